Source: an optimization exercise on an open RTL-to-GDS flow (aim: small area). Production flows keep margins and buffers that such runs may drop.
Where RTL was checked, it was by simulation tests only, not by an equivalence proof against the original.
Runs are listed by start time; runs that overlapped did not see each other's results, and the first one shown may already differ from the original design.
The series may have gaps, and a smaller design here may also do less where the tests do not look.
Function not checked in runs 1, 2 and 10: the RTL went through the layout flow alone.
The flow treats the clock pin as an ideal source, which a real chip does not have.

[design/flow/constraint.sdc]
create_clock -name core_clock -period 6.0 [get_ports {clk}]
set_input_delay 1.2000 -clock core_clock [delete_from_list [all_inputs] [get_ports {clk}]]
set_output_delay 1.2000 -clock core_clock [all_outputs]
set_load 0.01 [all_outputs]
[design/flow/config.mk]
export PLATFORM = sky130hd
export DESIGN_NAME = stego_top
export DESIGN_NICKNAME = stego_top
export VERILOG_FILES = /design/flow/design.v
export SDC_FILE = /design/flow/constraint.sdc
export NUM_CORES = 4
export LEC_CHECK = 0
export ABC_AREA = 1
export CAP_MARGIN = 20
export CORE_MARGIN = 2
export CORE_UTILIZATION = 55
export PLACE_DENSITY = 0.7
export SLEW_MARGIN = 20
[design/flow/run.sh]
#!/bin/bash
# synth_recipe.tcl (not shown) runs the flow's synth.tcl, then flattens the netlist and writes it again
# the make line also repeats each setting of config.mk as NAME=value (left out here)
make -C /OpenROAD-flow-scripts/flow DESIGN_CONFIG=/design/flow/config.mk WORK_HOME=/design/flow/orfs CLKGATE_MAP_FILE= SYNTH_SCRIPT=/design/flow/synth_recipe.tcl finish
[design/flow/design.v]
`timescale 1ns / 1ps
module Controller(
   input clk, rst, input [5:0] Switches,
   output reg [15:0] add_img,
   output reg [15:0] add_imgencoder,
   output reg [11:0] add_data,
   input flag_AV_edge_detected, flag_AV_starting_img_pixels
    );
wire m1  = Switches == 6'd1;
wire m2  = Switches == 6'd2;
wire m4  = Switches == 6'd4;
wire m8  = Switches == 6'd8;
wire m16 = Switches == 6'd16;
wire m32 = Switches == 6'd32;
wire valid = m1 | m2 | m4 | m8 | m16 | m32;
reg       started;
reg [4:0] c;
wire c_last = (m4  & c[4] & c[2] & c[1] & c[0]) |    
              (m8  & c[2] & c[0]) |                  
              (m16 & c[3] & c[1] & c[0]) |           
              (m32 & c[2]);                          
wire cmode  = m4 | m8 | m16 | m32;
wire run    = valid & flag_AV_starting_img_pixels & started;
wire hit    = run & flag_AV_edge_detected;
wire step   = hit & ((m1 & (&add_img[1:0])) | (m2 & (&add_img[2:0])) | c_last);
always @(posedge clk, posedge rst) begin
    if (rst) begin
        add_img <= 0;
        add_imgencoder <= 0;
        add_data <= 0;
        started <= 0;
        c <= 0;
    end else begin
        if (valid)
            add_img <= add_img + 1'b1;
        if (valid & flag_AV_starting_img_pixels)
            started <= 1'b1;
        if (run)
            add_imgencoder <= add_imgencoder + 1'b1;
        if (hit & cmode)
            c <= c_last ? 5'd0 : c + 1'b1;
        if (step)
            add_data <= add_data + 1'b1;
    end
end
endmodule
`timescale 1ns / 1ps
module encoder(
input clk, rst, input [5:0] Switches,
input [23:0]  message,
input [23:0] img,
output reg [23:0] stego_out,
input flagAV_edge_detected, flag_start_encoding,
output reg flag_starting_decoding
    );
wire m1  = Switches == 6'd1;
wire m2  = Switches == 6'd2;
wire m4  = Switches == 6'd4;
wire m8  = Switches == 6'd8;
wire m16 = Switches == 6'd16;
wire m32 = Switches == 6'd32;
wire valid = m1 | m2 | m4 | m8 | m16 | m32;
reg [4:0] p;
reg enable1, enable2;
wire p_last = (m1  & p[4]) |                          
              (m2  & p[4] & p[0]) |                   
              (m4  & p[4] & p[2] & p[1] & p[0]) |     
              (m8  & p[4] & p[2]) |                   
              (m16 & p[4] & p[2] & p[1]) |            
              (m32 & p[4]);                           
wire [2:0] w = m1 ? 3'd6 : m2 ? 3'd3 : m4 ? 3'd1 : m8 ? 3'd4 : m16 ? 3'd2 : 3'd5;
localparam [23:0] P1 = 24'b011101011101011101111101;   
localparam [23:0] P2 = 24'b001101011001011101111001;   
localparam [23:0] P3 = 24'b000101011001010101110001;   
localparam [23:0] P4 = 24'b000001001001010001100001;   
localparam [23:0] P5 = 24'b000001000001000001000001;   
wire [23:0] dec = 24'd1 << p;
wire M0 = |(dec & message);
wire M1 = |(dec & P1 & {1'b0, message[23:1]});
wire M2 = |(dec & P2 & {2'b0, message[23:2]});
wire M3 = |(dec & P3 & {3'b0, message[23:3]});
wire M4 = |(dec & P4 & {4'b0, message[23:4]});
wire M5 = |(dec & P5 & {5'b0, message[23:5]});
wire l32 = m32 & p[4];    
reg [23:0] emb;
always @* begin
    emb = img;
    emb[0]  = m4 ? img[0] : M0;
    emb[1]  = (m1 | m32 & ~l32) ? M1 : img[1];
    emb[8]  = m1 ? M2 : (m2 | m8 | l32) ? M1 : m32 ? M2 : img[8];
    emb[9]  = m1 ? M3 : img[9];
    emb[16] = m1 ? M4 : m4 ? M0 : m16 ? M1 : (m2 | m8 | l32) ? M2 : M3;
    emb[17] = m1 ? M5 : (m8 | l32) ? M3 : m32 ? M4 : img[17];
end
always @(posedge clk, posedge rst) begin
    if (rst) begin
        stego_out <= 0;
        p <= 0;
        flag_starting_decoding <= 0;
        enable1 <= 0;
        enable2 <= 0;
    end else if (flag_start_encoding) begin
        enable1 <= flagAV_edge_detected;
        enable2 <= enable1;
        if (enable2) begin
            flag_starting_decoding <= 1'b1;
            if (valid) begin
                stego_out <= emb;
                p <= p_last ? 5'd0 : p + w;
            end
        end else begin
            stego_out <= img;
            flag_starting_decoding <= 1'b0;
        end
    end
end
endmodule
`timescale 1ns / 1ps
module Decoderr(
    input clk, rst, input [5:0] Switches,
    input flag_enable_Decoder,
    input [23:0] stego_in,
    output reg [23:0] msg_out
    );
wire m1  = Switches == 6'd1;
wire m2  = Switches == 6'd2;
wire m4  = Switches == 6'd4;
wire m8  = Switches == 6'd8;
wire m16 = Switches == 6'd16;
wire m32 = Switches == 6'd32;
wire valid = m1 | m2 | m4 | m8 | m16 | m32;
reg [23:0] out;
reg [4:0] k;
wire k_last = (m1  & k[1] & k[0]) |                  
              (m2  & k[2] & k[1] & k[0]) |           
              (m4  & k[4] & k[2] & k[1] & k[0]) |    
              (m8  & k[2] & k[0]) |                  
              (m16 & k[3] & k[1] & k[0]) |           
              (m32 & k[2]);                          
wire l32 = m32 & k[2];
wire [5:0] s6 = {stego_in[17:16], stego_in[9:8], stego_in[1:0]};
wire [2:0] s3 = {stego_in[16], stego_in[8], stego_in[0]};
wire [3:0] s4 = {stego_in[17:16], stego_in[8], stego_in[0]};
wire [1:0] s2 = {stego_in[16], stego_in[0]};
wire [4:0] s5 = {stego_in[17:16], stego_in[8], stego_in[1:0]};
wire en = flag_enable_Decoder & valid;
wire sh1 = en & m4;
wire sh2 = en & m16;
wire sh3 = en & m2;
wire sh4 = en & (m8 | l32);
wire sh5 = en & m32 & ~l32;
wire sh6 = en & m1;
wire h   = ~en;
wire [29:0] ext = {stego_in[17], stego_in[16], stego_in[9], stego_in[8], stego_in[1], stego_in[0], out};
wire [23:0] nxt;
genvar i;
generate for (i = 0; i < 24; i = i + 1) begin : g
    wire x1 = (i + 1 < 24) ? out[(i+1) % 24] : stego_in[16];
    wire x2 = (i + 2 < 24) ? out[(i+2) % 24] : (i == 22 ? stego_in[0] : stego_in[16]);
    wire x3 = (i + 3 < 24) ? out[(i+3) % 24] : (i == 21 ? stego_in[0] : i == 22 ? stego_in[8] : stego_in[16]);
    wire x4 = (i + 4 < 24) ? out[(i+4) % 24] : (i == 20 ? stego_in[0] : i == 21 ? stego_in[8] : i == 22 ? stego_in[16] : stego_in[17]);
    wire x5 = (i + 5 < 24) ? out[(i+5) % 24] : (i == 19 ? stego_in[0] : i == 20 ? stego_in[1] : i == 21 ? stego_in[8] : i == 22 ? stego_in[16] : stego_in[17]);
    wire x6 = (i + 6 < 24) ? out[(i+6) % 24] : ext[i + 6 - 24 + 24];
    assign nxt[i] = (h & out[i]) | (sh1 & x1) | (sh2 & x2) | (sh3 & x3) | (sh4 & x4) | (sh5 & x5) | (sh6 & x6);
end endgenerate
always @(posedge clk, posedge rst) begin
    if (rst) begin
        out <= 0;
        k <= 0;
        msg_out <= 0;
    end else begin
        out <= nxt;
        if (en) begin
            if (k == 5'd0)
                msg_out <= out;
            k <= k_last ? 5'd0 : k + 1'b1;
        end
    end
end
endmodule
`timescale 1ns / 1ps
module stego_top(
    input         clk,
    input         rst,
    input  [5:0]  sw,
    input         edge_detected,
    input         start_pixels,
    input  [23:0] message,
    input  [23:0] img,
    output [15:0] add_img,
    output [15:0] add_imgencoder,
    output [11:0] add_data,
    output [23:0] stego_out,
    output        stego_valid,
    output [23:0] msg_out
    );
Controller u_ctrl(
    .clk(clk), .rst(rst), .Switches(sw),
    .add_img(add_img), .add_imgencoder(add_imgencoder), .add_data(add_data),
    .flag_AV_edge_detected(edge_detected),
    .flag_AV_starting_img_pixels(start_pixels)
    );
encoder u_enc(
    .clk(clk), .rst(rst), .Switches(sw),
    .message(message), .img(img),
    .stego_out(stego_out),
    .flagAV_edge_detected(edge_detected),
    .flag_start_encoding(start_pixels),
    .flag_starting_decoding(stego_valid)
    );
Decoderr u_dec(
    .clk(clk), .rst(rst), .Switches(sw),
    .flag_enable_Decoder(stego_valid),
    .stego_in(stego_out),
    .msg_out(msg_out)
    );
endmodule
==> flow_summary.ini, run 1 <==
[critical_path]
critPathLaunchType = primary input
critPathLaunch = sw[5]
r2r-start = u_enc.p[4]
end_kind = register
cp.arrival_ns = 4.38
r2r_slack_ns = 2.89
critPathKind = in -> reg
critPathMaxFanout = 37
cp.required_ns = 6.37

[timing]
finalClockSkew_ns = 0.007172
hold_viol = 0
setup_viol = 0
grt_setup_unrepaired = false
final.setup.tns_ns = 0
relSlewSlack_pct = 39.21
fmax_ghz = 0.2488
tightestPinTransition_ns = 0.9119
min_period_over_period_pct = 66.98
finalMaxSlewViolations = 0
fin_crit_ns = 4.019

[finish]
diodes = 0
nNetsFinal = 1255
stdcell_count = 1379
regArea_um2 = 3378
fill_cells = 1169
syn_to_final_growth_pct = 27.78
multi_input_area_um2 = 3735
drive_above_1_share_pct = 4.587

[clock_network]
cts_setup_buffers = 0
cts_buffers = 17
cts_root_buf = clkbuf_16
cts_tree = done
clkLatencyLatePin_ns = 0.43
htree_levels = 4
clockBufferDepth = 2
clk_pin_slew_ns = 0.06
hold_buffers = 0
cts.sinks = 135
cts_resized = 0

[global_route]
grt_pass1_vias = 6958
grt_max_degree = 99
gr-usage-all-layers_pct = 28.72
grt_first_pass_wirelength_mm = 34.02
antenna_found_initial = 0
grt_overflow_total = 0

[floorplanning]
io_pins = 151
start_util_pct = 56.09
die_w_um = 123.0
die-area_um2 = 15120
die_h_um = 123.0
coreArea_um2 = 13880
rows = 43

[placed_design]
place_congestion = 0.9532
dp.cells = 1347
hpwl_mm = 15.15
io_buffers = 150

[synth]
ys.flop_type = dfrtp_1
synth.area.top_cells = dfrtp_1 (43%), nand2_1 (13%), inv_1 (5.6%)
synth_seq_cells = 135
syn-num-nets = 1122
async_flop_share_pct = 100.0
ys_seq_area_share_pct = 43.39
syn_avg_cell_area_um2 = 7.394
yosys.area.top_type = dfrtp_1
netlist_instances = 1053
synth-edff-count = 0
synthesis.area_um2 = 7786
ys.warnings.count = 3
yosysTopAreaCellShare_pct = 43.39
ys_types = 40

[drt]
detailroute.via_count = 7641
final_antenna_net_count = 0
vias_per_cell = 5.541
drt_iter0_drc = 757
firstDrtPassIters = 7
routed_wl_mm = 21.58
wl_per_cell_um = 15.65
drc = 0

[worst_hold_path]
hold_path_class = reg -> reg
hold_start = u_ctrl.add_img[15]

[status]
status = complete, no violations

[job]
maxCapViolCount = 0
## logic make-up (layout without fill, tap and decap cells)
kind of cell / count (synthesis) / after routing / synth area share, %
AOI/OAI and AO/OA: 184 / 184 / 13.23
and+or+nand+nor: 520 / 520 / 28.57
adders and majority gates: 11 / 11 / 1.864
xor gates and xnor gates: 37 / 37 / 4.162
DFF: 135 / 135 / 43.39
muxes: 1 / 1 / 0.1446
buffers and inverters: 165 / 311 / 8.645
## critical path, cell delays in order
cell and delay [ns]:
clkdlybuf4s50_1 0.48, nor2_2 0.20, nand4_1 0.27, nand2_1 0.23, nor3_4 0.09, nor2_4 0.64, nand2_1 0.73, o22ai_1 0.39
nor2_1 0.07, nand2_1 0.06
## placed cells by master, fill, tap and decap left out, drive strengths merged, types with 3 or more instances in the layout
cell / Yosys / layout
a21oi: 59 / 59
xor2: 28 / 28
ha: 10 / 10
nor4: 7 / 7
clkdlybuf4s50: 0 / 150
dfrtp: 135 / 135
buf: 22 / 4
o211ai: 3 / 3
clkinvlp: 0 / 3
clkbuf: 18 / 19
clkinv: 4 / 10
nand3: 75 / 75
nand4: 29 / 29
nand2: 272 / 272
inv: 121 / 123
o22ai: 55 / 55
nor3: 24 / 24
nor2: 111 / 111
xnor2: 9 / 9
o21ai: 59 / 59
## registers in the layout, summed over array words and instances (netlist names)
| name | flops |
|---|---|
| u_ctrl.started | 1 |
| u_dec.out | 24 |
| u_dec.k | 5 |
| u_ctrl.add_img | 16 |
| u_ctrl.c | 5 |
| u_enc.flag_starting_decoding | 1 |
| u_enc.enable1 | 1 |
| u_ctrl.add_data | 12 |
| u_enc.stego_out | 24 |
| u_dec.msg_out | 24 |
| u_ctrl.add_imgencoder | 16 |
| u_enc.p | 5 |
| u_enc.enable2 | 1 |
## final cells by class
type | instances | share of cell area [%]
Multi-Input combinational cell | 753 | 37.54
Inverter | 125 | 4.816
Clock inverter | 13 | 1.484
Clock buffer | 19 | 4.552
Timing Repair Buffer | 154 | 15.39
Tap cell | 180 | 2.264
Sequential cell | 135 | 33.95
## stage by stage
| step | setup WS, ns | util [%] | hold slack [ns] | instance area, µm² |
|---|---|---|---|---|
| 2_1_floorplan | 1.189 | - | 0.4492 | 7786 |
| 3_3_place_gp | 1.729 | 67.35 | 0.4599 | 9349 |
| 3_5_place_dp | 1.651 | 67.35 | 0.4645 | 9349 |
| 4_1_cts | 2.091 | 71.68 | 0.4735 | 9950 |
| 5_1_grt | 1.677 | 71.68 | 0.4884 | 9950 |
| 6_report | 1.981 | 71.68 | 0.4671 | 9950 |
## path summary, 6_finish.rpt
check | to | depth (start not counted)
max | u_dec.out[16] | 10
min | u_ctrl.add_img[15] | 1
max reg2reg | u_enc.stego_out[9] | 9
min reg2reg | u_ctrl.add_img[15] | 1
max in group asynchronous | u_ctrl.add_data[9] | 3
min in group asynchronous | u_ctrl.add_img[13] | 2
## synth_stat cells (all sizes together) (2+ instances only)
master    n
inv     121
o22ai    55
nor4      7
nand4    29
nor2    111
o21ai    59
clkbuf   18
ha       10
a21oi    59
o211ai    3
dfrtp   135
clkinv    4
nand2   272
nand3    75
xnor2     9
a22oi     2
buf      22
o31ai     2
nor3     24
xor2     28
## metal layers
metal / global-route usage [%] / part of all wire (%)
met2: 47.38 / 50
met3: 6.135 / 5.3
met5: 0 / 0
met4: 10.37 / 2.9
met1: 37.43 / 42
Power of run 1 is not shown: the default activity estimate is doubtful for this run.
==> run 2: changes to the inputs <==
--- a/design/flow/design.v
+++ b/design/flow/design.v
@@ -23,24 +23,38 @@
 wire run    = valid & flag_AV_starting_img_pixels & started;
 wire hit    = run & flag_AV_edge_detected;
 wire step   = hit & ((m1 & (&add_img[1:0])) | (m2 & (&add_img[2:0])) | c_last);
+function [15:0] inc16(input [15:0] q, input en);
+    integer i;
+    reg t;
+    begin
+        t = en;
+        for (i = 0; i < 16; i = i + 1) begin
+            inc16[i] = q[i] ^ t;
+            t = t & q[i];
+        end
+    end
+endfunction
 always @(posedge clk, posedge rst) begin
     if (rst) begin
         add_img <= 0;
         add_imgencoder <= 0;
         add_data <= 0;
+    end else begin
+        add_img <= inc16(add_img, valid);
+        add_imgencoder <= inc16(add_imgencoder, run);
+        add_data <= inc16({4'd0, add_data}, step);
+    end
+end
+wire [15:0] c_inc = inc16({11'd0, c}, 1'b1);
+always @(posedge clk) begin
+    if (rst) begin
         started <= 0;
         c <= 0;
     end else begin
-        if (valid)
-            add_img <= add_img + 1'b1;
         if (valid & flag_AV_starting_img_pixels)
             started <= 1'b1;
-        if (run)
-            add_imgencoder <= add_imgencoder + 1'b1;
         if (hit & cmode)
-            c <= c_last ? 5'd0 : c + 1'b1;
-        if (step)
-            add_data <= add_data + 1'b1;
+            c <= c_last ? 5'd0 : c_inc[4:0];
     end
 end
 endmodule
@@ -69,18 +83,25 @@
               (m16 & p[4] & p[2] & p[1]) |            
               (m32 & p[4]);                           
 wire [2:0] w = m1 ? 3'd6 : m2 ? 3'd3 : m4 ? 3'd1 : m8 ? 3'd4 : m16 ? 3'd2 : 3'd5;
-localparam [23:0] P1 = 24'b011101011101011101111101;   
-localparam [23:0] P2 = 24'b001101011001011101111001;   
-localparam [23:0] P3 = 24'b000101011001010101110001;   
-localparam [23:0] P4 = 24'b000001001001010001100001;   
-localparam [23:0] P5 = 24'b000001000001000001000001;   
-wire [23:0] dec = 24'd1 << p;
-wire M0 = |(dec & message);
-wire M1 = |(dec & P1 & {1'b0, message[23:1]});
-wire M2 = |(dec & P2 & {2'b0, message[23:2]});
-wire M3 = |(dec & P3 & {3'b0, message[23:3]});
-wire M4 = |(dec & P4 & {4'b0, message[23:4]});
-wire M5 = |(dec & P5 & {5'b0, message[23:5]});
+function [4:0] add5(input [4:0] a, input [2:0] b);
+    integer i;
+    reg cy;
+    reg [4:0] bb;
+    begin
+        cy = 1'b0;
+        bb = {2'b00, b};
+        for (i = 0; i < 5; i = i + 1) begin
+            add5[i] = a[i] ^ bb[i] ^ cy;
+            cy = (a[i] & bb[i]) | (cy & (a[i] ^ bb[i]));
+        end
+    end
+endfunction
+wire M0 = (p[0] ? (p[1] ? (p[2] ? (p[3] ? message[15] : (p[4] ? message[23] : message[7])) : (p[3] ? message[11] : (p[4] ? message[19] : message[3]))) : (p[2] ? (p[3] ? message[13] : (p[4] ? message[21] : message[5])) : (p[3] ? message[9] : (p[4] ? message[17] : message[1])))) : (p[1] ? (p[2] ? (p[3] ? message[14] : (p[4] ? message[22] : message[6])) : (p[3] ? message[10] : (p[4] ? message[18] : message[2]))) : (p[2] ? (p[3] ? message[12] : (p[4] ? message[20] : message[4])) : (p[3] ? message[8] : (p[4] ? message[16] : message[0])))));   
+wire M1 = (p[0] ? (p[1] ? (p[2] ? message[16] : message[4]) : (p[2] ? (p[4] ? message[22] : message[6]) : message[10])) : (p[1] ? (p[2] ? (p[3] ? message[15] : (p[4] ? message[23] : message[7])) : (p[3] ? message[11] : (p[4] ? message[19] : message[3]))) : (p[2] ? (p[3] ? message[13] : (p[4] ? message[21] : message[5])) : (p[3] ? message[9] : (p[4] ? message[17] : message[1])))));   
+wire M2 = (p[0] ? (p[1] ? (p[2] ? message[17] : message[5]) : (p[2] ? (p[4] ? message[23] : message[7]) : message[11])) : (p[1] ? (p[2] ? message[8] : (p[3] ? message[12] : message[20])) : (p[2] ? (p[3] ? message[14] : (p[4] ? message[22] : message[6])) : (p[3] ? message[10] : (p[4] ? message[18] : message[2])))));   
+wire M3 = (p[0] ? (p[1] ? message[18] : message[8]) : (p[1] ? (p[2] ? message[9] : (p[3] ? message[13] : message[21])) : (p[2] ? (p[3] ? message[15] : (p[4] ? message[23] : message[7])) : (p[3] ? message[11] : (p[4] ? message[19] : message[3])))));   
+wire M4 = (p[0] ? (p[1] ? message[19] : message[9]) : (p[1] ? (p[2] ? message[10] : (p[3] ? message[14] : message[22])) : (p[2] ? message[16] : message[4])));   
+wire M5 = (p[1] ? (p[2] ? message[11] : message[23]) : (p[2] ? message[17] : message[5]));   
 wire l32 = m32 & p[4];    
 reg [23:0] emb;
 always @* begin
@@ -95,23 +116,28 @@
 always @(posedge clk, posedge rst) begin
     if (rst) begin
         stego_out <= 0;
+        flag_starting_decoding <= 0;
+    end else if (flag_start_encoding) begin
+        if (enable2) begin
+            flag_starting_decoding <= 1'b1;
+            if (valid)
+                stego_out <= emb;
+        end else begin
+            stego_out <= img;
+            flag_starting_decoding <= 1'b0;
+        end
+    end
+end
+always @(posedge clk) begin
+    if (rst) begin
         p <= 0;
-        flag_starting_decoding <= 0;
         enable1 <= 0;
         enable2 <= 0;
     end else if (flag_start_encoding) begin
         enable1 <= flagAV_edge_detected;
         enable2 <= enable1;
-        if (enable2) begin
-            flag_starting_decoding <= 1'b1;
-            if (valid) begin
-                stego_out <= emb;
-                p <= p_last ? 5'd0 : p + w;
-            end
-        end else begin
-            stego_out <= img;
-            flag_starting_decoding <= 1'b0;
-        end
+        if (enable2 & valid)
+            p <= p_last ? 5'd0 : add5(p, w);
     end
 end
 endmodule
@@ -137,13 +163,19 @@
               (m8  & k[2] & k[0]) |                  
               (m16 & k[3] & k[1] & k[0]) |           
               (m32 & k[2]);                          
-wire l32 = m32 & k[2];
-wire [5:0] s6 = {stego_in[17:16], stego_in[9:8], stego_in[1:0]};
-wire [2:0] s3 = {stego_in[16], stego_in[8], stego_in[0]};
-wire [3:0] s4 = {stego_in[17:16], stego_in[8], stego_in[0]};
-wire [1:0] s2 = {stego_in[16], stego_in[0]};
-wire [4:0] s5 = {stego_in[17:16], stego_in[8], stego_in[1:0]};
-wire en = flag_enable_Decoder & valid;
+wire l32 = m32 & k[2];    
+function [4:0] inc5(input [4:0] q);
+    integer i;
+    reg t;
+    begin
+        t = 1'b1;
+        for (i = 0; i < 5; i = i + 1) begin
+            inc5[i] = q[i] ^ t;
+            t = t & q[i];
+        end
+    end
+endfunction
+wire en  = flag_enable_Decoder & valid;
 wire sh1 = en & m4;
 wire sh2 = en & m16;
 wire sh3 = en & m2;
@@ -160,21 +192,23 @@
     wire x3 = (i + 3 < 24) ? out[(i+3) % 24] : (i == 21 ? stego_in[0] : i == 22 ? stego_in[8] : stego_in[16]);
     wire x4 = (i + 4 < 24) ? out[(i+4) % 24] : (i == 20 ? stego_in[0] : i == 21 ? stego_in[8] : i == 22 ? stego_in[16] : stego_in[17]);
     wire x5 = (i + 5 < 24) ? out[(i+5) % 24] : (i == 19 ? stego_in[0] : i == 20 ? stego_in[1] : i == 21 ? stego_in[8] : i == 22 ? stego_in[16] : stego_in[17]);
-    wire x6 = (i + 6 < 24) ? out[(i+6) % 24] : ext[i + 6 - 24 + 24];
+    wire x6 = ext[i + 6];
     assign nxt[i] = (h & out[i]) | (sh1 & x1) | (sh2 & x2) | (sh3 & x3) | (sh4 & x4) | (sh5 & x5) | (sh6 & x6);
 end endgenerate
 always @(posedge clk, posedge rst) begin
+    if (rst)
+        msg_out <= 0;
+    else if (en & (k == 5'd0))
+        msg_out <= out;
+end
+always @(posedge clk) begin
     if (rst) begin
         out <= 0;
         k <= 0;
-        msg_out <= 0;
     end else begin
         out <= nxt;
-        if (en) begin
-            if (k == 5'd0)
-                msg_out <= out;
-            k <= k_last ? 5'd0 : k + 1'b1;
-        end
+        if (en)
+            k <= k_last ? 5'd0 : inc5(k);
     end
 end
 endmodule
==> design/flow/flow/run.sh (new file) <==
#!/bin/bash
# Standard layout, with two changes in how it is made:
#  - ports are buffered with the smallest buffer (buf_1) instead of the
#    default pick;
#  - after floorplan, combinational cells are set to their smallest size;
#    placement and the timing repairs size them up where needed.
set -euo pipefail
export BUFFER_PORTS_ARGS="-buffer_cell sky130_fd_sc_hd__buf_1"
export POST_FLOORPLAN_TCL="$PWD/flow/downsize.tcl"
bash standard.sh > standard.log 2>&1
==> design/flow/flow/downsize.tcl (new file) <==
# Runs after floorplan (POST_FLOORPLAN_TCL): give every combinational cell
# the smallest cell of the same function. Registers keep their cells.
# Placement's repair_design and the later timing repairs size up again
# wherever slew, capacitance or timing need it.
sta::make_equiv_cells [lindex [get_libs *] 0]
set n 0
set saved 0.0
foreach inst [get_cells *] {
  set lc [get_lib_cells -of_objects $inst]
  set name [get_name $lc]
  if {[string match "*__df*" $name] || [string match "*__tap*" $name]} continue
  set eq [sta::find_equiv_cells $lc]
  if {$eq == ""} continue
  set best $lc
  if {[catch {set ba [get_property $lc area]}]} continue
  foreach c $eq {
    if {$c == "NULL" || $c == ""} continue
    set cn [get_name $c]
    if {[string match "*lpflow*" $cn] || [string match "*probe*" $cn]} continue
    if {[catch {set a [get_property $c area]}]} continue
    if {$a < $ba} { set best $c; set ba $a }
  }
  if {$best != $lc} {
    set saved [expr {$saved + [get_property $lc area] - $ba}]
    replace_cell $inst $best
    incr n
  }
}
puts "downsize: replaced $n cells, [format %.1f $saved] um2"
==> design/flow/standard.sh (new file) <==
#!/bin/bash
# synth_recipe.tcl (not shown) runs the flow's synth.tcl, then flattens the netlist and writes it again
# the make line also repeats each setting of config.mk as NAME=value (left out here)
make -C /OpenROAD-flow-scripts/flow DESIGN_CONFIG=/design/flow/config.mk WORK_HOME=/design/flow/orfs CLKGATE_MAP_FILE= SYNTH_SCRIPT=/design/flow/synth_recipe.tcl "${@:-finish}"
--- a/design/flow/config.mk
+++ b/design/flow/config.mk
@@ -5,9 +5,10 @@
 export SDC_FILE = /design/flow/constraint.sdc
 export NUM_CORES = 4
 export LEC_CHECK = 0
-export ABC_AREA = 1
+export ABC_AREA = 0
 export CAP_MARGIN = 20
 export CORE_MARGIN = 2
 export CORE_UTILIZATION = 55
+export CTS_BUF_LIST = sky130_fd_sc_hd__clkbuf_8
 export PLACE_DENSITY = 0.7
 export SLEW_MARGIN = 20
removed: design/flow/run.sh
==> run 2 against run 1 <==
Net effect:
- still clean
- final cell count decreased by 28%
- routed wire length is 23% lower
- via count decreased by 23%
- sequential share of layout area is 5.9 points higher
- first-iteration DRC count is 11% lower
- synthesized cell count fell by 35%
- die area fell by 8.9%
- global-route usage is 4.2 points lower
- critical path depth increased by 11
- critical endpoint is now u_ctrl.add_imgencoder[15]
==> flow_summary.ini, run 2 <==
[status]
status = complete, no violations

[worst_hold_path]
hold-path-endpoint = u_ctrl.add_imgencoder[15]
hold_path_class = reg -> reg
hold_depth = 1
hold_start = u_ctrl.add_imgencoder[15]

[synth]
synth_commonest_cells = nand2_1 (117), dfrtp_1 (93), ha_1 (50)
synth.area.top_cells = dfrtp_1 (33%), dfxtp_1 (12%), ha_1 (8.9%)
netlist_instances = 686
yosysTopAreaCellShare_pct = 32.93
ys_seq_area_share_pct = 44.82
yosys.area.top_type = dfrtp_1
async_flop_share_pct = 68.89
ys_types = 63
synth_top_family_by_area = compound AO/OA/AOI/OAI gates
ys.flop_type = dfrtp_1
synth_seq_cells = 135
yosysMostFrequentCell = nand2_1
synth-simple-area-share_pct = 14.20
synth-compound-area-share_pct = 15.74
synth_mux_area_share_pct = 10.14
synth-edff-count = 0
ys.warnings.count = 3
synth-xor-area-share_pct = 0.8674
synthAdderAreaFrac_pct = 9.418
synthesis.area_um2 = 7068
syn_avg_cell_area_um2 = 10.30
syn-num-nets = 796

[critical_path]
cp.arrival_ns = 5.46
end_kind = register
reg2reg_depth = 17
critPathMaxFanout = 11
critPathLaunchType = primary input
reg2reg_to = u_ctrl.add_imgencoder[15]
cp.required_ns = 6.35
r2r-start = u_ctrl.started
r2r_slack_ns = 2.55
critPathKind = in -> reg

[global_route]
grt_first_pass_wirelength_mm = 27.46
grt_overflow_total = 0
gr-usage-all-layers_pct = 24.50
antenna_found_initial = 0
grt_pass1_vias = 5636
grt_max_degree = 61

[floorplanning]
die_h_um = 117.4
die-area_um2 = 13770
rows = 41
io_pins = 151
start_util_pct = 56.24
coreArea_um2 = 12570
die_w_um = 117.4

[drt]
drt_iter0_drc = 673
drc = 0
final_antenna_net_count = 0
wl_per_cell_um = 16.74
firstDrtPassIters = 10
vias_per_cell = 5.968
detailroute.via_count = 5890
routed_wl_mm = 16.52

[clock_network]
cts_buffers = 17
clk_pin_slew_ns = 0.08
hold_buffers = 0
clkLatencyLatePin_ns = 0.46
cts_tree = done
cts_root_buf = clkbuf_8
htree_levels = 4
cts.sinks = 135
cts_resized = 0
cts_setup_buffers = 0
clockBufferDepth = 2

[timing]
grt_setup_unrepaired = false
finalMaxSlewViolations = 0
min_period_over_period_pct = 85.11
layout_setup_ws_ns = 0.8937
fin_crit_ns = 5.106
finalClockSkew_ns = 0.009101
relSlewSlack_pct = 28.15
tightestPinTransition_ns = 1.078
final.setup.tns_ns = 0
hold_viol = 0
setup_viol = 0
fmax_ghz = 0.1958

[finish]
reg_top3 = u_dec.msg_out: 24 flops, u_dec.out: 24 flops, u_enc.stego_out: 24 flops
mostFrequentLayoutCells = buf_1 (150), nand2_1 (117), dfrtp_1 (93), ha_1 (50), dfxtp_1 (42)
fill_cells = 1061
design_area_um2 = 7955
diodes = 0
syn_to_final_growth_pct = 12.55
nNetsFinal = 912
layout_commonest_cell = buf_1
drive_above_1_share_pct = 8.712

[placed_design]
place_congestion = 0.8412
placed_area_um2 = 7537
hpwl_mm = 11.57
io_buffers = 150
dp_slack_ns = 0.4056

[job]
maxCapViolCount = 0
run 2: kinds of logic after synthesis:
kind of cell	after synthesis
and+or+nand+nor	213
AOI/OAI and AO/OA	151
DFF	135
buffers and inverters	77
adders and majority gates	52
muxes	51
xor gates and xnor gates	7
run 2: how the worst max path moves through the flow:
| stage | from | end |
|---|---|---|
| after floorplan | sw[2] | u_ctrl.add_imgencoder[15] |
| after global placement | sw[3] | u_ctrl.add_imgencoder[15] |
| after detailed placement | sw[3] | u_ctrl.add_imgencoder[15] |
| after CTS | sw[3] | u_ctrl.add_imgencoder[15] |
| after global routing | sw[3] | u_ctrl.add_imgencoder[15] |
| final | sw[3] | u_ctrl.add_imgencoder[15] |
run 2: metal layers:
layer / vias to the layer above / part of all wire, % / global-route usage [%]
met5: - / 0 / 0
met4: 0 / 2.8 / 11.30
met3: 31 / 7.1 / 6.226
met2: 266 / 49 / 40.20
met1: 2840 / 41 / 30.47
li1: 2753 / - / -
run 2: worst max-delay path: stages:
cell	delay, ns
buf_1	0.32
nor2b_1	0.13
o311ai_1	0.44
nand4_1	0.24
and3_1	0.24
ha_1	0.19
ha_1	0.18
ha_1	0.18
ha_1	0.18
ha_1	0.18
ha_1	0.18
ha_1	0.18
ha_1	0.18
ha_1	0.18
ha_1	0.18
ha_1	0.19
ha_1	0.18
ha_1	0.18
ha_1	0.18
ha_1	0.18
xor2_1	0.15
run 2: cell type report:
type                       count  area (µm²)  area share, %
multi-input combinational    474        3446          43.32
inverter                      10       40.04         0.5033
clock inverter                13       156.4          1.966
timing repair buffer         164       668.1          8.399
tap                          172       215.2          2.705
clock buffer                  19       261.5          3.287
sequential                   135        3168          39.82
run 2: through the flow:
stage	utilization (%)	hold slack [ns]	std cells
global route	63.30	0.4875	987
CTS	63.30	0.4678	987
detailed placement	59.97	0.4558	955
global placement	59.97	0.4513	955
finish	63.30	0.4650	987
floorplan	-	0.4440	686
Power of run 2 is not shown: the default activity estimate is doubtful for this run.
==> run 3: changes to the inputs <==
--- a/design/flow/design.v
+++ b/design/flow/design.v
@@ -6,13 +6,14 @@
    output reg [11:0] add_data,
    input flag_AV_edge_detected, flag_AV_starting_img_pixels
     );
-wire m1  = Switches == 6'd1;
-wire m2  = Switches == 6'd2;
-wire m4  = Switches == 6'd4;
-wire m8  = Switches == 6'd8;
-wire m16 = Switches == 6'd16;
-wire m32 = Switches == 6'd32;
-wire valid = m1 | m2 | m4 | m8 | m16 | m32;
+wire valid = (Switches == 6'd1) | (Switches == 6'd2) | (Switches == 6'd4) |
+             (Switches == 6'd8) | (Switches == 6'd16) | (Switches == 6'd32);
+wire m1  = Switches[0];
+wire m2  = Switches[1];
+wire m4  = Switches[2];
+wire m8  = Switches[3];
+wire m16 = Switches[4];
+wire m32 = Switches[5];
 reg       started;
 reg [4:0] c;
 wire c_last = (m4  & c[4] & c[2] & c[1] & c[0]) |    
@@ -67,13 +68,14 @@
 input flagAV_edge_detected, flag_start_encoding,
 output reg flag_starting_decoding
     );
-wire m1  = Switches == 6'd1;
-wire m2  = Switches == 6'd2;
-wire m4  = Switches == 6'd4;
-wire m8  = Switches == 6'd8;
-wire m16 = Switches == 6'd16;
-wire m32 = Switches == 6'd32;
-wire valid = m1 | m2 | m4 | m8 | m16 | m32;
+wire valid = (Switches == 6'd1) | (Switches == 6'd2) | (Switches == 6'd4) |
+             (Switches == 6'd8) | (Switches == 6'd16) | (Switches == 6'd32);
+wire m1  = Switches[0];
+wire m2  = Switches[1];
+wire m4  = Switches[2];
+wire m8  = Switches[3];
+wire m16 = Switches[4];
+wire m32 = Switches[5];
 reg [4:0] p;
 reg enable1, enable2;
 wire p_last = (m1  & p[4]) |                          
@@ -82,7 +84,7 @@
               (m8  & p[4] & p[2]) |                   
               (m16 & p[4] & p[2] & p[1]) |            
               (m32 & p[4]);                           
-wire [2:0] w = m1 ? 3'd6 : m2 ? 3'd3 : m4 ? 3'd1 : m8 ? 3'd4 : m16 ? 3'd2 : 3'd5;
+wire [2:0] w = {m1 | m8 | m32, m1 | m2 | m16, m2 | m4 | m32};
 function [4:0] add5(input [4:0] a, input [2:0] b);
     integer i;
     reg cy;
@@ -148,13 +150,14 @@
     input [23:0] stego_in,
     output reg [23:0] msg_out
     );
-wire m1  = Switches == 6'd1;
-wire m2  = Switches == 6'd2;
-wire m4  = Switches == 6'd4;
-wire m8  = Switches == 6'd8;
-wire m16 = Switches == 6'd16;
-wire m32 = Switches == 6'd32;
-wire valid = m1 | m2 | m4 | m8 | m16 | m32;
+wire valid = (Switches == 6'd1) | (Switches == 6'd2) | (Switches == 6'd4) |
+             (Switches == 6'd8) | (Switches == 6'd16) | (Switches == 6'd32);
+wire m1  = Switches[0];
+wire m2  = Switches[1];
+wire m4  = Switches[2];
+wire m8  = Switches[3];
+wire m16 = Switches[4];
+wire m32 = Switches[5];
 reg [23:0] out;
 reg [4:0] k;
 wire k_last = (m1  & k[1] & k[0]) |                  
==> design/flow/flow/run.sh (replaced) <==
#!/bin/bash
# Standard layout, with these changes in how it is made:
#  - ports are buffered with the smallest buffer (buf_1) instead of the
#    default pick;
#  - after floorplan, combinational cells are set to their smallest size;
#    placement and the timing repairs size them up where needed;
#  - clock tree: clkbuf_8 buffers, no dummy loads.
set -euo pipefail
export BUFFER_PORTS_ARGS="-buffer_cell sky130_fd_sc_hd__buf_1"
export POST_FLOORPLAN_TCL="$PWD/flow/downsize.tcl"
export CTS_ARGS="-sink_clustering_enable -repair_clock_nets -buf_list sky130_fd_sc_hd__clkbuf_8 -dont_use_dummy_load"
bash standard.sh > standard.log 2>&1
--- a/design/flow/flow/downsize.tcl
+++ b/design/flow/flow/downsize.tcl
@@ -1,7 +1,9 @@
-# Runs after floorplan (POST_FLOORPLAN_TCL): give every combinational cell
-# the smallest cell of the same function. Registers keep their cells.
+# Runs after floorplan (POST_FLOORPLAN_TCL): removes synthesis buffers and
+# gives every combinational cell the smallest cell of the same function.
+# Registers keep their cells.
 # Placement's repair_design and the later timing repairs size up again
 # wherever slew, capacitance or timing need it.
+remove_buffers
 sta::make_equiv_cells [lindex [get_libs *] 0]
 set n 0
 set saved 0.0
--- a/design/flow/config.mk
+++ b/design/flow/config.mk
@@ -8,7 +8,7 @@
 export ABC_AREA = 0
 export CAP_MARGIN = 20
 export CORE_MARGIN = 2
-export CORE_UTILIZATION = 55
-export CTS_BUF_LIST = sky130_fd_sc_hd__clkbuf_8
-export PLACE_DENSITY = 0.7
+export CORE_UTILIZATION = 45
+export GPL_TIMING_DRIVEN = 0
+export PLACE_DENSITY = 0.6
 export SLEW_MARGIN = 20
==> run 3 against run 2 <==
Net effect:
- still clean
- synthesized area shrank 2.9%
- critical path depth is the same
- non-clock buffer count shrank 8
- first-iteration DRC count shrank 21%
- flip-flop and latch count is the same
- sequential share of layout area grew 1.0 points
- global-route usage shrank 3.7 points
- critical path type unchanged
==> flow_summary.ini, run 3 <==
[status]
status = complete, no violations

[worst_hold_path]
hold_depth = 1
hold_path_class = reg -> reg

[global_route]
grt_first_pass_wirelength_mm = 27.14
grt_overflow_total = 0
grt_pass1_vias = 5403
grt_max_degree = 73
gr-usage-all-layers_pct = 20.81
antenna_found_initial = 0

[critical_path]
critPathKind = in -> reg
reg2reg_depth = 16
cpMaxStageDelayCell = buf_1
crit_path_end = u_ctrl.add_imgencoder[15]
critPathLaunchType = primary input
crit_chain = buf_1, nor2b_1, o211ai_1, nand3_1, and3_1, ha_1, ha_1, ha_1, ha_1, ha_1, ha_1, ha_1, ha_1, ha_1, ha_1, ha_1, ha_1, ha_1, ha_1, ha_1, xor2_1
cp.arrival_ns = 5.97
r2r_slack_ns = 2.39
crit_path_frequent_cell = ha_1
r2r-start = u_ctrl.c[2]
critical-path-max-stage-delay_ns = 0.67
end_kind = register
critPathMaxFanout = 21
cp.required_ns = 6.33
reg2reg_to = u_ctrl.add_data[11]
critPathLaunch = sw[5]

[clock_network]
cts_resized = 0
clkLatencyLatePin_ns = 0.44
hold_buffers = 0
htree_levels = 4
cts_tree = done
clk_pin_slew_ns = 0.07
clockBufferDepth = 2
cts_buffers = 17
cts.sinks = 135
cts_setup_buffers = 0
cts_root_buf = clkbuf_8

[floorplanning]
rows = 45
coreArea_um2 = 15030
die-area_um2 = 16260
start_util_pct = 45.68
die_w_um = 127.5
io_pins = 151
die_h_um = 127.5

[synth]
async_flop_share_pct = 68.89
ys_seq_area_share_pct = 46.14
yosysMostFrequentCell = dfrtp_1
yosysTopAreaCellShare_pct = 33.89
syn-num-nets = 728
synth-edff-count = 0
ys.warnings.count = 3
syn_avg_cell_area_um2 = 11.11
netlist_instances = 618
synth_commonest_cells = dfrtp_1 (93), ha_1 (50), mux2_1 (50)
synthesis.area_um2 = 6867
ys_types = 55
yosys.area.top_type = dfrtp_1
synth_seq_cells = 135
ys.flop_type = dfrtp_1
synth.area.top_cells = dfrtp_1 (34%), dfxtp_1 (12%), ha_1 (9.1%)

[job]
maxCapViolCount = 0

[finish]
reg_top3 = u_dec.msg_out: 24 flops, u_dec.out: 24 flops, u_enc.stego_out: 24 flops
drive_above_1_share_pct = 5.420
nNetsFinal = 850
syn_to_final_growth_pct = 12.96
mostFrequentLayoutCells = buf_1 (147), dfrtp_1 (93), mux2_1 (51), ha_1 (50), nand2_1 (47)
regArea_um2 = 3168
diodes = 0
multi_input_area_um2 = 3358
layout_commonest_cell = buf_1
fill_cells = 1360

[drt]
wl_per_cell_um = 17.63
routed_wl_mm = 16.33
drt_iter0_drc = 532
firstDrtPassIters = 7
final_antenna_net_count = 0
wl_met3_mm = 1.033
wirelength_met1_mm = 6.900
routed.top_layer = met4
wl_met2_mm = 8.165
drc = 0
detailroute.via_count = 5411
vias_per_cell = 5.843

[timing]
fin_crit_ns = 5.640
hold_viol = 0
finalMaxSlewViolations = 0
relSlewSlack_pct = 36.15
final.setup.tns_ns = 0
fmax_ghz = 0.1773
setup_viol = 0
min_period_over_period_pct = 93.99
grt_setup_unrepaired = false
finalClockSkew_ns = 0.01927
tightestPinTransition_ns = 0.9535

[placed_design]
hpwl_mm = 11.54
io_buffers = 150
place_congestion = 0.8753
-- run 3: layer usage --
metal,vias up,track usage [%]
li1,2542,-
met1,2654,26.12
met2,196,34.73
met3,19,5.528
met4,0,7.434
met5,-,0
-- run 3: kinds of logic (layout without fill, tap and decap cells) --
family | Yosys count | after routing | share of synthesized area [%]
AO/OA/AOI/OAI | 166 | 166 | 16.82
XOR/XNOR | 6 | 6 | 0.7653
adder cells (fa/ha/maj) | 52 | 52 | 9.694
buffers and inverters | 67 | 187 | 5.266
flip-flops | 135 | 135 | 46.14
multiplexers | 75 | 75 | 13.19
AND/OR/NAND/NOR | 117 | 117 | 8.127
-- run 3: worst min-delay path by stage --
| stage | from | end | slack, ns |
|---|---|---|---|
| 6_report | u_ctrl.add_imgencoder[15] | u_ctrl.add_imgencoder[15] | 0.46 |
| 5_1_grt | u_ctrl.add_imgencoder[15] | u_ctrl.add_imgencoder[15] | 0.48 |
| 4_1_cts | u_ctrl.add_imgencoder[15] | u_ctrl.add_imgencoder[15] | 0.47 |
| 3_5_place_dp | u_ctrl.add_imgencoder[15] | u_ctrl.add_imgencoder[15] | 0.45 |
| 3_3_place_gp | u_dec.out[0] | u_dec.msg_out[0] | 0.45 |
| 2_1_floorplan | u_dec.out[0] | u_dec.msg_out[0] | 0.44 |
-- run 3: layout make-up --
type	count	share of cell area [%]
Multi-Input combinational cell	416	43.30
Timing Repair Buffer	156	9.066
Tap cell	188	3.033
Sequential cell	135	40.85
Inverter	14	0.7421
Clock buffer	17	3.017
-- run 3: stage by stage --
| stage | utilization (%) | setup WS (ns) | cells | cell area (µm²) | hold WS, ns |
|---|---|---|---|---|---|
| CTS | 51.49 | 0.3836 | 925 | 7741 | 0.4664 |
| finish | 51.59 | 0.3604 | 926 | 7756 | 0.4634 |
| global placement | 48.78 | -2.262 | 903 | 7333 | 0.4515 |
| floorplan | - | 0.9590 | 618 | 6867 | 0.4357 |
| detailed placement | 49.94 | -0.1001 | 908 | 7507 | 0.4528 |
| global route | 51.59 | 0.03460 | 926 | 7756 | 0.4803 |
-- run 3: critical path, delay by kind of cell --
kind                     cells  cell delay, ns
AO/OA/AOI/OAI                1            0.50
XOR/XNOR                     1            0.16
adder cells (fa/ha/maj)     15            2.70
buffers and inverters        1            0.67
AND/OR/NAND/NOR              3            0.76
Power of run 3 is not shown: the default activity estimate is doubtful for this run.
==> run 4: changes to the inputs <==
==> design/flow/flow/run.sh (replaced) <==
#!/bin/bash
# Standard layout (standard.sh, unchanged synthesis), with these changes in
# how it is made:
#  - ports are buffered with the smallest buffer (buf_1) instead of the
#    default pick;
#  - after floorplan, combinational cells are set to their smallest size;
#    placement's repair_design sizes them up where slew or load need it;
#  - clock tree: clkbuf_8 buffers, no dummy loads;
#  - after CTS, area recovery: each combinational cell takes the smallest
#    size that keeps slews, loads and slacks within margins.
set -euo pipefail
export BUFFER_PORTS_ARGS="-buffer_cell sky130_fd_sc_hd__buf_1"
export POST_FLOORPLAN_TCL="$PWD/flow/downsize.tcl"
export CTS_ARGS="-sink_clustering_enable -repair_clock_nets -buf_list sky130_fd_sc_hd__clkbuf_8 -dont_use_dummy_load"
export POST_CTS_TCL="$PWD/flow/area_recover.tcl"
bash standard.sh > standard.log 2>&1
==> design/flow/flow/area_recover.tcl (new file) <==
# Area recovery: gives each combinational cell the smallest cell of the
# same function that keeps every slew and capacitance at least
# AR_MARGIN below its limit and the setup and hold slacks above AR_SETUP
# and AR_HOLD (ns). Registers, clock-tree cells and port buffers keep
# their cells.
set ar_margin [expr {[info exists ::env(AR_MARGIN)] ? $::env(AR_MARGIN) : 0.2}]
set ar_setup  [expr {[info exists ::env(AR_SETUP)] ? $::env(AR_SETUP) : 0.3}]
set ar_hold   [expr {[info exists ::env(AR_HOLD)] ? $::env(AR_HOLD) : 0.05}]
estimate_parasitics -placement
sta::make_equiv_cells [lindex [get_libs *] 0]

proc ar_ok {} {
  global ar_margin ar_setup ar_hold
  if {[sta::max_slew_check_slack_limit] < $ar_margin} { return 0 }
  if {[sta::max_capacitance_check_slack_limit] < $ar_margin} { return 0 }
  if {[sta::worst_slack_cmd max] < $ar_setup * 1e-9} { return 0 }
  if {[sta::worst_slack_cmd min] < $ar_hold * 1e-9} { return 0 }
  return 1
}

if {![ar_ok]} {
  puts "area_recover: the design does not meet the margins before recovery; skipped"
} else {
  set cands {}
  foreach inst [get_cells *] {
    set lc [get_lib_cells -quiet -of_objects $inst]
    if {$lc == "" || [catch {set name [get_name $lc]}]} continue
    if {[regexp {__(df|tap|fill|decap|clkbuf|clkinv|conb)} $name]} continue
    set iname [get_full_name $inst]
    if {[regexp {^(input|output)[0-9]+$} $iname]} continue
    set skip 0
    foreach p [get_pins -of_objects $inst -filter "direction==output"] {
      set n [get_nets -quiet -of_objects $p]
      if {$n != "" && [[sta::sta_to_db_net $n] getSigType] == "CLOCK"} { set skip 1 }
    }
    if {$skip} continue
    if {[catch {set a0 [get_property $lc area]}]} continue
    lappend cands [list $inst $a0]
  }
  set saved 0.0
  set changed 0
  foreach c [lsort -real -decreasing -index 1 $cands] {
    lassign $c inst a0
    set lc0 [get_lib_cells -of_objects $inst]
    set smaller {}
    set eqs [sta::find_equiv_cells $lc0]
    if {$eqs == "" || $eqs == "NULL"} continue
    foreach e $eqs {
      if {$e == "NULL"} continue
      set en [get_name $e]
      if {[regexp {lpflow|probe} $en]} continue
      if {[catch {set a [get_property $e area]}]} continue
      if {$a < $a0} { lappend smaller [list $e $a] }
    }
    foreach s [lsort -real -index 1 $smaller] {
      lassign $s e a
      replace_cell $inst $e
      if {[ar_ok]} {
        set saved [expr {$saved + $a0 - $a}]
        incr changed
        break
      }
      replace_cell $inst $lc0
    }
  }
  puts "area_recover: resized $changed cells, [format %.1f $saved] um2 less"
}
--- a/design/flow/flow/downsize.tcl
+++ b/design/flow/flow/downsize.tcl
@@ -1,9 +1,7 @@
-# Runs after floorplan (POST_FLOORPLAN_TCL): removes synthesis buffers and
-# gives every combinational cell the smallest cell of the same function.
-# Registers keep their cells.
+# Runs after floorplan (POST_FLOORPLAN_TCL): give every combinational cell
+# the smallest cell of the same function. Registers keep their cells.
 # Placement's repair_design and the later timing repairs size up again
 # wherever slew, capacitance or timing need it.
-remove_buffers
 sta::make_equiv_cells [lindex [get_libs *] 0]
 set n 0
 set saved 0.0
--- a/design/flow/config.mk
+++ b/design/flow/config.mk
@@ -9,6 +9,5 @@
 export CAP_MARGIN = 20
 export CORE_MARGIN = 2
 export CORE_UTILIZATION = 45
-export GPL_TIMING_DRIVEN = 0
 export PLACE_DENSITY = 0.6
 export SLEW_MARGIN = 20
==> run 4 against run 3 <==
Net effect:
- synthesized area unchanged
- synthesized cell count unchanged
- the run now fails in 4_1_cts
==> flow_summary.ini, run 4 <==
[floorplanning]
die_w_um = 127.5
die_h_um = 127.5
rows = 45
io_pins = 151
start_util_pct = 45.68

[synth]
syn_avg_cell_area_um2 = 11.11
ys_seq_area_share_pct = 46.14
yosysTopAreaCellShare_pct = 33.89
ys.warnings.count = 3
synthesis.area_um2 = 6867
syn-num-nets = 728
ys_types = 55
synth_seq_cells = 135
netlist_instances = 618
synth-edff-count = 0
async_flop_share_pct = 68.89
yosysMostFrequentCell = dfrtp_1
synth_commonest_cells = dfrtp_1 (93), ha_1 (50), mux2_1 (50)
yosys.area.top_type = dfrtp_1
synth.area.top_cells = dfrtp_1 (34%), dfxtp_1 (12%), ha_1 (9.1%)
ys.flop_type = dfrtp_1

[placed_design]
dp_slack_ns = 0.3491
io_buffers = 150
place_congestion = 0.8619
hpwl_mm = 11.70

[status]
lastStage = 4_1_cts
stop_error = Error: cts.tcl, 90 can't read "ar_margin": no such variable
status = stopped before the end

[clock_network]
cts.sinks = 135
## run 4: cell counts after synthesis
Identical to the previous run, type by type.
## run 4: worst max-delay path by stage
stage	endpoint	slack, ns
2_1_floorplan	u_ctrl.add_imgencoder[15]	0.96
3_3_place_gp	u_ctrl.add_imgencoder[15]	0.57
3_5_place_dp	u_ctrl.add_imgencoder[15]	0.35
## run 4: kinds of logic after synthesis
family          Yosys count  synth area share, %
compound gates          166                16.82
flops                   135                46.14
simple gates            117                8.127
mux                      75                13.19
buf+inv                  67                5.266
fa+ha+maj                52                9.694
xor+xnor                  6               0.7653
## run 4: per-stage QoR
| step | util [%] | cells | area [µm²] |
|---|---|---|---|
| 3_5_place_dp | 49.68 | 917 | 7468 |
| 3_3_place_gp | 49.68 | 917 | 7468 |
| 2_1_floorplan | - | 618 | 6867 |
==> run 5: changes to the inputs <==
==> design/flow/flow/run.sh (replaced) <==
#!/bin/bash
# Standard layout, with these changes in how it is made:
#  - ports are buffered with the smallest buffer (buf_1) instead of the
#    default pick;
#  - after floorplan, combinational cells are set to their smallest size;
#    placement and the timing repairs size them up where needed;
#  - clock tree: clkbuf_8 buffers, no dummy loads.
set -euo pipefail
export BUFFER_PORTS_ARGS="-buffer_cell sky130_fd_sc_hd__buf_1"
export POST_FLOORPLAN_TCL="$PWD/flow/downsize.tcl"
export CTS_ARGS="-sink_clustering_enable -repair_clock_nets -buf_list sky130_fd_sc_hd__clkbuf_8 -dont_use_dummy_load"
bash standard.sh > standard.log 2>&1
--- a/design/flow/config.mk
+++ b/design/flow/config.mk
@@ -8,6 +8,7 @@
 export ABC_AREA = 0
 export CAP_MARGIN = 20
 export CORE_MARGIN = 2
-export CORE_UTILIZATION = 45
-export PLACE_DENSITY = 0.6
+export CORE_UTILIZATION = 55
+export CTS_BUF_LIST = sky130_fd_sc_hd__clkbuf_8
+export PLACE_DENSITY = 0.7
 export SLEW_MARGIN = 20
removed: design/flow/flow/area_recover.tcl
==> run 5 against run 4 <==
Net effect:
- the run now finishes clean
- synthesized area unchanged
- synthesized cell count unchanged
==> flow_summary.ini, run 5 <==
[global_route]
antenna_found_initial = 0
grt_max_degree = 94
gr-usage-all-layers_pct = 24.76
grt_pass1_vias = 5398
grt_overflow_total = 0
grt_first_pass_wirelength_mm = 26.05

[clock_network]
clkLatencyLatePin_ns = 0.44
htree_levels = 4
hold_buffers = 0
cts_setup_buffers = 0
cts_tree = done
cts_buffers = 17
cts.sinks = 135
cts_root_buf = clkbuf_8
clockBufferDepth = 2
clk_pin_slew_ns = 0.08
cts_resized = 0

[synth]
synth_seq_cells = 135
synthesis.area_um2 = 6867
syn_avg_cell_area_um2 = 11.11
ys.flop_type = dfrtp_1
synth-edff-count = 0
yosysTopAreaCellShare_pct = 33.89
synth.area.top_cells = dfrtp_1 (34%), dfxtp_1 (12%), ha_1 (9.1%)
yosys.area.top_type = dfrtp_1
netlist_instances = 618
ys.warnings.count = 3
synth_commonest_cells = dfrtp_1 (93), ha_1 (50), mux2_1 (50)
syn-num-nets = 728
yosysMostFrequentCell = dfrtp_1
ys_types = 55
ys_seq_area_share_pct = 46.14
async_flop_share_pct = 68.89

[finish]
layout_commonest_cell = buf_1
syn_to_final_growth_pct = 11.86
mostFrequentLayoutCells = buf_1 (150), dfrtp_1 (93), mux2_1 (51), ha_1 (50), nand2_1 (46)
diodes = 0
fill_cells = 1062
drive_above_1_share_pct = 5.772
nNetsFinal = 857
reg_top3 = u_dec.msg_out: 24 flops, u_dec.out: 24 flops, u_enc.stego_out: 24 flops

[drt]
firstDrtPassIters = 9
routed_wl_mm = 15.88
drt_iter0_drc = 629
vias_per_cell = 6.026
wl_per_cell_um = 17.39
final_antenna_net_count = 0
drc = 0
detailroute.via_count = 5502

[timing]
fmax_ghz = 0.1961
hold_viol = 0
min_period_over_period_pct = 84.99
relSlewSlack_pct = 44.32
fin_crit_ns = 5.099
grt_setup_unrepaired = false
tightestPinTransition_ns = 0.8351
final.setup.tns_ns = 0
finalMaxSlewViolations = 0
finalClockSkew_ns = 0.02565
setup_viol = 0

[placed_design]
place_congestion = 0.9012
io_buffers = 150
hpwl_mm = 11.19

[critical_path]
critPathMaxFanout = 8
end_kind = register
r2r_slack_ns = 2.37
cp.required_ns = 6.34
cp.arrival_ns = 5.44
critPathKind = in -> reg
critPathLaunchType = primary input
reg2reg_depth = 16

[worst_hold_path]
hold_path_class = reg -> reg
hold_depth = 1

[job]
maxCapViolCount = 0

[floorplanning]
rows = 40
io_pins = 151
die_w_um = 115.7
coreArea_um2 = 12110
die-area_um2 = 13390
die_h_um = 115.7
start_util_pct = 56.69

[status]
status = complete, no violations
## run 5: cell counts after synthesis
Identical to the previous run, type by type.
## run 5: logic make-up (layout without fill, tap and decap cells)
logic type | after synthesis | in the layout | synth area share [%]
buf+inv | 67 | 194 | 5.266
mux | 75 | 75 | 13.19
xor+xnor | 6 | 6 | 0.7653
fa+ha+maj | 52 | 52 | 9.694
simple gates | 117 | 117 | 8.127
compound gates | 166 | 166 | 16.82
flops | 135 | 135 | 46.14
## run 5: worst max-delay path: stages
cell and delay (ns):
buf_1 0.29, nor2_1 0.16, o211ai_1 0.27, nand3_1 0.36, and3_1 0.30, ha_1 0.18
ha_1 0.19, ha_1 0.18, ha_1 0.18, ha_1 0.18, ha_1 0.18, ha_1 0.18
ha_1 0.18, ha_1 0.18, ha_1 0.18, ha_1 0.18, ha_1 0.18, ha_1 0.17
ha_1 0.18, ha_1 0.18, xor2_1 0.15
## run 5: worst paths after layout
kind | start | end
setup / recovery | sw[1] | u_ctrl.add_imgencoder[15]
hold / removal | u_ctrl.add_imgencoder[15] | u_ctrl.add_imgencoder[15]
setup reg to reg | u_ctrl.c[2] | u_ctrl.add_data[11]
hold reg to reg | u_ctrl.add_imgencoder[15] | u_ctrl.add_imgencoder[15]
max in group asynchronous | rst | u_enc.stego_out[0]
min in group asynchronous | rst | u_dec.msg_out[0]
## run 5: area by class of cell
| cell class | count | area, µm² | area share (%) |
|---|---|---|---|
| inverters | 14 | 57.56 | 0.7493 |
| clock buffers | 17 | 234.0 | 3.046 |
| repair buffers | 163 | 660.6 | 8.601 |
| well taps | 168 | 210.2 | 2.737 |
| multi-input cells | 416 | 3351 | 43.62 |
| flip-flops and latches | 135 | 3168 | 41.24 |
## run 5: through the flow
stage | cells | instance area, µm² | util, % | worst slack (ns) | hold WS, ns
floorplan | 618 | 6867 | - | 0.9590 | 0.4357
global placement | 896 | 7436 | 61.39 | 0.5933 | 0.4518
detailed placement | 896 | 7436 | 61.39 | 0.4202 | 0.4567
CTS | 913 | 7670 | 63.33 | 0.8989 | 0.4686
global route | 913 | 7681 | 63.42 | 0.7129 | 0.4786
finish | 913 | 7681 | 63.42 | 0.9006 | 0.4642
## run 5: metal layers
layer  vias to the layer above  share of wire (%)  GRT usage, %
met5                         -                  0             0
met4                         0                2.5         10.63
met3                        34                5.7         5.230
met2                       214                 51         42.26
met1                      2697                 41         30.53
li1                       2557                  -             -
Power of run 5 is not shown: the default activity estimate is doubtful for this run.
==> run 6: changes to the inputs <==
==> design/flow/flow/run.sh (replaced) <==
#!/bin/bash
# Standard layout (standard.sh, unchanged synthesis), with these changes in
# how it is made:
#  - ports are buffered with the smallest buffer (buf_1) instead of the
#    default pick;
#  - after floorplan, combinational cells are set to their smallest size;
#    placement's repair_design sizes them up where slew or load need it;
#  - clock tree: clkbuf_8 buffers, no dummy loads;
#  - after CTS, area recovery: each combinational cell takes the smallest
#    size that keeps slews, loads and slacks within margins.
set -euo pipefail
export BUFFER_PORTS_ARGS="-buffer_cell sky130_fd_sc_hd__buf_1"
export POST_FLOORPLAN_TCL="$PWD/flow/downsize.tcl"
export CTS_ARGS="-sink_clustering_enable -repair_clock_nets -buf_list sky130_fd_sc_hd__clkbuf_8 -dont_use_dummy_load"
export POST_CTS_TCL="$PWD/flow/area_recover.tcl"
bash standard.sh > standard.log 2>&1
==> design/flow/flow/area_recover.tcl (new file) <==
# Area recovery: gives each combinational cell the smallest cell of the
# same function that keeps every slew and capacitance at least
# AR_MARGIN below its limit and the setup and hold slacks above AR_SETUP
# and AR_HOLD (ns). Registers, clock-tree cells and port buffers keep
# their cells.
set ::ar_margin [expr {[info exists ::env(AR_MARGIN)] ? $::env(AR_MARGIN) : 0.2}]
set ::ar_setup  [expr {[info exists ::env(AR_SETUP)] ? $::env(AR_SETUP) : 0.3}]
set ::ar_hold   [expr {[info exists ::env(AR_HOLD)] ? $::env(AR_HOLD) : 0.05}]
estimate_parasitics -placement
sta::make_equiv_cells [lindex [get_libs *] 0]

proc ar_ok {} {
  global ar_margin ar_setup ar_hold ;# set at global scope above
  if {[sta::max_slew_check_slack_limit] < $ar_margin} { return 0 }
  if {[sta::max_capacitance_check_slack_limit] < $ar_margin} { return 0 }
  if {[sta::worst_slack_cmd max] < $ar_setup * 1e-9} { return 0 }
  if {[sta::worst_slack_cmd min] < $ar_hold * 1e-9} { return 0 }
  return 1
}

if {![ar_ok]} {
  puts "area_recover: the design does not meet the margins before recovery; skipped"
} else {
  set cands {}
  foreach inst [get_cells *] {
    set lc [get_lib_cells -quiet -of_objects $inst]
    if {$lc == "" || [catch {set name [get_name $lc]}]} continue
    if {[regexp {__(df|tap|fill|decap|clkbuf|clkinv|conb)} $name]} continue
    set iname [get_full_name $inst]
    if {[regexp {^(input|output)[0-9]+$} $iname]} continue
    set skip 0
    foreach p [get_pins -of_objects $inst -filter "direction==output"] {
      set n [get_nets -quiet -of_objects $p]
      if {$n != "" && [[sta::sta_to_db_net $n] getSigType] == "CLOCK"} { set skip 1 }
    }
    if {$skip} continue
    if {[catch {set a0 [get_property $lc area]}]} continue
    lappend cands [list $inst $a0]
  }
  set saved 0.0
  set changed 0
  foreach c [lsort -real -decreasing -index 1 $cands] {
    lassign $c inst a0
    set lc0 [get_lib_cells -of_objects $inst]
    set smaller {}
    set eqs [sta::find_equiv_cells $lc0]
    if {$eqs == "" || $eqs == "NULL"} continue
    foreach e $eqs {
      if {$e == "NULL"} continue
      set en [get_name $e]
      if {[regexp {lpflow|probe} $en]} continue
      if {[catch {set a [get_property $e area]}]} continue
      if {$a < $a0} { lappend smaller [list $e $a] }
    }
    foreach s [lsort -real -index 1 $smaller] {
      lassign $s e a
      replace_cell $inst $e
      if {[ar_ok]} {
        set saved [expr {$saved + $a0 - $a}]
        incr changed
        break
      }
      replace_cell $inst $lc0
    }
  }
  puts "area_recover: resized $changed cells, [format %.1f $saved] um2 less"
}
--- a/design/flow/config.mk
+++ b/design/flow/config.mk
@@ -8,7 +8,6 @@
 export ABC_AREA = 0
 export CAP_MARGIN = 20
 export CORE_MARGIN = 2
-export CORE_UTILIZATION = 55
-export CTS_BUF_LIST = sky130_fd_sc_hd__clkbuf_8
-export PLACE_DENSITY = 0.7
+export CORE_UTILIZATION = 45
+export PLACE_DENSITY = 0.6
 export SLEW_MARGIN = 20
==> run 6 against run 5 <==
Net effect:
- non-clock buffer count rose by 2
- maximum frequency down 3.7%
- register-to-register slack gained 0.04 ns
==> flow_summary.ini, run 6 <==
[timing]
finalClockSkew_ns = 0.02185
layout_setup_ws_ns = 0.7047
fmax_ghz = 0.1888
tightestPinTransition_ns = 1.130
relSlewSlack_pct = 24.29
grt_setup_unrepaired = false
finalMaxSlewViolations = 0
setup_viol = 0
final.setup.tns_ns = 0
min_period_over_period_pct = 88.26
fin_crit_ns = 5.295
hold_viol = 0

[finish]
stdcell_count = 935
drive_above_1_share_pct = 4.552
nNetsFinal = 859
layout_commonest_cell = buf_1
syn_to_final_growth_pct = 11.57
reg_top3 = u_dec.msg_out: 24 flops, u_dec.out: 24 flops, u_enc.stego_out: 24 flops
mostFrequentLayoutCells = buf_1 (150), dfrtp_1 (93), mux2_1 (51), ha_1 (50), nand2_1 (47)
final_util_pct = 50.96
diodes = 0

[synth]
yosysMostFrequentCell = dfrtp_1
netlist_instances = 618
synth_commonest_cells = dfrtp_1 (93), ha_1 (50), mux2_1 (50)
ys_types = 55
synthesis.area_um2 = 6867
synth.area.top_cells = dfrtp_1 (34%), dfxtp_1 (12%), ha_1 (9.1%)
synth_seq_cells = 135
yosysTopAreaCellShare_pct = 33.89
syn_avg_cell_area_um2 = 11.11
syn-num-nets = 728
ys.warnings.count = 3
async_flop_share_pct = 68.89
synth-edff-count = 0
ys_seq_area_share_pct = 46.14
ys.flop_type = dfrtp_1
yosys.area.top_type = dfrtp_1

[global_route]
grt_first_pass_wirelength_mm = 26.93
grt_max_degree = 59
antenna_found_initial = 0
grt_overflow_total = 0
grt_pass1_vias = 5316
gr-usage-all-layers_pct = 20.65

[critical_path]
cp.arrival_ns = 5.62
critPathMaxFanout = 13
reg2reg_depth = 16
end_kind = register
crit_chain = buf_1, clkbuf_1, nor4b_1, o21ai_1, nand3_1, and3_1, ha_1, ha_1, ha_1, ha_1, ha_1, ha_1, ha_1, ha_1, ha_1, ha_1, ha_1, ha_1, ha_1, ha_1, ha_1, xor2_1
critical-path-max-stage-delay_ns = 0.49
crit_path_frequent_cell = ha_1
critPathKind = in -> reg
cp.required_ns = 6.33
cpMaxStageDelayCell = clkbuf_1
critPathLaunchType = primary input

[floorplanning]
coreArea_um2 = 15030
io_pins = 151
die_w_um = 127.5
rows = 45
start_util_pct = 45.68
die_h_um = 127.5
die-area_um2 = 16260

[clock_network]
clkLatencyLatePin_ns = 0.44
clk_pin_slew_ns = 0.07
cts_tree = done
cts.sinks = 135

[drt]
detailroute.via_count = 5473
firstDrtPassIters = 7
routed_wl_mm = 16.24
wl_per_cell_um = 17.37
drc = 0
final_antenna_net_count = 0
drt_iter0_drc = 673
vias_per_cell = 5.853

[placed_design]
io_buffers = 150
hpwl_mm = 11.70
place_congestion = 0.8619
dp_slack_ns = 0.3491
dp.cells = 917

[worst_hold_path]
hold_depth = 1
hold_path_class = reg -> reg

[status]
status = complete, no violations

[job]
maxCapViolCount = 0
[run 6: changes by cell type in the layout (fill, tap and decap cells not counted), sizes merged]
cell    delta
buf       -11
clkbuf    +13
[run 6: logic make-up (layout without fill, tap and decap cells)]
family          count (synthesis)  count (layout)  synth area share [%]
compound gates                166             166                 16.82
flops                         135             135                 46.14
simple gates                  117             117                 8.127
mux                            75              75                 13.19
buf+inv                        67             196                 5.266
fa+ha+maj                      52              52                 9.694
xor+xnor                        6               6                0.7653
[run 6: worst max-delay path: cells and delay by family]
family          cells  cell delay, ns
xor+xnor            1            0.16
fa+ha+maj          15            2.75
compound gates      1            0.19
buf+inv             2            0.72
simple gates        3            0.63
[run 6: final cells by class]
| cell class | instances | area (µm²) |
|---|---|---|
| clock buffers | 17 | 234.0 |
| fillers | 1418 | 7372 |
| inverters | 14 | 52.55 |
| multi-input cells | 416 | 3327 |
| flip-flops and latches | 135 | 3168 |
| well taps | 188 | 235.2 |
| repair buffers | 165 | 644.4 |
[run 6: worst paths after layout]
path / startpoint / endpoint / slack (ns)
max: sw[2] / u_ctrl.add_imgencoder[15] / 0.70
min in group asynchronous: rst / u_ctrl.add_data[7] / 1.42
max in group asynchronous: rst / u_dec.msg_out[16] / 3.40
min reg2reg: u_ctrl.add_data[11] / u_ctrl.add_data[11] / 0.46
min: u_ctrl.add_data[11] / u_ctrl.add_data[11] / 0.46
max reg2reg: u_ctrl.c[2] / u_ctrl.add_data[11] / 2.41
[run 6: per-layer routing]
| metal | GRT usage (%) | share of wire [%] | vias up |
|---|---|---|---|
| met3 | 5.025 | 6.7 | 24 |
| met5 | 0 | 0 | - |
| met4 | 5.882 | 1.3 | 0 |
| met2 | 33.69 | 48 | 247 |
| met1 | 27.50 | 44 | 2642 |
| li1 | - | - | 2560 |
[run 6: per-stage QoR]
step | area [µm²] | hold slack, ns
detailed placement | 7468 | 0.4566
global placement | 7468 | 0.4516
global route | 7661 | 0.4800
floorplan | 6867 | 0.4357
finish | 7661 | 0.4599
Power of run 6 is not shown: the default activity estimate is doubtful for this run.
==> run 7: changes to the inputs <==
--- a/design/flow/flow/area_recover.tcl
+++ b/design/flow/flow/area_recover.tcl
@@ -1,11 +1,7 @@
-# Area recovery: gives each combinational cell the smallest cell of the
-# same function that keeps every slew and capacitance at least
-# AR_MARGIN below its limit and the setup and hold slacks above AR_SETUP
-# and AR_HOLD (ns). Registers, clock-tree cells and port buffers keep
-# their cells.
 set ::ar_margin [expr {[info exists ::env(AR_MARGIN)] ? $::env(AR_MARGIN) : 0.2}]
 set ::ar_setup  [expr {[info exists ::env(AR_SETUP)] ? $::env(AR_SETUP) : 0.3}]
 set ::ar_hold   [expr {[info exists ::env(AR_HOLD)] ? $::env(AR_HOLD) : 0.05}]
+set ::ar_clk_slew [expr {[info exists ::env(AR_CLK_SLEW)] ? $::env(AR_CLK_SLEW) : 0.10}]
 estimate_parasitics -placement
 sta::make_equiv_cells [lindex [get_libs *] 0]
 
@@ -16,6 +12,15 @@
   if {[sta::worst_slack_cmd max] < $ar_setup * 1e-9} { return 0 }
   if {[sta::worst_slack_cmd min] < $ar_hold * 1e-9} { return 0 }
   return 1
+}
+
+proc ar_clk_slew {} {
+  set mx 0
+  foreach p [get_pins -quiet */CLK] {
+    set s [get_property $p slew_max]
+    if {$s > $mx} { set mx $s }
+  }
+  return $mx
 }
 
 if {![ar_ok]} {
@@ -64,4 +69,28 @@
     }
   }
   puts "area_recover: resized $changed cells, [format %.1f $saved] um2 less"
+
+  # clock buffers: smallest clkbuf that keeps the clock pins' slews low
+  set csaved 0.0
+  set cchanged 0
+  set clkbufs {}
+  foreach b {1 2 4 8 16} { lappend clkbufs [get_lib_cells sky130_fd_sc_hd__clkbuf_$b] }
+  foreach inst [get_cells *] {
+    set lc0 [get_lib_cells -quiet -of_objects $inst]
+    if {$lc0 == "" || [catch {set n0 [get_name $lc0]}]} continue
+    if {![regexp {__clkbuf_[0-9]+$} $n0]} continue
+    set a0 [get_property $lc0 area]
+    foreach c $clkbufs {
+      set a [get_property $c area]
+      if {$a >= $a0} break
+      replace_cell $inst $c
+      if {[ar_clk_slew] <= $::ar_clk_slew && [ar_ok]} {
+        set csaved [expr {$csaved + $a0 - $a}]
+        incr cchanged
+        break
+      }
+      replace_cell $inst $lc0
+    }
+  }
+  puts "area_recover: resized $cchanged clock buffers, [format %.1f $csaved] um2 less, clock pin slew [format %.1f [expr {[ar_clk_slew] * 1e3}]] ps"
 }
--- a/design/flow/config.mk
+++ b/design/flow/config.mk
@@ -5,7 +5,7 @@
 export SDC_FILE = /design/flow/constraint.sdc
 export NUM_CORES = 4
 export LEC_CHECK = 0
-export ABC_AREA = 0
+export ABC_AREA = 1
 export CAP_MARGIN = 20
 export CORE_MARGIN = 2
 export CORE_UTILIZATION = 45
==> run 7 against run 6 <==
Net effect:
- still clean on timing, DRC and antenna
- critical path depth up 3
- flip-flop and latch count unchanged
- sequential share of layout area up 0.47 points
- count of clock-buffer cells in the layout unchanged
- clock skew up 0.012 ns
- register-to-register slack better by 0.22 ns
- die area up 0.64%
- utilization down 0.76 points
- synthesized area up 0.66%
- routed wire length up 5.0%
- global-route usage up 0.92 points
- maximum frequency up 16%
- largest cell class is now registers
==> flow_summary.ini, run 7 <==
[status]
status = complete, no violations

[synth]
ys.flop_type = dfrtp_1
synth-edff-count = 0
synthesis.area_um2 = 6912
yosysMostFrequentCell = nand2_1
syn-num-nets = 936
ys_seq_area_share_pct = 45.84
yosys.area.top_type = dfrtp_1
syn_avg_cell_area_um2 = 8.368
ys_types = 46
synth_commonest_cells = nand2_1 (188), dfrtp_1 (93), nor2_1 (90)
synth.area.top_cells = dfrtp_1 (34%), dfxtp_1 (12%), nand2_1 (10%)
async_flop_share_pct = 68.89
synth_seq_cells = 135
netlist_instances = 826
yosysTopAreaCellShare_pct = 33.67
ys.warnings.count = 3

[floorplanning]
io_pins = 151
die_w_um = 127.9
die-area_um2 = 16370
die_h_um = 127.9
rows = 45
start_util_pct = 45.80
coreArea_um2 = 15090

[timing]
finalMaxSlewViolations = 0
fin_crit_ns = 4.559
min_period_over_period_pct = 75.98
fmax_ghz = 0.2194
hold_viol = 0
finalClockSkew_ns = 0.03344
grt_setup_unrepaired = false
tightestPinTransition_ns = 1.020
relSlewSlack_pct = 32.02
setup_viol = 0
final.setup.tns_ns = 0

[global_route]
grt_overflow_total = 0
grt_max_degree = 58
grt_pass1_vias = 5614
gr-usage-all-layers_pct = 21.57
antenna_found_initial = 1
grt_first_pass_wirelength_mm = 28.03

[critical_path]
end_kind = register
critPathMaxFanout = 11
cp.required_ns = 6.59
critPathLaunchType = primary input
critPathKind = in -> reg
cp.arrival_ns = 5.15

[clock_network]
clk_pin_slew_ns = 0.10
clkLatencyLatePin_ns = 0.70
cts.sinks = 135
cts_tree = done

[job]
maxCapViolCount = 0

[drt]
firstDrtPassIters = 5
wl_per_cell_um = 14.81
drt_iter0_drc = 598
detailroute.via_count = 6079
drc = 0
vias_per_cell = 5.277
final_antenna_net_count = 0
routed_wl_mm = 17.06

[finish]
multi_input_area_um2 = 3117
drive_above_1_share_pct = 3.430
syn_to_final_growth_pct = 9.594
mostFrequentLayoutCells = nand2_1 (196), buf_1 (150), nor2_1 (96), dfrtp_1 (93), inv_1 (61)
regArea_um2 = 3168
reg_top3 = u_dec.msg_out: 24 flops, u_dec.out: 24 flops, u_enc.stego_out: 24 flops
layout_commonest_cell = nand2_1
fill_cells = 1541
nNetsFinal = 1074

[placed_design]
io_buffers = 150
hpwl_mm = 12.02
place_congestion = 0.8973

[worst_hold_path]
hold_path_class = reg -> reg
==> run 7: stage by stage <==
stage,instance area (µm²),cells,setup WS [ns],utilization (%),hold slack [ns]
final,7575,1152,1.441,50.20,0.4610
after global routing,7575,1152,1.253,50.20,0.5003
after detailed placement,7415,1132,0.6724,49.14,0.4580
after global placement,7415,1132,0.7772,49.14,0.4520
after floorplan,6912,826,1.195,-,0.4474
==> run 7: layer usage <==
layer,global-route usage (%),part of all wire [%],vias to the layer above
met5,0,0,-
met4,5.882,1.0,0
li1,-,-,3036
met3,4.508,5.8,14
met2,35.17,47,200
met1,29.31,46,2829
==> run 7: cells by family (layout without fill, tap and decap cells) <==
| logic type | after synthesis | after routing | share of synthesized area [%] |
|---|---|---|---|
| adder cells (fa/ha/maj) | 52 | 52 | 9.631 |
| other | 0 | 2 | 0 |
| AND/OR/NAND/NOR | 342 | 342 | 21.51 |
| AO/OA/AOI/OAI | 183 | 183 | 15.22 |
| buffers and inverters | 110 | 246 | 7.295 |
| XOR/XNOR | 4 | 4 | 0.5068 |
| flip-flops | 135 | 135 | 45.84 |
==> run 7: worst paths after layout <==
| check | from | to | slack, ns | depth (start not counted) |
|---|---|---|---|---|
| min | u_ctrl.add_img[15] | u_ctrl.add_img[15] | 0.46 | 1 |
| max | sw[5] | u_ctrl.add_imgencoder[15] | 1.44 | 25 |
| max reg2reg | u_enc.flag_starting_decoding | u_dec.out[20] | 2.63 | 11 |
| max in group asynchronous | rst | u_ctrl.add_data[11] | 3.72 | 4 |
| min in group asynchronous | rst | u_enc.stego_out[8] | 1.16 | 3 |
| min reg2reg | u_ctrl.add_img[15] | u_ctrl.add_img[15] | 0.46 | 1 |
==> run 7: worst max-delay path, stage by stage <==
cell and delay (ns):
buf_1 0.21, inv_1 0.22, nand2_1 0.08, nor2_1 0.22, inv_2 0.04, nand4_1 0.07
nand2_1 0.10, nand2_1 0.12, nor2_1 0.07, ha_1 0.18, ha_1 0.18, ha_1 0.18
ha_1 0.18, ha_1 0.18, ha_1 0.18, ha_1 0.18, ha_1 0.18, ha_1 0.18
ha_1 0.18, ha_1 0.18, ha_1 0.18, ha_1 0.18, ha_1 0.17, ha_1 0.18
xor2_1 0.15
==> run 7: layout make-up <==
type,count,area share [%]
diodes,2,0.06607
clock buffers,17,2.065
inverters,69,3.419
multi-input cells,581,41.15
flip-flops and latches,135,41.82
well taps,188,3.105
repair buffers,160,8.375
Power of run 7 is not shown: the default activity estimate is doubtful for this run.
==> run 8: changes to the inputs <==
--- a/design/flow/config.mk
+++ b/design/flow/config.mk
@@ -5,7 +5,7 @@
 export SDC_FILE = /design/flow/constraint.sdc
 export NUM_CORES = 4
 export LEC_CHECK = 0
-export ABC_AREA = 1
+export ABC_AREA = 0
 export CAP_MARGIN = 20
 export CORE_MARGIN = 2
 export CORE_UTILIZATION = 45
==> run 8 against run 7 <==
Net effect:
- highest routed layer unchanged
- final cell count down 19%
- count of clock-buffer cells in the layout unchanged
- routed wire length down 4.5%
- maximum frequency down 9.5%
- flip-flop and latch count unchanged
- still clean on timing, DRC and antenna
==> flow_summary.ini, run 8 <==
[job]
maxCapViolCount = 0

[timing]
fin_crit_ns = 5.037
final.setup.tns_ns = 0
fmax_ghz = 0.1985
hold_viol = 0
setup_viol = 0
finalClockSkew_ns = 0.03271
tightestPinTransition_ns = 1.126
grt_setup_unrepaired = false
min_period_over_period_pct = 83.96
finalMaxSlewViolations = 0
relSlewSlack_pct = 24.52

[critical_path]
critPathKind = in -> reg
cp.arrival_ns = 5.63
end_kind = register
reg2reg_to = u_ctrl.add_data[11]
critPathMaxFanout = 13
cp.required_ns = 6.59
reg2reg_depth = 16
critPathLaunchType = primary input
r2r-start = u_ctrl.c[2]
r2r_slack_ns = 2.40

[floorplanning]
coreArea_um2 = 15030
rows = 45
die_h_um = 127.5
die-area_um2 = 16260
die_w_um = 127.5
io_pins = 151
start_util_pct = 45.68

[finish]
mostFrequentLayoutCells = buf_1 (150), dfrtp_1 (93), mux2_1 (51), ha_1 (50), nand2_1 (47)
nNetsFinal = 859
layout_commonest_cell = buf_1
drive_above_1_share_pct = 4.552
reg_top3 = u_dec.msg_out: 24 flops, u_dec.out: 24 flops, u_enc.stego_out: 24 flops
syn_to_final_growth_pct = 10.68
final_util_pct = 50.55

[worst_hold_path]
hold-path-endpoint = u_ctrl.add_data[11]
hold_path_class = reg -> reg
hold_depth = 1
hold_start = u_ctrl.add_data[11]

[drt]
routed_wl_mm = 16.30
detailroute.via_count = 5487
drc = 0
final_antenna_net_count = 0
drt_iter0_drc = 729
vias_per_cell = 5.862
wl_per_cell_um = 17.42
firstDrtPassIters = 8

[clock_network]
clk_pin_slew_ns = 0.08
clkLatencyLatePin_ns = 0.72
cts.sinks = 135
cts_tree = done

[synth]
ys_types = 55
synth_commonest_cells = dfrtp_1 (93), ha_1 (50), mux2_1 (50)
netlist_instances = 618
ys_seq_area_share_pct = 46.14
ys.flop_type = dfrtp_1
ys.warnings.count = 3
synth_seq_cells = 135
synth-edff-count = 0
yosysTopAreaCellShare_pct = 33.89
yosysMostFrequentCell = dfrtp_1
synthesis.area_um2 = 6867
syn_avg_cell_area_um2 = 11.11
yosys.area.top_type = dfrtp_1
async_flop_share_pct = 68.89
syn-num-nets = 728
synth.area.top_cells = dfrtp_1 (34%), dfxtp_1 (12%), ha_1 (9.1%)

[global_route]
gr-usage-all-layers_pct = 20.67
grt_first_pass_wirelength_mm = 26.93
grt_pass1_vias = 5312
grt_overflow_total = 0
antenna_found_initial = 1
grt_max_degree = 59

[placed_design]
hpwl_mm = 11.70
place_congestion = 0.8619
io_buffers = 150

[status]
status = complete, no violations
==> run 8: cell types whose count changed after synthesis, moves of 16 or more <==
cell      before  now
mux2_1         0   50
nand3_1       31    3
a222oi_1       0   35
inv_1         60   13
mux2i_1        0   17
o21ai_0       46   30
o22ai_1       50    3
nor2_1        90   28
nand2_1      188   47
==> run 8: logic make-up after synthesis <==
| kind of cell | Yosys count | share of synthesized area (%) |
|---|---|---|
| buffers and inverters | 67 | 5.266 |
| flip-flops | 135 | 46.14 |
| adder cells (fa/ha/maj) | 52 | 9.694 |
| XOR/XNOR | 6 | 0.7653 |
| multiplexers | 75 | 13.19 |
| AO/OA/AOI/OAI | 166 | 16.82 |
| AND/OR/NAND/NOR | 117 | 8.127 |
==> run 8: area by class of cell <==
type                       instances  area [µm²]
inverter                          14       53.80
sequential                       135        3168
clock buffer                      17       168.9
tap                              188       235.2
antenna                            1       2.502
timing repair buffer             165       644.4
fill                            1424        7433
multi-input combinational        416        3327
==> run 8: critical path: stages <==
cell,delay (ns)
buf_1,0.24
clkbuf_1,0.48
nor4b_1,0.12
o21ai_1,0.19
nand3_1,0.22
and3_1,0.29
ha_1,0.18
ha_1,0.18
ha_1,0.18
ha_1,0.19
ha_1,0.19
ha_1,0.18
ha_1,0.17
ha_1,0.18
ha_1,0.18
ha_1,0.18
ha_1,0.20
ha_1,0.19
ha_1,0.18
ha_1,0.18
ha_1,0.19
xor2_1,0.16
==> run 8: layer usage <==
layer / vias to the layer above / routed length (µm) / GRT usage, %
li1: 2563 / - / -
met1: 2654 / 7083 / 27.55
met2: 247 / 7819 / 33.66
met3: 23 / 1191 / 5.067
met4: 0 / 208 / 5.882
met5: - / 0 / 0
==> run 8: how the worst max path moves through the flow <==
stage / startpoint / endpoint / slack, ns / depth (start not counted)
after floorplan: sw[2] / u_ctrl.add_imgencoder[15] / 0.96 / 21
after global placement: sw[2] / u_ctrl.add_imgencoder[15] / 0.57 / 21
after detailed placement: sw[4] / u_ctrl.add_imgencoder[15] / 0.35 / 21
after global routing: sw[2] / u_ctrl.add_imgencoder[15] / 0.68 / 22
final: sw[2] / u_ctrl.add_imgencoder[15] / 0.96 / 22
==> run 8: per-stage QoR <==
stage / worst slack (ns) / hold slack, ns / cells / instance area (µm²)
detailed placement: 0.3491 / 0.4566 / 917 / 7468
floorplan: 0.9590 / 0.4357 / 618 / 6867
finish: 0.9625 / 0.4610 / 936 / 7600
global route: 0.6767 / 0.4812 / 936 / 7600
global placement: 0.5658 / 0.4516 / 917 / 7468
Power of run 8 is not shown: the default activity estimate is doubtful for this run.
==> run 9: changes to the inputs <==
--- a/design/flow/flow/run.sh
+++ b/design/flow/flow/run.sh
@@ -13,4 +13,6 @@
 export POST_FLOORPLAN_TCL="$PWD/flow/downsize.tcl"
 export CTS_ARGS="-sink_clustering_enable -repair_clock_nets -buf_list sky130_fd_sc_hd__clkbuf_8 -dont_use_dummy_load"
 export POST_CTS_TCL="$PWD/flow/area_recover.tcl"
+export AR_MARGIN=0.1
+export AR_CLK_SLEW=0.11
 bash standard.sh > standard.log 2>&1
==> design/flow/config.mk (replaced) <==
export PLATFORM = sky130hd
export DESIGN_NAME = stego_top
export DESIGN_NICKNAME = stego_top
export VERILOG_FILES = /design/flow/design.v
export SDC_FILE = /design/flow/constraint.sdc
export NUM_CORES = 4
export LEC_CHECK = 0
export ABC_AREA = 1
export CAP_MARGIN = 10
export CORE_MARGIN = 2
export CORE_UTILIZATION = 45
export PLACE_DENSITY = 0.6
export SLEW_MARGIN = 10
==> run 9 against run 8 <==
Net effect:
- setup slack improved by 0.47 ns
- final cell count rose by 23%
- critical endpoint unchanged
- routed wire length increased by 4.9%
- count of clock-buffer cells in the layout did not move
- synthesized cell count grew 34%
- synthesized area grew 0.66%
- maximum frequency rose by 10%
- sequential share of layout area is 0.18 points higher
- via count grew 11%
- highest routed layer unchanged
- critical path depth increased by 3
- hold slack is essentially flat
==> flow_summary.ini, run 9 <==
[global_route]
gr-usage-all-layers_pct = 21.57
grtUsageMet1_pct = 29.31
grt_first_pass_wirelength_mm = 28.03
grt_max_degree = 58
met2_usage_pct = 35.17
gr-usage-met3_pct = 4.508
grt_pass1_vias = 5614
grt_overflow_total = 0
antenna_found_initial = 1
gr-max-usage-layer = met2

[finish]
layout_commonest_cell = nand2_1
reg_top3 = u_dec.msg_out: 24 flops, u_dec.out: 24 flops, u_enc.stego_out: 24 flops
nNetsFinal = 1074
final_util_pct = 50.15
fill_cells = 1543
design_area_um2 = 7567
syn_to_final_growth_pct = 9.486
mostFrequentLayoutCells = nand2_1 (196), buf_1 (150), nor2_1 (96), dfrtp_1 (93), inv_1 (61)
drive_above_1_share_pct = 3.326

[timing]
fmax_ghz = 0.2191
hold_viol = 0
fin_crit_ns = 4.564
layout_setup_ws_ns = 1.436
grt_setup_unrepaired = false
relSlewSlack_pct = 25.01
min_period_over_period_pct = 76.07
finalMaxSlewViolations = 0
tightestPinTransition_ns = 1.125
final.setup.tns_ns = 0
finalClockSkew_ns = 0.03969
setup_viol = 0

[synth]
ys_types = 46
synth_commonest_cells = nand2_1 (188), dfrtp_1 (93), nor2_1 (90)
ys.warnings.count = 3
synth-xor-area-share_pct = 0.5069
syn-num-nets = 936
synth_top_family_by_area = simple AND/OR/NAND/NOR gates
yosys.area.top_type = dfrtp_1
synthAdderAreaFrac_pct = 9.631
ys_seq_area_share_pct = 45.84
yosysTopAreaCellShare_pct = 33.67
synth-compound-area-share_pct = 15.22
yosysMostFrequentCell = nand2_1
netlist_instances = 826
ys.flop_type = dfrtp_1
synth.area.top_cells = dfrtp_1 (34%), dfxtp_1 (12%), nand2_1 (10%)
syn_avg_cell_area_um2 = 8.368
synth_seq_cells = 135
synth-edff-count = 0
synth_mux_area_share_pct = 0
async_flop_share_pct = 68.89
synthesis.area_um2 = 6912
synth-simple-area-share_pct = 21.51

[critical_path]
cp.required_ns = 6.59
end_kind = register
cp.arrival_ns = 5.16
critPathMaxFanout = 11
critPathKind = in -> reg
critPathLaunchType = primary input

[worst_hold_path]
hold_path_class = reg -> reg

[drt]
drt_iter0_drc = 599
firstDrtPassIters = 5
routed_wl_mm = 17.11
wl_per_cell_um = 14.85
drc = 0
detailroute.via_count = 6076
vias_per_cell = 5.274
final_antenna_net_count = 0

[clock_network]
cts_tree = done
clk_pin_slew_ns = 0.10
clkLatencyLatePin_ns = 0.71
cts.sinks = 135

[placed_design]
io_buffers = 150
place_congestion = 0.8973
dp_slack_ns = 0.6724
hpwl_mm = 12.02
placed_area_um2 = 7415

[job]
maxCapViolCount = 0

[floorplanning]
die_w_um = 127.9
coreArea_um2 = 15090
start_util_pct = 45.80
die-area_um2 = 16370
rows = 45
io_pins = 151
die_h_um = 127.9

[status]
status = complete, no violations
-- run 9: area by class of cell --
class	count	area, µm²	share of cell area, %
multi-input combinational	581	3117	41.19
sequential	135	3168	41.87
antenna	2	5.005	0.06614
timing repair buffer	160	633.1	8.366
tap	188	235.2	3.108
inverter	69	259.0	3.423
clock buffer	17	150.1	1.984
-- run 9: path summary, 6_finish.rpt --
check / from / to / slack (ns) / cells past startpoint
max: sw[5] / u_ctrl.add_imgencoder[15] / 1.44 / 25
min in group asynchronous: rst / u_enc.stego_out[8] / 1.17 / 3
min reg2reg: u_ctrl.add_img[15] / u_ctrl.add_img[15] / 0.46 / 1
min: u_ctrl.add_img[15] / u_ctrl.add_img[15] / 0.46 / 1
max reg2reg: u_enc.flag_starting_decoding / u_dec.out[20] / 2.61 / 11
max in group asynchronous: rst / u_ctrl.add_data[11] / 3.71 / 4
-- run 9: logic make-up after synthesis --
logic type	count (synthesis)
adders and majority gates	52
and+or+nand+nor	342
xor gates and xnor gates	4
DFF	135
AOI/OAI and AO/OA	183
buffers and inverters	110
-- run 9: per-layer routing --
| layer | wire length [µm] | part of all wire [%] |
|---|---|---|
| met1 | 7710 | 45 |
| met2 | 8066 | 47 |
| met3 | 1149 | 6.7 |
| met4 | 180 | 1.1 |
| met5 | 0 | 0 |
-- run 9: metrics by stage --
stage / std cells / hold slack, ns
2_1_floorplan: 826 / 0.4474
3_3_place_gp: 1132 / 0.4520
3_5_place_dp: 1132 / 0.4580
5_1_grt: 1152 / 0.5003
6_report: 1152 / 0.4610
-- run 9: critical path, stage by stage --
cell,delay (ns)
buf_1,0.21
inv_1,0.22
nand2_1,0.08
nor2_1,0.22
inv_2,0.04
nand4_1,0.07
nand2_1,0.10
nand2_1,0.12
nor2_1,0.07
ha_1,0.18
ha_1,0.18
ha_1,0.18
ha_1,0.18
ha_1,0.18
ha_1,0.18
ha_1,0.18
ha_1,0.18
ha_1,0.18
ha_1,0.18
ha_1,0.18
ha_1,0.18
ha_1,0.18
ha_1,0.17
ha_1,0.18
xor2_1,0.15
Power of run 9 is not shown: the default activity estimate is doubtful for this run.
==> run 10: changes to the inputs <==
--- a/design/flow/design.v
+++ b/design/flow/design.v
@@ -48,15 +48,9 @@
 end
 wire [15:0] c_inc = inc16({11'd0, c}, 1'b1);
 always @(posedge clk) begin
-    if (rst) begin
-        started <= 0;
-        c <= 0;
-    end else begin
-        if (valid & flag_AV_starting_img_pixels)
-            started <= 1'b1;
-        if (hit & cmode)
-            c <= c_last ? 5'd0 : c_inc[4:0];
-    end
+    started <= ~rst & (started | (valid & flag_AV_starting_img_pixels));
+    if ((hit & cmode) | rst)
+        c <= (c_last | rst) ? 5'd0 : c_inc[4:0];
 end
 endmodule
 `timescale 1ns / 1ps
@@ -131,16 +125,12 @@
     end
 end
 always @(posedge clk) begin
-    if (rst) begin
-        p <= 0;
-        enable1 <= 0;
-        enable2 <= 0;
-    end else if (flag_start_encoding) begin
-        enable1 <= flagAV_edge_detected;
-        enable2 <= enable1;
-        if (enable2 & valid)
-            p <= p_last ? 5'd0 : add5(p, w);
-    end
+    if (flag_start_encoding | rst) begin
+        enable1 <= flagAV_edge_detected & ~rst;
+        enable2 <= enable1 & ~rst;
+    end
+    if ((flag_start_encoding & enable2 & valid) | rst)
+        p <= (p_last | rst) ? 5'd0 : add5(p, w);
 end
 endmodule
 `timescale 1ns / 1ps
@@ -178,14 +168,14 @@
         end
     end
 endfunction
-wire en  = flag_enable_Decoder & valid;
+wire en  = flag_enable_Decoder & valid & ~rst;
 wire sh1 = en & m4;
 wire sh2 = en & m16;
 wire sh3 = en & m2;
 wire sh4 = en & (m8 | l32);
 wire sh5 = en & m32 & ~l32;
 wire sh6 = en & m1;
-wire h   = ~en;
+wire h   = ~(flag_enable_Decoder & valid) & ~rst;
 wire [29:0] ext = {stego_in[17], stego_in[16], stego_in[9], stego_in[8], stego_in[1], stego_in[0], out};
 wire [23:0] nxt;
 genvar i;
@@ -205,14 +195,9 @@
         msg_out <= out;
 end
 always @(posedge clk) begin
-    if (rst) begin
-        out <= 0;
-        k <= 0;
-    end else begin
-        out <= nxt;
-        if (en)
-            k <= k_last ? 5'd0 : inc5(k);
-    end
+    out <= nxt;
+    if (en | rst)
+        k <= (k_last | rst) ? 5'd0 : inc5(k);
 end
 endmodule
 `timescale 1ns / 1ps
==> design/flow/flow/run.sh (replaced) <==
#!/bin/bash
# Standard layout (standard.sh, unchanged synthesis), with these changes in
# how it is made:
#  - ports are buffered with the smallest buffer (buf_1) instead of the
#    default pick;
#  - clock tree: clkbuf_8 buffers, no dummy loads;
#  - after CTS, area recovery: each combinational cell takes the smallest
#    size that keeps slews, loads and slacks within margins.

set -euo pipefail
export BUFFER_PORTS_ARGS="-buffer_cell sky130_fd_sc_hd__buf_1"
export CTS_ARGS="-sink_clustering_enable -repair_clock_nets -buf_list sky130_fd_sc_hd__clkbuf_8 -dont_use_dummy_load"
export POST_CTS_TCL="$PWD/flow/area_recover.tcl"
bash standard.sh > standard.log 2>&1
--- a/design/flow/config.mk
+++ b/design/flow/config.mk
@@ -6,8 +6,8 @@
 export NUM_CORES = 4
 export LEC_CHECK = 0
 export ABC_AREA = 1
-export CAP_MARGIN = 10
+export CAP_MARGIN = 20
 export CORE_MARGIN = 2
 export CORE_UTILIZATION = 45
 export PLACE_DENSITY = 0.6
-export SLEW_MARGIN = 10
+export SLEW_MARGIN = 20
removed: design/flow/flow/downsize.tcl
==> run 10 against run 9 <==
Net effect:
- routed wire length increased by 0.71%
- sequential share of layout area increased by 2.2 points
- first-iteration DRC count decreased by 37%
- hold slack got worse by 0.0024 ns
- synthesized cell count decreased by 5.9%
- register-to-register slack got worse by 0.03 ns
- clock skew increased by 0.014 ns
- largest cell class unchanged
- final cell count decreased by 5.0%
- count of clock-buffer cells in the layout unchanged
- global-route usage increased by 0.29 points
- maximum frequency decreased by 2.5%
==> flow_summary.ini, run 10 <==
[global_route]
gr-usage-met3_pct = 4.816
gr-max-usage-layer = met2
grtUsageMet1_pct = 29.14
met2_usage_pct = 35.26
grt_overflow_total = 0
grt_max_degree = 59
grt_first_pass_wirelength_mm = 28.01
grt_pass1_vias = 5617
gr-usage-all-layers_pct = 21.86
antenna_found_initial = 1

[critical_path]
crit_chain = buf_1, clkinv_1, nand2_1, nor2_1, nand3b_1, nand2_1, nand2_1, nor2_1, ha_1, ha_1, ha_1, ha_1, ha_1, ha_1, ha_1, ha_1, ha_1, ha_1, ha_1, ha_1, ha_1, ha_1, ha_1, xor2_1
crit_path_end = u_ctrl.add_imgencoder[15]
critical-path-max-stage-delay_ns = 0.36
critPathLaunchType = primary input
crit_path_frequent_cell = ha_1
r2r-start = u_ctrl.add_img[0]
cp.required_ns = 6.58
cp.arrival_ns = 5.27
reg2reg_to = u_ctrl.add_img[15]
critPathKind = in -> reg
critPathLaunch = sw[5]
cpMaxStageDelayCell = buf_1
cp_num_buf_inv = 2
reg2reg_depth = 16
cpLargestDelayFamily = adder cells
r2r_slack_ns = 2.58
path_depth = 24
end_kind = register
critPathMaxFanout = 10

[synth]
ys_seq_area_share_pct = 48.95
synth_top_family_by_area = simple AND/OR/NAND/NOR gates
ys.warnings.count = 3
synth_commonest_cells = nand2_1 (188), dfrtp_1 (93), inv_1 (73)
yosysMostFrequentCell = nand2_1
synth_seq_cells = 135
syn_avg_cell_area_um2 = 8.778
async_flop_share_pct = 68.89
synthesis.area_um2 = 6820
synthAdderAreaFrac_pct = 9.760
ys.flop_type = dfrtp_1
synth-simple-area-share_pct = 18.35
synth_mux_area_share_pct = 0.1468
ys_types = 39
synth-xor-area-share_pct = 0.7705
yosysTopAreaCellShare_pct = 34.12
synth-compound-area-share_pct = 14.18
yosys.area.top_type = dfrtp_1
synth.area.top_cells = dfrtp_1 (34%), nand2_1 (10%), ha_1 (9.2%)
netlist_instances = 777
syn-num-nets = 887
synth-edff-count = 17

[timing]
grt_setup_unrepaired = false
tightestPinTransition_ns = 0.8979
fmax_ghz = 0.2136
relSlewSlack_pct = 39.51
final.setup.tns_ns = 0
finalClockSkew_ns = 0.05321
fin_crit_ns = 4.682
finalMaxSlewViolations = 0
min_period_over_period_pct = 78.04
hold_viol = 0
setup_viol = 0

[job]
maxCapViolCount = 0

[finish]
mostFrequentLayoutCells = nand2_1 (193), buf_1 (150), dfrtp_1 (93), inv_1 (72), a21oi_1 (57)
fill_cells = 1438
syn_to_final_growth_pct = 10.95
nNetsFinal = 1021
reg_top3 = u_dec.msg_out: 24 flops, u_dec.out: 24 flops, u_enc.stego_out: 24 flops
drive_above_1_share_pct = 3.630
final_util_pct = 51.67
layout_commonest_cell = nand2_1

[drt]
firstDrtPassIters = 5
wl_per_cell_um = 15.75
routed_wl_mm = 17.23
vias_per_cell = 5.434
detailroute.via_count = 5945
final_antenna_net_count = 0
drt_iter0_drc = 380
drc = 0

[floorplanning]
die-area_um2 = 16160
rows = 44
start_util_pct = 46.57
die_h_um = 127.1
die_w_um = 127.1
io_pins = 151
coreArea_um2 = 14640

[clock_network]
cts.sinks = 135
cts_tree = done
clk_pin_slew_ns = 0.07
clkLatencyLatePin_ns = 0.72

[worst_hold_path]
hold_path_class = reg -> reg

[status]
status = complete, no violations

[placed_design]
place_congestion = 0.8961
hpwl_mm = 12.90
io_buffers = 150
-- run 10: area by class of cell --
cell class                 count  area, µm²  share of cell area [%]
clock buffer                  17      160.2                   2.116
multi-input combinational    521       2904                   38.38
tap                          184      230.2                   3.042
inverter                      82      307.8                   4.067
sequential                   135       3338                   44.11
timing repair buffer         154      624.3                   8.251
antenna                        1      2.502                 0.03307
-- run 10: logic make-up after synthesis --
group           after synthesis
compound gates              165
xor+xnor                      6
fa+ha+maj                    52
buf+inv                     121
flops                       135
mux                           1
simple gates                297
-- run 10: layer usage --
layer  vias to the layer above  part of all wire [%]
met3                        26                   5.5
met4                         0                   1.6
met5                         -                     0
met1                      2851                    45
li1                       2872                     -
met2                       196                    48
-- run 10: worst min path at each step --
stage | start | endpoint | slack [ns] | depth (start not counted)
3_5_place_dp | u_ctrl.add_imgencoder[15] | u_ctrl.add_imgencoder[15] | 0.45 | 1
3_3_place_gp | u_ctrl.started | u_ctrl.started | 0.45 | 2
5_1_grt | u_ctrl.add_imgencoder[15] | u_ctrl.add_imgencoder[15] | 0.48 | 1
6_report | u_ctrl.add_imgencoder[15] | u_ctrl.add_imgencoder[15] | 0.46 | 1
2_1_floorplan | u_dec.out[0] | u_dec.msg_out[0] | 0.43 | 2
-- run 10: stage by stage --
stage	setup slack (ns)	instances	area (µm²)	hold WS, ns
6_report	1.318	1094	7567	0.4586
3_3_place_gp	0.7800	1073	7396	0.4494
2_1_floorplan	1.246	777	6820	0.4349
5_1_grt	1.082	1094	7567	0.4759
3_5_place_dp	0.6432	1073	7396	0.4533
Power of run 10 is not shown: the default activity estimate is doubtful for this run.
==> run 11: changes to the inputs <==
--- a/design/flow/design.v
+++ b/design/flow/design.v
@@ -48,9 +48,15 @@
 end
 wire [15:0] c_inc = inc16({11'd0, c}, 1'b1);
 always @(posedge clk) begin
-    started <= ~rst & (started | (valid & flag_AV_starting_img_pixels));
-    if ((hit & cmode) | rst)
-        c <= (c_last | rst) ? 5'd0 : c_inc[4:0];
+    if (rst) begin
+        started <= 0;
+        c <= 0;
+    end else begin
+        if (valid & flag_AV_starting_img_pixels)
+            started <= 1'b1;
+        if (hit & cmode)
+            c <= c_last ? 5'd0 : c_inc[4:0];
+    end
 end
 endmodule
 `timescale 1ns / 1ps
@@ -125,12 +131,16 @@
     end
 end
 always @(posedge clk) begin
-    if (flag_start_encoding | rst) begin
-        enable1 <= flagAV_edge_detected & ~rst;
-        enable2 <= enable1 & ~rst;
-    end
-    if ((flag_start_encoding & enable2 & valid) | rst)
-        p <= (p_last | rst) ? 5'd0 : add5(p, w);
+    if (rst) begin
+        p <= 0;
+        enable1 <= 0;
+        enable2 <= 0;
+    end else if (flag_start_encoding) begin
+        enable1 <= flagAV_edge_detected;
+        enable2 <= enable1;
+        if (enable2 & valid)
+            p <= p_last ? 5'd0 : add5(p, w);
+    end
 end
 endmodule
 `timescale 1ns / 1ps
@@ -168,14 +178,14 @@
         end
     end
 endfunction
-wire en  = flag_enable_Decoder & valid & ~rst;
+wire en  = flag_enable_Decoder & valid;
 wire sh1 = en & m4;
 wire sh2 = en & m16;
 wire sh3 = en & m2;
 wire sh4 = en & (m8 | l32);
 wire sh5 = en & m32 & ~l32;
 wire sh6 = en & m1;
-wire h   = ~(flag_enable_Decoder & valid) & ~rst;
+wire h   = ~en;
 wire [29:0] ext = {stego_in[17], stego_in[16], stego_in[9], stego_in[8], stego_in[1], stego_in[0], out};
 wire [23:0] nxt;
 genvar i;
@@ -195,9 +205,14 @@
         msg_out <= out;
 end
 always @(posedge clk) begin
-    out <= nxt;
-    if (en | rst)
-        k <= (k_last | rst) ? 5'd0 : inc5(k);
+    if (rst) begin
+        out <= 0;
+        k <= 0;
+    end else begin
+        out <= nxt;
+        if (en)
+            k <= k_last ? 5'd0 : inc5(k);
+    end
 end
 endmodule
 `timescale 1ns / 1ps
--- a/design/flow/config.mk
+++ b/design/flow/config.mk
@@ -8,6 +8,6 @@
 export ABC_AREA = 1
 export CAP_MARGIN = 20
 export CORE_MARGIN = 2
-export CORE_UTILIZATION = 45
-export PLACE_DENSITY = 0.6
+export CORE_UTILIZATION = 55
+export PLACE_DENSITY = 0.7
 export SLEW_MARGIN = 20
==> run 11 against run 10 <==
Net effect:
- still clean on timing, DRC and antenna
- utilization rose by 10 points
- critical path depth is the same
- maximum frequency increased by 2.2%
- largest cell class unchanged
==> flow_summary.ini, run 11 <==
[floorplanning]
io_pins = 151
rows = 40
die_h_um = 116.1
die-area_um2 = 13480
die_w_um = 116.1
coreArea_um2 = 12160
start_util_pct = 56.83

[placed_design]
hpwl_mm = 12.26
io_buffers = 150
place_congestion = 0.9175
dp.cells = 1106
placed_area_um2 = 7475

[critical_path]
cpMaxStageDelayCell = buf_1
crit_chain = buf_1, inv_1, nand3_1, nand2_1, nand4_1, nand2_1, nand2_1, nor2_1, ha_1, ha_1, ha_1, ha_1, ha_1, ha_1, ha_1, ha_1, ha_1, ha_1, ha_1, ha_1, ha_1, ha_1, ha_1, xor2_1
end_kind = register
critPathLaunchType = primary input
cp.arrival_ns = 5.22
critical-path-max-stage-delay_ns = 0.36
critPathKind = in -> reg
crit_path_frequent_cell = ha_1
critPathMaxFanout = 11
cp.required_ns = 6.64

[clock_network]
cts.sinks = 135
cts_tree = done
clkLatencyLatePin_ns = 0.77
clk_pin_slew_ns = 0.09

[synth]
synth_mux_area_share_pct = 0
synthAdderAreaFrac_pct = 9.631
synth.area.top_cells = dfrtp_1 (34%), dfxtp_1 (12%), nand2_1 (10%)
ys.warnings.count = 3
synth-simple-area-share_pct = 21.51
synth-compound-area-share_pct = 15.22
ys.flop_type = dfrtp_1
synth-edff-count = 0
synth_top_family_by_area = simple AND/OR/NAND/NOR gates
syn_avg_cell_area_um2 = 8.368
async_flop_share_pct = 68.89
ys_types = 46
yosys.area.top_type = dfrtp_1
netlist_instances = 826
synth_seq_cells = 135
synth_commonest_cells = nand2_1 (188), dfrtp_1 (93), nor2_1 (90)
synthesis.area_um2 = 6912
syn-num-nets = 936
yosysMostFrequentCell = nand2_1
synth-xor-area-share_pct = 0.5069
ys_seq_area_share_pct = 45.84
yosysTopAreaCellShare_pct = 33.67

[global_route]
grt_pass1_vias = 6013
gr-usage-all-layers_pct = 26.70
antenna_found_initial = 1
grt_max_degree = 70
grt_overflow_total = 0
grt_first_pass_wirelength_mm = 28.11

[drt]
routed_wl_mm = 17.20
vias_per_cell = 5.573
firstDrtPassIters = 5
drc = 0
detailroute.via_count = 6270
drt_iter0_drc = 498
wl_per_cell_um = 15.29
final_antenna_net_count = 0

[finish]
syn_to_final_growth_pct = 8.997
reg_top3 = u_dec.msg_out: 24 flops, u_dec.out: 24 flops, u_enc.stego_out: 24 flops
design_area_um2 = 7533
drive_above_1_share_pct = 3.243
layout_commonest_cell = nand2_1
mostFrequentLayoutCells = nand2_1 (196), buf_1 (150), nor2_1 (95), dfrtp_1 (93), inv_1 (61)
nNetsFinal = 1068
stdcell_count = 1125
fill_cells = 1175
final_util_pct = 61.94

[timing]
finalClockSkew_ns = 0.03971
grt_setup_unrepaired = false
finalMaxSlewViolations = 0
fmax_ghz = 0.2182
final.setup.tns_ns = 0
relSlewSlack_pct = 42.60
min_period_over_period_pct = 76.37
setup_viol = 0
fin_crit_ns = 4.582
tightestPinTransition_ns = 0.8586
hold_viol = 0

[status]
status = complete, no violations

[job]
maxCapViolCount = 0

[worst_hold_path]
hold_path_class = reg -> reg
[run 11: through the flow]
step / hold WS, ns / worst slack [ns]
5_1_grt: 0.5012 / 1.210
3_3_place_gp: 0.4519 / 0.7433
3_5_place_dp: 0.4516 / 0.6310
6_report: 0.4669 / 1.418
2_1_floorplan: 0.4474 / 1.195
[run 11: cell type report]
cell class	instances	area, µm²	share of cell area [%]
multi-input cells	581	3124	41.47
diodes	1	2.502	0.03322
flip-flops and latches	135	3168	42.05
inverters	69	261.5	3.471
clock buffers	17	168.9	2.242
repair buffers	154	598.1	7.939
well taps	168	210.2	2.790
[run 11: worst paths after layout]
check / start / endpoint / slack (ns) / cells past startpoint
max: sw[5] / u_ctrl.add_imgencoder[15] / 1.42 / 24
min: u_ctrl.started / u_ctrl.started / 0.47 / 2
max reg2reg: u_ctrl.started / u_ctrl.add_imgencoder[15] / 2.59 / 18
min reg2reg: u_ctrl.started / u_ctrl.started / 0.47 / 2
max in group asynchronous: rst / u_ctrl.add_imgencoder[1] / 3.65 / 5
min in group asynchronous: rst / u_dec.msg_out[15] / 0.98 / 3
[run 11: cells by family after synthesis]
kind of cell,count (synthesis)
and+or+nand+nor,342
adders and majority gates,52
buffers and inverters,110
AOI/OAI and AO/OA,183
xor gates and xnor gates,4
DFF,135
[run 11: routing by layer]
layer  GRT usage [%]  part of all wire (%)  vias up
met3           7.628                   8.0       35
met2           44.37                    47      260
li1                -                     -     3016
met4           10.40                   2.0        0
met5               0                     0        -
met1           33.16                    42     2959
[run 11: worst max-delay path: cells and delay by family]
family	cells	cell delay [ns]
adders and majority gates	15	2.70
xor gates and xnor gates	1	0.16
and+or+nand+nor	6	0.58
buffers and inverters	2	0.57
Power of run 11 is not shown: the default activity estimate is doubtful for this run.
==> run 12: changes to the inputs <==
--- a/design/flow/config.mk
+++ b/design/flow/config.mk
@@ -8,6 +8,6 @@
 export ABC_AREA = 1
 export CAP_MARGIN = 20
 export CORE_MARGIN = 2
-export CORE_UTILIZATION = 55
-export PLACE_DENSITY = 0.7
+export CORE_UTILIZATION = 45
+export PLACE_DENSITY = 0.6
 export SLEW_MARGIN = 20
==> run 12 against run 11 <==
Net effect:
- still clean on timing, DRC and antenna
- first-iteration DRC count down 8.8%
- count of clock-buffer cells in the layout unchanged
- routed wire length rose by 0.15%
- flip-flop and latch count unchanged
- non-clock buffer count did not move
- design area hardly changed
- via count decreased by 5.0%
- clock skew is 0.0051 ns lower
- register-to-register slack improved by 0.03 ns
- highest routed layer unchanged
==> flow_summary.ini, run 12 <==
[drt]
routed_wl_mm = 17.23
drt_iter0_drc = 454
detailroute.via_count = 5957
wl_per_cell_um = 15.05
firstDrtPassIters = 6
vias_per_cell = 5.203
drc = 0
final_antenna_net_count = 0

[synth]
ys_seq_area_share_pct = 45.84
ys.flop_type = dfrtp_1
yosys.area.top_type = dfrtp_1
synth_commonest_cells = nand2_1 (188), dfrtp_1 (93), nor2_1 (90)
yosysTopAreaCellShare_pct = 33.67
ys_types = 46
synth-edff-count = 0
synthesis.area_um2 = 6912
syn_avg_cell_area_um2 = 8.368
async_flop_share_pct = 68.89
synth.area.top_cells = dfrtp_1 (34%), dfxtp_1 (12%), nand2_1 (10%)
netlist_instances = 826
syn-num-nets = 936
yosysMostFrequentCell = nand2_1
ys.warnings.count = 3
synth_seq_cells = 135

[timing]
final.setup.tns_ns = 0
tightestPinTransition_ns = 0.9304
grt_setup_unrepaired = false
fin_crit_ns = 4.508
fmax_ghz = 0.2219
setup_viol = 0
hold_viol = 0
min_period_over_period_pct = 75.13
finalClockSkew_ns = 0.03456
finalMaxSlewViolations = 0
layout_setup_ws_ns = 1.492
relSlewSlack_pct = 37.80

[critical_path]
critPathKind = in -> reg
cp.arrival_ns = 5.08
critPathMaxFanout = 6
r2r-start = u_ctrl.add_img[0]
end_kind = register
reg2reg_to = u_ctrl.add_img[15]
r2r_slack_ns = 2.62
reg2reg_depth = 16
cp.required_ns = 6.57
critPathLaunchType = primary input

[clock_network]
clk_pin_slew_ns = 0.08
cts_tree = done
clkLatencyLatePin_ns = 0.71
cts.sinks = 135

[finish]
nNetsFinal = 1068
final_util_pct = 49.90
drive_above_1_share_pct = 3.138
syn_to_final_growth_pct = 8.943
fill_cells = 1594
stdcell_count = 1145
reg_top3 = u_dec.msg_out: 24 flops, u_dec.out: 24 flops, u_enc.stego_out: 24 flops
layout_commonest_cell = nand2_1
mostFrequentLayoutCells = nand2_1 (196), buf_1 (150), nor2_1 (95), dfrtp_1 (93), inv_1 (61)

[placed_design]
dp.cells = 1127
place_congestion = 0.8862
hpwl_mm = 12.10
dp_slack_ns = 0.8170
io_buffers = 150

[floorplanning]
start_util_pct = 45.80
die-area_um2 = 16370
rows = 45
die_h_um = 127.9
coreArea_um2 = 15090
io_pins = 151
die_w_um = 127.9

[job]
maxCapViolCount = 0

[status]
status = complete, no violations

[global_route]
gr-usage-all-layers_pct = 21.88
grt_pass1_vias = 5636
antenna_found_initial = 1
grt_overflow_total = 0
grt_max_degree = 74
grt_first_pass_wirelength_mm = 28.45

[worst_hold_path]
hold_start = u_ctrl.started
hold_depth = 2
hold_path_class = reg -> reg
hold-path-endpoint = u_ctrl.started
[run 12: cell count changes in the layout (fill, tap and decap cells not counted)]
cell | before | now
clkbuf_2 | 4 | 3
inv_2 | 6 | 7
clkbuf_1 | 0 | 1
clkbuf_8 | 7 | 5
buf_4 | 0 | 1
inv_4 | 1 | 0
buf_12 | 1 | 0
clkbuf_4 | 9 | 11
[run 12: how the worst max path moves through the flow]
stage          slack, ns                         to  start
6_report            1.49  u_ctrl.add_imgencoder[15]  sw[4]
5_1_grt             1.32  u_ctrl.add_imgencoder[15]  sw[4]
3_5_place_dp        0.82  u_ctrl.add_imgencoder[15]  sw[0]
3_3_place_gp        0.91  u_ctrl.add_imgencoder[15]  sw[0]
2_1_floorplan       1.19  u_ctrl.add_imgencoder[15]  sw[0]
[run 12: metal layers]
layer  global-route usage [%]  wire length [µm]
met5                        0                 0
met3                    5.467               981
met4                    5.559               194
met1                    29.24              7984
met2                    35.77              8068
[run 12: stage by stage]
stage                     cell area, µm²  hold slack [ns]
after floorplan                     6912           0.4474
after global placement              7507           0.4553
after detailed placement            7507           0.4528
after global routing                7530           0.4971
final                               7530           0.4690
[run 12: area by class of cell]
| type | instances | area, µm² | area share [%] |
|---|---|---|---|
| Multi-Input combinational cell | 581 | 3124 | 41.49 |
| Tap cell | 188 | 235.2 | 3.124 |
| Timing Repair Buffer | 154 | 584.3 | 7.760 |
| Clock buffer | 17 | 156.4 | 2.077 |
| Sequential cell | 135 | 3168 | 42.07 |
| Antenna cell | 1 | 2.502 | 0.03323 |
| Inverter | 69 | 259.0 | 3.440 |
[run 12: cell families (layout without fill, tap and decap cells)]
| kind of cell | count (synthesis) | in the layout | share of synthesized area (%) |
|---|---|---|---|
| buf+inv | 110 | 240 | 7.295 |
| fa+ha+maj | 52 | 52 | 9.631 |
| simple gates | 342 | 342 | 21.51 |
| flops | 135 | 135 | 45.84 |
| xor+xnor | 4 | 4 | 0.5068 |
| compound gates | 183 | 183 | 15.22 |
| other cells | 0 | 1 | 0 |
[run 12: critical path: stages]
cell and delay (ns):
buf_1 0.16, inv_1 0.17, nand2_1 0.08, nor2_1 0.23
inv_2 0.04, nand4_1 0.07, nand2_1 0.11, nand2_1 0.13
nor2_1 0.08, ha_1 0.18, ha_1 0.18, ha_1 0.18
ha_1 0.17, ha_1 0.18, ha_1 0.18, ha_1 0.17
ha_1 0.17, ha_1 0.18, ha_1 0.18, ha_1 0.18
ha_1 0.18, ha_1 0.18, ha_1 0.18, ha_1 0.18
xor2_1 0.15
Power of run 12 is not shown: the default activity estimate is doubtful for this run.
==> run 13: changes to the inputs <==
==> design/flow/flow/run.sh (replaced) <==
#!/bin/bash
# Layout made with ORFS as in standard.sh, with these changes in how it is
# made:
#  - synthesis: the standard script (synth_recipe.tcl, so the same registers
#    and names), except that ABC maps the logic with flow/abc_area_own.script
#    (area-only mapping) instead of ORFS's area script;
#  - ports are buffered with the smallest buffer (buf_1) instead of the
#    default pick;
#  - clock tree: clkbuf_8 buffers, no dummy loads;
#  - after CTS, area recovery: each combinational cell takes the smallest
#    size that keeps slews, loads and slacks within margins; clock buffers
#    too, keeping flip-flop clock-pin slews low.
set -euo pipefail
W=$PWD
{ echo "source $W/flow/synth_abc.tcl"; cat synth_recipe.tcl; } > own_synth.tcl
sed -E "s#SYNTH_SCRIPT=[^ ]+#SYNTH_SCRIPT=$W/own_synth.tcl#" standard.sh > standard_own.sh
grep -q "SYNTH_SCRIPT=$W/own_synth.tcl" standard_own.sh
export OWN_ABC_SCRIPT="$W/flow/abc_area_own.script"
export BUFFER_PORTS_ARGS="-buffer_cell sky130_fd_sc_hd__buf_1"
export CTS_ARGS="-sink_clustering_enable -repair_clock_nets -buf_list sky130_fd_sc_hd__clkbuf_8 -dont_use_dummy_load"
export POST_CTS_TCL="$W/flow/area_recover.tcl"
bash standard_own.sh > standard.log 2>&1
==> design/flow/flow/abc_area_own.script (new file) <==
strash
dc2
balance
rewrite
refactor
balance
rewrite
rewrite -z
balance
refactor -z
rewrite -z
balance
dch -f
map -a
strash
dch -f
map -a
topo
dnsize -c
==> design/flow/flow/synth_abc.tcl (new file) <==
# Sourced by own_synth.tcl: ABC maps the logic with flow/abc_area_own.script
# (area-only mapping, no buffering or upsizing for speed) instead of the
# script ORFS picks. Everything else in the synthesis is the standard one.
proc abc {args} {
  set i [lsearch -exact $args -script]
  if {$i >= 0} {
    lset args [expr {$i + 1}] $::env(OWN_ABC_SCRIPT)
  }
  yosys abc {*}$args
}
==> run 13 against run 12 <==
Net effect:
- still clean
- design area fell by 2.5%
- maximum frequency down 3.7%
- non-clock buffer count up 9
- utilization increased by 3.2 points
- global-route usage is 2.1 points higher
- synthesized area shrank 8.1%
- flip-flop and latch count stayed put
- register-to-register slack about the same
==> flow_summary.ini, run 13 <==
[status]
status = complete, no violations

[drt]
drt_iter0_drc = 518
detailroute.via_count = 5897
drc = 0
vias_per_cell = 5.736
final_antenna_net_count = 0
routed_wl_mm = 17.10
firstDrtPassIters = 5
wl_per_cell_um = 16.63

[finish]
drive_above_1_share_pct = 3.420
diodes = 0
syn_to_final_growth_pct = 15.53
reg_top3 = u_dec.msg_out: 24 flops, u_dec.out: 24 flops, u_enc.stego_out: 24 flops
layout_commonest_cell = buf_1
mostFrequentLayoutCells = buf_1 (150), nand2_1 (114), dfrtp_1 (93), a21oi_1 (63), clkinv_1 (56)
nNetsFinal = 960
design_area_um2 = 7342

[floorplanning]
die-area_um2 = 15090
die_h_um = 122.8
rows = 43
start_util_pct = 45.96
io_pins = 151
die_w_um = 122.8
coreArea_um2 = 13830

[timing]
tightestPinTransition_ns = 0.9963
fmax_ghz = 0.2136
fin_crit_ns = 4.681
finalClockSkew_ns = 0.05329
final.setup.tns_ns = 0
grt_setup_unrepaired = false
hold_viol = 0
min_period_over_period_pct = 78.02
finalMaxSlewViolations = 0
relSlewSlack_pct = 33.58
setup_viol = 0

[clock_network]
cts_tree = done
cts.sinks = 135
clk_pin_slew_ns = 0.10
clkLatencyLatePin_ns = 0.76

[synth]
ys_types = 32
yosysMostFrequentCell = nand2_1
yosysTopAreaCellShare_pct = 36.62
synth-edff-count = 0
ys_seq_area_share_pct = 49.85
ys.warnings.count = 3
synth_seq_cells = 135
async_flop_share_pct = 68.89
synthesis.area_um2 = 6355
syn_avg_cell_area_um2 = 9.429
synth.area.top_cells = dfrtp_1 (37%), dfxtp_1 (13%), ha_1 (9.8%)
netlist_instances = 674
yosys.area.top_type = dfrtp_1
syn-num-nets = 784
ys.flop_type = dfrtp_1
synth_commonest_cells = nand2_1 (114), dfrtp_1 (93), a21oi_1 (63)

[placed_design]
io_buffers = 150
hpwl_mm = 12.22
placed_area_um2 = 7191
place_congestion = 0.9685

[worst_hold_path]
hold-path-endpoint = u_enc.enable2
hold_path_class = reg -> reg
hold_start = u_enc.enable1
hold_depth = 2

[critical_path]
critPathKind = in -> reg
reg2reg_depth = 6
cp.arrival_ns = 5.35
end_kind = register
reg2reg_to = u_enc.stego_out[0]
cp.required_ns = 6.67
critPathLaunchType = primary input
r2r-start = u_enc.enable2
critPathMaxFanout = 7
r2r_slack_ns = 2.62

[global_route]
gr-usage-all-layers_pct = 23.96
grt_pass1_vias = 5648
grt_first_pass_wirelength_mm = 28.10
antenna_found_initial = 0
grt_max_degree = 75
grt_overflow_total = 0

[job]
maxCapViolCount = 0
[run 13: layout make-up]
cell class	count	area, µm²
multi-input cells	476	2928
flip-flops and latches	135	3168
fillers	1288	6485
clock buffers	17	172.7
repair buffers	163	634.4
well taps	180	225.2
inverters	57	214.0
[run 13: kinds of logic (layout without fill, tap and decap cells)]
| group | after synthesis | after routing | share of synthesized area [%] |
|---|---|---|---|
| flip-flops | 135 | 135 | 49.85 |
| multiplexers | 8 | 8 | 1.398 |
| AO/OA/AOI/OAI | 232 | 232 | 22.52 |
| buffers and inverters | 63 | 237 | 4.076 |
| AND/OR/NAND/NOR | 180 | 180 | 11.12 |
| adder cells (fa/ha/maj) | 52 | 52 | 10.47 |
| XOR/XNOR | 4 | 4 | 0.5514 |
[run 13: layer usage]
layer	wire (µm)	global-route usage (%)	up-vias
li1	-	-	2794
met1	7224	31.55	2758
met2	8090	37.40	306
met3	1413	6.041	39
met4	370	10.34	0
met5	0	0	-
[run 13: critical path: stages]
cell and delay [ns]:
buf_1 0.30, clkinv_1 0.26, nand3_1 0.18, clkinv_1 0.09, o21ai_0 0.09, o32ai_1 0.17, nand2_1 0.15, nor2_1 0.08
ha_1 0.18, ha_1 0.18, ha_1 0.18, ha_1 0.18, ha_1 0.18, ha_1 0.18, ha_1 0.18, ha_1 0.18
ha_1 0.17, ha_1 0.18, ha_1 0.18, ha_1 0.18, ha_1 0.18, ha_1 0.18, ha_1 0.19, xor2_1 0.16
[run 13: worst max path at each step]
stage | cells after the start | startpoint | end
final | 24 | sw[5] | u_ctrl.add_imgencoder[15]
after global routing | 22 | sw[0] | u_ctrl.add_imgencoder[15]
after detailed placement | 24 | sw[5] | u_ctrl.add_imgencoder[15]
after global placement | 24 | sw[5] | u_ctrl.add_imgencoder[15]
after floorplan | 23 | sw[5] | u_ctrl.add_imgencoder[15]
[run 13: stage by stage]
stage	instances	hold slack (ns)	util (%)	setup slack, ns
2_1_floorplan	674	0.4191	-	1.291
3_5_place_dp	1010	0.4386	52.00	0.5524
5_1_grt	1028	0.4736	53.10	1.170
6_report	1028	0.4600	53.10	1.319
3_3_place_gp	1010	0.4307	52.00	0.7551
Power of run 13 is not shown: the default activity estimate is doubtful for this run.
==> run 14: changes to the inputs <==
--- a/design/flow/flow/run.sh
+++ b/design/flow/flow/run.sh
@@ -3,7 +3,7 @@
 # made:
 #  - synthesis: the standard script (synth_recipe.tcl, so the same registers
 #    and names), except that ABC maps the logic with flow/abc_area_own.script
-#    (area-only mapping) instead of ORFS's area script;
+#    (area-oriented mapping with the delay target relaxed) instead of ORFS's area script;
 #  - ports are buffered with the smallest buffer (buf_1) instead of the
 #    default pick;
 #  - clock tree: clkbuf_8 buffers, no dummy loads;
==> design/flow/flow/abc_area_own.script (replaced) <==
strash
dc2
&get -n
&st
&dch -f
&nf -R 1000 -p -F 8 -A 4
&put
strash
dch -f
&get -n
&st
&dch -f
&nf -R 1000 -p -F 8 -A 4
&put
topo
dnsize -c
==> run 14 against run 13 <==
Net effect:
- non-clock buffer count unchanged
- sequential share of layout area increased by 0.39 points
- via count decreased by 11%
- maximum frequency decreased by 1.7%
- critical endpoint unchanged
==> flow_summary.ini, run 14 <==
[finish]
reg_top3 = u_dec.msg_out: 24 flops, u_dec.out: 24 flops, u_enc.stego_out: 24 flops
drive_above_1_share_pct = 3.506
layout_commonest_cell = buf_1
nNetsFinal = 825
syn_to_final_growth_pct = 15.65
mostFrequentLayoutCells = buf_1 (150), dfrtp_1 (93), ha_1 (50), mux2_1 (46), dfxtp_1 (42)

[critical_path]
crit_path_frequent_cell = ha_1
critPathMaxFanout = 12
critical-path-max-stage-delay_ns = 0.43
path_depth = 22
crit_chain = buf_1, clkbuf_1, a22oi_1, a311oi_1, nor2_1, and3_1, ha_1, ha_1, ha_1, ha_1, ha_1, ha_1, ha_1, ha_1, ha_1, ha_1, ha_1, ha_1, ha_1, ha_1, ha_1, xor2_1
critPathLaunchType = primary input
cp.required_ns = 6.60
critPathKind = in -> reg
cp_num_buf_inv = 2
cpMaxStageDelayCell = clkbuf_1
cpLargestDelayFamily = adder cells
reg2reg_depth = 17
end_kind = register
cp.arrival_ns = 5.36

[floorplanning]
coreArea_um2 = 13770
die_w_um = 122.2
start_util_pct = 45.68
io_pins = 151
die-area_um2 = 14940
rows = 43
die_h_um = 122.2

[timing]
final.setup.tns_ns = 0
fin_crit_ns = 4.760
relSlewSlack_pct = 30.32
grt_setup_unrepaired = false
hold_viol = 0
fmax_ghz = 0.2101
tightestPinTransition_ns = 1.045
setup_viol = 0
finalClockSkew_ns = 0.05588
finalMaxSlewViolations = 0
min_period_over_period_pct = 79.33

[synth]
yosys.area.top_type = dfrtp_1
netlist_instances = 539
syn_avg_cell_area_um2 = 11.67
yosysTopAreaCellShare_pct = 36.99
ys_seq_area_share_pct = 50.36
ys.flop_type = dfrtp_1
yosysMostFrequentCell = dfrtp_1
async_flop_share_pct = 68.89
synth_seq_cells = 135
synthesis.area_um2 = 6291
syn-num-nets = 649
synth_commonest_cells = dfrtp_1 (93), ha_1 (50), mux2_1 (46)
ys_types = 45
synth-edff-count = 0
ys.warnings.count = 3
synth.area.top_cells = dfrtp_1 (37%), dfxtp_1 (13%), ha_1 (9.9%)

[drt]
drc = 0
drt_iter0_drc = 933
firstDrtPassIters = 9
final_antenna_net_count = 0
routed_wl_mm = 15.54
wl_per_cell_um = 17.38
vias_per_cell = 5.888
detailroute.via_count = 5264

[clock_network]
clk_pin_slew_ns = 0.08
cts_tree = done
cts.sinks = 135
clkLatencyLatePin_ns = 0.75

[worst_hold_path]
hold_depth = 1
hold_path_class = reg -> reg

[global_route]
gr-usage-all-layers_pct = 21.45
grt_max_degree = 72
antenna_found_initial = 1
grt_pass1_vias = 5011
grt_first_pass_wirelength_mm = 25.21
grt_overflow_total = 0

[placed_design]
hpwl_mm = 10.96
io_buffers = 150
place_congestion = 0.9293

[job]
maxCapViolCount = 0

[status]
status = complete, no violations
-- run 14: changes by cell type in the layout (fill, tap and decap cells not counted), moves of 6 or more --
cell / previous run / this run
a222oi_1: 0 / 40
o21ai_0: 51 / 20
nor2_1: 46 / 38
clkinv_1: 56 / 13
and3_1: 2 / 8
o22ai_1: 27 / 1
mux2i_1: 1 / 14
nand2_1: 114 / 37
a22oi_1: 34 / 8
mux2_1: 0 / 46
a221oi_1: 18 / 4
mux2_2: 7 / 0
a21oi_1: 63 / 31
-- run 14: cells by family (layout without fill, tap and decap cells) --
| group | Yosys count | after routing | synth area share [%] |
|---|---|---|---|
| XOR/XNOR | 5 | 5 | 0.6961 |
| adder cells (fa/ha/maj) | 53 | 53 | 10.74 |
| other | 0 | 1 | 0 |
| multiplexers | 61 | 61 | 10.82 |
| buffers and inverters | 20 | 194 | 1.551 |
| AO/OA/AOI/OAI | 156 | 156 | 18.14 |
| AND/OR/NAND/NOR | 109 | 109 | 7.697 |
| flip-flops | 135 | 135 | 50.36 |
-- run 14: final timing paths --
| kind | from | endpoint | slack (ns) |
|---|---|---|---|
| hold reg to reg | u_ctrl.add_data[11] | u_ctrl.add_data[11] | 0.47 |
| hold / removal | u_ctrl.add_data[11] | u_ctrl.add_data[11] | 0.47 |
| max in group asynchronous | rst | u_ctrl.add_imgencoder[5] | 3.92 |
| setup / recovery | sw[5] | u_ctrl.add_imgencoder[15] | 1.24 |
| setup reg to reg | u_ctrl.started | u_ctrl.add_imgencoder[15] | 2.58 |
| min in group asynchronous | rst | u_dec.msg_out[4] | 0.77 |
-- run 14: area by class of cell --
cell class | count | area (µm²)
fillers | 1349 | 6497
flip-flops and latches | 135 | 3168
repair buffers | 163 | 635.6
inverters | 14 | 52.55
well taps | 180 | 225.2
diodes | 1 | 2.502
clock buffers | 17 | 166.4
multi-input cells | 384 | 3025
-- run 14: per-layer routing --
| layer | vias up | GRT usage, % | wire, µm |
|---|---|---|---|
| met5 | - | 0 | 0 |
| met4 | 0 | 8.764 | 278 |
| met3 | 24 | 5.065 | 1041 |
| met2 | 214 | 34.79 | 7703 |
| met1 | 2563 | 27.68 | 6515 |
| li1 | 2463 | - | - |
-- run 14: worst reg2reg max path, stage by stage, from the launching register on --
cell,delay (ns)
dfxtp_1,0.33
and3_1,0.18
ha_1,0.19
ha_1,0.18
ha_1,0.18
ha_1,0.18
ha_1,0.17
ha_1,0.18
ha_1,0.17
ha_1,0.18
ha_1,0.18
ha_1,0.17
ha_1,0.17
ha_1,0.18
ha_1,0.17
ha_1,0.18
ha_1,0.18
xor2_1,0.16
-- run 14: through the flow --
step           instances  utilization [%]  cell area [µm²]  worst slack [ns]  hold slack (ns)
6_report             894            52.83             7276             1.240           0.4713
2_1_floorplan        539                -             6291            0.7071           0.4318
3_3_place_gp         875            51.82             7137            0.6222           0.4504
5_1_grt              894            52.83             7276            0.9745           0.4888
3_5_place_dp         875            51.82             7137            0.5225           0.4626
Power of run 14 is not shown: the default activity estimate is doubtful for this run.
==> run 15: changes to the inputs <==
--- a/design/flow/design.v
+++ b/design/flow/design.v
@@ -178,14 +178,14 @@
         end
     end
 endfunction
-wire en  = flag_enable_Decoder & valid;
+wire en  = flag_enable_Decoder & valid & ~rst;
 wire sh1 = en & m4;
 wire sh2 = en & m16;
 wire sh3 = en & m2;
 wire sh4 = en & (m8 | l32);
 wire sh5 = en & m32 & ~l32;
 wire sh6 = en & m1;
-wire h   = ~en;
+wire h   = ~(flag_enable_Decoder & valid) & ~rst;
 wire [29:0] ext = {stego_in[17], stego_in[16], stego_in[9], stego_in[8], stego_in[1], stego_in[0], out};
 wire [23:0] nxt;
 genvar i;
@@ -204,15 +204,13 @@
     else if (en & (k == 5'd0))
         msg_out <= out;
 end
+always @(posedge clk)
+    out <= nxt;    
 always @(posedge clk) begin
-    if (rst) begin
-        out <= 0;
+    if (rst)
         k <= 0;
-    end else begin
-        out <= nxt;
-        if (en)
-            k <= k_last ? 5'd0 : inc5(k);
-    end
+    else if (en)
+        k <= k_last ? 5'd0 : inc5(k);
 end
 endmodule
 `timescale 1ns / 1ps
==> run 15 against run 14 <==
Net effect:
- still clean
- register-to-register slack got worse by 0.09 ns
- sequential share of layout area rose by 0.22 points
- maximum frequency fell by 1.2%
- count of clock-buffer cells in the layout did not move
- first-iteration DRC count rose by 2.3%
- utilization fell by 0.057 points
- flip-flop and latch count did not move
- global-route usage fell by 0.63 points
- clock skew fell by 0.0026 ns
- critical path depth did not move
- critical path type unchanged
==> flow_summary.ini, run 15 <==
[critical_path]
cpMaxStageDelayCell = nor4_1
critPathKind = in -> reg
cp.arrival_ns = 5.43
critPathLaunchType = primary input
cp_num_buf_inv = 2
cp.required_ns = 6.61
end_kind = register
crit_chain = buf_1, nor4_1, a21oi_1, nand3_1, a21oi_1, clkbuf_1, ha_1, ha_1, ha_1, ha_1, ha_1, ha_1, ha_1, ha_1, ha_1, ha_1, ha_1, ha_1, ha_1, ha_1, ha_1, xor2_1
r2r_slack_ns = 2.49
critical-path-max-stage-delay_ns = 0.62
crit_path_frequent_cell = ha_1
cpLargestDelayFamily = adder cells
critPathMaxFanout = 11

[drt]
wl_per_cell_um = 16.88
vias_per_cell = 5.776
drt_iter0_drc = 954
detailroute.via_count = 5204
final_antenna_net_count = 0
routed_wl_mm = 15.21
drc = 0
firstDrtPassIters = 10

[worst_hold_path]
hold_path_class = reg -> reg

[finish]
drive_above_1_share_pct = 2.913
design_area_um2 = 7239
mostFrequentLayoutCells = buf_1 (150), dfrtp_1 (93), ha_1 (50), mux2_1 (46), dfxtp_1 (42)
syn_to_final_growth_pct = 15.65
layout_commonest_cell = buf_1
reg_top3 = u_dec.msg_out: 24 flops, u_dec.out: 24 flops, u_enc.stego_out: 24 flops
fill_cells = 1312
nNetsFinal = 833
diodes = 0

[timing]
setup_viol = 0
min_period_over_period_pct = 80.29
grt_setup_unrepaired = false
fmax_ghz = 0.2076
relSlewSlack_pct = 27.66
finalClockSkew_ns = 0.05332
hold_viol = 0
fin_crit_ns = 4.817
final.setup.tns_ns = 0
finalMaxSlewViolations = 0
tightestPinTransition_ns = 1.084

[synth]
ys.warnings.count = 3
ys_seq_area_share_pct = 50.61
async_flop_share_pct = 68.89
syn-num-nets = 657
yosys.area.top_type = dfrtp_1
synth.area.top_cells = dfrtp_1 (37%), dfxtp_1 (13%), ha_1 (10%)
netlist_instances = 547
syn_avg_cell_area_um2 = 11.44
yosysTopAreaCellShare_pct = 37.18
synth_commonest_cells = dfrtp_1 (93), ha_1 (50), mux2_1 (46)
synthesis.area_um2 = 6260
synth-edff-count = 0
yosysMostFrequentCell = dfrtp_1
ys_types = 37
synth_seq_cells = 135
ys.flop_type = dfrtp_1

[floorplanning]
rows = 43
io_pins = 151
die_w_um = 121.9
die-area_um2 = 14870
die_h_um = 121.9
start_util_pct = 45.63
coreArea_um2 = 13720

[placed_design]
placed_area_um2 = 7111
hpwl_mm = 11.00
io_buffers = 150
place_congestion = 0.8784

[status]
status = complete, no violations

[global_route]
met2_usage_pct = 33.80
gr-max-usage-layer = met2
grt_first_pass_wirelength_mm = 24.14
gr-usage-all-layers_pct = 20.82
antenna_found_initial = 0
gr-usage-met3_pct = 5.150
grt_max_degree = 63
grt_pass1_vias = 4893
grt_overflow_total = 0
grtUsageMet1_pct = 27.00

[job]
maxCapViolCount = 0

[clock_network]
cts.sinks = 135
clkLatencyLatePin_ns = 0.76
cts_tree = done
clk_pin_slew_ns = 0.07
-- run 15: kinds of logic after synthesis --
logic type	after synthesis	synth area share, %
AOI/OAI and AO/OA	145	16.71
DFF	135	50.61
and+or+nand+nor	133	9.434
muxes	61	10.67
adders and majority gates	52	10.63
buffers and inverters	17	1.379
xor gates and xnor gates	4	0.5598
-- run 15: cell type report --
type                            instances  area (µm²)  area share [%]
Sequential cell                       135        3168           43.76
Multi-Input combinational cell        395        3005           41.51
Timing Repair Buffer                  163       633.1           8.745
Tap cell                              180       225.2           3.111
Clock buffer                           17       166.4           2.299
Inverter                               11       41.29          0.5703
-- run 15: per-stage QoR --
stage | util, % | cells | hold WS, ns | worst slack (ns)
5_1_grt | 52.77 | 901 | 0.5037 | 1.015
2_1_floorplan | - | 547 | 0.4323 | 0.8552
3_5_place_dp | 51.83 | 883 | 0.4622 | 0.4930
3_3_place_gp | 51.83 | 883 | 0.4462 | 0.7072
6_report | 52.77 | 901 | 0.4731 | 1.183
-- run 15: layer usage --
metal / vias to the layer above / wire length [µm]
met5: - / 0
li1: 2470 / -
met2: 214 / 7595
met4: 0 / 231
met3: 16 / 1033
met1: 2504 / 6347
-- run 15: path summary, 6_finish.rpt --
| check | to | depth (start not counted) | start |
|---|---|---|---|
| worst max-delay path | u_ctrl.add_img[15] | 22 | sw[2] |
| worst min-delay path | u_ctrl.add_data[11] | 1 | u_ctrl.add_data[11] |
| worst max register to register | u_ctrl.add_imgencoder[15] | 17 | u_ctrl.started |
| worst min register to register | u_ctrl.add_data[11] | 1 | u_ctrl.add_data[11] |
| max in group asynchronous | u_ctrl.add_imgencoder[7] | 3 | rst |
| min in group asynchronous | u_enc.stego_out[1] | 2 | rst |
Power of run 15 is not shown: the default activity estimate is doubtful for this run.
==> run 16: changes to the inputs <==
--- a/design/flow/flow/run.sh
+++ b/design/flow/flow/run.sh
@@ -18,5 +18,6 @@
 export OWN_ABC_SCRIPT="$W/flow/abc_area_own.script"
 export BUFFER_PORTS_ARGS="-buffer_cell sky130_fd_sc_hd__buf_1"
 export CTS_ARGS="-sink_clustering_enable -repair_clock_nets -buf_list sky130_fd_sc_hd__clkbuf_8 -dont_use_dummy_load"
+export AR_CLK_SLEW=0.09
 export POST_CTS_TCL="$W/flow/area_recover.tcl"
 bash standard_own.sh > standard.log 2>&1
==> run 16 against run 15 <==
Net effect:
- maximum frequency is 1.4% higher
- count of clock-buffer cells in the layout stayed put
- synthesized cell count stayed put
- global-route usage hardly changed
- synthesized area stayed put
==> flow_summary.ini, run 16 <==
[status]
status = complete, no violations

[timing]
hold_viol = 0
final.setup.tns_ns = 0
whs_ns = 0.4745
finalMaxSlewViolations = 0
fmax_ghz = 0.2106
min_period_over_period_pct = 79.16
finalClockSkew_ns = 0.03531
tightestPinTransition_ns = 1.064
grt_setup_unrepaired = false
fin_crit_ns = 4.749
relSlewSlack_pct = 29.05
setup_viol = 0

[synth]
synthesis.area_um2 = 6260
synth_seq_cells = 135
yosysMostFrequentCell = dfrtp_1
synth_commonest_cells = dfrtp_1 (93), ha_1 (50), mux2_1 (46)
async_flop_share_pct = 68.89
ys.warnings.count = 3
yosys.area.top_type = dfrtp_1
ys.flop_type = dfrtp_1
yosysTopAreaCellShare_pct = 37.18
syn_avg_cell_area_um2 = 11.44
ys_seq_area_share_pct = 50.61
synth.area.top_cells = dfrtp_1 (37%), dfxtp_1 (13%), ha_1 (10%)
syn-num-nets = 657
netlist_instances = 547
ys_types = 37
synth-edff-count = 0

[clock_network]
clk_pin_slew_ns = 0.07
cts.sinks = 135
clkLatencyLatePin_ns = 0.78
cts_tree = done

[finish]
layout_commonest_cell = buf_1
mostFrequentLayoutCells = buf_1 (150), dfrtp_1 (93), ha_1 (50), mux2_1 (46), dfxtp_1 (42)
reg_top3 = u_dec.msg_out: 24 flops, u_dec.out: 24 flops, u_enc.stego_out: 24 flops
nNetsFinal = 833
drive_above_1_share_pct = 2.913
stdcell_count = 901
fill_cells = 1307
syn_to_final_growth_pct = 16.09
final_util_pct = 52.97
diodes = 0

[floorplanning]
die_w_um = 121.9
die-area_um2 = 14870
rows = 43
die_h_um = 121.9
coreArea_um2 = 13720
start_util_pct = 45.63
io_pins = 151

[global_route]
antenna_found_initial = 0
grt_overflow_total = 0
gr-usage-all-layers_pct = 20.85
grt_max_degree = 63
grtUsageMet1_pct = 27.00
grt_first_pass_wirelength_mm = 24.14
grt_pass1_vias = 4891
gr-usage-met3_pct = 5.290
met2_usage_pct = 33.80
gr-max-usage-layer = met2

[drt]
firstDrtPassIters = 9
detailroute.via_count = 5192
final_antenna_net_count = 0
drt_iter0_drc = 767
drc = 0
vias_per_cell = 5.762
wl_per_cell_um = 16.90
routed_wl_mm = 15.23

[critical_path]
cpLargestDelayFamily = adder cells
cp.arrival_ns = 5.39
end_kind = register
crit_chain = buf_1, nor4_1, a21oi_1, nand3_1, a21oi_1, clkbuf_1, ha_1, ha_1, ha_1, ha_1, ha_1, ha_1, ha_1, ha_1, ha_1, ha_1, ha_1, ha_1, ha_1, ha_1, ha_1, xor2_1
cpMaxStageDelayCell = nor4_1
critPathKind = in -> reg
cp.required_ns = 6.64
crit_path_frequent_cell = ha_1
critPathMaxFanout = 11
critPathLaunchType = primary input
critical-path-max-stage-delay_ns = 0.59
cp_num_buf_inv = 2

[placed_design]
io_buffers = 150
hpwl_mm = 11.00
dp.cells = 883
place_congestion = 0.8784

[job]
maxCapViolCount = 0

[worst_hold_path]
hold_path_class = reg -> reg
==> run 16: per-layer routing <==
metal	wire length, µm	part of all wire [%]
met5	0	0
met4	229	1.5
met3	920	6.0
met2	7662	50
met1	6415	42
==> run 16: worst paths after layout <==
path,from,to,cells past startpoint,slack [ns]
setup / recovery,sw[2],u_ctrl.add_img[15],22,1.25
hold / removal,u_ctrl.add_data[11],u_ctrl.add_data[11],1,0.47
setup reg to reg,u_ctrl.started,u_ctrl.add_imgencoder[15],17,2.50
hold reg to reg,u_ctrl.add_data[11],u_ctrl.add_data[11],1,0.47
max in group asynchronous,rst,u_ctrl.add_imgencoder[9],3,4.28
min in group asynchronous,rst,u_enc.stego_out[1],2,0.61
==> run 16: kinds of logic (layout without fill, tap and decap cells) <==
kind of cell	Yosys count	after routing	share of synthesized area, %
buffers and inverters	17	191	1.379
flip-flops	135	135	50.61
adder cells (fa/ha/maj)	52	52	10.63
XOR/XNOR	4	4	0.5598
multiplexers	61	61	10.67
AND/OR/NAND/NOR	133	133	9.434
AO/OA/AOI/OAI	145	145	16.71
==> run 16: layout make-up <==
type / instances / area (µm²) / area share (%)
Sequential cell: 135 / 3168 / 43.60
Multi-Input combinational cell: 395 / 3005 / 41.36
Timing Repair Buffer: 163 / 633.1 / 8.712
Tap cell: 180 / 225.2 / 3.099
Clock buffer: 17 / 193.9 / 2.669
Inverter: 11 / 41.29 / 0.5682
==> run 16: per-stage QoR <==
step | cell area [µm²] | setup WS (ns)
final | 7267 | 1.251
after detailed placement | 7111 | 0.4930
after global routing | 7267 | 1.055
after global placement | 7111 | 0.7072
after floorplan | 6260 | 0.8552
Power of run 16 is not shown: the default activity estimate is doubtful for this run.
==> run 17: changes to the inputs <==
--- a/design/flow/flow/run.sh
+++ b/design/flow/flow/run.sh
@@ -3,13 +3,11 @@
 # made:
 #  - synthesis: the standard script (synth_recipe.tcl, so the same registers
 #    and names), except that ABC maps the logic with flow/abc_area_own.script
-#    (area-oriented mapping with the delay target relaxed) instead of ORFS's area script;
+#    (area-oriented mapping with the delay target relaxed) instead of
+#    ORFS's area script;
 #  - ports are buffered with the smallest buffer (buf_1) instead of the
 #    default pick;
 #  - clock tree: clkbuf_8 buffers, no dummy loads;
-#  - after CTS, area recovery: each combinational cell takes the smallest
-#    size that keeps slews, loads and slacks within margins; clock buffers
-#    too, keeping flip-flop clock-pin slews low.
 set -euo pipefail
 W=$PWD
 { echo "source $W/flow/synth_abc.tcl"; cat synth_recipe.tcl; } > own_synth.tcl
==> design/flow/flow/synth_abc.tcl (replaced) <==
# Sourced by own_synth.tcl: ABC maps the logic with flow/abc_area_own.script
# (area-oriented mapping with the delay target relaxed, no buffering or
# upsizing for speed) instead of the
# script ORFS picks. Everything else in the synthesis is the standard one.
proc abc {args} {
  set i [lsearch -exact $args -script]
  if {$i >= 0} {
    lset args [expr {$i + 1}] $::env(OWN_ABC_SCRIPT)
  }
  yosys abc {*}$args
}
==> run 17 against run 16 <==
Net effect:
- utilization unchanged
- synthesized area unchanged
- die area unchanged
- final cell count unchanged
- clock skew unchanged
- register-to-register slack about the same
- global-route usage unchanged
- still clean on timing, DRC and antenna
- routed wire length unchanged
- flip-flop and latch count unchanged
- critical path depth unchanged
- setup slack unchanged
- synthesized cell count unchanged
==> flow_summary.ini, run 17 <==
[finish]
syn_to_final_growth_pct = 16.09
reg_top3 = u_dec.msg_out: 24 flops, u_dec.out: 24 flops, u_enc.stego_out: 24 flops
layout_commonest_cell = buf_1
mostFrequentLayoutCells = buf_1 (150), dfrtp_1 (93), ha_1 (50), mux2_1 (46), dfxtp_1 (42)
fill_cells = 1307
drive_above_1_share_pct = 2.913
nNetsFinal = 833
diodes = 0

[timing]
fmax_ghz = 0.2106
finalClockSkew_ns = 0.03531
final.setup.tns_ns = 0
min_period_over_period_pct = 79.16
hold_viol = 0
tightestPinTransition_ns = 1.064
grt_setup_unrepaired = false
setup_viol = 0
whs_ns = 0.4745
finalMaxSlewViolations = 0
relSlewSlack_pct = 29.05
fin_crit_ns = 4.749

[synth]
synth_commonest_cells = dfrtp_1 (93), ha_1 (50), mux2_1 (46)
syn-num-nets = 657
ys_types = 37
yosys.area.top_type = dfrtp_1
synthesis.area_um2 = 6260
async_flop_share_pct = 68.89
synth.area.top_cells = dfrtp_1 (37%), dfxtp_1 (13%), ha_1 (10%)
ys.flop_type = dfrtp_1
netlist_instances = 547
ys_seq_area_share_pct = 50.61
syn_avg_cell_area_um2 = 11.44
synth-edff-count = 0
synth_seq_cells = 135
ys.warnings.count = 3
yosysMostFrequentCell = dfrtp_1
yosysTopAreaCellShare_pct = 37.18

[drt]
wirelength_met1_mm = 6.415
final_antenna_net_count = 0
vias_per_cell = 5.762
wl_met2_mm = 7.662
drc = 0
wl_per_cell_um = 16.90
routed_wl_mm = 15.23
drt_iter0_drc = 767
wl_met3_um = 920
detailroute.via_count = 5192
firstDrtPassIters = 9
routed.top_layer = met4

[floorplanning]
coreArea_um2 = 13720
start_util_pct = 45.63
rows = 43
die_w_um = 121.9
io_pins = 151
die-area_um2 = 14870
die_h_um = 121.9

[critical_path]
critPathKind = in -> reg
end_kind = register
cp.required_ns = 6.64
critPathMaxFanout = 11
cp.arrival_ns = 5.39
critPathLaunchType = primary input

[global_route]
antenna_found_initial = 0
grt_first_pass_wirelength_mm = 24.14
grt_pass1_vias = 4891
grt_overflow_total = 0
grt_max_degree = 63
gr-usage-all-layers_pct = 20.85

[clock_network]
cts.sinks = 135
clk_pin_slew_ns = 0.07
clkLatencyLatePin_ns = 0.78
cts_tree = done

[placed_design]
io_buffers = 150
hpwl_mm = 11.00
place_congestion = 0.8784

[job]
maxCapViolCount = 0

[status]
status = complete, no violations

[worst_hold_path]
hold_path_class = reg -> reg
run 17: cell counts after synthesis:
Identical to the previous run, type by type.
run 17: area by class of cell:
cell class / count / area, µm² / area share, %
Clock buffer: 17 / 193.9 / 2.669
Inverter: 11 / 41.29 / 0.5682
Multi-Input combinational cell: 395 / 3005 / 41.36
Sequential cell: 135 / 3168 / 43.60
Tap cell: 180 / 225.2 / 3.099
Timing Repair Buffer: 163 / 633.1 / 8.712
run 17: kinds of logic after synthesis:
| group | after synthesis | synth area share (%) |
|---|---|---|
| AO/OA/AOI/OAI | 145 | 16.71 |
| flip-flops | 135 | 50.61 |
| multiplexers | 61 | 10.67 |
| AND/OR/NAND/NOR | 133 | 9.434 |
| XOR/XNOR | 4 | 0.5598 |
| buffers and inverters | 17 | 1.379 |
| adder cells (fa/ha/maj) | 52 | 10.63 |
run 17: stage by stage:
step | setup WS (ns) | util [%] | cells | instance area, µm²
finish | 1.251 | 52.97 | 901 | 7267
global route | 1.055 | 52.97 | 901 | 7267
detailed placement | 0.4930 | 51.83 | 883 | 7111
global placement | 0.7072 | 51.83 | 883 | 7111
floorplan | 0.8552 | - | 547 | 6260
run 17: worst max-delay path, stage by stage:
cell and delay, ns:
buf_1 0.21, nor4_1 0.59, a21oi_1 0.08, nand3_1 0.11, a21oi_1 0.09, clkbuf_1 0.19, ha_1 0.21, ha_1 0.18
ha_1 0.18, ha_1 0.18, ha_1 0.19, ha_1 0.19, ha_1 0.19, ha_1 0.18, ha_1 0.18, ha_1 0.18
ha_1 0.18, ha_1 0.18, ha_1 0.18, ha_1 0.18, ha_1 0.18, xor2_1 0.16
run 17: worst paths after layout:
path / from / to / slack [ns] / cells after the start
hold / removal: u_ctrl.add_data[11] / u_ctrl.add_data[11] / 0.47 / 1
max in group asynchronous: rst / u_ctrl.add_imgencoder[9] / 4.28 / 3
hold reg to reg: u_ctrl.add_data[11] / u_ctrl.add_data[11] / 0.47 / 1
setup reg to reg: u_ctrl.started / u_ctrl.add_imgencoder[15] / 2.50 / 17
min in group asynchronous: rst / u_enc.stego_out[1] / 0.61 / 2
setup / recovery: sw[2] / u_ctrl.add_img[15] / 1.25 / 22
run 17: routing by layer:
metal  vias to the layer above  global-route usage (%)
li1                       2469                       -
met1                      2502                   27.00
met2                       203                   33.80
met3                        18                   5.290
met4                         0                   7.830
met5                         -                       0
Power of run 17 is not shown: the default activity estimate is doubtful for this run.
==> run 18: changes to the inputs <==
--- a/design/flow/flow/run.sh
+++ b/design/flow/flow/run.sh
@@ -16,6 +16,5 @@
 export OWN_ABC_SCRIPT="$W/flow/abc_area_own.script"
 export BUFFER_PORTS_ARGS="-buffer_cell sky130_fd_sc_hd__buf_1"
 export CTS_ARGS="-sink_clustering_enable -repair_clock_nets -buf_list sky130_fd_sc_hd__clkbuf_8 -dont_use_dummy_load"
-export AR_CLK_SLEW=0.09
 export POST_CTS_TCL="$W/flow/area_recover.tcl"
 bash standard_own.sh > standard.log 2>&1
==> run 18 against run 17 <==
Net effect:
- critical path type unchanged
- still clean on timing, DRC and antenna
- final cell count unchanged
- synthesized cell count unchanged
- synthesized area unchanged
==> flow_summary.ini, run 18 <==
[critical_path]
reg2reg_to = u_ctrl.add_imgencoder[15]
critPathLaunchType = primary input
r2r-start = u_ctrl.started
end_kind = register
critPathKind = in -> reg
cp.arrival_ns = 5.43
r2r_slack_ns = 2.49
critPathMaxFanout = 11
cp.required_ns = 6.61
reg2reg_depth = 17

[synth]
synth-compound-area-share_pct = 16.71
netlist_instances = 547
ys_seq_area_share_pct = 50.61
ys.warnings.count = 3
ys.flop_type = dfrtp_1
synthesis.area_um2 = 6260
synth-edff-count = 0
syn_avg_cell_area_um2 = 11.44
synthAdderAreaFrac_pct = 10.63
synth-simple-area-share_pct = 9.434
synth_seq_cells = 135
async_flop_share_pct = 68.89
syn-num-nets = 657
yosysMostFrequentCell = dfrtp_1
synth_top_family_by_area = compound AO/OA/AOI/OAI gates
yosysTopAreaCellShare_pct = 37.18
ys_types = 37
synth-xor-area-share_pct = 0.5597
synth_mux_area_share_pct = 10.67
yosys.area.top_type = dfrtp_1
synth_commonest_cells = dfrtp_1 (93), ha_1 (50), mux2_1 (46)
synth.area.top_cells = dfrtp_1 (37%), dfxtp_1 (13%), ha_1 (10%)

[worst_hold_path]
hold-path-endpoint = u_ctrl.add_data[11]
hold_path_class = reg -> reg
hold_depth = 1
hold_start = u_ctrl.add_data[11]

[timing]
hold_viol = 0
whs_ns = 0.4731
setup_viol = 0
finalMaxSlewViolations = 0
final.setup.tns_ns = 0
fmax_ghz = 0.2076
fin_crit_ns = 4.817
tightestPinTransition_ns = 1.084
min_period_over_period_pct = 80.29
relSlewSlack_pct = 27.66
finalClockSkew_ns = 0.05332
grt_setup_unrepaired = false

[drt]
drc = 0
drt_iter0_drc = 954
routed_wl_mm = 15.21
final_antenna_net_count = 0
vias_per_cell = 5.776
wl_per_cell_um = 16.88
detailroute.via_count = 5204
wirelength_met1_mm = 6.347
wl_met2_mm = 7.595
routed.top_layer = met4
firstDrtPassIters = 10
wl_met3_mm = 1.033

[finish]
diodes = 0
layout_commonest_cell = buf_1
fill_cells = 1312
drive_above_1_share_pct = 2.913
nNetsFinal = 833
mostFrequentLayoutCells = buf_1 (150), dfrtp_1 (93), ha_1 (50), mux2_1 (46), dfxtp_1 (42)
syn_to_final_growth_pct = 15.65
reg_top3 = u_dec.msg_out: 24 flops, u_dec.out: 24 flops, u_enc.stego_out: 24 flops

[floorplanning]
io_pins = 151
die_w_um = 121.9
rows = 43
die-area_um2 = 14870
start_util_pct = 45.63
coreArea_um2 = 13720
die_h_um = 121.9

[job]
maxCapViolCount = 0

[global_route]
gr-usage-all-layers_pct = 20.82
grt_first_pass_wirelength_mm = 24.14
antenna_found_initial = 0
grt_pass1_vias = 4893
grt_max_degree = 63
grt_overflow_total = 0

[placed_design]
io_buffers = 150
hpwl_mm = 11.00
place_congestion = 0.8784

[clock_network]
cts_tree = done
cts.sinks = 135
clk_pin_slew_ns = 0.07
clkLatencyLatePin_ns = 0.76

[status]
status = complete, no violations
run 18: cell counts after synthesis:
Identical to the previous run, type by type.
run 18: per-layer routing:
layer | up-vias | global-route usage (%)
li1 | 2470 | -
met1 | 2504 | 27.00
met2 | 214 | 33.80
met3 | 16 | 5.150
met4 | 0 | 7.830
met5 | - | 0
run 18: cell families (layout without fill, tap and decap cells):
family	Yosys count	in the layout
AOI/OAI and AO/OA	145	145
DFF	135	135
buffers and inverters	17	191
adders and majority gates	52	52
muxes	61	61
xor gates and xnor gates	4	4
and+or+nand+nor	133	133
run 18: layout make-up:
class	count	area (µm²)	area share, %
Sequential cell	135	3168	43.76
Multi-Input combinational cell	395	3005	41.51
Timing Repair Buffer	163	633.1	8.745
Tap cell	180	225.2	3.111
Clock buffer	17	166.4	2.299
Inverter	11	41.29	0.5703
run 18: critical path, cell delays in order:
cell	delay [ns]
buf_1	0.21
nor4_1	0.62
a21oi_1	0.08
nand3_1	0.11
a21oi_1	0.09
clkbuf_1	0.20
ha_1	0.22
ha_1	0.18
ha_1	0.18
ha_1	0.18
ha_1	0.19
ha_1	0.19
ha_1	0.19
ha_1	0.18
ha_1	0.18
ha_1	0.18
ha_1	0.18
ha_1	0.18
ha_1	0.18
ha_1	0.18
ha_1	0.18
xor2_1	0.16
run 18: worst max-delay path by stage:
stage / from / to / slack (ns) / cells past startpoint
global placement: sw[2] / u_ctrl.add_imgencoder[15] / 0.71 / 22
global route: sw[2] / u_ctrl.add_img[15] / 1.02 / 22
floorplan: sw[5] / u_dec.msg_out[0] / 0.86 / 6
detailed placement: sw[2] / u_ctrl.add_imgencoder[15] / 0.49 / 22
finish: sw[2] / u_ctrl.add_img[15] / 1.18 / 22
run 18: per-stage QoR:
step / cell area (µm²) / setup WS, ns / utilization [%] / instances
finish: 7239 / 1.183 / 52.77 / 901
global route: 7239 / 1.015 / 52.77 / 901
detailed placement: 7111 / 0.4930 / 51.83 / 883
global placement: 7111 / 0.7072 / 51.83 / 883
floorplan: 6260 / 0.8552 / - / 547
Power of run 18 is not shown: the default activity estimate is doubtful for this run.
==> run 19: changes to the inputs <==
--- a/design/flow/flow/run.sh
+++ b/design/flow/flow/run.sh
@@ -3,7 +3,8 @@
 # made:
 #  - synthesis: the standard script (synth_recipe.tcl, so the same registers
 #    and names), except that ABC maps the logic with flow/abc_area_own.script
-#    (area-oriented mapping with the delay target relaxed) instead of
+#    (AIG optimisation by &deepsyn for up to 60 s, then area-oriented
+#    mapping with the delay target relaxed) instead of
 #    ORFS's area script;
 #  - ports are buffered with the smallest buffer (buf_1) instead of the
 #    default pick;
--- a/design/flow/flow/abc_area_own.script
+++ b/design/flow/flow/abc_area_own.script
@@ -1,4 +1,7 @@
 strash
+&get -n
+&deepsyn -T 60
+&put
 dc2
 &get -n
 &st
==> run 19 against run 18 <==
Net effect:
- maximum frequency up 1.1%
- global-route usage rose by 0.58 points
- flip-flop and latch count unchanged
- design area fell by 0.85%
- synthesized cell count shrank 2.9%
- clock skew shrank 0.018 ns
- sequential share of layout area up 0.37 points
==> flow_summary.ini, run 19 <==
[finish]
layout_commonest_cell = buf_1
syn_to_final_growth_pct = 15.57
diodes = 0
fill_cells = 1262
reg_top3 = u_dec.msg_out: 24 flops, u_dec.out: 24 flops, u_enc.stego_out: 24 flops
multi_input_area_um2 = 2957
regArea_um2 = 3168
nNetsFinal = 814
mostFrequentLayoutCells = buf_1 (150), dfrtp_1 (93), ha_1 (50), a22oi_1 (43)
drive_above_1_share_pct = 3.134

[critical_path]
critPathMaxFanout = 15
cp.required_ns = 6.58
reg2reg_depth = 17
critical-path-max-stage-delay_ns = 0.49
crit_chain = buf_1, clkbuf_1, nand2_1, nand4_1, o21ai_0, clkbuf_1, and3_1, ha_1, ha_1, ha_1, ha_1, ha_1, ha_1, ha_1, ha_1, ha_1, ha_1, ha_1, ha_1, ha_1, ha_1, ha_1, xor2_1
end_kind = register
critPathLaunchType = primary input
cpMaxStageDelayCell = clkbuf_1
cp.arrival_ns = 5.34
crit_path_frequent_cell = ha_1
critPathKind = in -> reg

[drt]
wl_per_cell_um = 17.62
firstDrtPassIters = 10
drt_iter0_drc = 726
drc = 0
final_antenna_net_count = 0
vias_per_cell = 5.903
detailroute.via_count = 5183
routed_wl_mm = 15.47

[timing]
setup_viol = 0
hold_viol = 0
final.setup.tns_ns = 0
finalMaxSlewViolations = 0
finalClockSkew_ns = 0.03483
min_period_over_period_pct = 79.41
tightestPinTransition_ns = 1.140
grt_setup_unrepaired = false
relSlewSlack_pct = 23.94
fin_crit_ns = 4.764
fmax_ghz = 0.2099

[placed_design]
hpwl_mm = 11.24
io_buffers = 150
place_congestion = 0.8468

[synth]
synth-edff-count = 0
synth.area.top_cells = dfrtp_1 (37%), dfxtp_1 (14%), ha_1 (10%)
ys.warnings.count = 3
async_flop_share_pct = 68.89
ys_types = 46
yosysTopAreaCellShare_pct = 37.47
yosysMostFrequentCell = dfrtp_1
synth_commonest_cells = dfrtp_1 (93), ha_1 (50), a22oi_1 (43)
netlist_instances = 531
yosys.area.top_type = dfrtp_1
synthesis.area_um2 = 6211
syn-num-nets = 641
ys.flop_type = dfrtp_1
ys_seq_area_share_pct = 51.01
synth_seq_cells = 135
syn_avg_cell_area_um2 = 11.70

[floorplanning]
die_h_um = 121.5
io_pins = 151
start_util_pct = 46.53
die-area_um2 = 14760
die_w_um = 121.5
coreArea_um2 = 13350
rows = 42

[worst_hold_path]
hold_depth = 1
hold_path_class = reg -> reg

[clock_network]
clkLatencyLatePin_ns = 0.72
clk_pin_slew_ns = 0.07
cts.sinks = 135
cts_tree = done

[global_route]
grt_first_pass_wirelength_mm = 24.94
grt_pass1_vias = 5005
antenna_found_initial = 0
grt_overflow_total = 0
grt_max_degree = 88
gr-usage-all-layers_pct = 21.41

[job]
maxCapViolCount = 0

[status]
status = complete, no violations
-- run 19: critical path, delay by kind of cell --
family          cells  cell delay, ns
fa+ha+maj          15            2.71
buf+inv             3            0.76
simple gates        3            0.44
xor+xnor            1            0.16
compound gates      1            0.10
-- run 19: cell families (layout without fill, tap and decap cells) --
kind of cell / Yosys count / after routing / share of synthesized area, %
AND/OR/NAND/NOR: 118 / 118 / 8.783
buffers and inverters: 20 / 191 / 1.571
XOR/XNOR: 6 / 6 / 0.8461
multiplexers: 47 / 47 / 8.421
AO/OA/AOI/OAI: 153 / 153 / 18.65
adder cells (fa/ha/maj): 52 / 52 / 10.72
flip-flops: 135 / 135 / 51.01
-- run 19: final timing paths --
| check | startpoint | to | slack [ns] |
|---|---|---|---|
| setup / recovery | sw[0] | u_ctrl.add_imgencoder[15] | 1.24 |
| hold / removal | u_ctrl.add_imgencoder[15] | u_ctrl.add_imgencoder[15] | 0.46 |
| setup reg to reg | u_ctrl.started | u_ctrl.add_imgencoder[15] | 2.56 |
| hold reg to reg | u_ctrl.add_imgencoder[15] | u_ctrl.add_imgencoder[15] | 0.46 |
| max in group asynchronous | rst | u_enc.stego_out[21] | 4.23 |
| min in group asynchronous | rst | u_dec.msg_out[1] | 0.74 |
-- run 19: area by class of cell --
| class | count | area share [%] |
|---|---|---|
| Multi-Input combinational cell | 376 | 41.19 |
| Timing Repair Buffer | 160 | 8.506 |
| Clock buffer | 17 | 2.353 |
| Sequential cell | 135 | 44.13 |
| Inverter | 14 | 0.7495 |
| Tap cell | 176 | 3.068 |
-- run 19: through the flow --
stage,hold slack (ns),setup WS (ns),std cells,util [%],instance area [µm²]
after floorplan,0.4323,1.209,531,-,6211
after global placement,0.4494,0.7900,861,52.78,7046
after detailed placement,0.4529,0.6817,861,52.83,7052
after global routing,0.4784,1.102,878,53.78,7178
final,0.4607,1.236,878,53.78,7178
-- run 19: layer usage --
metal | global-route usage (%) | vias to the layer above | routed length [µm]
met5 | 0 | - | 0
met4 | 8.621 | 0 | 342
met3 | 4.464 | 28 | 968
met2 | 34.06 | 222 | 7463
met1 | 28.60 | 2512 | 6693
li1 | - | 2421 | -
Power of run 19 is not shown: the default activity estimate is doubtful for this run.

-- what the ideal ports hide --
Ports are ideal in the flow. The routed layouts listed here were re-timed in OpenROAD.
Step 1 (the two cells are an assumption about what drives the block):
set clk [get_ports {clk}]
set_driving_cell -lib_cell sky130_fd_sc_hd__clkbuf_16 $clk
set_driving_cell -lib_cell sky130_fd_sc_hd__buf_2 [delete_from_list [all_inputs] $clk]
Step 2, shift: input delay + t, output delay - t, t = (earliest + latest rising clock arrival at the registers) / 2. This alone moves slack from input paths to output paths.
a / b / c = ideal ports / drivers / drivers and shift; a / b = the first two.
run | shift t [ns] | slack for setup (ns) | worst data-port slew with drivers (ns) | pins driven straight from the clock port
run 1 | 0.469 | 1.981 / 2.005 / 1.536 | 0.06 | 1
run 2 | 0.493 | 0.894 / 0.905 / 0.412 | 0.05 | 1
run 3 | 0.473 | 0.360 / 0.357 / -0.116 | 0.05 | 1
run 5 | 0.466 | 0.901 / 0.899 / 0.433 | 0.06 | 1
run 6 | 0.464 | 0.705 / 0.719 / 0.255 | 0.06 | 1
run 7 | 0.719 | 1.441 / 1.443 / 0.724 | 0.06 | 1
run 8 | 0.744 | 0.963 / 0.977 / 0.233 | 0.06 | 1
run 9 | 0.724 | 1.436 / 1.438 / 0.714 | 0.06 | 1
run 10 | 0.735 | 1.318 / 1.324 / 0.589 | 0.05 | 1
run 11 | 0.788 | 1.418 / 1.429 / 0.641 | 0.04 | 1
run 12 | 0.732 | 1.492 / 1.499 / 0.767 | 0.04 | 1
run 13 | 0.772 | 1.319 / 1.329 / 0.557 | 0.04 | 1
run 14 | 0.754 | 1.240 / 1.244 / 0.490 | 0.04 | 1
run 15 | 0.765 | 1.183 / 1.189 / 0.424 | 0.04 | 1
run 16 | 0.797 | 1.251 / 1.257 / 0.460 | 0.04 | 1
run 17 | 0.797 | 1.251 / 1.257 / 0.460 | 0.04 | 1
run 18 | 0.765 | 1.183 / 1.189 / 0.424 | 0.04 | 1
run 19 | 0.733 | 1.236 / 1.243 / 0.510 | 0.05 | 1
Met with ideal ports but missed after step 2: setup timing in run 3.
